From an optimization exercise on the open Yosys and OpenROAD flow, aimed at small area and a short achievable clock period; shortcuts taken in it are not production practice. RTL that was checked went through simulation tests only; none was proved equivalent to the original. Runs are listed by start time; runs that overlapped did not see each other's results, and the first one shown may already differ from the original design. The series may have gaps, and a smaller design here may also do less where the tests do not look. Only the layout flow was run in runs 2 to 4; the RTL was not checked for function there.

`flow/config.mk`:
```
export PLATFORM = sky130hd
export DESIGN_NAME = cayde_top
export DESIGN_NICKNAME = cayde_top
export VERILOG_FILES = /design/flow/design.v
export SDC_FILE = /design/flow/constraint.sdc
export NUM_CORES = 4
export LEC_CHECK = 0
export CAP_MARGIN = 20
export CORE_MARGIN = 2
export CORE_UTILIZATION = 40
export PLACE_DENSITY = 0.6
export SETUP_SLACK_MARGIN = 0.5
export SLEW_MARGIN = 20
```
`flow/constraint.sdc`:
```
create_clock -name core_clock -period 13.0 [get_ports {clk}]
set_input_delay 2.6000 -clock core_clock [delete_from_list [all_inputs] [get_ports {clk}]]
set_output_delay 2.6000 -clock core_clock [all_outputs]
set_load 0.01 [all_outputs]
```
`flow/design.v`:
```
module cayde_adder #(parameter WIDTH = 32) 
	( input logic [WIDTH-1:0] a, b,
	  output logic [WIDTH-1:0] y
	);
	assign y = a + b;
endmodule
module cayde_dff #( parameter WIDTH = 32 )
	( input logic clk, rst,
	  input logic [WIDTH-1:0] d,
	  output logic [WIDTH-1:0] q
	);
	always_ff @(posedge clk) begin
		if(rst)
			q <= 0;
		else
			q <= d;
	end
endmodule
module cayde_controller(input logic [6:0]opcode,
			output logic RegWrite,
			output logic [1:0] ALUop
		       );
	localparam logic [6:0] R_TYPE = 7'b0110011;
	localparam logic [6:0] I_TYPE = 7'b0010011;
	localparam logic [6:0] U_LUI  = 7'b0110111;
	assign RegWrite = (opcode==R_TYPE) || (opcode==I_TYPE) || (opcode==U_LUI);
	assign ALUop[0] = (opcode==I_TYPE) || (opcode==U_LUI);
	assign ALUop[1] = (opcode==R_TYPE) || (opcode==I_TYPE);
endmodule
module cayde_decoder ( input logic [31:0] instr_in,
		       input logic [1:0] ALUop,
		       output logic [3:0] alu_op,
		       output logic illegal_instr
		     );
	localparam logic [3:0] ALU_ADD  = 4'd0;
	localparam logic [3:0] ALU_SUB  = 4'd1;
	localparam logic [3:0] ALU_XOR  = 4'd2;
	localparam logic [3:0] ALU_AND  = 4'd3;
	localparam logic [3:0] ALU_OR   = 4'd4;
	localparam logic [3:0] ALU_SLT  = 4'd5;
	localparam logic [3:0] ALU_SLTU = 4'd6;
	localparam logic [3:0] ALU_SLL  = 4'd7;
	localparam logic [3:0] ALU_SRL  = 4'd8;
	localparam logic [3:0] ALU_SRA  = 4'd9;
	logic [31:0] instr;
	logic [6:0] funct7;
	logic [2:0] funct3;
	assign instr = instr_in;
	assign funct7 = instr[31:25];
	assign funct3 = instr[14:12];
	always_comb begin
		illegal_instr = 1'b0;
		alu_op = ALU_ADD;
		case (ALUop)
			2'b10: begin  
				case ({funct7, funct3})
					{7'b000_0000, 3'b000}: alu_op = ALU_ADD;
					{7'b010_0000, 3'b000}: alu_op = ALU_SUB;
					{7'b000_0000, 3'b100}: alu_op = ALU_XOR;
					{7'b000_0000, 3'b111}: alu_op = ALU_AND;
					{7'b000_0000, 3'b110}: alu_op = ALU_OR;
					{7'b000_0000, 3'b010}: alu_op = ALU_SLT;
					{7'b000_0000, 3'b011}: alu_op = ALU_SLTU;
					{7'b000_0000, 3'b001}: alu_op = ALU_SLL;
					{7'b000_0000, 3'b101}: alu_op = ALU_SRL;
					{7'b010_0000, 3'b101}: alu_op = ALU_SRA;
					default: illegal_instr = 1'b1;
				endcase
			end
			2'b11: begin  
				case (funct3)
					3'b000: alu_op = ALU_ADD;
					3'b100: alu_op = ALU_XOR;
					3'b111: alu_op = ALU_AND;
					3'b110: alu_op = ALU_OR;
					3'b010: alu_op = ALU_SLT;
					3'b011: alu_op = ALU_SLTU;
					3'b001: begin
						alu_op = ALU_SLL;
						illegal_instr = (funct7 != 7'b000_0000);
					end
					3'b101: begin
						alu_op = (funct7 == 7'b010_0000) ? ALU_SRA : ALU_SRL;
						illegal_instr = (funct7 != 7'b000_0000) && (funct7 != 7'b010_0000);
					end
					default: illegal_instr = 1'b1;
				endcase
			end
			2'b01: alu_op = ALU_ADD;  
			default: illegal_instr = 1'b1;
		endcase
	end
endmodule
module cayde_alu ( input logic [3:0] op_i,
		   input logic [31:0] op_a,
		   input logic [31:0] op_b,
		   output logic [31:0] res_var
		);
	localparam logic [3:0] ALU_ADD  = 4'd0;
	localparam logic [3:0] ALU_SUB  = 4'd1;
	localparam logic [3:0] ALU_XOR  = 4'd2;
	localparam logic [3:0] ALU_AND  = 4'd3;
	localparam logic [3:0] ALU_OR   = 4'd4;
	localparam logic [3:0] ALU_SLT  = 4'd5;
	localparam logic [3:0] ALU_SLTU = 4'd6;
	localparam logic [3:0] ALU_SLL  = 4'd7;
	localparam logic [3:0] ALU_SRL  = 4'd8;
	localparam logic [3:0] ALU_SRA  = 4'd9;
	always_comb begin
		case (op_i)
			ALU_ADD: res_var = op_a + op_b;
			ALU_SUB: res_var = op_a - op_b;
			ALU_XOR: res_var = op_a ^ op_b;
			ALU_AND: res_var = op_a & op_b;
			ALU_OR: res_var = op_a | op_b;
			ALU_SLT: res_var = {31'b0, $signed(op_a) < $signed(op_b)};
			ALU_SLTU: res_var = {31'b0, op_a < op_b};
			ALU_SLL: res_var = op_a << op_b[4:0];
			ALU_SRL: res_var = op_a >> op_b[4:0];
			ALU_SRA: res_var = $signed(op_a) >>> op_b[4:0];
			default: res_var = 32'b0;
		endcase
	end
endmodule
module cayde_regfile ( input logic clk,
		       input logic rst,
		       input logic [4:0] raddr_in1,
		       input logic [4:0] raddr_in2,
		       input logic [4:0] waddr_in,
		       input logic [31:0] wdata_in,
		       input logic wen_in,
		       output logic [31:0] rdata_out1,
		       output logic [31:0] rdata_out2
		     );
	reg [31:0] x1, x2, x3, x4, x5, x6, x7, x8, x9;
	reg [31:0] x10, x11, x12, x13, x14, x15, x16, x17, x18, x19;
	reg [31:0] x20, x21, x22, x23, x24, x25, x26, x27, x28, x29, x30, x31;
	always @(*) begin
		case (raddr_in1)
			5'b0_0000: rdata_out1 = 32'b0;
			5'b0_0001: rdata_out1 = x1;
			5'b0_0010: rdata_out1 = x2;
			5'b0_0011: rdata_out1 = x3;
			5'b0_0100: rdata_out1 = x4;
			5'b0_0101: rdata_out1 = x5;
			5'b0_0110: rdata_out1 = x6;
			5'b0_0111: rdata_out1 = x7;
			5'b0_1000: rdata_out1 = x8;
			5'b0_1001: rdata_out1 = x9;
			5'b0_1010: rdata_out1 = x10;
			5'b0_1011: rdata_out1 = x11;
			5'b0_1100: rdata_out1 = x12;
			5'b0_1101: rdata_out1 = x13;
			5'b0_1110: rdata_out1 = x14;
			5'b0_1111: rdata_out1 = x15;
			5'b1_0000: rdata_out1 = x16;
			5'b1_0001: rdata_out1 = x17;
			5'b1_0010: rdata_out1 = x18;
			5'b1_0011: rdata_out1 = x19;
			5'b1_0100: rdata_out1 = x20;
			5'b1_0101: rdata_out1 = x21;
			5'b1_0110: rdata_out1 = x22;
			5'b1_0111: rdata_out1 = x23;
			5'b1_1000: rdata_out1 = x24;
			5'b1_1001: rdata_out1 = x25;
			5'b1_1010: rdata_out1 = x26;
			5'b1_1011: rdata_out1 = x27;
			5'b1_1100: rdata_out1 = x28;
			5'b1_1101: rdata_out1 = x29;
			5'b1_1110: rdata_out1 = x30;
			5'b1_1111: rdata_out1 = x31;
			default: rdata_out1 = 32'b0;
		endcase
	end
	always @(*) begin
		case (raddr_in2)
			5'b0_0000: rdata_out2 = 32'b0;
			5'b0_0001: rdata_out2 = x1;
			5'b0_0010: rdata_out2 = x2;
			5'b0_0011: rdata_out2 = x3;
			5'b0_0100: rdata_out2 = x4;
			5'b0_0101: rdata_out2 = x5;
			5'b0_0110: rdata_out2 = x6;
			5'b0_0111: rdata_out2 = x7;
			5'b0_1000: rdata_out2 = x8;
			5'b0_1001: rdata_out2 = x9;
			5'b0_1010: rdata_out2 = x10;
			5'b0_1011: rdata_out2 = x11;
			5'b0_1100: rdata_out2 = x12;
			5'b0_1101: rdata_out2 = x13;
			5'b0_1110: rdata_out2 = x14;
			5'b0_1111: rdata_out2 = x15;
			5'b1_0000: rdata_out2 = x16;
			5'b1_0001: rdata_out2 = x17;
			5'b1_0010: rdata_out2 = x18;
			5'b1_0011: rdata_out2 = x19;
			5'b1_0100: rdata_out2 = x20;
			5'b1_0101: rdata_out2 = x21;
			5'b1_0110: rdata_out2 = x22;
			5'b1_0111: rdata_out2 = x23;
			5'b1_1000: rdata_out2 = x24;
			5'b1_1001: rdata_out2 = x25;
			5'b1_1010: rdata_out2 = x26;
			5'b1_1011: rdata_out2 = x27;
			5'b1_1100: rdata_out2 = x28;
			5'b1_1101: rdata_out2 = x29;
			5'b1_1110: rdata_out2 = x30;
			5'b1_1111: rdata_out2 = x31;
			default: rdata_out2 = 32'b0;
		endcase
	end
	always @(posedge clk) begin
		if (rst == 1) begin
			x1 <= 32'b0;
			x2 <= 32'b0;
			x3 <= 32'b0;
			x4 <= 32'b0;
			x5 <= 32'b0;
			x6 <= 32'b0;
			x7 <= 32'b0;
			x8 <= 32'b0;
			x9 <= 32'b0;
			x10 <= 32'b0;
			x11 <= 32'b0;
			x12 <= 32'b0;
			x13 <= 32'b0;
			x14 <= 32'b0;
			x15 <= 32'b0;
			x16 <= 32'b0;
			x17 <= 32'b0;
			x18 <= 32'b0;
			x19 <= 32'b0;
			x20 <= 32'b0;
			x21 <= 32'b0;
			x22 <= 32'b0;
			x23 <= 32'b0;
			x24 <= 32'b0;
			x25 <= 32'b0;
			x26 <= 32'b0;
			x27 <= 32'b0;
			x28 <= 32'b0;
			x29 <= 32'b0;
			x30 <= 32'b0;
			x31 <= 32'b0;
		end
		else if (wen_in) begin
			case (waddr_in)
				5'b0_0001: x1 <= wdata_in;
				5'b0_0010: x2 <= wdata_in;
				5'b0_0011: x3 <= wdata_in;
				5'b0_0100: x4 <= wdata_in;
				5'b0_0101: x5 <= wdata_in;
				5'b0_0110: x6 <= wdata_in;
				5'b0_0111: x7 <= wdata_in;
				5'b0_1000: x8 <= wdata_in;
				5'b0_1001: x9 <= wdata_in;
				5'b0_1010: x10 <= wdata_in;
				5'b0_1011: x11 <= wdata_in;
				5'b0_1100: x12 <= wdata_in;
				5'b0_1101: x13 <= wdata_in;
				5'b0_1110: x14 <= wdata_in;
				5'b0_1111: x15 <= wdata_in;
				5'b1_0000: x16 <= wdata_in;
				5'b1_0001: x17 <= wdata_in;
				5'b1_0010: x18 <= wdata_in;
				5'b1_0011: x19 <= wdata_in;
				5'b1_0100: x20 <= wdata_in;
				5'b1_0101: x21 <= wdata_in;
				5'b1_0110: x22 <= wdata_in;
				5'b1_0111: x23 <= wdata_in;
				5'b1_1000: x24 <= wdata_in;
				5'b1_1001: x25 <= wdata_in;
				5'b1_1010: x26 <= wdata_in;
				5'b1_1011: x27 <= wdata_in;
				5'b1_1100: x28 <= wdata_in;
				5'b1_1101: x29 <= wdata_in;
				5'b1_1110: x30 <= wdata_in;
				5'b1_1111: x31 <= wdata_in;
				default: ;
			endcase
		end
	end	
endmodule
module cayde (  input logic clk, rst,
		input logic RegWrite,
		input logic [1:0] ALUop,
		input logic [31:0] imem_rdata,
		output logic [8:0] imem_addr,
		output logic [6:0] opcode,
		output logic [6:0] funct7,
		output logic [2:0] funct3,
	        output logic [31:0] alu_output
	     );
	logic [8:0] PC, PCp4, PCval;
	logic [31:0] instr;
	logic [31:0] res;
	logic [31:0] alu_result;
	logic [4:0] rs1, rs2, rd;
	logic [3:0] alu_op;
	logic illegal_instr, wen;
	logic [31:0] reg1, reg2;
	logic [31:0] imm, op_a, op_b;
	assign rs1 = instr[19:15];
	assign rd = instr[11:7];
	assign rs2 = instr[24:20];
	cayde_adder #(9) pcadd (PC, 9'b100, PCp4);
	assign PCval = PCp4;
	cayde_dff #(9) pcreg (clk, rst, PCval, PC);
	assign imem_addr = PC;
	assign instr = imem_rdata;
	assign opcode = instr[6:0];
	assign funct7 = instr[31:25];
	assign funct3 = instr[14:12];
	cayde_decoder decoder (instr, ALUop, alu_op, illegal_instr);
	assign wen = RegWrite & ~illegal_instr;
	cayde_regfile regfile(clk, rst, rs1, rs2, rd, res, wen, reg1, reg2);
	assign imm = ALUop[1] ? {{20{instr[31]}}, instr[31:20]} : {instr[31:12], 12'b0};
	assign op_a = ALUop[1] ? reg1 : 32'b0;
	assign op_b = ALUop[0] ? imm : reg2;
	cayde_alu alu (alu_op, op_a, op_b, alu_result);
	assign res = alu_result;
	assign alu_output = res;
endmodule
module cayde_top ( input logic clk, rst,
		   input logic [31:0] imem_rdata,
		   output logic [8:0] imem_addr,
		   output logic [31:0] out
		 );
	logic [6:0] opcode;
	logic RegWrite;
	logic [1:0] ALUop;
	logic [6:0] funct7;
	logic [2:0] funct3;
	cayde_controller controller (opcode, RegWrite, ALUop);
	cayde top (clk, rst, RegWrite, ALUop, imem_rdata, imem_addr, opcode, funct7, funct3, out);
endmodule
```
`flow/run.sh`:
```
#!/bin/bash
# synth_recipe.tcl (not shown) runs the flow's synth.tcl, then flattens the netlist and writes it again
# the make line also repeats each setting of config.mk as NAME=value (left out here)
make -C /OpenROAD-flow-scripts/flow DESIGN_CONFIG=/design/flow/config.mk WORK_HOME=/design/flow/orfs CLKGATE_MAP_FILE= SYNTH_SCRIPT=/design/flow/synth_recipe.tcl finish
```
==> impl_metrics.toml, run 1 <==
[route]
vias = 72776
viasPerCell = 7.56
drc = 0
dr.pass1.iters = 15
drt_iter0_markers = 14827
ant_nets = 0
wl_per_cell_um = 42.1
totalWireLength_mm = 405

[synthesis]
synth.most_common_cell = "nor2_1"
synth_common_cells = "1213 x nor2_1, 999 x dfxtp_1, 799 x a211oi_1, 718 x nand3_1, 539 x clkbuf_1"
synth_edf_count = 0
ys_seq_elements = 999
synthTopCellsByArea = "dfxtp_1 34%, a211oi_1 10%, nor2_1 7.7%"
ys_seq_area_share_pct = 33.7
synth_area_leader_cell = "dfxtp_1"
syn_avg_cell_area_um2 = 7.67
synthArstFlopShare_pct = 0
netlist-cell-type-count = 115
yosys_warnings = 4
syn_inst = 7741
ys.flop_type = "dfxtp_1"
synth.cell_area_um2 = 59400
yosysTopAreaCellShare_pct = 33.7

[clock_network]
clockBufferDepth = 3
cts_max_level = 3
cts_num_sinks = 999
tritoncts = "built"
cts_hold_buf = 0
clk_pin_slew_worst_paths_ns = 0.06
cts_root_buf = "clkbuf_16"
cts_buffers = 107
clk_latency_ns = 0.83

[floorplan]
std_cell_rows = 141
die_h_um = 389
die_w_um = 389
dieArea_um2 = 152000
coreArea_um2 = 148000
ios = 75
start_util_pct = 40.2

[setup_path]
worst-path-buf-inv = 7
worst-r2r-cell-count = 24
crit_fanout = 26
worstPathRequired_ns = 10.40
rrSetupSlack_ns = 6.38
arrival_ns = 9.93
cp_top_family = "compound AO/OA/AOI/OAI gates"
max_stage_delay_ns = 0.71
timing.rr.start = "top.regfile.x10[0]"
crit_type = "in -> out"
timing.rr.end = "top.regfile.x5[30]"
cp-end-kind = "output pin"
start_kind = "input pin"
cp_slowest_cell = "a311oi_4"
crit_path_cell_trace = "clkdlybuf4s50_1 > buf_4 > and3b_4 > buf_12 > buf_4 > buf_6 > and3_1 > a2111oi_0 > nand4_1 > o21ai_2 > inv_2 > a21oi_1 > nor3_1 > o21ai_0 > and2_1 > nand2_1 > a311oi_4 > nand3_1 > clkdlybuf4s50_1"

[worst_hold_path]
hold_start = "top.pcreg.q[2]"
min_to = "top.pcreg.q[2]"
hold_class = "reg -> reg"
hold_path_depth = 1

[sta]
min_period_ns = 12.53
setup_tns_ns = 0
maxSlewViolCount = 0
fin_ws_ns = 0.474
tightest_slew_ns = 1.32
max_freq_ghz = 0.0798
fin_skew_ns = 0.0642
finalSetupViolations = 0
hold_slack_ns = 0.465
slew_headroom_pct = 11.7
timing.final.hold_violations = 0
post-route-period-util_pct = 96.4
rsz0062_at_grt = "true"

[finish]
syn_to_final_growth_pct = 14.4
finalNetCount = 7708
fin_cells = 9632
layout-drive-gt1-share_pct = 12.2

[grt]
grt_pass1_vias = 65772
grt_pass1_wl_mm = 546
grt_overflow = 0
grt_use_total_pct = 51.0
grt_max_degree = 247
antenna_found_initial = 34

[place]
hpwlAfterDp_mm = 278
dpl_worst_slack_ns = 0.194
io_buffers = 72
finalWeightedCongestion = 1.12
dpl.cell_count = 9380

[status]
run_status = "timing/DRC/antenna clean"

[job]
cap_violations = 0
[metrics by stage]
step | cell area [um2] | utilization (%)
floorplan | 59400 | -
global placement | 63800 | 43.2
detailed placement | 63900 | 43.2
CTS | 67700 | 45.8
global route | 67900 | 46.0
finish | 68000 | 46.0
[layout by cell type (no fill, tap or decap), types with 36 or more instances in the layout]
master,n
nor2_4,66
dfxtp_1,999
buf_4,480
o21a_1,51
a211o_1,40
diode_2,42
a31oi_1,49
clkbuf_16,108
a211oi_1,796
clkdlybuf4s50_1,64
a22oi_1,459
buf_12,39
nand4_1,210
and3_1,129
nor2_1,1137
a22o_1,77
nand3_1,716
a21oi_1,243
nand2_1,339
ha_1,100
inv_1,117
o21ai_0,163
a221oi_1,36
o211ai_1,71
nor3_1,148
nor4_1,115
[cells by family after synthesis]
logic type      after synthesis  synth area share [%]
xor+xnor                     24                 0.354
fa+ha+maj                   102                  2.17
buf+inv                    1002                  7.30
flops                       999                  33.7
simple gates               3096                  24.7
compound gates             2476                  31.0
other cells                   1               0.00631
mux                          41                 0.708
[how the worst max path moves through the flow]
stage / from / endpoint / slack, ns / depth (start not counted)
final: imem_rdata[17] / out[16] / 0.47 / 19
after CTS: imem_rdata[19] / out[30] / 0.51 / 22
after global routing: imem_rdata[22] / out[30] / 0.38 / 25
after floorplan: imem_rdata[21] / out[30] / 2.42 / 28
after global placement: imem_rdata[19] / out[17] / -0.50 / 24
after detailed placement: imem_rdata[19] / out[17] / 0.19 / 24
[area by class of cell]
class	count	area [um2]
multi-input cells	5744	36000
fillers	14751	79700
repair buffers	593	5140
well taps	1930	2410
inverters	127	478
clock inverters	44	692
flip-flops and latches	999	20000
diodes	42	105
clock buffers	153	3100
[routing by layer]
| layer | GRT usage, % | vias to the layer above | part of all wire, % |
|---|---|---|---|
| li1 | - | 28975 | - |
| met1 | 58.7 | 34470 | 34 |
| met2 | 71.3 | 6933 | 39 |
| met3 | 23.0 | 2366 | 15 |
| met4 | 43.7 | 32 | 11 |
| met5 | 1.82 | - | 0.19 |
[timing repair]
| item | 4_1_cts | 5_1_grt |
|---|---|---|
| pin swaps | 1 | 5 |
| setup endpoints to repair | 9 | 14 |
| cloned | 0 | 3 |
| setup buffers | 3 | 5 |
| resized for setup | 10 | 25 |
Power of run 1 is not shown: the default activity estimate is doubtful for this run.
==> inputs of run 2 (changes only) <==
==> flow/design.v (replaced) <==
module cayde_dec5 ( input logic [4:0] idx,
		    output logic [31:1] oh
		  );
	always_comb
		for (int j = 1; j < 32; j++)
			oh[j] = (idx == j);
endmodule
module cayde_legal ( input logic [31:0] instr,
		     output logic legal
		   );
	logic [6:0] opcode, funct7;
	logic [2:0] funct3;
	logic is_op, is_imm, is_lui;
	assign opcode = instr[6:0];
	assign funct3 = instr[14:12];
	assign funct7 = instr[31:25];
	assign is_op  = (opcode == 7'b0110011) &&
	                ((funct7 == 7'b0) || (funct7 == 7'b0100000 && (funct3 == 3'b000 || funct3 == 3'b101)));
	assign is_imm = (opcode == 7'b0010011) &&
	                ((funct3 == 3'b001) ? (funct7 == 7'b0) :
	                 (funct3 == 3'b101) ? (funct7 == 7'b0 || funct7 == 7'b0100000) : 1'b1);
	assign is_lui = (opcode == 7'b0110111);
	assign legal  = is_op | is_imm | is_lui;
endmodule
module cayde_alu ( input logic [2:0] f3,
		   input logic sub,
		   input logic arith,
		   input logic [31:0] op_a,
		   input logic [31:0] op_b,
		   output logic [31:0] res
		);
	logic inv, left, lt, ltu;
	logic [31:0] b_x, sum, a_rev, sh_in, shr, shl;
	logic [32:0] sum_c;
	assign inv   = (f3 == 3'b000) ? sub : (f3[2:1] == 2'b01);
	assign b_x   = op_b ^ {32{inv}};
	assign sum_c = {1'b0, op_a} + {1'b0, b_x} + {32'b0, inv};
	assign sum   = sum_c[31:0];
	assign ltu   = ~sum_c[32];
	assign lt    = (op_a[31] ^ op_b[31]) ? op_a[31] : sum[31];
	always_comb
		for (int k = 0; k < 32; k++)
			a_rev[k] = op_a[31-k];
	assign left  = ~f3[2];
	assign sh_in = left ? a_rev : op_a;
	assign shr   = $signed({arith & ~left & op_a[31], sh_in}) >>> op_b[4:0];
	always_comb
		for (int k = 0; k < 32; k++)
			shl[k] = shr[31-k];
	always_comb begin
		case (f3)
			3'b000: res = sum;
			3'b001: res = shl;
			3'b010: res = {31'b0, lt};
			3'b011: res = {31'b0, ltu};
			3'b100: res = op_a ^ op_b;
			3'b101: res = shr;
			3'b110: res = op_a | op_b;
			default: res = op_a & op_b;
		endcase
	end
endmodule
module cayde_rdport ( input logic [31:1] sel,
		      input logic [32*32-1:32] regs,
		      output logic [31:0] rdata
		    );
	always_comb begin
		rdata = 32'b0;
		for (int j = 1; j < 32; j++)
			rdata = rdata | ({32{sel[j]}} & regs[32*j +: 32]);
	end
endmodule
module cayde_wrmux ( input logic en, nen,
		     input logic [31:0] d,
		     input logic [31:0] q,
		     output logic [31:0] nxt
		   );
	assign nxt = ({32{en}} & d) | ({32{nen}} & q);
endmodule
module cayde ( input logic [31:0] instr,
	       input logic [31:0] reg1, reg2,
	       output logic [31:0] result
	     );
	logic [31:0] op_b, alu_res;
	assign op_b = instr[5] ? reg2 : {{20{instr[31]}}, instr[31:20]};
	cayde_alu alu (.f3(instr[14:12]), .sub(instr[5] & instr[30]), .arith(instr[30]),
	               .op_a(reg1), .op_b(op_b), .res(alu_res));
	assign result = instr[2] ? {instr[31:12], 12'b0} : alu_res;
endmodule
module cayde_top ( input logic clk, rst,
		   input logic [31:0] imem_rdata,
		   output logic [8:0] imem_addr,
		   output logic [31:0] out
		 );
	logic [8:2] pc;
	logic [32*32-1:32] regs, nxt;
	logic [31:1] sel1, sel2, seld, en, nen;
	logic [31:0] reg1, reg2, wd;
	logic legal;
	always_ff @(posedge clk)
		if (rst) pc <= 7'b0;
		else pc <= pc + 7'b1;
	assign imem_addr = {pc, 2'b00};
	cayde_dec5 dec_rs1 (.idx(imem_rdata[19:15]), .oh(sel1));
	cayde_dec5 dec_rs2 (.idx(imem_rdata[24:20]), .oh(sel2));
	cayde_dec5 dec_rd  (.idx(imem_rdata[11:7]),  .oh(seld));
	cayde_legal legality (.instr(imem_rdata), .legal(legal));
	cayde_rdport rd1 (.sel(sel1), .regs(regs), .rdata(reg1));
	cayde_rdport rd2 (.sel(sel2), .regs(regs), .rdata(reg2));
	cayde core (.instr(imem_rdata), .reg1(reg1), .reg2(reg2), .result(out));
	assign wd  = rst ? 32'b0 : out;
	assign en  = {31{rst}} | ({31{legal}} & seld);
	assign nen = ~en;
	genvar i;
	generate
		for (i = 1; i < 32; i = i + 1) begin : g_x
			cayde_wrmux wr (.en(en[i]), .nen(nen[i]), .d(wd), .q(regs[32*i +: 32]), .nxt(nxt[32*i +: 32]));
		end
	endgenerate
	always_ff @(posedge clk)
		regs <= nxt;
endmodule
--- a/flow/config.mk
+++ b/flow/config.mk
@@ -10,4 +10,5 @@
 export CORE_UTILIZATION = 40
 export PLACE_DENSITY = 0.6
-export SETUP_SLACK_MARGIN = 0.5
+export SETUP_SLACK_MARGIN = 5
 export SLEW_MARGIN = 20
+export SYNTH_HIERARCHICAL = 1
==> run 2 against run 1 <==
  * Non-clock buffer count is 47 higher
  * Critical path type unchanged
  * Still clean
  * Clock skew shrank 0.013 ns
  * Count of clock-buffer cells in the layout decreased by 3
==> impl_metrics.toml, run 2 <==
[route]
ant_nets = 0
vias = 51002
drt_iter0_markers = 9387
drc = 0
totalWireLength_mm = 259
dr.pass1.iters = 8
wl_per_cell_um = 37.0
viasPerCell = 7.28

[grt]
grt_use_total_pct = 37.7
grt_pass1_vias = 46413
grt_pass1_wl_mm = 358
grt_overflow = 0
grt_max_degree = 56
antenna_found_initial = 45

[setup_path]
rrSetupSlack_ns = 7.10
crit_fanout = 9
crit_type = "in -> out"
cp-end-kind = "output pin"
arrival_ns = 7.89
worstPathRequired_ns = 10.40
start_kind = "input pin"

[status]
run_status = "timing/DRC/antenna clean"

[finish]
syn_to_final_growth_pct = 23.0
reg.largest.list = "regs x992, pc x7"
final_cell_mix = "999 x dfxtp_1, 994 x a22o_1, 748 x a22oi_1, 446 x buf_4, 135 x nand4_1"
largest_reg_flops = 992
top_register = "regs"
final_common_cell = "dfxtp_1"
finalNetCount = 5390
layout-drive-gt1-share_pct = 28.1

[place]
io_buffers = 72
finalWeightedCongestion = 1.05
hpwlAfterDp_mm = 157

[sta]
slew_headroom_pct = 14.6
maxSlewViolCount = 0
rsz0062_at_grt = "true"
max_freq_ghz = 0.0953
timing.final.hold_violations = 0
finalSetupViolations = 0
post-route-period-util_pct = 80.7
tightest_slew_ns = 1.28
min_period_ns = 10.49
setup_tns_ns = 0
fin_skew_ns = 0.0510

[synthesis]
synth.cell_area_um2 = 50700
ys_seq_elements = 999
ys.flop_type = "dfxtp_1"
syn_avg_cell_area_um2 = 10.2
synth.most_common_cell = "dfxtp_1"
synthArstFlopShare_pct = 0
synth_common_cells = "999 x dfxtp_1, 994 x a22o_1, 781 x a22oi_1, 208 x clkbuf_1, 203 x buf_6"
yosysTopAreaCellShare_pct = 39.4
synth_edf_count = 0
syn_inst = 4958
synthTopCellsByArea = "dfxtp_1 39%, a22o_1 17%, a22oi_1 12%"
synth_area_leader_cell = "dfxtp_1"
ys_seq_area_share_pct = 39.4
netlist-cell-type-count = 75
yosys_warnings = 10

[clock_network]
tritoncts = "built"
cts_max_level = 3
clockBufferDepth = 3
cts_hold_buf = 0
clk_pin_slew_worst_paths_ns = 0.06
cts_num_sinks = 999
clk_latency_ns = 0.75
cts_root_buf = "clkbuf_16"
cts_buffers = 104

[floorplan]
die_h_um = 360
die_w_um = 360
ios = 75
dieArea_um2 = 130000
coreArea_um2 = 126000
start_util_pct = 40.3
std_cell_rows = 130

[worst_hold_path]
hold_class = "reg -> reg"

[job]
cap_violations = 0
## run 2: cell count changes after synthesis, moves of 238 or more
cell	delta
nand2_1	-238
nor2_1	-1023
clkbuf_1	-331
a211oi_1	-788
a22oi_1	+322
nand3_1	-576
a22o_1	+917
## run 2: critical path: stages
cell and delay [ns]:
buf_12 0.12, or2_4 0.24, buf_6 0.13, nor2_4 0.05
buf_12 0.15, a22oi_1 0.19, nand4_1 0.76, or4_4 0.73
mux2_4 0.32, xnor2_4 0.14, ha_4 0.28, a21o_1 0.17
a21o_1 0.16, a21o_1 0.19, a31oi_2 0.24, o31ai_4 0.11
a31oi_1 0.23, mux2_4 0.35, a221o_1 0.28, mux2_4 0.30
buf_6 0.12
## run 2: kinds of logic (layout without fill, tap and decap cells)
kind of cell               Yosys count  count (layout)  synth area share (%)
xor gates and xnor gates            62              62                  1.07
buffers and inverters              580             939                  7.61
muxes                              138             139                  4.14
DFF                                999             999                  39.4
AOI/OAI and AO/OA                 2318            2318                  37.4
adders and majority gates           98              98                  2.43
other                                1              14               0.00739
and+or+nand+nor                    762             785                  7.87
## run 2: final timing paths
check                                 to  cells past startpoint           start
worst max register to register  regs[32]                     21        regs[69]
worst min-delay path               pc[2]                      1           pc[2]
worst min register to register     pc[2]                      1           pc[2]
worst max-delay path             out[26]                     21  imem_rdata[23]
## run 2: what timing repair did
item,in CTS,in global routing
buffers inserted,307,54
endpoints found under the hold margin,0,0
endpoints found under the setup margin,1024,212
gates resized for setup,662,159
pin swaps,213,147
cloned,27,3
## run 2: modules after synthesis, one instance, submodules excluded, excerpt
module / flops+latches / copies in the design / cells
cayde_legal: 0 / 1 / 13
cayde_rdport: 0 / 2 / 733
cayde_alu: 0 / 1 / 963
cayde_top: 999 / 1 / 1126
cayde_dec5: 0 / 3 / 46
cayde: 0 / 1 / 74
## run 2: layout make-up
| cell class | count | area, um2 |
|---|---|---|
| Fill cell | 11156 | 63300 |
| Multi-Input combinational cell | 3404 | 30000 |
| Sequential cell | 999 | 20000 |
| Timing Repair Buffer | 640 | 6170 |
| Clock buffer | 150 | 3040 |
| Tap cell | 1650 | 2060 |
| Clock inverter | 40 | 626 |
| Inverter | 109 | 432 |
| Antenna cell | 12 | 30.0 |
## run 2: per-stage QoR
step | instances | hold WS, ns | util (%) | area (um2) | worst slack, ns
finish | 7004 | 0.484 | 49.6 | 62400 | 2.51
global route | 6993 | 0.506 | 49.6 | 62400 | 2.59
CTS | 6934 | 0.484 | 48.6 | 61100 | 2.70
detailed placement | 6410 | 0.470 | 41.7 | 52400 | 0.651
global placement | 6407 | 0.458 | 41.6 | 52400 | 0.620
floorplan | 4959 | 0.461 | - | 51100 | 3.13
## run 2: routing by layer
layer / wire, um / GRT usage (%) / vias to the layer above
met4: 22400 / 26.8 / 58
met1: 94800 / 47.1 / 25148
li1: - / - / 20658
met3: 37100 / 14.1 / 965
met5: 465 / 0.592 / -
met2: 104000 / 53.1 / 4173
Power of run 2 is not shown: the default activity estimate is doubtful for this run.
==> inputs of run 3 (changes only) <==
==> flow/design.v (replaced) <==
module cayde_dec5 ( input logic [4:0] idx,
		    output logic [31:1] oh
		  );
	always_comb
		for (int j = 1; j < 32; j++)
			oh[j] = (idx == j);
endmodule
module cayde_legal ( input logic [31:0] instr,
		     output logic legal
		   );
	logic [6:0] opcode, funct7;
	logic [2:0] funct3;
	logic is_op, is_imm, is_lui;
	assign opcode = instr[6:0];
	assign funct3 = instr[14:12];
	assign funct7 = instr[31:25];
	assign is_op  = (opcode == 7'b0110011) &&
	                ((funct7 == 7'b0) || (funct7 == 7'b0100000 && (funct3 == 3'b000 || funct3 == 3'b101)));
	assign is_imm = (opcode == 7'b0010011) &&
	                ((funct3 == 3'b001) ? (funct7 == 7'b0) :
	                 (funct3 == 3'b101) ? (funct7 == 7'b0 || funct7 == 7'b0100000) : 1'b1);
	assign is_lui = (opcode == 7'b0110111);
	assign legal  = is_op | is_imm | is_lui;
endmodule
module cayde_alu ( input logic [2:0] f3,
		   input logic sub,
		   input logic arith,
		   input logic lui,
		   input logic [31:0] imm_u,
		   input logic [31:0] op_a,
		   input logic [31:0] op_b,
		   input logic [4:0] shamt,
		   output logic [31:0] res
		);
	logic inv, left, lt, ltu;
	logic [31:0] bx, p0, g0, sum, a_rev, sh_in, shr, shl;
	logic [31:0] G [0:5];
	logic [31:0] P [0:5];
	logic s_sum, s_shl, s_shr, s_lt, s_ltu, s_xor, s_or, s_and;
	assign inv = (f3 == 3'b000) ? sub : (f3[2:1] == 2'b01);
	assign bx  = op_b ^ {32{inv}};
	assign p0  = op_a ^ bx;
	assign g0  = op_a & bx;
	assign G[0] = {g0[31:1], g0[0] | (p0[0] & inv)};
	assign P[0] = p0;
	genvar l, i;
	generate
		for (l = 0; l < 5; l = l + 1) begin : g_lvl
			for (i = 0; i < 32; i = i + 1) begin : g_bit
				if ((i >> l) & 1) begin : g_node
					localparam integer J = ((i >> l) << l) - 1;
					assign G[l+1][i] = G[l][i] | (P[l][i] & G[l][J]);
					assign P[l+1][i] = P[l][i] & P[l][J];
				end else begin : g_pass
					assign G[l+1][i] = G[l][i];
					assign P[l+1][i] = P[l][i];
				end
			end
		end
	endgenerate
	assign sum = p0 ^ {G[5][30:0], inv};
	assign ltu = ~G[5][31];
	assign lt  = (op_a[31] ^ op_b[31]) ? op_a[31] : sum[31];
	always_comb
		for (int k = 0; k < 32; k++)
			a_rev[k] = op_a[31-k];
	assign left  = ~f3[2];
	assign sh_in = left ? a_rev : op_a;
	assign shr   = $signed({arith & ~left & op_a[31], sh_in}) >>> shamt;
	always_comb
		for (int k = 0; k < 32; k++)
			shl[k] = shr[31-k];
	assign s_sum = ~lui & (f3 == 3'b000);
	assign s_shl = ~lui & (f3 == 3'b001);
	assign s_lt  = ~lui & (f3 == 3'b010);
	assign s_ltu = ~lui & (f3 == 3'b011);
	assign s_xor = ~lui & (f3 == 3'b100);
	assign s_shr = ~lui & (f3 == 3'b101);
	assign s_or  = ~lui & (f3 == 3'b110);
	assign s_and = ~lui & (f3 == 3'b111);
	assign res = ({32{s_sum}} & sum) | ({32{s_shl}} & shl) | ({32{s_shr}} & shr) |
	             ({32{s_xor}} & p0) | ({32{s_or}} & (op_a | op_b)) | ({32{s_and}} & g0) |
	             {31'b0, (s_lt & lt) | (s_ltu & ltu)} | ({32{lui}} & imm_u);
endmodule
module cayde_ao3 ( input logic [2:0] s,
		   input logic [2:0] d,
		   output logic y_n
		 );
	assign y_n = ~|(s & d);
endmodule
module cayde_rdport #( parameter W = 32 )
		    ( input logic [32:1] sel,
		      input logic [32*32-1:32] regs,
		      input logic [31:0] extra,
		      output logic [W-1:0] rdata
		    );
	genvar b, g;
	generate
		for (b = 0; b < W; b = b + 1) begin : g_bit
			logic [33:1] d;
			logic [33:1] s;
			logic [10:0] t_n;
			for (g = 1; g < 32; g = g + 1) begin : g_d
				assign d[g] = regs[32*g + b];
			end
			assign d[32] = extra[b];
			assign d[33] = 1'b0;
			assign s = {1'b0, sel};
			for (g = 0; g < 11; g = g + 1) begin : g_t
				cayde_ao3 t (.s(s[3*g+1 +: 3]), .d(d[3*g+1 +: 3]), .y_n(t_n[g]));
			end
			assign rdata[b] = ~&t_n;
		end
	endgenerate
endmodule
module cayde_wrmux ( input logic en, nen,
		     input logic [31:0] d,
		     input logic [31:0] q,
		     output logic [31:0] nxt
		   );
	assign nxt = ({32{en}} & d) | ({32{nen}} & q);
endmodule
module cayde ( input logic [31:0] instr,
	       input logic [31:0] op_a, op_b,
	       input logic [4:0] shamt,
	       output logic [31:0] result
	     );
	cayde_alu alu (.f3(instr[14:12]), .sub(instr[5] & instr[30]), .arith(instr[30]),
	               .lui(instr[2]), .imm_u({instr[31:12], 12'b0}),
	               .op_a(op_a), .op_b(op_b), .shamt(shamt), .res(result));
endmodule
module cayde_top ( input logic clk, rst,
		   input logic [31:0] imem_rdata,
		   output logic [8:0] imem_addr,
		   output logic [31:0] out
		 );
	logic [8:2] pc;
	logic [32*32-1:32] regs, nxt;
	logic [31:1] sel1, sel2, seld, en, nen;
	logic [31:0] op_a, op_b, imm, wd;
	logic [4:0] shamt;
	logic legal;
	always_ff @(posedge clk)
		if (rst) pc <= 7'b0;
		else pc <= pc + 7'b1;
	assign imem_addr = {pc, 2'b00};
	cayde_dec5 dec_rs1 (.idx(imem_rdata[19:15]), .oh(sel1));
	cayde_dec5 dec_rs2 (.idx(imem_rdata[24:20]), .oh(sel2));
	cayde_dec5 dec_rd  (.idx(imem_rdata[11:7]),  .oh(seld));
	cayde_legal legality (.instr(imem_rdata), .legal(legal));
	assign imm = {{20{imem_rdata[31]}}, imem_rdata[31:20]};
	cayde_rdport rd1 (.sel({1'b0, sel1}), .regs(regs), .extra(32'b0), .rdata(op_a));
	cayde_rdport rd2 (.sel({~imem_rdata[5], sel2 & {31{imem_rdata[5]}}}), .regs(regs), .extra(imm), .rdata(op_b));
	cayde_rdport #(5) rd2s (.sel({~imem_rdata[5], sel2 & {31{imem_rdata[5]}}}), .regs(regs), .extra(imm), .rdata(shamt));
	cayde core (.instr(imem_rdata), .op_a(op_a), .op_b(op_b), .shamt(shamt), .result(out));
	assign wd  = rst ? 32'b0 : out;
	assign en  = {31{rst}} | ({31{legal}} & seld);
	assign nen = ~en;
	genvar i;
	generate
		for (i = 1; i < 32; i = i + 1) begin : g_x
			cayde_wrmux wr (.en(en[i]), .nen(nen[i]), .d(wd), .q(regs[32*i +: 32]), .nxt(nxt[32*i +: 32]));
		end
	endgenerate
	always_ff @(posedge clk)
		regs <= nxt;
endmodule
==> run 3 against run 2 <==
  * Core utilization about the same
  * Still clean on timing, DRC and antenna
  * Critical path depth fell by 3
  * Maximum frequency decreased by 5.6%
  * Via count down 0.88%
  * Worst setup slack got worse by 0.62 ns
  * Synthesized cell count is 14% lower
  * Die area shrank 5.9%
  * Area after synthesis down 6.0%
  * Count of clock-buffer cells in the layout shrank 3
  * Final area is 6.1% lower
  * Non-clock buffer count decreased by 150
  * Worst hold slack got worse by 0.016 ns
==> impl_metrics.toml, run 3 <==
[status]
run_status = "timing/DRC/antenna clean"

[setup_path]
timing.rr.end = "regs[474]"
worst-r2r-cell-count = 17
rrSetupSlack_ns = 6.19
max_stage_delay_ns = 0.79
cp-end-kind = "output pin"
crit_path_cell_trace = "buf_2 > nand3b_1 > buf_6 > nor2_4 > a222oi_1 > nand4_1 > or3_4 > ha_1 > and4_4 > nand3_2 > or4_4 > a21oi_4 > o21a_1 > o21a_1 > mux2_4 > o211ai_1 > buf_4 > buf_6"
worst-path-buf-inv = 4
path_depth = 18
start_kind = "input pin"
cp_top_family = "simple AND/OR/NAND/NOR gates"
timing.rr.start = "regs[44]"
cp_slowest_cell = "o211ai_1"
arrival_ns = 8.51
worstPathRequired_ns = 10.40
crit_fanout = 15
crit_type = "in -> out"

[synthesis]
synth_common_cells = "999 x dfxtp_1, 930 x a22o_1, 771 x a222oi_1, 189 x buf_6, 157 x nor2_1"
syn_avg_cell_area_um2 = 11.1
synth.most_common_cell = "dfxtp_1"
synthArstFlopShare_pct = 0
yosys_warnings = 11
synth.cell_area_um2 = 47700
syn_inst = 4279
ys_seq_area_share_pct = 41.9
synth_edf_count = 0
ys.flop_type = "dfxtp_1"
yosysTopAreaCellShare_pct = 41.9
ys_seq_elements = 999
synthTopCellsByArea = "dfxtp_1 42%, a22o_1 17%, a222oi_1 16%"
synth_area_leader_cell = "dfxtp_1"
netlist-cell-type-count = 72

[sta]
min_period_ns = 11.11
maxSlewViolCount = 0
timing.final.hold_violations = 0
slew_headroom_pct = 15.8
fin_ws_ns = 1.89
max_freq_ghz = 0.0900
tightest_slew_ns = 1.26
fin_skew_ns = 0.0312
hold_slack_ns = 0.468
finalSetupViolations = 0
post-route-period-util_pct = 85.4
setup_tns_ns = 0
rsz0062_at_grt = "true"

[floorplan]
coreArea_um2 = 118000
die_w_um = 349
std_cell_rows = 126
start_util_pct = 40.4
die_h_um = 349
dieArea_um2 = 122000
ios = 75

[grt]
gr-usage-met3_pct = 17.0
antenna_found_initial = 16
grt_busiest_layer = "met2"
grt_use_met1_pct = 50.8
grt_max_degree = 49
gr-usage-met2_pct = 53.8
grt_pass1_vias = 45028
grt_pass1_wl_mm = 353
grt_overflow = 0
grt_use_total_pct = 39.9

[route]
vias = 50553
dr.pass1.iters = 14
totalWireLength_mm = 257
wl_per_cell_um = 39.7
drt_iter0_markers = 14809
drc = 0
viasPerCell = 7.79
ant_nets = 0

[worst_hold_path]
hold_path_depth = 1
hold_start = "pc[2]"
min_to = "pc[2]"
hold_class = "reg -> reg"

[place]
finalWeightedCongestion = 1.05
dpl_worst_slack_ns = 0.706
io_buffers = 72
placed_cell_area_um2 = 50500
hpwlAfterDp_mm = 147

[finish]
layout-drive-gt1-share_pct = 23.6
reg.largest.list = "regs x992, pc x7"
final_common_cell = "dfxtp_1"
finish.instance_area_um2 = 58600
syn_to_final_growth_pct = 22.9
final_cell_mix = "999 x dfxtp_1, 930 x a22o_1, 771 x a222oi_1, 334 x buf_4, 216 x conb_1"
fillers = 10531
regArea_um2 = 20000
finalNetCount = 4933
largest_reg_flops = 992
multi_input_area_um2 = 28300
top_register = "regs"

[clock_network]
tritoncts = "built"
cts_buffers = 104
clk_pin_slew_worst_paths_ns = 0.07
cts_root_buf = "clkbuf_16"
cts_hold_buf = 0
clk_latency_ns = 0.74
clockBufferDepth = 3
cts_max_level = 3
cts_num_sinks = 999

[job]
cap_violations = 0
-- run 3: cell types whose count changed after synthesis, moves of 27 or more --
cell,delta
a21oi_1,-60
a221oi_2,-61
a222oi_1,+707
a22o_1,-64
a22oi_1,-772
and2_1,+35
clkbuf_1,-155
ha_1,-62
inv_1,-58
mux2_4,-27
nand3_1,-57
nor2_1,-33
or3_1,+70
or4_1,-63
-- run 3: final cells by class --
| cell class | count | share of cell area, % |
|---|---|---|
| Inverter | 49 | 0.329 |
| Clock inverter | 44 | 0.982 |
| Antenna cell | 8 | 0.0342 |
| Clock buffer | 147 | 5.15 |
| Sequential cell | 999 | 34.1 |
| Timing Repair inverter | 1 | 0.0128 |
| Timing Repair Buffer | 490 | 7.86 |
| Multi-Input combinational cell | 3214 | 48.2 |
| Tap cell | 1536 | 3.28 |
-- run 3: how the worst max path moves through the flow --
stage | start | endpoint
finish | imem_rdata[17] | out[26]
global route | imem_rdata[19] | out[26]
CTS | imem_rdata[23] | out[26]
detailed placement | imem_rdata[18] | out[26]
global placement | imem_rdata[18] | out[26]
floorplan | imem_rdata[21] | out[16]
-- run 3: modules after synthesis, one instance, submodules excluded, excerpt --
module	cells inside	flops+latches
cayde_rdport	129	0
cayde_wrmux	38	0
cayde_alu	749	0
cayde_dec5	46	0
cayde_ao3	1	0
cayde_top	1161	999
cayde_legal	13	0
cayde	2	0
-- run 3: per-stage QoR --
step           util (%)  std cells
2_1_floorplan         -       4490
3_3_place_gp       42.7       5961
3_5_place_dp       42.7       5962
4_1_cts            48.8       6418
5_1_grt            49.6       6483
6_report           49.6       6488
-- run 3: cell families (layout without fill, tap and decap cells) --
group,Yosys count,count (layout),synth area share [%]
compound gates,2041,2041,38.4
xor+xnor,55,55,1.01
fa+ha+maj,40,40,1.13
buf+inv,325,731,5.62
flops,999,999,41.9
mux,129,129,4.16
other cells,5,224,0.0394
simple gates,685,733,7.67
-- run 3: worst register-to-register path, delay by kind of cell, from the launching register on --
family	cells	cell delay, ns
AOI/OAI and AO/OA	6	2.41
xor gates and xnor gates	1	0.16
adders and majority gates	1	0.36
buffers and inverters	2	0.73
DFF	1	0.33
muxes	1	0.31
and+or+nand+nor	6	2.42
-- run 3: layer usage --
metal	routed length, um	share of wire [%]
met5	338	0.13
met4	22100	8.6
met3	45600	18
met1	90600	35
met2	98800	38
-- run 3: what timing repair did --
action	4_1_cts	5_1_grt
resized for setup	486	67
gates cloned	51	1
setup endpoints to repair	1024	202
setup buffers	214	58
pin swaps	239	74
Power of run 3 is not shown: the default activity estimate is doubtful for this run.
==> inputs of run 4 (changes only) <==
--- a/flow/config.mk
+++ b/flow/config.mk
@@ -9,4 +9,6 @@
 export CORE_MARGIN = 2
 export CORE_UTILIZATION = 40
+export CTS_BUF_LIST = sky130_fd_sc_hd__clkbuf_8
+export CTS_CLUSTER_SIZE = 20
 export PLACE_DENSITY = 0.6
 export SETUP_SLACK_MARGIN = 5
==> run 4 against run 3 <==
  * Final area about the same
  * Still clean
  * Largest cell class unchanged
  * Worst setup slack better by 0.11 ns
  * Register-to-register slack better by 0.11 ns
  * Count of clock-buffer cells in the layout grew 64
  * Via count grew 1.5%
  * Critical endpoint unchanged
  * Flip-flop and latch count unchanged
  * Final cell count is 2.0% higher
  * Clock skew is 0.029 ns higher
  * Wire length up 0.19%
  * Core utilization hardly changed
  * First-iteration DRC count up 7.7%
==> impl_metrics.toml, run 4 <==
[floorplan]
start_util_pct = 40.4
die_h_um = 349
die_w_um = 349
coreArea_um2 = 118000
dieArea_um2 = 122000
std_cell_rows = 126
ios = 75

[grt]
grt_overflow = 0
grt_pass1_wl_mm = 355
grt_use_total_pct = 40.1
grt_pass1_vias = 45863
grt_max_degree = 49
antenna_found_initial = 16

[clock_network]
clk_pin_slew_worst_paths_ns = 0.06
cts_max_level = 4
tritoncts = "built"
cts_buffers = 167
cts_root_buf = "clkbuf_8"
clk_latency_ns = 0.92
clockBufferDepth = 3
cts_num_sinks = 999

[worst_hold_path]
hold_class = "reg -> reg"
hold_start = "pc[2]"
min_to = "pc[2]"
hold_path_depth = 1

[synthesis]
synth_xor_xnor_area_share_pct = 1.01
synth.cell_area_um2 = 47700
yosys_warnings = 11
ys_seq_area_share_pct = 41.9
yosys.area_share.adder_pct = 1.13
ys.flop_type = "dfxtp_1"
synth-simple-area-share_pct = 7.67
synth_area_leader_cell = "dfxtp_1"
synthMuxAreaShare_pct = 4.16
netlist-cell-type-count = 72
synth_compound_area_share_pct = 38.4
synthTopCellsByArea = "dfxtp_1 42%, a22o_1 17%, a222oi_1 16%"
syn_inst = 4279
yosysTopAreaCellShare_pct = 41.9
synthArstFlopShare_pct = 0
synth_common_cells = "999 x dfxtp_1, 930 x a22o_1, 771 x a222oi_1, 189 x buf_6, 157 x nor2_1"
synth_top_family_by_area = "compound AO/OA/AOI/OAI gates"
syn_avg_cell_area_um2 = 11.1
ys_seq_elements = 999
synth_edf_count = 0
synth.most_common_cell = "dfxtp_1"

[route]
drc = 0
ant_nets = 0
vias = 51331
dr.pass1.iters = 17
met1_length_mm = 91.8
wl_met3_mm = 44.3
dr_wl_met2_mm = 98.4
wl_per_cell_um = 39.0
drt_iter0_markers = 15952
viasPerCell = 7.76
totalWireLength_mm = 258
top_layer_used = "met5"

[sta]
setup_tns_ns = 0
min_period_ns = 10.99
rsz0062_at_grt = "true"
fin_skew_ns = 0.0599
maxSlewViolCount = 0
post-route-period-util_pct = 84.6
max_freq_ghz = 0.0910
slew_headroom_pct = 15.5
timing.final.hold_violations = 0
tightest_slew_ns = 1.27
finalSetupViolations = 0

[place]
io_buffers = 72
finalWeightedCongestion = 1.05
hpwlAfterDp_mm = 147

[finish]
regArea_um2 = 20000
top_register = "regs"
syn_to_final_growth_pct = 22.8
largest_reg_flops = 992
multi_input_area_um2 = 28300
reg.largest.list = "regs x992, pc x7"
final_common_cell = "dfxtp_1"
layout-drive-gt1-share_pct = 24.7
finalNetCount = 5010
fillers = 10608
final_cell_mix = "999 x dfxtp_1, 930 x a22o_1, 771 x a222oi_1, 351 x buf_4, 216 x conb_1"

[setup_path]
crit_type = "in -> out"
cp-end-kind = "output pin"
crit_fanout = 8
timing.rr.end = "regs[922]"
start_kind = "input pin"
timing.rr.start = "regs[47]"
setup.worst_path.start = "imem_rdata[23]"
worst-r2r-cell-count = 17
arrival_ns = 8.39
rrSetupSlack_ns = 6.30
worstPathRequired_ns = 10.40

[status]
run_status = "timing/DRC/antenna clean"

[job]
cap_violations = 0
[run 4: cell counts after synthesis]
No cell type changed its count.
[run 4: worst max-delay path by stage]
| stage | cells past startpoint | to |
|---|---|---|
| after floorplan | 19 | out[16] |
| after global placement | 18 | out[26] |
| after detailed placement | 18 | out[26] |
| after CTS | 21 | out[26] |
| after global routing | 21 | out[26] |
| final | 21 | out[26] |
[run 4: logic make-up (layout without fill, tap and decap cells)]
kind of cell,after synthesis,in the layout
AOI/OAI and AO/OA,2041,2041
DFF,999,999
and+or+nand+nor,685,730
buffers and inverters,325,858
muxes,129,129
xor gates and xnor gates,55,55
adders and majority gates,40,40
other,5,228
[run 4: per-module statistics from Yosys, one instance, submodules excluded, a selection]
module | cells inside | times used
cayde_legal | 13 | 1
cayde_top | 1161 | 1
cayde | 2 | 1
cayde_alu | 749 | 1
cayde_dec5 | 46 | 3
cayde_ao3 | 1 | 759
[run 4: through the flow]
stage,instance area (um2),hold slack [ns],setup slack (ns),utilization (%),instances
after floorplan,49100,0.460,4.13,-,4490
after CTS,57200,0.472,2.68,48.5,6521
after detailed placement,50500,0.456,0.706,42.7,5962
after global routing,58500,0.506,2.27,49.6,6608
final,58500,0.468,2.01,49.6,6616
after global placement,50500,0.446,0.721,42.7,5961
[run 4: critical path: stages]
cell      delay (ns)
buf_12          0.10
or2_4           0.23
buf_6           0.13
nor2_4          0.04
and2_4          0.16
buf_6           0.14
a222oi_1        0.52
nand4_1         0.53
or3_4           0.56
xnor2_2         0.14
ha_1            0.32
and4_4          0.25
nand3_2         0.07
or4_4           0.48
a21oi_4         0.21
o21a_1          0.19
o21a_1          0.18
mux2_4          0.32
o211ai_1        0.81
buf_4           0.28
buf_6           0.11
[run 4: cell type report]
type                    instances  share of cell area, %
multi-input cells            3211                   48.3
flip-flops and latches        999                   34.2
repair buffers                507                   7.95
clock buffers                 211                   4.96
well taps                    1536                   3.28
clock inverters                90                  0.983
inverters                      49                  0.333
diodes                         12                 0.0513
repair inverters                1                 0.0128
[run 4: layer usage]
metal / vias up / global-route usage, %
met4: 16 / 28.3
met2: 5266 / 53.8
met5: - / 1.08
met3: 1099 / 16.9
li1: 20187 / -
met1: 24763 / 51.2
[run 4: repair_timing]
action                     4_1_cts  5_1_grt
cloned                          46        3
setup endpoints to repair      973      183
buffers inserted               212       77
gates resized for setup        441      120
hold buffers                     0        0
pin swaps                      225      122
Power of run 4 is not shown: the default activity estimate is doubtful for this run.
==> inputs of run 5 (changes only) <==
==> flow/design.v (replaced) <==
module cayde_g_nor2 (input logic a, b, output logic y);
	assign y = ~(a | b);
endmodule
module cayde_g_nand2 (input logic a, b, output logic y);
	assign y = ~(a & b);
endmodule
module cayde_g_inv (input logic a, output logic y);
	assign y = ~a;
endmodule
module cayde_g_xor2 (input logic a, b, output logic y);
	assign y = a ^ b;
endmodule
module cayde_g_aoi21 (input logic a1, a2, b1, output logic y);
	assign y = ~((a1 & a2) | b1);
endmodule
module cayde_g_oai21 (input logic a1, a2, b1, output logic y);
	assign y = ~((a1 | a2) & b1);
endmodule
module cayde_g_ao21 (input logic a1, a2, b1, output logic y);
	assign y = (a1 & a2) | b1;
endmodule
module cayde_g_a221o (input logic a1, a2, b1, b2, c1, output logic y);
	assign y = (a1 & a2) | (b1 & b2) | c1;
endmodule
module cayde_g_mux2i (input logic s, a0, a1, output logic y);
	assign y = ~(s ? a1 : a0);
endmodule
module cayde_adder ( input logic [31:0] an,
		     input logic [31:0] bxn,
		     input logic inv,
		     output logic [32:1] c,
		     output logic [31:0] g0,
		     output logic [31:0] t0
		   );
	logic g1, t2, g5, t6, g9, t10, g13, t14, g17, t18, g21, t22, g25, t26, g29, t30, g33, t34, g37, t38, g41, t42, g45, t46, g49, t50, g53, t54, g57, t58, g61, t62, g65, t66, g69, t70, g73, t74, g77, t78, g81, t82, g85, t86, g89, t90, g93, t94, g97, t98, g101, t102, g105, t106, g109, t110, g113, t114, g117, t118, g121, t122, g125, t126, g129, g131, g133, t135, g137, t139, g141, t143, g145, t147, g149, t151, g153, t155, g157, t159, g161, t163, g165, t167, g169, t171, g173, t175, g177, t179, g181, t183, g185, t187, g189, t191, n193, n195, g197, g199, n201, n203, g205, t207, g209, t211, n213, n215, g217, t219, g221, t223, n225, n227, g229, t231, g233, t235, n237, n239, g241, t243, g245, t247, n249, n251, g253, t255, g257, t259, n261, n263, g265, t267, g269, t271, n273, n275, g277, t279, g281, t283, g285, n287, n289, g291, g293, g295, g297, t299, n301, n303, g305, t307, g309, t311, g313, t315, g317, t319, n321, n323, g325, t327, g329, t331, g333, t335, g337, t339, n341, n343, g345, t347, g349, t351, g353, t355, n357, n359, g361, g363, n365, n367, g369, n371, n373, g375, g377, g379, g381, g383, n385, n387, g389, t391, g393, t395, n397, n399, g401, t403, n405, n407, g409, t411, g413, t415, g417, t419, g421, t423, g425, t427, g429, n431, n433, g435, g437, g439, n441, n443, g445, n447, n449, g451, n453, n455, g457, n459, n461, g463, g465, g467, g469, g471, g473, g475, g477, g479;
	cayde_g_nor2 u3 (.a(an[0]), .b(bxn[0]), .y(g1));
	cayde_g_nand2 u4 (.a(an[0]), .b(bxn[0]), .y(t2));
	cayde_g_nor2 u7 (.a(an[1]), .b(bxn[1]), .y(g5));
	cayde_g_nand2 u8 (.a(an[1]), .b(bxn[1]), .y(t6));
	cayde_g_nor2 u11 (.a(an[2]), .b(bxn[2]), .y(g9));
	cayde_g_nand2 u12 (.a(an[2]), .b(bxn[2]), .y(t10));
	cayde_g_nor2 u15 (.a(an[3]), .b(bxn[3]), .y(g13));
	cayde_g_nand2 u16 (.a(an[3]), .b(bxn[3]), .y(t14));
	cayde_g_nor2 u19 (.a(an[4]), .b(bxn[4]), .y(g17));
	cayde_g_nand2 u20 (.a(an[4]), .b(bxn[4]), .y(t18));
	cayde_g_nor2 u23 (.a(an[5]), .b(bxn[5]), .y(g21));
	cayde_g_nand2 u24 (.a(an[5]), .b(bxn[5]), .y(t22));
	cayde_g_nor2 u27 (.a(an[6]), .b(bxn[6]), .y(g25));
	cayde_g_nand2 u28 (.a(an[6]), .b(bxn[6]), .y(t26));
	cayde_g_nor2 u31 (.a(an[7]), .b(bxn[7]), .y(g29));
	cayde_g_nand2 u32 (.a(an[7]), .b(bxn[7]), .y(t30));
	cayde_g_nor2 u35 (.a(an[8]), .b(bxn[8]), .y(g33));
	cayde_g_nand2 u36 (.a(an[8]), .b(bxn[8]), .y(t34));
	cayde_g_nor2 u39 (.a(an[9]), .b(bxn[9]), .y(g37));
	cayde_g_nand2 u40 (.a(an[9]), .b(bxn[9]), .y(t38));
	cayde_g_nor2 u43 (.a(an[10]), .b(bxn[10]), .y(g41));
	cayde_g_nand2 u44 (.a(an[10]), .b(bxn[10]), .y(t42));
	cayde_g_nor2 u47 (.a(an[11]), .b(bxn[11]), .y(g45));
	cayde_g_nand2 u48 (.a(an[11]), .b(bxn[11]), .y(t46));
	cayde_g_nor2 u51 (.a(an[12]), .b(bxn[12]), .y(g49));
	cayde_g_nand2 u52 (.a(an[12]), .b(bxn[12]), .y(t50));
	cayde_g_nor2 u55 (.a(an[13]), .b(bxn[13]), .y(g53));
	cayde_g_nand2 u56 (.a(an[13]), .b(bxn[13]), .y(t54));
	cayde_g_nor2 u59 (.a(an[14]), .b(bxn[14]), .y(g57));
	cayde_g_nand2 u60 (.a(an[14]), .b(bxn[14]), .y(t58));
	cayde_g_nor2 u63 (.a(an[15]), .b(bxn[15]), .y(g61));
	cayde_g_nand2 u64 (.a(an[15]), .b(bxn[15]), .y(t62));
	cayde_g_nor2 u67 (.a(an[16]), .b(bxn[16]), .y(g65));
	cayde_g_nand2 u68 (.a(an[16]), .b(bxn[16]), .y(t66));
	cayde_g_nor2 u71 (.a(an[17]), .b(bxn[17]), .y(g69));
	cayde_g_nand2 u72 (.a(an[17]), .b(bxn[17]), .y(t70));
	cayde_g_nor2 u75 (.a(an[18]), .b(bxn[18]), .y(g73));
	cayde_g_nand2 u76 (.a(an[18]), .b(bxn[18]), .y(t74));
	cayde_g_nor2 u79 (.a(an[19]), .b(bxn[19]), .y(g77));
	cayde_g_nand2 u80 (.a(an[19]), .b(bxn[19]), .y(t78));
	cayde_g_nor2 u83 (.a(an[20]), .b(bxn[20]), .y(g81));
	cayde_g_nand2 u84 (.a(an[20]), .b(bxn[20]), .y(t82));
	cayde_g_nor2 u87 (.a(an[21]), .b(bxn[21]), .y(g85));
	cayde_g_nand2 u88 (.a(an[21]), .b(bxn[21]), .y(t86));
	cayde_g_nor2 u91 (.a(an[22]), .b(bxn[22]), .y(g89));
	cayde_g_nand2 u92 (.a(an[22]), .b(bxn[22]), .y(t90));
	cayde_g_nor2 u95 (.a(an[23]), .b(bxn[23]), .y(g93));
	cayde_g_nand2 u96 (.a(an[23]), .b(bxn[23]), .y(t94));
	cayde_g_nor2 u99 (.a(an[24]), .b(bxn[24]), .y(g97));
	cayde_g_nand2 u100 (.a(an[24]), .b(bxn[24]), .y(t98));
	cayde_g_nor2 u103 (.a(an[25]), .b(bxn[25]), .y(g101));
	cayde_g_nand2 u104 (.a(an[25]), .b(bxn[25]), .y(t102));
	cayde_g_nor2 u107 (.a(an[26]), .b(bxn[26]), .y(g105));
	cayde_g_nand2 u108 (.a(an[26]), .b(bxn[26]), .y(t106));
	cayde_g_nor2 u111 (.a(an[27]), .b(bxn[27]), .y(g109));
	cayde_g_nand2 u112 (.a(an[27]), .b(bxn[27]), .y(t110));
	cayde_g_nor2 u115 (.a(an[28]), .b(bxn[28]), .y(g113));
	cayde_g_nand2 u116 (.a(an[28]), .b(bxn[28]), .y(t114));
	cayde_g_nor2 u119 (.a(an[29]), .b(bxn[29]), .y(g117));
	cayde_g_nand2 u120 (.a(an[29]), .b(bxn[29]), .y(t118));
	cayde_g_nor2 u123 (.a(an[30]), .b(bxn[30]), .y(g121));
	cayde_g_nand2 u124 (.a(an[30]), .b(bxn[30]), .y(t122));
	cayde_g_nor2 u127 (.a(an[31]), .b(bxn[31]), .y(g125));
	cayde_g_nand2 u128 (.a(an[31]), .b(bxn[31]), .y(t126));
	cayde_g_ao21 u130 (.a1(t2), .a2(inv), .b1(g1), .y(g129));
	cayde_g_aoi21 u132 (.a1(t6), .a2(g129), .b1(g5), .y(g131));
	cayde_g_aoi21 u134 (.a1(t14), .a2(g9), .b1(g13), .y(g133));
	cayde_g_nand2 u136 (.a(t14), .b(t10), .y(t135));
	cayde_g_aoi21 u138 (.a1(t22), .a2(g17), .b1(g21), .y(g137));
	cayde_g_nand2 u140 (.a(t22), .b(t18), .y(t139));
	cayde_g_aoi21 u142 (.a1(t30), .a2(g25), .b1(g29), .y(g141));
	cayde_g_nand2 u144 (.a(t30), .b(t26), .y(t143));
	cayde_g_aoi21 u146 (.a1(t38), .a2(g33), .b1(g37), .y(g145));
	cayde_g_nand2 u148 (.a(t38), .b(t34), .y(t147));
	cayde_g_aoi21 u150 (.a1(t46), .a2(g41), .b1(g45), .y(g149));
	cayde_g_nand2 u152 (.a(t46), .b(t42), .y(t151));
	cayde_g_aoi21 u154 (.a1(t54), .a2(g49), .b1(g53), .y(g153));
	cayde_g_nand2 u156 (.a(t54), .b(t50), .y(t155));
	cayde_g_aoi21 u158 (.a1(t62), .a2(g57), .b1(g61), .y(g157));
	cayde_g_nand2 u160 (.a(t62), .b(t58), .y(t159));
	cayde_g_aoi21 u162 (.a1(t70), .a2(g65), .b1(g69), .y(g161));
	cayde_g_nand2 u164 (.a(t70), .b(t66), .y(t163));
	cayde_g_aoi21 u166 (.a1(t78), .a2(g73), .b1(g77), .y(g165));
	cayde_g_nand2 u168 (.a(t78), .b(t74), .y(t167));
	cayde_g_aoi21 u170 (.a1(t86), .a2(g81), .b1(g85), .y(g169));
	cayde_g_nand2 u172 (.a(t86), .b(t82), .y(t171));
	cayde_g_aoi21 u174 (.a1(t94), .a2(g89), .b1(g93), .y(g173));
	cayde_g_nand2 u176 (.a(t94), .b(t90), .y(t175));
	cayde_g_aoi21 u178 (.a1(t102), .a2(g97), .b1(g101), .y(g177));
	cayde_g_nand2 u180 (.a(t102), .b(t98), .y(t179));
	cayde_g_aoi21 u182 (.a1(t110), .a2(g105), .b1(g109), .y(g181));
	cayde_g_nand2 u184 (.a(t110), .b(t106), .y(t183));
	cayde_g_aoi21 u186 (.a1(t118), .a2(g113), .b1(g117), .y(g185));
	cayde_g_nand2 u188 (.a(t118), .b(t114), .y(t187));
	cayde_g_aoi21 u190 (.a1(t126), .a2(g121), .b1(g125), .y(g189));
	cayde_g_nand2 u192 (.a(t126), .b(t122), .y(t191));
	cayde_g_inv u194 (.a(g9), .y(n193));
	cayde_g_inv u196 (.a(t10), .y(n195));
	cayde_g_oai21 u198 (.a1(n195), .a2(g131), .b1(n193), .y(g197));
	cayde_g_oai21 u200 (.a1(t135), .a2(g131), .b1(g133), .y(g199));
	cayde_g_inv u202 (.a(g25), .y(n201));
	cayde_g_inv u204 (.a(t26), .y(n203));
	cayde_g_oai21 u206 (.a1(n203), .a2(g137), .b1(n201), .y(g205));
	cayde_g_nor2 u208 (.a(n203), .b(t139), .y(t207));
	cayde_g_oai21 u210 (.a1(t143), .a2(g137), .b1(g141), .y(g209));
	cayde_g_nor2 u212 (.a(t143), .b(t139), .y(t211));
	cayde_g_inv u214 (.a(g41), .y(n213));
	cayde_g_inv u216 (.a(t42), .y(n215));
	cayde_g_oai21 u218 (.a1(n215), .a2(g145), .b1(n213), .y(g217));
	cayde_g_nor2 u220 (.a(n215), .b(t147), .y(t219));
	cayde_g_oai21 u222 (.a1(t151), .a2(g145), .b1(g149), .y(g221));
	cayde_g_nor2 u224 (.a(t151), .b(t147), .y(t223));
	cayde_g_inv u226 (.a(g57), .y(n225));
	cayde_g_inv u228 (.a(t58), .y(n227));
	cayde_g_oai21 u230 (.a1(n227), .a2(g153), .b1(n225), .y(g229));
	cayde_g_nor2 u232 (.a(n227), .b(t155), .y(t231));
	cayde_g_oai21 u234 (.a1(t159), .a2(g153), .b1(g157), .y(g233));
	cayde_g_nor2 u236 (.a(t159), .b(t155), .y(t235));
	cayde_g_inv u238 (.a(g73), .y(n237));
	cayde_g_inv u240 (.a(t74), .y(n239));
	cayde_g_oai21 u242 (.a1(n239), .a2(g161), .b1(n237), .y(g241));
	cayde_g_nor2 u244 (.a(n239), .b(t163), .y(t243));
	cayde_g_oai21 u246 (.a1(t167), .a2(g161), .b1(g165), .y(g245));
	cayde_g_nor2 u248 (.a(t167), .b(t163), .y(t247));
	cayde_g_inv u250 (.a(g89), .y(n249));
	cayde_g_inv u252 (.a(t90), .y(n251));
	cayde_g_oai21 u254 (.a1(n251), .a2(g169), .b1(n249), .y(g253));
	cayde_g_nor2 u256 (.a(n251), .b(t171), .y(t255));
	cayde_g_oai21 u258 (.a1(t175), .a2(g169), .b1(g173), .y(g257));
	cayde_g_nor2 u260 (.a(t175), .b(t171), .y(t259));
	cayde_g_inv u262 (.a(g105), .y(n261));
	cayde_g_inv u264 (.a(t106), .y(n263));
	cayde_g_oai21 u266 (.a1(n263), .a2(g177), .b1(n261), .y(g265));
	cayde_g_nor2 u268 (.a(n263), .b(t179), .y(t267));
	cayde_g_oai21 u270 (.a1(t183), .a2(g177), .b1(g181), .y(g269));
	cayde_g_nor2 u272 (.a(t183), .b(t179), .y(t271));
	cayde_g_inv u274 (.a(g121), .y(n273));
	cayde_g_inv u276 (.a(t122), .y(n275));
	cayde_g_oai21 u278 (.a1(n275), .a2(g185), .b1(n273), .y(g277));
	cayde_g_nor2 u280 (.a(n275), .b(t187), .y(t279));
	cayde_g_oai21 u282 (.a1(t191), .a2(g185), .b1(g189), .y(g281));
	cayde_g_nor2 u284 (.a(t191), .b(t187), .y(t283));
	cayde_g_aoi21 u286 (.a1(t18), .a2(g199), .b1(g17), .y(g285));
	cayde_g_inv u288 (.a(g137), .y(n287));
	cayde_g_inv u290 (.a(t139), .y(n289));
	cayde_g_aoi21 u292 (.a1(n289), .a2(g199), .b1(n287), .y(g291));
	cayde_g_aoi21 u294 (.a1(t207), .a2(g199), .b1(g205), .y(g293));
	cayde_g_aoi21 u296 (.a1(t211), .a2(g199), .b1(g209), .y(g295));
	cayde_g_aoi21 u298 (.a1(t50), .a2(g221), .b1(g49), .y(g297));
	cayde_g_nand2 u300 (.a(t50), .b(t223), .y(t299));
	cayde_g_inv u302 (.a(g153), .y(n301));
	cayde_g_inv u304 (.a(t155), .y(n303));
	cayde_g_aoi21 u306 (.a1(n303), .a2(g221), .b1(n301), .y(g305));
	cayde_g_nand2 u308 (.a(n303), .b(t223), .y(t307));
	cayde_g_aoi21 u310 (.a1(t231), .a2(g221), .b1(g229), .y(g309));
	cayde_g_nand2 u312 (.a(t231), .b(t223), .y(t311));
	cayde_g_aoi21 u314 (.a1(t235), .a2(g221), .b1(g233), .y(g313));
	cayde_g_nand2 u316 (.a(t235), .b(t223), .y(t315));
	cayde_g_aoi21 u318 (.a1(t82), .a2(g245), .b1(g81), .y(g317));
	cayde_g_nand2 u320 (.a(t82), .b(t247), .y(t319));
	cayde_g_inv u322 (.a(g169), .y(n321));
	cayde_g_inv u324 (.a(t171), .y(n323));
	cayde_g_aoi21 u326 (.a1(n323), .a2(g245), .b1(n321), .y(g325));
	cayde_g_nand2 u328 (.a(n323), .b(t247), .y(t327));
	cayde_g_aoi21 u330 (.a1(t255), .a2(g245), .b1(g253), .y(g329));
	cayde_g_nand2 u332 (.a(t255), .b(t247), .y(t331));
	cayde_g_aoi21 u334 (.a1(t259), .a2(g245), .b1(g257), .y(g333));
	cayde_g_nand2 u336 (.a(t259), .b(t247), .y(t335));
	cayde_g_aoi21 u338 (.a1(t114), .a2(g269), .b1(g113), .y(g337));
	cayde_g_nand2 u340 (.a(t114), .b(t271), .y(t339));
	cayde_g_inv u342 (.a(g185), .y(n341));
	cayde_g_inv u344 (.a(t187), .y(n343));
	cayde_g_aoi21 u346 (.a1(n343), .a2(g269), .b1(n341), .y(g345));
	cayde_g_nand2 u348 (.a(n343), .b(t271), .y(t347));
	cayde_g_aoi21 u350 (.a1(t279), .a2(g269), .b1(g277), .y(g349));
	cayde_g_nand2 u352 (.a(t279), .b(t271), .y(t351));
	cayde_g_aoi21 u354 (.a1(t283), .a2(g269), .b1(g281), .y(g353));
	cayde_g_nand2 u356 (.a(t283), .b(t271), .y(t355));
	cayde_g_inv u358 (.a(g33), .y(n357));
	cayde_g_inv u360 (.a(t34), .y(n359));
	cayde_g_oai21 u362 (.a1(n359), .a2(g295), .b1(n357), .y(g361));
	cayde_g_oai21 u364 (.a1(t147), .a2(g295), .b1(g145), .y(g363));
	cayde_g_inv u366 (.a(g217), .y(n365));
	cayde_g_inv u368 (.a(t219), .y(n367));
	cayde_g_oai21 u370 (.a1(n367), .a2(g295), .b1(n365), .y(g369));
	cayde_g_inv u372 (.a(g221), .y(n371));
	cayde_g_inv u374 (.a(t223), .y(n373));
	cayde_g_oai21 u376 (.a1(n373), .a2(g295), .b1(n371), .y(g375));
	cayde_g_oai21 u378 (.a1(t299), .a2(g295), .b1(g297), .y(g377));
	cayde_g_oai21 u380 (.a1(t307), .a2(g295), .b1(g305), .y(g379));
	cayde_g_oai21 u382 (.a1(t311), .a2(g295), .b1(g309), .y(g381));
	cayde_g_oai21 u384 (.a1(t315), .a2(g295), .b1(g313), .y(g383));
	cayde_g_inv u386 (.a(g97), .y(n385));
	cayde_g_inv u388 (.a(t98), .y(n387));
	cayde_g_oai21 u390 (.a1(n387), .a2(g333), .b1(n385), .y(g389));
	cayde_g_nor2 u392 (.a(n387), .b(t335), .y(t391));
	cayde_g_oai21 u394 (.a1(t179), .a2(g333), .b1(g177), .y(g393));
	cayde_g_nor2 u396 (.a(t179), .b(t335), .y(t395));
	cayde_g_inv u398 (.a(g265), .y(n397));
	cayde_g_inv u400 (.a(t267), .y(n399));
	cayde_g_oai21 u402 (.a1(n399), .a2(g333), .b1(n397), .y(g401));
	cayde_g_nor2 u404 (.a(n399), .b(t335), .y(t403));
	cayde_g_inv u406 (.a(g269), .y(n405));
	cayde_g_inv u408 (.a(t271), .y(n407));
	cayde_g_oai21 u410 (.a1(n407), .a2(g333), .b1(n405), .y(g409));
	cayde_g_nor2 u412 (.a(n407), .b(t335), .y(t411));
	cayde_g_oai21 u414 (.a1(t339), .a2(g333), .b1(g337), .y(g413));
	cayde_g_nor2 u416 (.a(t339), .b(t335), .y(t415));
	cayde_g_oai21 u418 (.a1(t347), .a2(g333), .b1(g345), .y(g417));
	cayde_g_nor2 u420 (.a(t347), .b(t335), .y(t419));
	cayde_g_oai21 u422 (.a1(t351), .a2(g333), .b1(g349), .y(g421));
	cayde_g_nor2 u424 (.a(t351), .b(t335), .y(t423));
	cayde_g_oai21 u426 (.a1(t355), .a2(g333), .b1(g353), .y(g425));
	cayde_g_nor2 u428 (.a(t355), .b(t335), .y(t427));
	cayde_g_aoi21 u430 (.a1(t66), .a2(g383), .b1(g65), .y(g429));
	cayde_g_inv u432 (.a(g161), .y(n431));
	cayde_g_inv u434 (.a(t163), .y(n433));
	cayde_g_aoi21 u436 (.a1(n433), .a2(g383), .b1(n431), .y(g435));
	cayde_g_aoi21 u438 (.a1(t243), .a2(g383), .b1(g241), .y(g437));
	cayde_g_aoi21 u440 (.a1(t247), .a2(g383), .b1(g245), .y(g439));
	cayde_g_inv u442 (.a(g317), .y(n441));
	cayde_g_inv u444 (.a(t319), .y(n443));
	cayde_g_aoi21 u446 (.a1(n443), .a2(g383), .b1(n441), .y(g445));
	cayde_g_inv u448 (.a(g325), .y(n447));
	cayde_g_inv u450 (.a(t327), .y(n449));
	cayde_g_aoi21 u452 (.a1(n449), .a2(g383), .b1(n447), .y(g451));
	cayde_g_inv u454 (.a(g329), .y(n453));
	cayde_g_inv u456 (.a(t331), .y(n455));
	cayde_g_aoi21 u458 (.a1(n455), .a2(g383), .b1(n453), .y(g457));
	cayde_g_inv u460 (.a(g333), .y(n459));
	cayde_g_inv u462 (.a(t335), .y(n461));
	cayde_g_aoi21 u464 (.a1(n461), .a2(g383), .b1(n459), .y(g463));
	cayde_g_aoi21 u466 (.a1(t391), .a2(g383), .b1(g389), .y(g465));
	cayde_g_aoi21 u468 (.a1(t395), .a2(g383), .b1(g393), .y(g467));
	cayde_g_aoi21 u470 (.a1(t403), .a2(g383), .b1(g401), .y(g469));
	cayde_g_aoi21 u472 (.a1(t411), .a2(g383), .b1(g409), .y(g471));
	cayde_g_aoi21 u474 (.a1(t415), .a2(g383), .b1(g413), .y(g473));
	cayde_g_aoi21 u476 (.a1(t419), .a2(g383), .b1(g417), .y(g475));
	cayde_g_aoi21 u478 (.a1(t423), .a2(g383), .b1(g421), .y(g477));
	cayde_g_aoi21 u480 (.a1(t427), .a2(g383), .b1(g425), .y(g479));
	assign c[1] = g129;
	assign c[2] = g131;
	assign c[3] = g197;
	assign c[4] = g199;
	assign c[5] = g285;
	assign c[6] = g291;
	assign c[7] = g293;
	assign c[8] = g295;
	assign c[9] = g361;
	assign c[10] = g363;
	assign c[11] = g369;
	assign c[12] = g375;
	assign c[13] = g377;
	assign c[14] = g379;
	assign c[15] = g381;
	assign c[16] = g383;
	assign c[17] = g429;
	assign c[18] = g435;
	assign c[19] = g437;
	assign c[20] = g439;
	assign c[21] = g445;
	assign c[22] = g451;
	assign c[23] = g457;
	assign c[24] = g463;
	assign c[25] = g465;
	assign c[26] = g467;
	assign c[27] = g469;
	assign c[28] = g471;
	assign c[29] = g473;
	assign c[30] = g475;
	assign c[31] = g477;
	assign c[32] = g479;
	assign g0[0] = g1;
	assign t0[0] = t2;
	assign g0[1] = g5;
	assign t0[1] = t6;
	assign g0[2] = g9;
	assign t0[2] = t10;
	assign g0[3] = g13;
	assign t0[3] = t14;
	assign g0[4] = g17;
	assign t0[4] = t18;
	assign g0[5] = g21;
	assign t0[5] = t22;
	assign g0[6] = g25;
	assign t0[6] = t26;
	assign g0[7] = g29;
	assign t0[7] = t30;
	assign g0[8] = g33;
	assign t0[8] = t34;
	assign g0[9] = g37;
	assign t0[9] = t38;
	assign g0[10] = g41;
	assign t0[10] = t42;
	assign g0[11] = g45;
	assign t0[11] = t46;
	assign g0[12] = g49;
	assign t0[12] = t50;
	assign g0[13] = g53;
	assign t0[13] = t54;
	assign g0[14] = g57;
	assign t0[14] = t58;
	assign g0[15] = g61;
	assign t0[15] = t62;
	assign g0[16] = g65;
	assign t0[16] = t66;
	assign g0[17] = g69;
	assign t0[17] = t70;
	assign g0[18] = g73;
	assign t0[18] = t74;
	assign g0[19] = g77;
	assign t0[19] = t78;
	assign g0[20] = g81;
	assign t0[20] = t82;
	assign g0[21] = g85;
	assign t0[21] = t86;
	assign g0[22] = g89;
	assign t0[22] = t90;
	assign g0[23] = g93;
	assign t0[23] = t94;
	assign g0[24] = g97;
	assign t0[24] = t98;
	assign g0[25] = g101;
	assign t0[25] = t102;
	assign g0[26] = g105;
	assign t0[26] = t106;
	assign g0[27] = g109;
	assign t0[27] = t110;
	assign g0[28] = g113;
	assign t0[28] = t114;
	assign g0[29] = g117;
	assign t0[29] = t118;
	assign g0[30] = g121;
	assign t0[30] = t122;
	assign g0[31] = g125;
	assign t0[31] = t126;
endmodule
module cayde_dec5 ( input logic [4:0] idx,
		    input logic en,
		    output logic [31:1] oh
		  );
	always_comb
		for (int j = 1; j < 32; j++)
			oh[j] = en & (idx == j);
endmodule
module cayde_legal ( input logic [31:0] instr,
		     output logic legal
		   );
	logic [6:0] opcode, funct7;
	logic [2:0] funct3;
	logic is_op, is_imm, is_lui;
	assign opcode = instr[6:0];
	assign funct3 = instr[14:12];
	assign funct7 = instr[31:25];
	assign is_op  = (opcode == 7'b0110011) &&
	                ((funct7 == 7'b0) || (funct7 == 7'b0100000 && (funct3 == 3'b000 || funct3 == 3'b101)));
	assign is_imm = (opcode == 7'b0010011) &&
	                ((funct3 == 3'b001) ? (funct7 == 7'b0) :
	                 (funct3 == 3'b101) ? (funct7 == 7'b0 || funct7 == 7'b0100000) : 1'b1);
	assign is_lui = (opcode == 7'b0110111);
	assign legal  = is_op | is_imm | is_lui;
endmodule
module cayde_alu ( input logic [2:0] f3,
		   input logic sub,
		   input logic arith,
		   input logic lui,
		   input logic [31:0] imm_u,
		   input logic [31:0] an,
		   input logic [31:0] bn,
		   input logic [4:0] shamtn,
		   output logic [31:0] res
		);
	localparam logic [32:1] CPOL = 32'b00000000000000001111111100001101;
	logic inv, left, diff, s_sum, s_shl, s_shr, s_lt, s_ltu, s_xor, s_or, s_and;
	logic [31:0] bxn, p, g0, t0, an_rev, shin_n, shr, shl, o, x0, x1;
	logic [32:1] c;
	logic [32:0] sh_n;
	assign inv = (f3 == 3'b000) ? sub : (f3[2:1] == 2'b01);
	genvar i;
	generate
		for (i = 0; i < 32; i = i + 1) begin : g_in
			cayde_g_xor2 ux (.a(bn[i]), .b(inv), .y(bxn[i]));
			cayde_g_xor2 up (.a(an[i]), .b(bxn[i]), .y(p[i]));
		end
	endgenerate
	cayde_adder add (.an(an), .bxn(bxn), .inv(inv), .c(c), .g0(g0), .t0(t0));
	always_comb
		for (int k = 0; k < 32; k++)
			an_rev[k] = an[31-k];
	assign left   = ~f3[2];
	assign shin_n = left ? an_rev : an;
	assign sh_n   = $signed({~(arith & ~left & ~an[31]), shin_n}) >>> ~shamtn;
	always_comb
		for (int k = 0; k < 32; k++) begin
			shr[k] = ~sh_n[k];
			shl[k] = ~sh_n[31-k];
		end
	assign s_sum = ~lui & (f3 == 3'b000);
	assign s_shl = ~lui & (f3 == 3'b001);
	assign s_lt  = ~lui & (f3 == 3'b010);
	assign s_ltu = ~lui & (f3 == 3'b011);
	assign s_xor = ~lui & (f3 == 3'b100);
	assign s_shr = ~lui & (f3 == 3'b101);
	assign s_or  = ~lui & (f3 == 3'b110);
	assign s_and = ~lui & (f3 == 3'b111);
	assign o = ({32{s_shl}} & shl) | ({32{s_shr}} & shr) | ({32{s_xor}} & p) |
	           ({32{s_or}} & t0) | ({32{s_and}} & g0) | ({32{lui}} & imm_u);
	assign x0 = ~(o | ({32{s_sum}} & p));
	assign x1 = ~(o | ({32{s_sum}} & ~p));
	generate
		for (i = 1; i < 32; i = i + 1) begin : g_out
			if (CPOL[i]) begin : g_t
				cayde_g_mux2i um (.s(c[i]), .a0(x0[i]), .a1(x1[i]), .y(res[i]));
			end else begin : g_f
				cayde_g_mux2i um (.s(c[i]), .a0(x1[i]), .a1(x0[i]), .y(res[i]));
			end
		end
	endgenerate
	logic e, k, nc31, nc32;
	assign diff = an[31] ^ bn[31];
	assign e = o[0] | (s_sum & (p[0] ^ inv)) | (s_lt & diff & ~an[31]);
	assign k = s_lt & ~diff;
	generate
		if (CPOL[31]) begin : g_c31
			cayde_g_inv ui (.a(c[31]), .y(nc31));
		end else begin : g_c31n
			assign nc31 = c[31];
		end
		if (CPOL[32]) begin : g_c32
			cayde_g_inv ui (.a(c[32]), .y(nc32));
		end else begin : g_c32n
			assign nc32 = c[32];
		end
	endgenerate
	cayde_g_a221o u0 (.a1(k), .a2(nc31), .b1(s_ltu), .b2(nc32), .c1(e), .y(res[0]));
endmodule
module cayde_g_ao3n ( input logic [2:0] s,
		      input logic [2:0] d,
		      output logic y_n
		    );
	assign y_n = ~|(s & d);
endmodule
module cayde_g_nand4 (input logic a, b, c, d, output logic y);
	assign y = ~(a & b & c & d);
endmodule
module cayde_g_nand3 (input logic a, b, c, output logic y);
	assign y = ~(a & b & c);
endmodule
module cayde_g_nor3 (input logic a, b, c, output logic y);
	assign y = ~(a | b | c);
endmodule
module cayde_rdport #( parameter W = 32 )
		    ( input logic [32:1] sel,
		      input logic [32*32-1:32] regs,
		      input logic [31:0] extra,
		      output logic [W-1:0] rdata_n
		    );
	genvar b, g;
	generate
		for (b = 0; b < W; b = b + 1) begin : g_bit
			logic [33:1] d;
			logic [33:1] s;
			logic [10:0] t_n;
			logic [2:0] u;
			for (g = 1; g < 32; g = g + 1) begin : g_d
				assign d[g] = regs[32*g + b];
			end
			assign d[32] = extra[b];
			assign d[33] = 1'b0;
			assign s = {1'b0, sel};
			for (g = 0; g < 11; g = g + 1) begin : g_t
				cayde_g_ao3n t (.s(s[3*g+1 +: 3]), .d(d[3*g+1 +: 3]), .y_n(t_n[g]));
			end
			cayde_g_nand4 u0 (.a(t_n[0]), .b(t_n[1]), .c(t_n[2]), .d(t_n[3]), .y(u[0]));
			cayde_g_nand4 u1 (.a(t_n[4]), .b(t_n[5]), .c(t_n[6]), .d(t_n[7]), .y(u[1]));
			cayde_g_nand3 u2 (.a(t_n[8]), .b(t_n[9]), .c(t_n[10]), .y(u[2]));
			cayde_g_nor3 u3 (.a(u[0]), .b(u[1]), .c(u[2]), .y(rdata_n[b]));
		end
	endgenerate
endmodule
module cayde_wrmux ( input logic en, nen,
		     input logic [31:0] d,
		     input logic [31:0] q,
		     output logic [31:0] nxt
		   );
	assign nxt = ({32{en}} & d) | ({32{nen}} & q);
endmodule
module cayde ( input logic [31:0] instr,
	       input logic [31:0] an, bn,
	       input logic [4:0] shamtn,
	       output logic [31:0] result
	     );
	cayde_alu alu (.f3(instr[14:12]), .sub(instr[5] & instr[30]), .arith(instr[30]),
	               .lui(instr[2]), .imm_u({instr[31:12], 12'b0}),
	               .an(an), .bn(bn), .shamtn(shamtn), .res(result));
endmodule
module cayde_top ( input logic clk, rst,
		   input logic [31:0] imem_rdata,
		   output logic [8:0] imem_addr,
		   output logic [31:0] out
		 );
	logic [8:2] pc;
	logic [32*32-1:32] regs, nxt;
	logic [31:1] sel1, sel2, seld, en, nen;
	logic [31:0] an, bn, imm, wd;
	logic [4:0] shamtn;
	logic legal;
	always_ff @(posedge clk)
		if (rst) pc <= 7'b0;
		else pc <= pc + 7'b1;
	assign imem_addr = {pc, 2'b00};
	cayde_dec5 dec_rs1 (.idx(imem_rdata[19:15]), .en(1'b1), .oh(sel1));
	cayde_dec5 dec_rs2 (.idx(imem_rdata[24:20]), .en(imem_rdata[5]), .oh(sel2));
	cayde_dec5 dec_rd  (.idx(imem_rdata[11:7]), .en(1'b1), .oh(seld));
	cayde_legal legality (.instr(imem_rdata), .legal(legal));
	assign imm = {{20{imem_rdata[31]}}, imem_rdata[31:20]};
	cayde_rdport rd1 (.sel({1'b0, sel1}), .regs(regs), .extra(32'b0), .rdata_n(an));
	cayde_rdport rd2 (.sel({~imem_rdata[5], sel2}), .regs(regs), .extra(imm), .rdata_n(bn));
	cayde_rdport #(5) rd2s (.sel({~imem_rdata[5], sel2}), .regs(regs), .extra(imm), .rdata_n(shamtn));
	cayde core (.instr(imem_rdata), .an(an), .bn(bn), .shamtn(shamtn), .result(out));
	assign wd  = rst ? 32'b0 : out;
	assign en  = {31{rst}} | ({31{legal}} & seld);
	assign nen = ~en;
	genvar i;
	generate
		for (i = 1; i < 32; i = i + 1) begin : g_x
			cayde_wrmux wr (.en(en[i]), .nen(nen[i]), .d(wd), .q(regs[32*i +: 32]), .nxt(nxt[32*i +: 32]));
		end
	endgenerate
	always_ff @(posedge clk)
		regs <= nxt;
endmodule
--- a/flow/config.mk
+++ b/flow/config.mk
@@ -9,6 +9,4 @@
 export CORE_MARGIN = 2
 export CORE_UTILIZATION = 40
-export CTS_BUF_LIST = sky130_fd_sc_hd__clkbuf_8
-export CTS_CLUSTER_SIZE = 20
 export PLACE_DENSITY = 0.6
 export SETUP_SLACK_MARGIN = 5
==> run 5 against run 4 <==
  * Area after synthesis rose by 4.1%
  * Flip-flop and latch count did not move
  * Sequential share of layout area fell by 3.1 points
  * Clock skew fell by 0.017 ns
  * Register-to-register slack improved by 0.74 ns
  * First-iteration DRC count fell by 6.2%
  * Non-clock buffer count rose by 301
  * Count of clock-buffer cells in the layout fell by 63
  * Core utilization rose by 2.6 points
  * Via count rose by 4.8%
==> impl_metrics.toml, run 5 <==
[place]
io_buffers = 72
finalWeightedCongestion = 1.03
hpwlAfterDp_mm = 154
dpl_worst_slack_ns = 1.35

[finish]
syn_to_final_growth_pct = 30.0
top_register = "regs"
post-route-util_pct = 52.2
final_common_cell = "dfxtp_1"
largest_reg_flops = 992
finalNetCount = 5415
reg.largest.list = "regs x992, pc x7"
final_cell_mix = "999 x dfxtp_1, 931 x a22o_1, 769 x a222oi_1, 473 x buf_4, 232 x conb_1"
layout-drive-gt1-share_pct = 29.6

[clock_network]
cts_root_buf = "clkbuf_16"
clockBufferDepth = 3
cts_hold_buf = 0
clk_latency_ns = 0.75
clk_pin_slew_worst_paths_ns = 0.06
tritoncts = "built"
cts_max_level = 3
cts_buffers = 105
cts_num_sinks = 999

[floorplan]
dieArea_um2 = 127000
die_h_um = 356
start_util_pct = 40.2
std_cell_rows = 129
die_w_um = 356
coreArea_um2 = 123000
ios = 75

[setup_path]
crit_path_cell_trace = "buf_12 > or4b_4 > buf_12 > nor2_4 > buf_12 > buf_8 > a222oi_1 > nand4_1 > nor3_2 > buf_6 > mux4_2 > inv_2 > mux4_2 > buf_6 > a21o_1 > a221o_1 > a211oi_2 > mux2i_2 > buf_2"
max_stage_delay_ns = 0.77
cp_top_family = "compound AO/OA/AOI/OAI gates"
timing.rr.end = "regs[742]"
path_depth = 19
worst-path-buf-inv = 8
crit_fanout = 8
crit_end = "out[26]"
worst-r2r-cell-count = 30
arrival_ns = 7.35
cp_common_cell = "buf_12"
cp-end-kind = "output pin"
setup.worst_path.start = "imem_rdata[18]"
timing.rr.start = "regs[36]"
cp_slowest_cell = "a222oi_1"
crit_type = "in -> out"
worstPathRequired_ns = 10.40
rrSetupSlack_ns = 7.04
start_kind = "input pin"

[grt]
grt_use_total_pct = 39.4
antenna_found_initial = 10
grt_overflow = 0
grt_pass1_wl_mm = 365
grt_pass1_vias = 48618
grt_max_degree = 53

[sta]
max_freq_ghz = 0.101
finalSetupViolations = 0
hold_slack_ns = 0.477
slew_headroom_pct = 17.5
timing.final.hold_violations = 0
post-route-period-util_pct = 76.5
fin_skew_ns = 0.0429
fin_ws_ns = 3.05
setup_tns_ns = 0
tightest_slew_ns = 1.24
rsz0062_at_grt = "true"
min_period_ns = 9.95
maxSlewViolCount = 0

[synthesis]
synthArstFlopShare_pct = 0
synth.cell_area_um2 = 49600
syn_avg_cell_area_um2 = 10.9
netlist-cell-type-count = 81
ys_seq_elements = 999
ys.flop_type = "dfxtp_1"
yosysTopAreaCellShare_pct = 40.3
synth_common_cells = "999 x dfxtp_1, 933 x a22o_1, 769 x a222oi_1, 231 x nor2_1, 188 x buf_6"
synth.most_common_cell = "dfxtp_1"
synth_area_leader_cell = "dfxtp_1"
yosys_warnings = 9
ys_seq_area_share_pct = 40.3
synthTopCellsByArea = "dfxtp_1 40%, a22o_1 16%, a222oi_1 16%"
synth_edf_count = 0
syn_inst = 4570

[route]
totalWireLength_mm = 267
viasPerCell = 7.57
dr.pass1.iters = 22
wl_per_cell_um = 37.6
vias = 53776
drt_iter0_markers = 14970
drc = 0
ant_nets = 0

[job]
cap_violations = 0

[status]
run_status = "timing/DRC/antenna clean"

[worst_hold_path]
hold_class = "reg -> reg"
## run 5: cell types whose count changed after synthesis, sizes merged, moves of 31 or more
cell	delta
ha	-34
inv	+35
or3	-75
buf	+92
and2	-31
nand2	+42
mux2i	+46
nor2	+74
xor2	+55
xnor2	-40
nor3	+80
## run 5: timing repair
item	in CTS	in global routing
gates resized for setup	687	191
gates cloned	46	6
pin swaps	346	182
setup buffers	384	97
endpoints found under the setup margin	1024	63
## run 5: modules after synthesis, one instance, submodules excluded, excerpt
module / cells inside / copies in the design / flip-flops and latches
cayde_g_xor2: 1 / 64 / 0
cayde_g_a221o: 1 / 1 / 0
cayde_adder: 96 / 1 / 0
cayde: 2 / 1 / 0
cayde_g_nor3: 1 / 69 / 0
cayde_wrmux: 38 / 31 / 0
cayde_rdport: 1 / 2 / 0
cayde_dec5: 46 / 3 / 0
cayde_g_ao3n: 1 / 759 / 0
cayde_g_nor2: 1 / 54 / 0
cayde_alu: 641 / 1 / 0
cayde_top: 1128 / 1 / 999
cayde_g_aoi21: 1 / 48 / 0
cayde_g_oai21: 1 / 32 / 0
cayde_g_nand4: 1 / 138 / 0
## run 5: how the worst min path moves through the flow
| stage | from | end | slack [ns] | cells past startpoint |
|---|---|---|---|---|
| after floorplan | regs[1000] | regs[1000] | 0.46 | 1 |
| after global placement | pc[2] | pc[2] | 0.46 | 1 |
| after detailed placement | pc[2] | pc[2] | 0.47 | 1 |
| after CTS | pc[2] | pc[2] | 0.49 | 1 |
| after global routing | pc[2] | pc[2] | 0.51 | 1 |
| final | pc[2] | pc[2] | 0.48 | 1 |
## run 5: per-layer routing
| layer | share of wire, % | GRT usage (%) |
|---|---|---|
| met5 | 0.10 | 0.370 |
| met4 | 9.0 | 27.5 |
| met3 | 17 | 16.5 |
| met2 | 39 | 54.2 |
| met1 | 35 | 49.3 |
## run 5: logic make-up (layout without fill, tap and decap cells)
family	after synthesis	after routing	share of synthesized area, %
AO/OA/AOI/OAI	2074	2074	37.7
flip-flops	999	999	40.3
AND/OR/NAND/NOR	798	834	8.76
buffers and inverters	453	1087	7.22
multiplexers	169	169	4.67
XOR/XNOR	70	70	1.24
other	6	237	0.0454
adder cells (fa/ha/maj)	1	1	0.0252
## run 5: metrics by stage
stage / cell area (um2) / instances
final: 64500 / 7108
after global routing: 64500 / 7103
after CTS: 62500 / 6997
after detailed placement: 52600 / 6374
after global placement: 52500 / 6373
after floorplan: 51000 / 4796
## run 5: worst reg2reg max path, delay by kind of cell (launching register included)
family / cells / cell delay (ns)
AOI/OAI and AO/OA: 5 / 1.72
buffers and inverters: 18 / 2.15
DFF: 1 / 0.34
muxes: 3 / 0.49
and+or+nand+nor: 4 / 1.14
## run 5: layout make-up
class,count,area (um2)
fillers,10779,59000
multi-input cells,3380,30100
flip-flops and latches,999,20000
repair buffers,808,8400
clock buffers,148,3040
well taps,1637,2050
clock inverters,45,510
inverters,86,324
diodes,5,12.5
Power of run 5 is not shown: the default activity estimate is doubtful for this run.
==> inputs of run 6 (changes only) <==
--- a/flow/config.mk
+++ b/flow/config.mk
@@ -13,2 +13,3 @@
 export SLEW_MARGIN = 20
 export SYNTH_HIERARCHICAL = 1
+export TNS_END_PERCENT = 0
==> run 6 against run 5 <==
  * Register-to-register slack better by 0.09 ns
  * Via count decreased by 3.0%
  * Maximum frequency down 0.14%
  * Non-clock buffer count down 198
  * Critical path type unchanged
==> impl_metrics.toml, run 6 <==
[finish]
final_cell_mix = "999 x dfxtp_1, 933 x a22o_1, 769 x a222oi_1, 412 x buf_4, 232 x conb_1"
regArea_um2 = 20000
finalNetCount = 5213
multi_input_area_um2 = 29100
syn_to_final_growth_pct = 23.4
layout-drive-gt1-share_pct = 24.1
reg.largest.list = "regs x992, pc x7"
fin_cells = 6901
finish.instance_area_um2 = 61200
final_common_cell = "dfxtp_1"
largest_reg_flops = 992
top_register = "regs"
fillers = 11174

[setup_path]
cp-end-kind = "output pin"
crit_type = "in -> out"
worstPathRequired_ns = 10.40
arrival_ns = 7.36
worst-r2r-cell-count = 24
crit_path_cell_trace = "bufbuf_16 > nand4b_1 > buf_6 > nor2_4 > buf_4 > buf_4 > a222oi_1 > nand4_1 > nor3_4 > xor2_1 > nor2_1 > a21oi_2 > o21ai_4 > a21oi_4 > o21ai_1 > a21oi_4 > a221o_1 > dlygate4sd2_1"
cp_top_family = "compound AO/OA/AOI/OAI gates"
crit_fanout = 11
worst-path-buf-inv = 5
timing.rr.end = "regs[326]"
rrSetupSlack_ns = 7.13
max_stage_delay_ns = 0.54
timing.rr.start = "regs[61]"
start_kind = "input pin"
cp_slowest_cell = "nand4_1"

[clock_network]
clockBufferDepth = 3
clk_latency_ns = 0.73
cts_num_sinks = 999
cts_hold_buf = 0
cts_max_level = 3
tritoncts = "built"
cts_root_buf = "clkbuf_16"
cts_buffers = 108
clk_pin_slew_worst_paths_ns = 0.06

[route]
viasPerCell = 7.56
wl_per_cell_um = 37.1
vias = 52148
ant_nets = 0
drt_iter0_markers = 14764
totalWireLength_mm = 256
dr.pass1.iters = 17
drc = 0

[synthesis]
ys_seq_elements = 999
synthTopCellsByArea = "dfxtp_1 40%, a22o_1 16%, a222oi_1 16%"
yosys_warnings = 9
syn_avg_cell_area_um2 = 10.9
synth_common_cells = "999 x dfxtp_1, 933 x a22o_1, 769 x a222oi_1, 231 x nor2_1, 188 x buf_6"
syn_inst = 4570
synthArstFlopShare_pct = 0
synth_edf_count = 0
ys.flop_type = "dfxtp_1"
ys_seq_area_share_pct = 40.3
synth.most_common_cell = "dfxtp_1"
synth_area_leader_cell = "dfxtp_1"
yosysTopAreaCellShare_pct = 40.3
netlist-cell-type-count = 81
synth.cell_area_um2 = 49600

[floorplan]
start_util_pct = 40.2
coreArea_um2 = 123000
ios = 75
die_w_um = 356
std_cell_rows = 129
dieArea_um2 = 127000
die_h_um = 356

[sta]
maxSlewViolCount = 0
slew_headroom_pct = 30.6
setup_tns_ns = 0
fin_skew_ns = 0.0440
max_freq_ghz = 0.100
min_period_ns = 9.96
timing.final.hold_violations = 0
post-route-period-util_pct = 76.6
finalSetupViolations = 0
tightest_slew_ns = 1.04
rsz0062_at_grt = "true"

[worst_hold_path]
hold_class = "reg -> reg"
min_to = "pc[2]"
hold_start = "pc[2]"
hold_path_depth = 1

[grt]
grt_pass1_wl_mm = 356
grt_use_total_pct = 38.3
grt_pass1_vias = 47391
antenna_found_initial = 3
grt_overflow = 0
grt_max_degree = 47

[place]
io_buffers = 72
finalWeightedCongestion = 1.06
dpl.cell_count = 6347
hpwlAfterDp_mm = 153
placed_cell_area_um2 = 52200

[status]
run_status = "timing/DRC/antenna clean"

[job]
cap_violations = 0
-- run 6: cell types whose count changed in the layout (fill, tap and decap cells not counted), moves of 11 or more --
cell | previous run | this run
nor2_2 | 26 | 15
buf_6 | 142 | 44
dlygate4sd2_1 | 0 | 22
buf_4 | 473 | 412
a211oi_1 | 3 | 14
buf_12 | 104 | 72
nor3_2 | 44 | 27
nand2_2 | 17 | 4
a21oi_4 | 23 | 6
nor2_1 | 142 | 156
nand2_1 | 103 | 118
buf_2 | 28 | 8
a21oi_1 | 18 | 32
-- run 6: repair_timing --
item,4_1_cts,5_1_grt
buffers inserted,303,14
gates cloned,40,0
resized for setup,479,25
pin swaps,243,32
setup endpoints to repair,1024,63
-- run 6: kinds of logic after synthesis --
group | Yosys count | share of synthesized area, %
compound gates | 2074 | 37.7
flops | 999 | 40.3
simple gates | 798 | 8.76
buf+inv | 453 | 7.22
mux | 169 | 4.67
xor+xnor | 70 | 1.24
other cells | 6 | 0.0454
fa+ha+maj | 1 | 0.0252
-- run 6: worst reg2reg max path, delay by kind of cell (launching register included) --
family                 cells  cell delay, ns
muxes                      2            0.25
buffers and inverters     12            1.72
and+or+nand+nor            4            1.41
DFF                        1            0.32
AOI/OAI and AO/OA          6            2.05
-- run 6: worst max path at each step --
stage / slack, ns / endpoint / from / cells after the start
after floorplan: 4.17 / out[15] / imem_rdata[22] / 14
after global placement: 1.04 / out[22] / imem_rdata[21] / 18
after detailed placement: 1.04 / out[22] / imem_rdata[24] / 17
after CTS: 3.46 / out[23] / imem_rdata[17] / 20
after global routing: 3.13 / out[23] / imem_rdata[18] / 21
final: 3.04 / out[0] / imem_rdata[23] / 18
-- run 6: Yosys stat by module, one instance, submodules excluded, a selection --
module         cell area [um2]  flops+latches
cayde_top                20700            999
cayde_alu                 4940              0
cayde_wrmux                350              0
cayde_dec5                 230              0
cayde_legal               88.8              0
cayde                     10.0              0
cayde_g_nor3              10.0              0
cayde_g_mux2i             10.0              0
cayde_g_ao3n              10.0              0
cayde_g_xor2              8.76              0
cayde_g_nand4             6.26              0
cayde_g_oai21             5.00              0
cayde_g_nand3             5.00              0
cayde_g_nand2             3.75              0
cayde_rdport              3.75              0
-- run 6: per-stage QoR --
stage / utilization (%) / setup slack, ns / hold WS (ns)
finish: 49.6 / 3.04 / 0.473
global route: 49.6 / 3.13 / 0.505
CTS: 49.4 / 3.46 / 0.477
detailed placement: 42.3 / 1.04 / 0.463
global placement: 42.3 / 1.04 / 0.455
floorplan: - / 4.17 / 0.460
-- run 6: final cells by class --
cell class | count | area share [%]
Clock buffer | 156 | 5.19
Tap cell | 1637 | 3.35
Clock inverter | 39 | 0.803
Multi-Input combinational cell | 3373 | 47.5
Inverter | 86 | 0.527
Antenna cell | 1 | 0.00409
Sequential cell | 999 | 32.7
Timing Repair Buffer | 610 | 9.94
-- run 6: per-layer routing --
layer | global-route usage [%] | wire length [um] | vias up
met1 | 48.2 | 91100 | 25249
met4 | 26.2 | 21400 | 6
met5 | 0 | 240 | -
li1 | - | - | 20886
met3 | 15.2 | 41600 | 1065
met2 | 53.4 | 102000 | 4942
Power of run 6 is not shown: the default activity estimate is doubtful for this run.
==> inputs of run 7 (changes only) <==
--- a/flow/config.mk
+++ b/flow/config.mk
@@ -9,4 +9,7 @@
 export CORE_MARGIN = 2
 export CORE_UTILIZATION = 40
+export CTS_BUF_LIST = sky130_fd_sc_hd__clkbuf_16
+export CTS_CLUSTER_DIAMETER = 80
+export CTS_CLUSTER_SIZE = 24
 export PLACE_DENSITY = 0.6
 export SETUP_SLACK_MARGIN = 5
==> run 7 against run 6 <==
  * Via count decreased by 1.7%
  * Wire length down 1.6%
  * Critical path depth fell by 2
  * Count of clock-buffer cells in the layout down 101
  * Still clean on timing, DRC and antenna
  * Worst hold slack better by 0.0072 ns
  * Sequential share of layout area is 1.3 points higher
  * Core utilization fell by 1.9 points
  * Worst setup slack worse by 0.049 ns
  * Highest routed layer unchanged
==> impl_metrics.toml, run 7 <==
[sta]
min_period_ns = 10.01
setup_tns_ns = 0
slew_headroom_pct = 14.5
maxSlewViolCount = 0
tightest_slew_ns = 1.28
fin_ws_ns = 2.99
finalSetupViolations = 0
rsz0062_at_grt = "true"
max_freq_ghz = 0.0999
fin_skew_ns = 0.0435
post-route-period-util_pct = 77.0
timing.final.hold_violations = 0

[setup_path]
timing.rr.start = "regs[61]"
setup.worst_path.start = "imem_rdata[15]"
arrival_ns = 7.41
cp_top_family = "compound AO/OA/AOI/OAI gates"
max_stage_delay_ns = 0.71
timing.rr.end = "regs[326]"
crit_fanout = 8
cp-end-kind = "output pin"
worst-path-buf-inv = 4
worstPathRequired_ns = 10.40
crit_path_cell_trace = "buf_12 > nand2b_4 > buf_6 > nor2_4 > buf_8 > a222oi_1 > nand4_1 > nor3_4 > mux2i_4 > a22o_1 > mux4_2 > a21o_1 > a221o_1 > a211oi_2 > mux2i_2 > buf_2"
start_kind = "input pin"
worst-r2r-cell-count = 20
cp_slowest_cell = "nand4_1"
rrSetupSlack_ns = 7.14
crit_type = "in -> out"

[job]
cap_violations = 0

[floorplan]
die_w_um = 356
coreArea_um2 = 123000
start_util_pct = 40.2
die_h_um = 356
ios = 75
dieArea_um2 = 127000
std_cell_rows = 129

[place]
io_buffers = 72
hpwlAfterDp_mm = 153
finalWeightedCongestion = 1.06
dpl_worst_slack_ns = 1.04

[route]
ant_nets = 0
dr_wl_met2_mm = 101
wl_per_cell_um = 37.2
drt_iter0_markers = 14306
viasPerCell = 7.57
totalWireLength_mm = 252
drc = 0
met1_length_mm = 90.5
dr.pass1.iters = 17
vias = 51284
top_layer_used = "met5"
wl_met3_mm = 39.7

[finish]
syn_to_final_growth_pct = 18.6
largest_reg_flops = 992
final_common_cell = "dfxtp_1"
layout-drive-gt1-share_pct = 22.4
reg.largest.list = "regs x992, pc x7"
finalNetCount = 5144
top_register = "regs"
final_cell_mix = "999 x dfxtp_1, 933 x a22o_1, 769 x a222oi_1, 406 x buf_4, 232 x conb_1"
post-route-util_pct = 47.7

[synthesis]
ys.flop_type = "dfxtp_1"
synth.most_common_cell = "dfxtp_1"
synth_common_cells = "999 x dfxtp_1, 933 x a22o_1, 769 x a222oi_1, 231 x nor2_1, 188 x buf_6"
synth_area_leader_cell = "dfxtp_1"
synth_edf_count = 0
synthTopCellsByArea = "dfxtp_1 40%, a22o_1 16%, a222oi_1 16%"
syn_inst = 4570
synthArstFlopShare_pct = 0
yosysTopAreaCellShare_pct = 40.3
netlist-cell-type-count = 81
ys_seq_elements = 999
syn_avg_cell_area_um2 = 10.9
ys_seq_area_share_pct = 40.3
synth.cell_area_um2 = 49600
yosys_warnings = 9

[clock_network]
cts_root_buf = "clkbuf_16"
tritoncts = "built"
cts_num_sinks = 999
cts_buffers = 53
clk_latency_ns = 0.71
clk_pin_slew_worst_paths_ns = 0.09
cts_max_level = 2
clockBufferDepth = 3

[status]
run_status = "timing/DRC/antenna clean"

[worst_hold_path]
hold_path_depth = 1
hold_class = "reg -> reg"
min_to = "pc[2]"
hold_start = "pc[2]"

[grt]
grt_pass1_vias = 46309
grt_use_total_pct = 37.6
antenna_found_initial = 4
grt_pass1_wl_mm = 351
grt_max_degree = 47
grt_overflow = 0
-- run 7: cell counts after synthesis --
Identical to the previous run, type by type.
-- run 7: logic make-up (layout without fill, tap and decap cells) --
family,count (synthesis),after routing,share of synthesized area (%)
AO/OA/AOI/OAI,2074,2074,37.7
flip-flops,999,999,40.3
AND/OR/NAND/NOR,798,826,8.76
buffers and inverters,453,761,7.22
multiplexers,169,169,4.67
XOR/XNOR,70,70,1.24
other,6,237,0.0454
adder cells (fa/ha/maj),1,1,0.0252
-- run 7: how the worst max path moves through the flow --
stage               slack (ns)  cells past startpoint       to
floorplan                 4.17                     14  out[15]
global placement          1.04                     18  out[22]
detailed placement        1.04                     17  out[22]
CTS                       3.44                     19  out[23]
global route              3.20                     19  out[10]
finish                    2.99                     16  out[26]
-- run 7: stage by stage --
step	instances	instance area [um2]	hold slack (ns)
global placement	6345	52200	0.455
CTS	6750	58500	0.485
finish	6774	58900	0.480
global route	6769	58800	0.513
detailed placement	6347	52200	0.463
floorplan	4796	50800	0.460
-- run 7: worst reg2reg max path, delay by kind of cell (launching register included) --
family / cells / cell delay (ns)
flops: 1 / 0.33
simple gates: 4 / 1.49
mux: 3 / 0.85
buf+inv: 8 / 1.16
compound gates: 5 / 1.94
-- run 7: cell type report --
class / count / area [um2]
Antenna cell: 5 / 12.5
Clock buffer: 55 / 1380
Clock inverter: 23 / 224
Fill cell: 11385 / 64600
Inverter: 86 / 323
Multi-Input combinational cell: 3372 / 29000
Sequential cell: 999 / 20000
Tap cell: 1637 / 2050
Timing Repair Buffer: 597 / 5850
-- run 7: what timing repair did --
item                                    4_1_cts  5_1_grt
gates resized for setup                     454       32
endpoints found under the setup margin     1024       32
hold buffers                                  0        0
setup buffers                               290       19
gates cloned                                 35        0
endpoints found under the hold margin         0        0
pin swaps                                   229       41
-- run 7: Yosys stat by module, one instance, submodules excluded, excerpt --
module         times used  flip-flops and latches
cayde                   1                       0
cayde_rdport            2                       0
cayde_g_nor2           54                       0
cayde_g_nand4         138                       0
cayde_g_nand2          59                       0
cayde_g_ao21            1                       0
-- run 7: metal layers --
metal | vias up | track usage [%]
met5 | - | 0.370
met4 | 4 | 25.6
met3 | 995 | 13.6
met2 | 4725 | 52.8
met1 | 24871 | 48.0
li1 | 20689 | -
Power of run 7 is not shown: the default activity estimate is doubtful for this run.
==> inputs of run 8 (changes only) <==
--- a/flow/design.v
+++ b/flow/design.v
@@ -379,4 +379,32 @@
 			oh[j] = en & (idx == j);
 endmodule
+module cayde_rdec #( parameter HAS_EN = 1 )
+		  ( input logic [4:0] idx,
+		    input logic en,
+		    output logic [31:1] oh
+		  );
+	logic [4:0] ni;
+	logic [3:0] an;
+	logic [7:0] bn;
+	genvar k, j;
+	generate
+		for (k = 0; k < 5; k = k + 1) begin : g_ni
+			cayde_g_inv u (.a(idx[k]), .y(ni[k]));
+		end
+		for (k = 0; k < 4; k = k + 1) begin : g_a
+			if (HAS_EN) begin : g_e
+				cayde_g_nand3 u (.a(k[1] ? idx[1] : ni[1]), .b(k[0] ? idx[0] : ni[0]), .c(en), .y(an[k]));
+			end else begin : g_n
+				cayde_g_nand2 u (.a(k[1] ? idx[1] : ni[1]), .b(k[0] ? idx[0] : ni[0]), .y(an[k]));
+			end
+		end
+		for (k = 0; k < 8; k = k + 1) begin : g_b
+			cayde_g_nand3 u (.a(k[2] ? idx[4] : ni[4]), .b(k[1] ? idx[3] : ni[3]), .c(k[0] ? idx[2] : ni[2]), .y(bn[k]));
+		end
+		for (j = 1; j < 32; j = j + 1) begin : g_o
+			cayde_g_nor2 u (.a(an[j % 4]), .b(bn[j / 4]), .y(oh[j]));
+		end
+	endgenerate
+endmodule
 module cayde_legal ( input logic [31:0] instr,
 		     output logic legal
@@ -396,4 +424,361 @@
 	assign legal  = is_op | is_imm | is_lui;
 endmodule
+module cayde_g_ao2n ( input logic [1:0] s,
+		      input logic [1:0] d,
+		      output logic y_n
+		    );
+	assign y_n = ~|(s & d);
+endmodule
+module cayde_shift ( input logic [31:0] an,
+		     input logic [4:0] shamtn,
+		     input logic left,
+		     output logic [31:0] y
+		   );
+	logic [4:0] s;
+	logic [3:0] d1;
+	logic [7:0] d2;
+	logic [31:0] v, y1;
+	assign s = ~shamtn;
+	assign d1 = 4'b1 << s[1:0];
+	assign d2 = 8'b1 << s[4:2];
+	cayde_g_mux2i urev0 (.s(left), .a0(an[0]), .a1(an[31]), .y(v[0]));
+	cayde_g_mux2i urev1 (.s(left), .a0(an[1]), .a1(an[30]), .y(v[1]));
+	cayde_g_mux2i urev2 (.s(left), .a0(an[2]), .a1(an[29]), .y(v[2]));
+	cayde_g_mux2i urev3 (.s(left), .a0(an[3]), .a1(an[28]), .y(v[3]));
+	cayde_g_mux2i urev4 (.s(left), .a0(an[4]), .a1(an[27]), .y(v[4]));
+	cayde_g_mux2i urev5 (.s(left), .a0(an[5]), .a1(an[26]), .y(v[5]));
+	cayde_g_mux2i urev6 (.s(left), .a0(an[6]), .a1(an[25]), .y(v[6]));
+	cayde_g_mux2i urev7 (.s(left), .a0(an[7]), .a1(an[24]), .y(v[7]));
+	cayde_g_mux2i urev8 (.s(left), .a0(an[8]), .a1(an[23]), .y(v[8]));
+	cayde_g_mux2i urev9 (.s(left), .a0(an[9]), .a1(an[22]), .y(v[9]));
+	cayde_g_mux2i urev10 (.s(left), .a0(an[10]), .a1(an[21]), .y(v[10]));
+	cayde_g_mux2i urev11 (.s(left), .a0(an[11]), .a1(an[20]), .y(v[11]));
+	cayde_g_mux2i urev12 (.s(left), .a0(an[12]), .a1(an[19]), .y(v[12]));
+	cayde_g_mux2i urev13 (.s(left), .a0(an[13]), .a1(an[18]), .y(v[13]));
+	cayde_g_mux2i urev14 (.s(left), .a0(an[14]), .a1(an[17]), .y(v[14]));
+	cayde_g_mux2i urev15 (.s(left), .a0(an[15]), .a1(an[16]), .y(v[15]));
+	cayde_g_mux2i urev16 (.s(left), .a0(an[16]), .a1(an[15]), .y(v[16]));
+	cayde_g_mux2i urev17 (.s(left), .a0(an[17]), .a1(an[14]), .y(v[17]));
+	cayde_g_mux2i urev18 (.s(left), .a0(an[18]), .a1(an[13]), .y(v[18]));
+	cayde_g_mux2i urev19 (.s(left), .a0(an[19]), .a1(an[12]), .y(v[19]));
+	cayde_g_mux2i urev20 (.s(left), .a0(an[20]), .a1(an[11]), .y(v[20]));
+	cayde_g_mux2i urev21 (.s(left), .a0(an[21]), .a1(an[10]), .y(v[21]));
+	cayde_g_mux2i urev22 (.s(left), .a0(an[22]), .a1(an[9]), .y(v[22]));
+	cayde_g_mux2i urev23 (.s(left), .a0(an[23]), .a1(an[8]), .y(v[23]));
+	cayde_g_mux2i urev24 (.s(left), .a0(an[24]), .a1(an[7]), .y(v[24]));
+	cayde_g_mux2i urev25 (.s(left), .a0(an[25]), .a1(an[6]), .y(v[25]));
+	cayde_g_mux2i urev26 (.s(left), .a0(an[26]), .a1(an[5]), .y(v[26]));
+	cayde_g_mux2i urev27 (.s(left), .a0(an[27]), .a1(an[4]), .y(v[27]));
+	cayde_g_mux2i urev28 (.s(left), .a0(an[28]), .a1(an[3]), .y(v[28]));
+	cayde_g_mux2i urev29 (.s(left), .a0(an[29]), .a1(an[2]), .y(v[29]));
+	cayde_g_mux2i urev30 (.s(left), .a0(an[30]), .a1(an[1]), .y(v[30]));
+	cayde_g_mux2i urev31 (.s(left), .a0(an[31]), .a1(an[0]), .y(v[31]));
+	logic tn1;
+	cayde_g_ao2n utn1 (.s({d1[1], d1[0]}), .d({v[1], v[0]}), .y_n(tn1));
+	logic tn2;
+	cayde_g_ao2n utn2 (.s({d1[3], d1[2]}), .d({v[3], v[2]}), .y_n(tn2));
+	cayde_g_nand2 uy1_0 (.a(tn1), .b(tn2), .y(y1[0]));
+	logic tn3;
+	cayde_g_ao2n utn3 (.s({d1[1], d1[0]}), .d({v[2], v[1]}), .y_n(tn3));
+	logic tn4;
+	cayde_g_ao2n utn4 (.s({d1[3], d1[2]}), .d({v[4], v[3]}), .y_n(tn4));
+	cayde_g_nand2 uy1_1 (.a(tn3), .b(tn4), .y(y1[1]));
+	logic tn5;
+	cayde_g_ao2n utn5 (.s({d1[1], d1[0]}), .d({v[3], v[2]}), .y_n(tn5));
+	logic tn6;
+	cayde_g_ao2n utn6 (.s({d1[3], d1[2]}), .d({v[5], v[4]}), .y_n(tn6));
+	cayde_g_nand2 uy1_2 (.a(tn5), .b(tn6), .y(y1[2]));
+	logic tn7;
+	cayde_g_ao2n utn7 (.s({d1[1], d1[0]}), .d({v[4], v[3]}), .y_n(tn7));
+	logic tn8;
+	cayde_g_ao2n utn8 (.s({d1[3], d1[2]}), .d({v[6], v[5]}), .y_n(tn8));
+	cayde_g_nand2 uy1_3 (.a(tn7), .b(tn8), .y(y1[3]));
+	logic tn9;
+	cayde_g_ao2n utn9 (.s({d1[1], d1[0]}), .d({v[5], v[4]}), .y_n(tn9));
+	logic tn10;
+	cayde_g_ao2n utn10 (.s({d1[3], d1[2]}), .d({v[7], v[6]}), .y_n(tn10));
+	cayde_g_nand2 uy1_4 (.a(tn9), .b(tn10), .y(y1[4]));
+	logic tn11;
+	cayde_g_ao2n utn11 (.s({d1[1], d1[0]}), .d({v[6], v[5]}), .y_n(tn11));
+	logic tn12;
+	cayde_g_ao2n utn12 (.s({d1[3], d1[2]}), .d({v[8], v[7]}), .y_n(tn12));
+	cayde_g_nand2 uy1_5 (.a(tn11), .b(tn12), .y(y1[5]));
+	logic tn13;
+	cayde_g_ao2n utn13 (.s({d1[1], d1[0]}), .d({v[7], v[6]}), .y_n(tn13));
+	logic tn14;
+	cayde_g_ao2n utn14 (.s({d1[3], d1[2]}), .d({v[9], v[8]}), .y_n(tn14));
+	cayde_g_nand2 uy1_6 (.a(tn13), .b(tn14), .y(y1[6]));
+	logic tn15;
+	cayde_g_ao2n utn15 (.s({d1[1], d1[0]}), .d({v[8], v[7]}), .y_n(tn15));
+	logic tn16;
+	cayde_g_ao2n utn16 (.s({d1[3], d1[2]}), .d({v[10], v[9]}), .y_n(tn16));
+	cayde_g_nand2 uy1_7 (.a(tn15), .b(tn16), .y(y1[7]));
+	logic tn17;
+	cayde_g_ao2n utn17 (.s({d1[1], d1[0]}), .d({v[9], v[8]}), .y_n(tn17));
+	logic tn18;
+	cayde_g_ao2n utn18 (.s({d1[3], d1[2]}), .d({v[11], v[10]}), .y_n(tn18));
+	cayde_g_nand2 uy1_8 (.a(tn17), .b(tn18), .y(y1[8]));
+	logic tn19;
+	cayde_g_ao2n utn19 (.s({d1[1], d1[0]}), .d({v[10], v[9]}), .y_n(tn19));
+	logic tn20;
+	cayde_g_ao2n utn20 (.s({d1[3], d1[2]}), .d({v[12], v[11]}), .y_n(tn20));
+	cayde_g_nand2 uy1_9 (.a(tn19), .b(tn20), .y(y1[9]));
+	logic tn21;
+	cayde_g_ao2n utn21 (.s({d1[1], d1[0]}), .d({v[11], v[10]}), .y_n(tn21));
+	logic tn22;
+	cayde_g_ao2n utn22 (.s({d1[3], d1[2]}), .d({v[13], v[12]}), .y_n(tn22));
+	cayde_g_nand2 uy1_10 (.a(tn21), .b(tn22), .y(y1[10]));
+	logic tn23;
+	cayde_g_ao2n utn23 (.s({d1[1], d1[0]}), .d({v[12], v[11]}), .y_n(tn23));
+	logic tn24;
+	cayde_g_ao2n utn24 (.s({d1[3], d1[2]}), .d({v[14], v[13]}), .y_n(tn24));
+	cayde_g_nand2 uy1_11 (.a(tn23), .b(tn24), .y(y1[11]));
+	logic tn25;
+	cayde_g_ao2n utn25 (.s({d1[1], d1[0]}), .d({v[13], v[12]}), .y_n(tn25));
+	logic tn26;
+	cayde_g_ao2n utn26 (.s({d1[3], d1[2]}), .d({v[15], v[14]}), .y_n(tn26));
+	cayde_g_nand2 uy1_12 (.a(tn25), .b(tn26), .y(y1[12]));
+	logic tn27;
+	cayde_g_ao2n utn27 (.s({d1[1], d1[0]}), .d({v[14], v[13]}), .y_n(tn27));
+	logic tn28;
+	cayde_g_ao2n utn28 (.s({d1[3], d1[2]}), .d({v[16], v[15]}), .y_n(tn28));
+	cayde_g_nand2 uy1_13 (.a(tn27), .b(tn28), .y(y1[13]));
+	logic tn29;
+	cayde_g_ao2n utn29 (.s({d1[1], d1[0]}), .d({v[15], v[14]}), .y_n(tn29));
+	logic tn30;
+	cayde_g_ao2n utn30 (.s({d1[3], d1[2]}), .d({v[17], v[16]}), .y_n(tn30));
+	cayde_g_nand2 uy1_14 (.a(tn29), .b(tn30), .y(y1[14]));
+	logic tn31;
+	cayde_g_ao2n utn31 (.s({d1[1], d1[0]}), .d({v[16], v[15]}), .y_n(tn31));
+	logic tn32;
+	cayde_g_ao2n utn32 (.s({d1[3], d1[2]}), .d({v[18], v[17]}), .y_n(tn32));
+	cayde_g_nand2 uy1_15 (.a(tn31), .b(tn32), .y(y1[15]));
+	logic tn33;
+	cayde_g_ao2n utn33 (.s({d1[1], d1[0]}), .d({v[17], v[16]}), .y_n(tn33));
+	logic tn34;
+	cayde_g_ao2n utn34 (.s({d1[3], d1[2]}), .d({v[19], v[18]}), .y_n(tn34));
+	cayde_g_nand2 uy1_16 (.a(tn33), .b(tn34), .y(y1[16]));
+	logic tn35;
+	cayde_g_ao2n utn35 (.s({d1[1], d1[0]}), .d({v[18], v[17]}), .y_n(tn35));
+	logic tn36;
+	cayde_g_ao2n utn36 (.s({d1[3], d1[2]}), .d({v[20], v[19]}), .y_n(tn36));
+	cayde_g_nand2 uy1_17 (.a(tn35), .b(tn36), .y(y1[17]));
+	logic tn37;
+	cayde_g_ao2n utn37 (.s({d1[1], d1[0]}), .d({v[19], v[18]}), .y_n(tn37));
+	logic tn38;
+	cayde_g_ao2n utn38 (.s({d1[3], d1[2]}), .d({v[21], v[20]}), .y_n(tn38));
+	cayde_g_nand2 uy1_18 (.a(tn37), .b(tn38), .y(y1[18]));
+	logic tn39;
+	cayde_g_ao2n utn39 (.s({d1[1], d1[0]}), .d({v[20], v[19]}), .y_n(tn39));
+	logic tn40;
+	cayde_g_ao2n utn40 (.s({d1[3], d1[2]}), .d({v[22], v[21]}), .y_n(tn40));
+	cayde_g_nand2 uy1_19 (.a(tn39), .b(tn40), .y(y1[19]));
+	logic tn41;
+	cayde_g_ao2n utn41 (.s({d1[1], d1[0]}), .d({v[21], v[20]}), .y_n(tn41));
+	logic tn42;
+	cayde_g_ao2n utn42 (.s({d1[3], d1[2]}), .d({v[23], v[22]}), .y_n(tn42));
+	cayde_g_nand2 uy1_20 (.a(tn41), .b(tn42), .y(y1[20]));
+	logic tn43;
+	cayde_g_ao2n utn43 (.s({d1[1], d1[0]}), .d({v[22], v[21]}), .y_n(tn43));
+	logic tn44;
+	cayde_g_ao2n utn44 (.s({d1[3], d1[2]}), .d({v[24], v[23]}), .y_n(tn44));
+	cayde_g_nand2 uy1_21 (.a(tn43), .b(tn44), .y(y1[21]));
+	logic tn45;
+	cayde_g_ao2n utn45 (.s({d1[1], d1[0]}), .d({v[23], v[22]}), .y_n(tn45));
+	logic tn46;
+	cayde_g_ao2n utn46 (.s({d1[3], d1[2]}), .d({v[25], v[24]}), .y_n(tn46));
+	cayde_g_nand2 uy1_22 (.a(tn45), .b(tn46), .y(y1[22]));
+	logic tn47;
+	cayde_g_ao2n utn47 (.s({d1[1], d1[0]}), .d({v[24], v[23]}), .y_n(tn47));
+	logic tn48;
+	cayde_g_ao2n utn48 (.s({d1[3], d1[2]}), .d({v[26], v[25]}), .y_n(tn48));
+	cayde_g_nand2 uy1_23 (.a(tn47), .b(tn48), .y(y1[23]));
+	logic tn49;
+	cayde_g_ao2n utn49 (.s({d1[1], d1[0]}), .d({v[25], v[24]}), .y_n(tn49));
+	logic tn50;
+	cayde_g_ao2n utn50 (.s({d1[3], d1[2]}), .d({v[27], v[26]}), .y_n(tn50));
+	cayde_g_nand2 uy1_24 (.a(tn49), .b(tn50), .y(y1[24]));
+	logic tn51;
+	cayde_g_ao2n utn51 (.s({d1[1], d1[0]}), .d({v[26], v[25]}), .y_n(tn51));
+	logic tn52;
+	cayde_g_ao2n utn52 (.s({d1[3], d1[2]}), .d({v[28], v[27]}), .y_n(tn52));
+	cayde_g_nand2 uy1_25 (.a(tn51), .b(tn52), .y(y1[25]));
+	logic tn53;
+	cayde_g_ao2n utn53 (.s({d1[1], d1[0]}), .d({v[27], v[26]}), .y_n(tn53));
+	logic tn54;
+	cayde_g_ao2n utn54 (.s({d1[3], d1[2]}), .d({v[29], v[28]}), .y_n(tn54));
+	cayde_g_nand2 uy1_26 (.a(tn53), .b(tn54), .y(y1[26]));
+	logic tn55;
+	cayde_g_ao2n utn55 (.s({d1[1], d1[0]}), .d({v[28], v[27]}), .y_n(tn55));
+	logic tn56;
+	cayde_g_ao2n utn56 (.s({d1[3], d1[2]}), .d({v[30], v[29]}), .y_n(tn56));
+	cayde_g_nand2 uy1_27 (.a(tn55), .b(tn56), .y(y1[27]));
+	logic tn57;
+	cayde_g_ao2n utn57 (.s({d1[1], d1[0]}), .d({v[29], v[28]}), .y_n(tn57));
+	logic tn58;
+	cayde_g_ao2n utn58 (.s({d1[3], d1[2]}), .d({v[31], v[30]}), .y_n(tn58));
+	cayde_g_nand2 uy1_28 (.a(tn57), .b(tn58), .y(y1[28]));
+	logic tn59;
+	cayde_g_ao3n utn59 (.s({d1[2], d1[1], d1[0]}), .d({v[31], v[30], v[29]}), .y_n(tn59));
+	cayde_g_inv uy1_29 (.a(tn59), .y(y1[29]));
+	logic tn60;
+	cayde_g_ao2n utn60 (.s({d1[1], d1[0]}), .d({v[31], v[30]}), .y_n(tn60));
+	cayde_g_inv uy1_30 (.a(tn60), .y(y1[30]));
+	logic tn61;
+	cayde_g_nand2 utn61 (.a(d1[0]), .b(v[31]), .y(tn61));
+	cayde_g_inv uy1_31 (.a(tn61), .y(y1[31]));
+	logic tn62;
+	cayde_g_ao3n utn62 (.s({d2[2], d2[1], d2[0]}), .d({y1[8], y1[4], y1[0]}), .y_n(tn62));
+	logic tn63;
+	cayde_g_ao3n utn63 (.s({d2[5], d2[4], d2[3]}), .d({y1[20], y1[16], y1[12]}), .y_n(tn63));
+	logic tn64;
+	cayde_g_ao2n utn64 (.s({d2[7], d2[6]}), .d({y1[28], y1[24]}), .y_n(tn64));
+	cayde_g_nand3 uy_0 (.a(tn62), .b(tn63), .c(tn64), .y(y[0]));
+	logic tn65;
+	cayde_g_ao3n utn65 (.s({d2[2], d2[1], d2[0]}), .d({y1[9], y1[5], y1[1]}), .y_n(tn65));
+	logic tn66;
+	cayde_g_ao3n utn66 (.s({d2[5], d2[4], d2[3]}), .d({y1[21], y1[17], y1[13]}), .y_n(tn66));
+	logic tn67;
+	cayde_g_ao2n utn67 (.s({d2[7], d2[6]}), .d({y1[29], y1[25]}), .y_n(tn67));
+	cayde_g_nand3 uy_1 (.a(tn65), .b(tn66), .c(tn67), .y(y[1]));
+	logic tn68;
+	cayde_g_ao3n utn68 (.s({d2[2], d2[1], d2[0]}), .d({y1[10], y1[6], y1[2]}), .y_n(tn68));
+	logic tn69;
+	cayde_g_ao3n utn69 (.s({d2[5], d2[4], d2[3]}), .d({y1[22], y1[18], y1[14]}), .y_n(tn69));
+	logic tn70;
+	cayde_g_ao2n utn70 (.s({d2[7], d2[6]}), .d({y1[30], y1[26]}), .y_n(tn70));
+	cayde_g_nand3 uy_2 (.a(tn68), .b(tn69), .c(tn70), .y(y[2]));
+	logic tn71;
+	cayde_g_ao3n utn71 (.s({d2[2], d2[1], d2[0]}), .d({y1[11], y1[7], y1[3]}), .y_n(tn71));
+	logic tn72;
+	cayde_g_ao3n utn72 (.s({d2[5], d2[4], d2[3]}), .d({y1[23], y1[19], y1[15]}), .y_n(tn72));
+	logic tn73;
+	cayde_g_ao2n utn73 (.s({d2[7], d2[6]}), .d({y1[31], y1[27]}), .y_n(tn73));
+	cayde_g_nand3 uy_3 (.a(tn71), .b(tn72), .c(tn73), .y(y[3]));
+	logic tn74;
+	cayde_g_ao3n utn74 (.s({d2[2], d2[1], d2[0]}), .d({y1[12], y1[8], y1[4]}), .y_n(tn74));
+	logic tn75;
+	cayde_g_ao2n utn75 (.s({d2[4], d2[3]}), .d({y1[20], y1[16]}), .y_n(tn75));
+	logic tn76;
+	cayde_g_ao2n utn76 (.s({d2[6], d2[5]}), .d({y1[28], y1[24]}), .y_n(tn76));
+	cayde_g_nand3 uy_4 (.a(tn74), .b(tn75), .c(tn76), .y(y[4]));
+	logic tn77;
+	cayde_g_ao3n utn77 (.s({d2[2], d2[1], d2[0]}), .d({y1[13], y1[9], y1[5]}), .y_n(tn77));
+	logic tn78;
+	cayde_g_ao2n utn78 (.s({d2[4], d2[3]}), .d({y1[21], y1[17]}), .y_n(tn78));
+	logic tn79;
+	cayde_g_ao2n utn79 (.s({d2[6], d2[5]}), .d({y1[29], y1[25]}), .y_n(tn79));
+	cayde_g_nand3 uy_5 (.a(tn77), .b(tn78), .c(tn79), .y(y[5]));
+	logic tn80;
+	cayde_g_ao3n utn80 (.s({d2[2], d2[1], d2[0]}), .d({y1[14], y1[10], y1[6]}), .y_n(tn80));
+	logic tn81;
+	cayde_g_ao2n utn81 (.s({d2[4], d2[3]}), .d({y1[22], y1[18]}), .y_n(tn81));
+	logic tn82;
+	cayde_g_ao2n utn82 (.s({d2[6], d2[5]}), .d({y1[30], y1[26]}), .y_n(tn82));
+	cayde_g_nand3 uy_6 (.a(tn80), .b(tn81), .c(tn82), .y(y[6]));
+	logic tn83;
+	cayde_g_ao3n utn83 (.s({d2[2], d2[1], d2[0]}), .d({y1[15], y1[11], y1[7]}), .y_n(tn83));
+	logic tn84;
+	cayde_g_ao2n utn84 (.s({d2[4], d2[3]}), .d({y1[23], y1[19]}), .y_n(tn84));
+	logic tn85;
+	cayde_g_ao2n utn85 (.s({d2[6], d2[5]}), .d({y1[31], y1[27]}), .y_n(tn85));
+	cayde_g_nand3 uy_7 (.a(tn83), .b(tn84), .c(tn85), .y(y[7]));
+	logic tn86;
+	cayde_g_ao3n utn86 (.s({d2[2], d2[1], d2[0]}), .d({y1[16], y1[12], y1[8]}), .y_n(tn86));
+	logic tn87;
+	cayde_g_ao3n utn87 (.s({d2[5], d2[4], d2[3]}), .d({y1[28], y1[24], y1[20]}), .y_n(tn87));
+	cayde_g_nand2 uy_8 (.a(tn86), .b(tn87), .y(y[8]));
+	logic tn88;
+	cayde_g_ao3n utn88 (.s({d2[2], d2[1], d2[0]}), .d({y1[17], y1[13], y1[9]}), .y_n(tn88));
+	logic tn89;
+	cayde_g_ao3n utn89 (.s({d2[5], d2[4], d2[3]}), .d({y1[29], y1[25], y1[21]}), .y_n(tn89));
+	cayde_g_nand2 uy_9 (.a(tn88), .b(tn89), .y(y[9]));
+	logic tn90;
+	cayde_g_ao3n utn90 (.s({d2[2], d2[1], d2[0]}), .d({y1[18], y1[14], y1[10]}), .y_n(tn90));
+	logic tn91;
+	cayde_g_ao3n utn91 (.s({d2[5], d2[4], d2[3]}), .d({y1[30], y1[26], y1[22]}), .y_n(tn91));
+	cayde_g_nand2 uy_10 (.a(tn90), .b(tn91), .y(y[10]));
+	logic tn92;
+	cayde_g_ao3n utn92 (.s({d2[2], d2[1], d2[0]}), .d({y1[19], y1[15], y1[11]}), .y_n(tn92));
+	logic tn93;
+	cayde_g_ao3n utn93 (.s({d2[5], d2[4], d2[3]}), .d({y1[31], y1[27], y1[23]}), .y_n(tn93));
+	cayde_g_nand2 uy_11 (.a(tn92), .b(tn93), .y(y[11]));
+	logic tn94;
+	cayde_g_ao3n utn94 (.s({d2[2], d2[1], d2[0]}), .d({y1[20], y1[16], y1[12]}), .y_n(tn94));
+	logic tn95;
+	cayde_g_ao2n utn95 (.s({d2[4], d2[3]}), .d({y1[28], y1[24]}), .y_n(tn95));
+	cayde_g_nand2 uy_12 (.a(tn94), .b(tn95), .y(y[12]));
+	logic tn96;
+	cayde_g_ao3n utn96 (.s({d2[2], d2[1], d2[0]}), .d({y1[21], y1[17], y1[13]}), .y_n(tn96));
+	logic tn97;
+	cayde_g_ao2n utn97 (.s({d2[4], d2[3]}), .d({y1[29], y1[25]}), .y_n(tn97));
+	cayde_g_nand2 uy_13 (.a(tn96), .b(tn97), .y(y[13]));
+	logic tn98;
+	cayde_g_ao3n utn98 (.s({d2[2], d2[1], d2[0]}), .d({y1[22], y1[18], y1[14]}), .y_n(tn98));
+	logic tn99;
+	cayde_g_ao2n utn99 (.s({d2[4], d2[3]}), .d({y1[30], y1[26]}), .y_n(tn99));
+	cayde_g_nand2 uy_14 (.a(tn98), .b(tn99), .y(y[14]));
+	logic tn100;
+	cayde_g_ao3n utn100 (.s({d2[2], d2[1], d2[0]}), .d({y1[23], y1[19], y1[15]}), .y_n(tn100));
+	logic tn101;
+	cayde_g_ao2n utn101 (.s({d2[4], d2[3]}), .d({y1[31], y1[27]}), .y_n(tn101));
+	cayde_g_nand2 uy_15 (.a(tn100), .b(tn101), .y(y[15]));
+	logic tn102;
+	cayde_g_ao2n utn102 (.s({d2[1], d2[0]}), .d({y1[20], y1[16]}), .y_n(tn102));
+	logic tn103;
+	cayde_g_ao2n utn103 (.s({d2[3], d2[2]}), .d({y1[28], y1[24]}), .y_n(tn103));
+	cayde_g_nand2 uy_16 (.a(tn102), .b(tn103), .y(y[16]));
+	logic tn104;
+	cayde_g_ao2n utn104 (.s({d2[1], d2[0]}), .d({y1[21], y1[17]}), .y_n(tn104));
+	logic tn105;
+	cayde_g_ao2n utn105 (.s({d2[3], d2[2]}), .d({y1[29], y1[25]}), .y_n(tn105));
+	cayde_g_nand2 uy_17 (.a(tn104), .b(tn105), .y(y[17]));
+	logic tn106;
+	cayde_g_ao2n utn106 (.s({d2[1], d2[0]}), .d({y1[22], y1[18]}), .y_n(tn106));
+	logic tn107;
+	cayde_g_ao2n utn107 (.s({d2[3], d2[2]}), .d({y1[30], y1[26]}), .y_n(tn107));
+	cayde_g_nand2 uy_18 (.a(tn106), .b(tn107), .y(y[18]));
+	logic tn108;
+	cayde_g_ao2n utn108 (.s({d2[1], d2[0]}), .d({y1[23], y1[19]}), .y_n(tn108));
+	logic tn109;
+	cayde_g_ao2n utn109 (.s({d2[3], d2[2]}), .d({y1[31], y1[27]}), .y_n(tn109));
+	cayde_g_nand2 uy_19 (.a(tn108), .b(tn109), .y(y[19]));
+	logic tn110;
+	cayde_g_ao3n utn110 (.s({d2[2], d2[1], d2[0]}), .d({y1[28], y1[24], y1[20]}), .y_n(tn110));
+	cayde_g_inv uy_20 (.a(tn110), .y(y[20]));
+	logic tn111;
+	cayde_g_ao3n utn111 (.s({d2[2], d2[1], d2[0]}), .d({y1[29], y1[25], y1[21]}), .y_n(tn111));
+	cayde_g_inv uy_21 (.a(tn111), .y(y[21]));
+	logic tn112;
+	cayde_g_ao3n utn112 (.s({d2[2], d2[1], d2[0]}), .d({y1[30], y1[26], y1[22]}), .y_n(tn112));
+	cayde_g_inv uy_22 (.a(tn112), .y(y[22]));
+	logic tn113;
+	cayde_g_ao3n utn113 (.s({d2[2], d2[1], d2[0]}), .d({y1[31], y1[27], y1[23]}), .y_n(tn113));
+	cayde_g_inv uy_23 (.a(tn113), .y(y[23]));
+	logic tn114;
+	cayde_g_ao2n utn114 (.s({d2[1], d2[0]}), .d({y1[28], y1[24]}), .y_n(tn114));
+	cayde_g_inv uy_24 (.a(tn114), .y(y[24]));
+	logic tn115;
+	cayde_g_ao2n utn115 (.s({d2[1], d2[0]}), .d({y1[29], y1[25]}), .y_n(tn115));
+	cayde_g_inv uy_25 (.a(tn115), .y(y[25]));
+	logic tn116;
+	cayde_g_ao2n utn116 (.s({d2[1], d2[0]}), .d({y1[30], y1[26]}), .y_n(tn116));
+	cayde_g_inv uy_26 (.a(tn116), .y(y[26]));
+	logic tn117;
+	cayde_g_ao2n utn117 (.s({d2[1], d2[0]}), .d({y1[31], y1[27]}), .y_n(tn117));
+	cayde_g_inv uy_27 (.a(tn117), .y(y[27]));
+	logic tn118;
+	cayde_g_nand2 utn118 (.a(d2[0]), .b(y1[28]), .y(tn118));
+	cayde_g_inv uy_28 (.a(tn118), .y(y[28]));
+	logic tn119;
+	cayde_g_nand2 utn119 (.a(d2[0]), .b(y1[29]), .y(tn119));
+	cayde_g_inv uy_29 (.a(tn119), .y(y[29]));
+	logic tn120;
+	cayde_g_nand2 utn120 (.a(d2[0]), .b(y1[30]), .y(tn120));
+	cayde_g_inv uy_30 (.a(tn120), .y(y[30]));
+	logic tn121;
+	cayde_g_nand2 utn121 (.a(d2[0]), .b(y1[31]), .y(tn121));
+	cayde_g_inv uy_31 (.a(tn121), .y(y[31]));
+endmodule
 module cayde_alu ( input logic [2:0] f3,
 		   input logic sub,
@@ -402,4 +787,5 @@
 		   input logic [31:0] imm_u,
 		   input logic [31:0] an,
+		   input logic [31:0] an_s,
 		   input logic [31:0] bn,
 		   input logic [4:0] shamtn,
@@ -408,7 +794,6 @@
 	localparam logic [32:1] CPOL = 32'b00000000000000001111111100001101;
 	logic inv, left, diff, s_sum, s_shl, s_shr, s_lt, s_ltu, s_xor, s_or, s_and;
-	logic [31:0] bxn, p, g0, t0, an_rev, shin_n, shr, shl, o, x0, x1;
+	logic [31:0] bxn, p, g0, t0, shr_l, shr, shl, o, x0, x1;
 	logic [32:1] c;
-	logic [32:0] sh_n;
 	assign inv = (f3 == 3'b000) ? sub : (f3[2:1] == 2'b01);
 	genvar i;
@@ -420,15 +805,18 @@
 	endgenerate
 	cayde_adder add (.an(an), .bxn(bxn), .inv(inv), .c(c), .g0(g0), .t0(t0));
+	assign left = ~f3[2];
+	cayde_shift sh (.an(an_s), .shamtn(shamtn), .left(left), .y(shr_l));
+	logic [4:0] shamt;
+	logic [31:0] mask;
+	logic sfill;
+	assign shamt = ~shamtn;
 	always_comb
 		for (int k = 0; k < 32; k++)
-			an_rev[k] = an[31-k];
-	assign left   = ~f3[2];
-	assign shin_n = left ? an_rev : an;
-	assign sh_n   = $signed({~(arith & ~left & ~an[31]), shin_n}) >>> ~shamtn;
+			mask[k] = (k >= 32 - shamt) && (shamt != 5'd0);
+	assign sfill = arith & ~an[31];
+	assign shr = shr_l | ({32{sfill}} & mask);
 	always_comb
-		for (int k = 0; k < 32; k++) begin
-			shr[k] = ~sh_n[k];
-			shl[k] = ~sh_n[31-k];
-		end
+		for (int k = 0; k < 32; k++)
+			shl[k] = shr_l[31-k];
 	assign s_sum = ~lui & (f3 == 3'b000);
 	assign s_shl = ~lui & (f3 == 3'b001);
@@ -485,9 +873,10 @@
 	assign y = ~(a | b | c);
 endmodule
-module cayde_rdport #( parameter W = 32 )
+module cayde_rdport #( parameter W = 32, parameter DUAL = 0 )
 		    ( input logic [32:1] sel,
 		      input logic [32*32-1:32] regs,
 		      input logic [31:0] extra,
-		      output logic [W-1:0] rdata_n
+		      output logic [W-1:0] rdata_n,
+		      output logic [W-1:0] rdata2_n
 		    );
 	genvar b, g;
@@ -511,4 +900,9 @@
 			cayde_g_nand3 u2 (.a(t_n[8]), .b(t_n[9]), .c(t_n[10]), .y(u[2]));
 			cayde_g_nor3 u3 (.a(u[0]), .b(u[1]), .c(u[2]), .y(rdata_n[b]));
+			if (DUAL) begin : g_dual
+				cayde_g_nor3 u4 (.a(u[0]), .b(u[1]), .c(u[2]), .y(rdata2_n[b]));
+			end else begin : g_single
+				assign rdata2_n[b] = 1'b0;
+			end
 		end
 	endgenerate
@@ -522,5 +916,5 @@
 endmodule
 module cayde ( input logic [31:0] instr,
-	       input logic [31:0] an, bn,
+	       input logic [31:0] an, an_s, bn,
 	       input logic [4:0] shamtn,
 	       output logic [31:0] result
@@ -528,5 +922,5 @@
 	cayde_alu alu (.f3(instr[14:12]), .sub(instr[5] & instr[30]), .arith(instr[30]),
 	               .lui(instr[2]), .imm_u({instr[31:12], 12'b0}),
-	               .an(an), .bn(bn), .shamtn(shamtn), .res(result));
+	               .an(an), .an_s(an_s), .bn(bn), .shamtn(shamtn), .res(result));
 endmodule
 module cayde_top ( input logic clk, rst,
@@ -538,6 +932,5 @@
 	logic [32*32-1:32] regs, nxt;
 	logic [31:1] sel1, sel2, seld, en, nen;
-	logic [31:0] an, bn, imm, wd;
-	logic [4:0] shamtn;
+	logic [31:0] an, an_s, bn, imm, wd;
 	logic legal;
 	always_ff @(posedge clk)
@@ -545,13 +938,12 @@
 		else pc <= pc + 7'b1;
 	assign imem_addr = {pc, 2'b00};
-	cayde_dec5 dec_rs1 (.idx(imem_rdata[19:15]), .en(1'b1), .oh(sel1));
-	cayde_dec5 dec_rs2 (.idx(imem_rdata[24:20]), .en(imem_rdata[5]), .oh(sel2));
+	cayde_rdec #(0) dec_rs1 (.idx(imem_rdata[19:15]), .en(1'b1), .oh(sel1));
+	cayde_rdec #(1) dec_rs2 (.idx(imem_rdata[24:20]), .en(imem_rdata[5]), .oh(sel2));
 	cayde_dec5 dec_rd  (.idx(imem_rdata[11:7]), .en(1'b1), .oh(seld));
 	cayde_legal legality (.instr(imem_rdata), .legal(legal));
 	assign imm = {{20{imem_rdata[31]}}, imem_rdata[31:20]};
-	cayde_rdport rd1 (.sel({1'b0, sel1}), .regs(regs), .extra(32'b0), .rdata_n(an));
-	cayde_rdport rd2 (.sel({~imem_rdata[5], sel2}), .regs(regs), .extra(imm), .rdata_n(bn));
-	cayde_rdport #(5) rd2s (.sel({~imem_rdata[5], sel2}), .regs(regs), .extra(imm), .rdata_n(shamtn));
-	cayde core (.instr(imem_rdata), .an(an), .bn(bn), .shamtn(shamtn), .result(out));
+	cayde_rdport #(32, 1) rd1 (.sel({1'b0, sel1}), .regs(regs), .extra(32'b0), .rdata_n(an), .rdata2_n(an_s));
+	cayde_rdport rd2 (.sel({~imem_rdata[5], sel2}), .regs(regs), .extra(imm), .rdata_n(bn), .rdata2_n());
+	cayde core (.instr(imem_rdata), .an(an), .an_s(an_s), .bn(bn), .shamtn(bn[4:0]), .result(out));
 	assign wd  = rst ? 32'b0 : out;
 	assign en  = {31{rst}} | ({31{legal}} & seld);
==> run 8 against run 7 <==
  * Critical path depth up 3
  * Core utilization up 0.15 points
  * Count of clock-buffer cells in the layout up 1
  * First-iteration DRC count up 1.1%
  * Die area down 1.1%
  * Maximum frequency down 0.56%
  * Clock skew up 0.030 ns
  * Non-clock buffer count down 24
  * Final area down 1.1%
  * Via count down 1.6%
  * Worst hold slack about the same
  * Worst setup slack worse by 0.056 ns
  * Critical endpoint is now out[31]
  * Largest cell class unchanged
==> impl_metrics.toml, run 8 <==
[finish]
top_register = "regs"
final_common_cell = "dfxtp_1"
largest_reg_flops = 992
layout-drive-gt1-share_pct = 23.8
final_cell_mix = "999 x dfxtp_1, 941 x a22o_1, 744 x a222oi_1, 427 x buf_4, 214 x conb_1"
finalNetCount = 5121
reg.largest.list = "regs x992, pc x7"
post-route-util_pct = 47.8
syn_to_final_growth_pct = 18.6
fillers = 11171
fin_cells = 6732

[route]
viasPerCell = 7.49
ant_nets = 0
drc = 0
wl_per_cell_um = 37.1
totalWireLength_mm = 250
dr.pass1.iters = 14
vias = 50447
drt_iter0_markers = 14461

[setup_path]
arrival_ns = 7.47
timing.rr.end = "regs[976]"
cp-end-kind = "output pin"
setup.worst_path.start = "imem_rdata[21]"
worstPathRequired_ns = 10.40
crit_type = "in -> out"
start_kind = "input pin"
timing.rr.start = "regs[129]"
crit_fanout = 8
worst-r2r-cell-count = 18
rrSetupSlack_ns = 7.32

[status]
run_status = "timing/DRC/antenna clean"

[worst_hold_path]
min_to = "pc[2]"
hold_path_depth = 1
hold_class = "reg -> reg"
hold_start = "pc[2]"

[sta]
finalSetupViolations = 0
post-route-period-util_pct = 77.4
slew_headroom_pct = 9.16
fin_skew_ns = 0.0731
hold_slack_ns = 0.481
maxSlewViolCount = 0
max_freq_ghz = 0.0993
setup_tns_ns = 0
timing.final.hold_violations = 0
min_period_ns = 10.07
rsz0062_at_grt = "true"
tightest_slew_ns = 1.36

[clock_network]
cts_root_buf = "clkbuf_16"
clockBufferDepth = 3
clk_pin_slew_worst_paths_ns = 0.09
cts_buffers = 55
tritoncts = "built"
cts_num_sinks = 999
cts_max_level = 2
clk_latency_ns = 0.75

[place]
finalWeightedCongestion = 1.04
hpwlAfterDp_mm = 152
dpl.cell_count = 6317
io_buffers = 72

[floorplan]
die_w_um = 354
ios = 75
coreArea_um2 = 122000
start_util_pct = 40.3
die_h_um = 354
std_cell_rows = 128
dieArea_um2 = 125000

[grt]
grt_max_degree = 40
grt_pass1_wl_mm = 347
grt_overflow = 0
grt_pass1_vias = 45836
grt_use_total_pct = 37.6
antenna_found_initial = 6

[synthesis]
syn_inst = 4551
syn_avg_cell_area_um2 = 10.8
synth.cell_area_um2 = 49100
yosys_warnings = 9

[job]
cap_violations = 0
-- run 8: timing repair --
| action | 4_1_cts | 5_1_grt |
|---|---|---|
| pin swaps | 241 | 74 |
| cloned | 33 | 0 |
| endpoints found under the setup margin | 1024 | 32 |
| hold buffers | 0 | 0 |
| setup buffers | 250 | 45 |
| gates resized for setup | 406 | 38 |
-- run 8: worst max-delay path by stage --
stage / depth (start not counted) / end
after floorplan: 18 / out[13]
after global placement: 20 / out[21]
after detailed placement: 20 / out[21]
after global routing: 22 / out[30]
final: 19 / out[31]
after CTS: 20 / out[18]
-- run 8: metrics by stage --
| stage | setup slack [ns] | cell area [um2] |
|---|---|---|
| floorplan | 4.19 | 50300 |
| global placement | 1.16 | 51800 |
| detailed placement | 1.07 | 51900 |
| CTS | 3.28 | 57500 |
| global route | 2.93 | 58200 |
| finish | 2.93 | 58200 |
-- run 8: worst max-delay path: stages --
cell           delay, ns
buf_2               0.11
buf_12              0.14
buf_4               0.15
nand3_2             0.17
buf_4               0.16
nor2_4              0.08
a222oi_1            0.67
nand4_1             0.66
nor3_2              0.34
xor2_1              0.29
nand2_1             0.18
a21oi_2             0.22
o21ai_4             0.18
a21oi_4             0.31
buf_4               0.17
o21ai_1             0.08
a21oi_2             0.20
mux2i_4             0.39
dlygate4sd2_1       0.32
-- run 8: final cells by class --
cell class | count | area [um2] | area share [%]
inverters | 115 | 469 | 0.806
flip-flops and latches | 999 | 20000 | 34.4
multi-input cells | 3337 | 28700 | 49.3
repair buffers | 573 | 5220 | 8.97
well taps | 1625 | 2030 | 3.49
clock buffers | 56 | 1400 | 2.41
diodes | 1 | 2.50 | 0.00430
clock inverters | 26 | 377 | 0.647
-- run 8: metal layers --
layer / global-route usage [%] / up-vias / wire length, um
met4: 23.1 / 2 / 18500
met2: 52.9 / 4546 / 99900
met3: 14.0 / 852 / 39000
li1: - / 20444 / -
met5: 0.415 / - / 181
met1: 48.5 / 24603 / 92100
Power of run 8 is not shown: the default activity estimate is doubtful for this run.

[static timing again, ports no longer ideal]
No port has a modelled driver above. Below, the same layouts with a new extraction and two added sets of constraints. Step 1 (the two cells are an assumption about what drives the block):
set clk [get_ports {clk}]
set_driving_cell -lib_cell sky130_fd_sc_hd__clkbuf_16 $clk
set_driving_cell -lib_cell sky130_fd_sc_hd__buf_2 [delete_from_list [all_inputs] $clk]
Step 2 adds t to the input delays and takes it off the output delays; t is the mean of the earliest and latest rising clock arrival at the registers after step 1. Input paths then give back, and output paths get back, about the clock's delay inside the block. Three values: ideal ports, drivers, drivers and shift; two values: the first two.
run | t, ns | slack for setup (ns) | clock arrival spread, ns | worst data-port slew with drivers (ns) | pins driven straight from the clock port
run 1 | 0.881 | 0.474 / 0.310 / 0.310 | 0.064 / 0.064 | 0.16 | 1
run 2 | 0.798 | 2.511 / 2.338 / 2.338 | 0.051 / 0.051 | 0.22 | 1
run 3 | 0.808 | 1.893 / 1.805 / 1.805 | 0.031 / 0.031 | 0.22 | 1
run 4 | 0.973 | 2.008 / 1.892 / 1.892 | 0.060 / 0.060 | 0.18 | 1
run 5 | 0.803 | 3.052 / 2.928 / 2.928 | 0.043 / 0.043 | 0.16 | 1
run 6 | 0.781 | 3.038 / 2.911 / 2.911 | 0.044 / 0.044 | 0.20 | 1
run 7 | 0.766 | 2.990 / 2.917 / 2.917 | 0.043 / 0.043 | 0.14 | 1
run 8 | 0.786 | 2.934 / 2.839 / 2.839 | 0.073 / 0.073 | 0.17 | 1
After both steps setup and hold are still met in every run listed. For run 2, which loses most, drivers alone change the setup slack by -0.173 ns; drivers and shift together by -0.173 ns.
